Context: an optimization exercise on an open-source flow, tuned for small area and a short achievable clock period. The choices shown serve that exercise and are no tape-out recipe. RTL that was checked went through simulation tests only; none was proved equivalent to the original. Runs are listed by start time; runs that overlapped did not see each other's results, and the first one shown may already differ from the original design. Some runs may be left out. An edit can pass the tests and still lose a function that they never use. For runs 2 and 3, only the layout was checked, not whether the RTL still works. Power and IR drop assume default switching activity.

File: flow/design.v
module ALU_RV32I #(parameter n = 32) 
	(input [n-1:0] op1, op2,
     input [3:0] op_code,
	 output reg [n-1:0] dout,
	 output zero_flag, sign_out,
	 output reg cry_out);
	wire [4:0] shift_amount = op2[4:0];
	wire [n-1:0] shift_l_1, shift_l_2, shift_l_4, shift_l_8, shift_l;
	wire [n-1:0] shift_r_1, shift_r_2, shift_r_4, shift_r_8, shift_r;
  always@(op1, op2, op_code, shift_l, shift_r) begin
		cry_out = 0;
		case (op_code)
			4'b0000: dout = op1 & op2;	 
			4'b0001: dout = op1 | op2;	 
			4'b0010: dout = op1 ^ op2;	 
			4'b0011: dout = $signed(op1) < $signed(op2) ;	 
			4'b0100: {cry_out, dout} = op1 + op2;	 
			4'b0101: {cry_out, dout} = op1 - op2;	 
			4'b0110: dout = shift_l;	 
			4'b0111: dout = shift_r;	 
			4'b1000: dout = op1 < op2;	 
			default: dout = op1;	
		endcase	
	end
	assign shift_l_1 = shift_amount[0]? {op1[30:0],1'b0} : op1;
	assign shift_l_2 = shift_amount[1]? {op1[29:0],2'b00} : shift_l_1;
	assign shift_l_4 = shift_amount[2]? {op1[27:0],4'b0000} : shift_l_2;
	assign shift_l_8 = shift_amount[3]? {op1[23:0],8'b0000_0000} : shift_l_4;
	assign shift_l = shift_amount[4]? {op1[15:0],16'b0000_0000_0000_0000} : shift_l_8;
	assign shift_r_1 = shift_amount[0]? {1'b0,op1[31:1]} : op1;
	assign shift_r_2 = shift_amount[1]? {2'b00,op1[31:2]} : shift_r_1;
	assign shift_r_4 = shift_amount[2]? {4'b0000,op1[31:4]} : shift_r_2;
	assign shift_r_8 = shift_amount[3]? {8'b0000_0000,op1[31:8]} : shift_r_4;
	assign shift_r = shift_amount[4]? {16'b0000_0000_0000_0000,op1[31:16]} : shift_r_8;
	assign zero_flag = dout ? 0 : 1;
	assign sign_out = dout[31];
endmodule
module Branch_CTLR
	(input [2:0] branch_in,
	 input zero_flag, sign_flag,
	 output reg pc_src);
	wire BEQ, BNQ, BLT, BGT;
	always@(branch_in, BEQ, BNQ, BLT, BGT) begin
		case (branch_in)
			3'b001: pc_src = BEQ;  
			3'b010: pc_src = BNQ;  
			3'b011: pc_src = BLT;  
			3'b100: pc_src = BGT;  
			3'b101: pc_src = 1'b1;	 
			3'b110: pc_src= 1'b1;	 
			default: pc_src = 1'b0;	
		endcase	
	end
	assign BEQ = zero_flag? 1'b1 : 1'b0;
	assign BNQ = zero_flag? 1'b0 : 1'b1;
	assign BLT = sign_flag? 1'b1 : 1'b0;
	assign BGT = sign_flag? 1'b0 : 1'b1;
endmodule
module CTLR_Unit_RV32I
	(input [6:0] op_code, func7,
	 input [2:0] func3,
	 output reg jump, mem_wr, stor_sel, alu_src, wr_reg, jalr_ctl,
	 output reg [2:0] to_reg, branch,
	 output reg [3:0]alu_op);
	always@(op_code, func3, func7) begin
		case (op_code)
			7'b0110011: 	 
				case (func3)
					3'b000:
						case (func7)
							7'b0000000: begin	 
								jump = 1'b0;
								mem_wr = 1'b0;
								stor_sel = 1'b0;
								alu_src = 1'b1;
								jalr_ctl = 1'b0;
								wr_reg = 1'b1;
								branch = 3'b000;
								to_reg = 3'b000;
								alu_op = 4'b0100;	
							end
							7'b0100000: begin	 
								jump = 1'b0;
								mem_wr = 1'b0;
								stor_sel = 1'b0;
								alu_src = 1'b1;
								jalr_ctl = 1'b0;
								wr_reg = 1'b1;
								branch = 3'b000;
								to_reg = 3'b000;
								alu_op = 4'b0101;
							end
							default: begin	 
								jump = 1'b0;
								mem_wr = 1'b0;
								stor_sel = 1'b0;
								alu_src = 1'b0;
								jalr_ctl = 1'b0;
								wr_reg = 1'b0;
								branch = 3'b000;
								to_reg = 3'b000;
								alu_op = 4'b0000;								
							end
						endcase
					3'b001:begin	 
						jump = 1'b0;
						mem_wr = 1'b0;
						stor_sel = 1'b0;
						alu_src = 1'b1;
						jalr_ctl = 1'b0;
						wr_reg = 1'b1;
						branch = 3'b000;
						to_reg = 3'b000;
						alu_op = 4'b0110;						
					end
					3'b010:begin	 
						jump = 1'b0;
						mem_wr = 1'b0;
						stor_sel = 1'b0;
						alu_src = 1'b1;
						jalr_ctl = 1'b0;
						wr_reg = 1'b1;
						branch = 3'b000;
						to_reg = 3'b000;
						alu_op = 4'b0011;						
					end
					3'b011:begin	 
						jump = 1'b0;
						mem_wr = 1'b0;
						stor_sel = 1'b0;
						alu_src = 1'b1;
						jalr_ctl = 1'b0;
						wr_reg = 1'b1;
						branch = 3'b000;
						to_reg = 3'b000;
						alu_op = 4'b1000;						
					end
					3'b100:begin	 
						jump = 1'b0;
						mem_wr = 1'b0;
						stor_sel = 1'b0;
						alu_src = 1'b1;
						jalr_ctl = 1'b0;
						wr_reg = 1'b1;
						branch = 3'b000;
						to_reg = 3'b000;
						alu_op = 4'b0010;						
					end
					3'b101:begin	 
						jump = 1'b0;
						mem_wr = 1'b0;
						stor_sel = 1'b0;
						alu_src = 1'b1;
						jalr_ctl = 1'b0;
						wr_reg = 1'b1;
						branch = 3'b000;
						to_reg = 3'b000;
						alu_op = 4'b0111;						
					end
					3'b110:begin	 
						jump = 1'b0;
						mem_wr = 1'b0;
						stor_sel = 1'b0;
						alu_src = 1'b1;
						jalr_ctl = 1'b0;
						wr_reg = 1'b1;
						branch = 3'b000;
						to_reg = 3'b000;
						alu_op = 4'b0001;						
					end
					3'b111:begin	 
						jump = 1'b0;
						mem_wr = 1'b0;
						stor_sel = 1'b0;
						alu_src = 1'b1;
						jalr_ctl = 1'b0;
						wr_reg = 1'b1;
						branch = 3'b000;
						to_reg = 3'b000;
						alu_op = 4'b0000;						
					end
					default: begin	 
						jump = 1'b0;
						mem_wr = 1'b0;
						stor_sel = 1'b0;
						alu_src = 1'b0;
						jalr_ctl = 1'b0;
						wr_reg = 1'b0;
						branch = 3'b000;
						to_reg = 3'b000;
						alu_op = 4'b0000;						
					end	
				endcase
			7'b0010011:		 
				case (func3)
					3'b000:begin	 
						jump = 1'b0;
						mem_wr = 1'b0;
						stor_sel = 1'b0;
						alu_src = 1'b0;
						jalr_ctl = 1'b0;
						wr_reg = 1'b1;
						branch = 3'b000;
						to_reg = 3'b000;
						alu_op = 4'b0100;						
					end
					3'b111:begin	 
						jump = 1'b0;
						mem_wr = 1'b0;
						stor_sel = 1'b0;
						alu_src = 1'b0;
						jalr_ctl = 1'b0;
						wr_reg = 1'b1;
						branch = 3'b000;
						to_reg = 3'b000;
						alu_op = 4'b0000;						
					end
					3'b100:begin	 
						jump = 1'b0;
						mem_wr = 1'b0;
						stor_sel = 1'b0;
						alu_src = 1'b0;
						jalr_ctl = 1'b0;
						wr_reg = 1'b1;
						branch = 3'b000;
						to_reg = 3'b000;
						alu_op = 4'b0010;						
					end	
					3'b110:begin	 
						jump = 1'b0;
						mem_wr = 1'b0;
						stor_sel = 1'b0;
						alu_src = 1'b0;
						jalr_ctl = 1'b0;
						wr_reg = 1'b1;
						branch = 3'b000;
						to_reg = 3'b000;
						alu_op = 4'b0001;						
					end	
					3'b010:begin	 
						jump = 1'b0;
						mem_wr = 1'b0;
						stor_sel = 1'b0;
						alu_src = 1'b0;
						jalr_ctl = 1'b0;
						wr_reg = 1'b1;
						branch = 3'b000;
						to_reg = 3'b000;
						alu_op = 4'b0011; 
					end	
					3'b011:begin	 
						jump = 1'b0;
						mem_wr = 1'b0;
						stor_sel = 1'b0;
						alu_src = 1'b0;
						jalr_ctl = 1'b0;
						wr_reg = 1'b1;
						branch = 3'b000;
						to_reg = 3'b000;
						alu_op = 4'b1000;  
					end												
					default: begin	 
						jump = 1'b0;
						mem_wr = 1'b0;
						stor_sel = 1'b0;
						alu_src = 1'b0;
						jalr_ctl = 1'b0;
						wr_reg = 1'b0;
						branch = 3'b000;
						to_reg = 3'b000;
						alu_op = 4'b0000;						
					end
				endcase
			7'b0000011:		 
				case (func3)
					3'b000:begin	 
						jump = 1'b0;
						mem_wr = 1'b0;
						stor_sel = 1'b0;
						alu_src = 1'b0;
						jalr_ctl = 1'b0;
						wr_reg = 1'b1;
						branch = 3'b000;
						to_reg = 3'b001;
						alu_op = 4'b0100;						
					end	
					3'b010:begin	 
						jump = 1'b0;
						mem_wr = 1'b0;
						stor_sel = 1'b0;
						alu_src = 1'b0;
						jalr_ctl = 1'b0;
						wr_reg = 1'b1;
						branch = 3'b000;
						to_reg = 3'b010;
						alu_op = 4'b0100;						
					end	
					default: begin	 
						jump = 1'b0;
						mem_wr = 1'b0;
						stor_sel = 1'b0;
						alu_src = 1'b0;
						jalr_ctl = 1'b0;
						wr_reg = 1'b0;
						branch = 3'b000;
						to_reg = 3'b000;
						alu_op = 4'b0000;						
					end					
				endcase
			7'b0100011:		 
				case (func3)
					3'b000:begin	 
						jump = 1'b0;
						mem_wr = 1'b1;
						stor_sel = 1'b1;
						alu_src = 1'b0;
						jalr_ctl = 1'b0;
						wr_reg = 1'b0;
						branch = 3'b000;
						to_reg = 3'b000;
						alu_op = 4'b0100;						
					end	
					3'b010:begin	 
						jump = 1'b0;
						mem_wr = 1'b1;
						stor_sel = 1'b0;
						alu_src = 1'b0;
						jalr_ctl = 1'b0;
						wr_reg = 1'b0;
						branch = 3'b000;
						to_reg = 3'b000;
						alu_op = 4'b0100;						
					end	
					default: begin	 
						jump = 1'b0;
						mem_wr = 1'b0;
						stor_sel = 1'b0;
						alu_src = 1'b0;
						jalr_ctl = 1'b0;
						wr_reg = 1'b0;
						branch = 3'b000;
						to_reg = 3'b000;
						alu_op = 4'b0000;						
					end					
				endcase				
			7'b1100011:		 
				case (func3)
					3'b000:begin	 
						jump = 1'b0;
						mem_wr = 1'b0;
						stor_sel = 1'b0;
						alu_src = 1'b1;
						jalr_ctl = 1'b0;
						wr_reg = 1'b0;
						branch = 3'b001;
						to_reg = 3'b000;
						alu_op = 4'b0101;						
					end	
					3'b001:begin	 
						jump = 1'b0;
						mem_wr = 1'b0;
						stor_sel = 1'b0;
						alu_src = 1'b1;
						jalr_ctl = 1'b0;
						wr_reg = 1'b0;
						branch = 3'b010;
						to_reg = 3'b000;
						alu_op = 4'b0101;						
					end	
					3'b100:begin	 
						jump = 1'b0;
						mem_wr = 1'b0;
						stor_sel = 1'b0;
						alu_src = 1'b1;
						jalr_ctl = 1'b0;
						wr_reg = 1'b0;
						branch = 3'b011;
						to_reg = 3'b000;
						alu_op = 4'b0101;						
					end	
					3'b101:begin	 
						jump = 1'b0;
						mem_wr = 1'b0;
						stor_sel = 1'b0;
						alu_src = 1'b1;
						jalr_ctl = 1'b0;
						wr_reg = 1'b0;
						branch = 3'b100;
						to_reg = 3'b000;
						alu_op = 4'b0101;						
					end						
					default: begin	 
						jump = 1'b0;
						mem_wr = 1'b0;
						stor_sel = 1'b0;
						alu_src = 1'b0;
						jalr_ctl = 1'b0;
						wr_reg = 1'b0;
						branch = 3'b000;
						to_reg = 3'b000;
						alu_op = 4'b0000;						
					end					
				endcase					
			7'b1100111: begin	 
				jump = 1'b1;
				mem_wr = 1'b0;
				stor_sel = 1'b0;
				alu_src = 1'b1;
				jalr_ctl = 1'b1;
				wr_reg = 1'b1;
				branch = 3'b101;
				to_reg = 3'b101;  
				alu_op = 4'b0100;  
			end
			7'b1101111:begin	 
				jump = 1'b0;
				mem_wr = 1'b0;
				stor_sel = 1'b0;
				alu_src = 1'b1;
				jalr_ctl = 1'b1;
				wr_reg = 1'b1;
				branch = 3'b110;
				to_reg = 3'b101;	 
				alu_op = 4'b0100;	 
			end
			7'b0110111: begin	 
				jump = 1'b0;
				mem_wr = 1'b0;
				stor_sel = 1'b0;
				alu_src = 1'b0;
				jalr_ctl = 1'b0;
				wr_reg = 1'b1;
				branch = 3'b000;
				to_reg = 3'b110;
				alu_op = 4'b0000;						
			end		
			7'b0010111: begin	 
				jump = 1'b0;
				mem_wr = 1'b0;
				stor_sel = 1'b0;
				alu_src = 1'b0;
				jalr_ctl = 1'b0;
				wr_reg = 1'b1;
				branch = 3'b000;
				to_reg = 3'b111;
				alu_op = 4'b0000;						
			end						
			default: begin	 
				jump = 1'b0;
				mem_wr = 1'b0;
				stor_sel = 1'b0;
				alu_src = 1'b0;
				jalr_ctl = 1'b0;
				wr_reg = 1'b0;
				branch = 3'b000;
				to_reg = 3'b000;
				alu_op = 4'b0000;						
			end			
		endcase	
	end
endmodule
module Immediate_Gen #(parameter n = 32) 
	(input [n-1:0] instruct,
	 output reg [n-1:0] immediate);
	wire [6:0] op_code = instruct[6:0];
	wire [n-1:0] I_type_imm, S_type_imm, SB_type_imm, UJ_type_imm, I_type_LUI, I_type_AUIPC;
	always@(op_code, I_type_imm, S_type_imm, SB_type_imm, UJ_type_imm) begin
		case (op_code)
			7'b0010011: immediate = I_type_imm;		 
			7'b0000011: immediate = I_type_imm;
			7'b0100011: immediate = S_type_imm;		 
			7'b1100011: immediate = SB_type_imm;	 
			7'b1100111: immediate = I_type_imm;		 
			7'b1101111: immediate = UJ_type_imm;	 
			7'b0110111: immediate = I_type_LUI;	 
			7'b0010111: immediate = I_type_AUIPC;	 
			default: immediate = {n{1'b0}};	
		endcase	
	end
	assign I_type_imm = instruct[31]? {20'hfffff, instruct[31:20]} : {20'h00000, instruct[31:20]};
	assign S_type_imm = instruct[31]? {20'hfffff, instruct[31:25], instruct[11:7]} : {20'h00000, instruct[31:25], instruct[11:7]};
	assign SB_type_imm = instruct[31]? {20'hfffff, instruct[31], instruct[7], instruct[30:25], instruct[11:8]} : {20'h00000, instruct[31], instruct[7], instruct[30:25], instruct[11:8]};
	assign UJ_type_imm = instruct[31]? {20'hfff, instruct[31], instruct[19:12], instruct[20], instruct[30:21]} : {20'h000, instruct[31], instruct[19:12], instruct[20], instruct[30:21]};
    assign I_type_LUI = {instruct[31:12],12'h000};
    assign I_type_AUIPC = {instruct[31:12],12'h000};
endmodule
module MUX_to_Reg_File #(parameter n = 32, m=3) 
  (input [n-1:0] in1, in2, in3, in4, in5, in6, in7, in8,
   input [m-1:0] sel,
   output reg [n-1:0] out);
	wire [n-1:0] load_byte;  
	wire sign_flag;
	 always@(sel, in1, load_byte, in3, in4, in5, in6) begin
		case (sel)
			3'b000: out = in1;	 
			3'b001: out = load_byte;	 
			3'b010: out = in3;	 
			3'b011: out = in4;	 
			3'b100: out = in5;	 
			3'b101: out = in6;	 
			3'b110: out = in7;	 
			3'b111: out = in8;	 
			default : out = {n{1'b0}};
		endcase
	end
	assign sign_flag = in2[7];
	assign load_byte = sign_flag ? (in2 | 32'hffffff00) : (in2 | 32'h000000ff);  
endmodule
module PC #(parameter n = 32) 
	(input clk, rst, shift_done,
	 input [n-1:0] din,
	 output reg [n-1:0] dout);
    always @ (posedge clk) begin
        if (rst)
			dout <= {n{1'b0}};	
        else if (shift_done)		
		  dout <= din;
		else
			dout <= dout;
	end
endmodule
module Register_File #(parameter m = 5, n = 32) 
	(input clk, w_en, rst,
	 input [m-1:0] rs1, rs2, rd,
	 input [n-1:0] din,
	 output [n-1:0] read_data1, read_data2);
  reg [n-1:0] REG [0:n-1];  
  integer j;
	always @ (posedge clk) begin
		if (rst) begin
		  for (j = 0; j<32; j=j+1)
		      REG[j] <= 32'b0;
		end      
		else if (w_en)
			REG[rd] <= din;	
	end
	assign read_data1 = rs1 ? REG[rs1]:{n{1'b0}};  
	assign read_data2 = rs2 ? REG[rs2]:{n{1'b0}};
endmodule
module Data_Path_RV32I #(parameter n = 32)
	(input clk, rst, shift_done,
	 input jalr_ctl, jump, wr_mem, store_sel, alu_src, wr_reg,
	 input [2:0] mux_sel_reg_file, branch,
	 input [3:0] alu_opcode,
	 input [n-1:0] dataout_mem,  
	 input [n-1:0] instruction,  
	 output [6:0] op_code, func7,
	 output [2:0] func3,
	 output [n-1:0] alu_out_to_dmem, datain_mem, pc_out_to_imem);
	wire [n-1:0] pc_in, pc_out, pc_out4, pc_AUIPC, new_addr_for_pc_branch;  
	wire [n-1:0] reg_data1, reg_data2;  
	wire [n-1:0] alu_out; 
	wire [n-1:0] imm;  
	wire [n-1:0] data_in_reg, alu_op2;
	wire [n-1:0] offset, reg_data2_anded, new_addr_for_pc, shifted;
	wire sign_flag, zero_flag, carry_flag;
	wire pc_src;
	assign op_code = instruction[6:0];
	assign func7 = instruction[31:25];
	assign func3 = instruction[14:12];
	assign alu_out_to_dmem = alu_out;
	assign pc_out_to_imem = pc_out;
	PC pc (clk, rst, shift_done, pc_in, pc_out);
	Register_File reg_file (clk, wr_reg, rst, instruction[19:15], instruction[24:20], instruction[11:7], data_in_reg, reg_data1, reg_data2);
	ALU_RV32I alu_rv32i (reg_data1, alu_op2, alu_opcode, alu_out, zero_flag, sign_flag, carry_flag);
	assign alu_op2 = alu_src ? reg_data2 : imm;  
	assign datain_mem = store_sel ? reg_data2_anded : reg_data2;  
	MUX_to_Reg_File mux_to_reg (alu_out, dataout_mem, dataout_mem, pc_out, {n{1'b0}}, pc_out4, imm, pc_AUIPC, mux_sel_reg_file, data_in_reg);
	assign offset = jump ? alu_out : imm;  
	assign pc_in = pc_src ? new_addr_for_pc : pc_out4;  
	Branch_CTLR branch_ctlr (branch, zero_flag, sign_flag, pc_src);
	Immediate_Gen imm_gen (instruction, imm);
	assign reg_data2_anded = reg_data2 & 32'h000000ff;
	assign pc_out4 = pc_out + 4'b0100;  
	assign shifted = {offset[30:0], 1'b0};
	assign new_addr_for_pc_branch = pc_out + shifted;  
	assign new_addr_for_pc = jalr_ctl ? {offset[31:1], 1'b0} : new_addr_for_pc_branch;  
	assign pc_AUIPC = pc_out + imm;
endmodule
module RV32I_Top #(parameter n = 32) 
	(input clk, rst, shift_done,
	input [n-1:0] dmem_out, imem_out,
	output w_en_to_bus_for_dmem,
	output [n-1:0] addr_dmem,
	output [n-1:0] data_dmem,
	output [n-1:0] pc_to_imem);
	wire [6:0] op_code, func7;
	wire [2:0] func3;
	wire jump, stor_sel, alu_src, wr_reg, jalr_ctl_top;  
	wire [2:0] to_reg, branch;
	wire [3:0] alu_op;
	Data_Path_RV32I DUT_data_path (clk, rst, shift_done, jalr_ctl_top, jump, w_en_to_bus_for_dmem, stor_sel, alu_src, wr_reg, to_reg, branch, alu_op, dmem_out,imem_out, op_code, func7, func3, addr_dmem, data_dmem,pc_to_imem);
	CTLR_Unit_RV32I DUT_ctlr_unit (op_code, func7, func3, jump, w_en_to_bus_for_dmem, stor_sel, alu_src, wr_reg, jalr_ctl_top, to_reg, branch, alu_op);
endmodule
File: flow/run.sh
#!/bin/bash
# synth_recipe.tcl (not shown) runs the flow's synth.tcl, then flattens the netlist and writes it again
# the make line also repeats each setting of config.mk as NAME=value (left out here)
make -C /OpenROAD-flow-scripts/flow DESIGN_CONFIG=/design/flow/config.mk WORK_HOME=/design/flow/orfs CLKGATE_MAP_FILE= SYNTH_SCRIPT=/design/flow/synth_recipe.tcl finish
File: flow/config.mk
export PLATFORM = sky130hd
export DESIGN_NAME = RV32I_Top
export DESIGN_NICKNAME = RV32I_Top
export VERILOG_FILES = /design/flow/design.v
export SDC_FILE = /design/flow/constraint.sdc
export NUM_CORES = 4
export LEC_CHECK = 0
export CAP_MARGIN = 20
export CORE_MARGIN = 2
export CORE_UTILIZATION = 40
export SLEW_MARGIN = 20
File: flow/constraint.sdc
create_clock -name core_clock -period 12.5 [get_ports {clk}]
set_input_delay 2.5000 -clock core_clock [delete_from_list [all_inputs] [get_ports {clk}]]
set_output_delay 2.5000 -clock core_clock [all_outputs]
set_load 0.01 [all_outputs]
==> results of run 1 <==
==> critical path: cells and delay by family <==
family,cells,cell delay [ps]
adder cells (fa/ha/maj),1,370
buffers and inverters,6,2300
AND/OR/NAND/NOR,8,2130
AO/OA/AOI/OAI,8,2350
==> logic make-up after synthesis <==
family	Yosys count
AO/OA/AOI/OAI	1118
multiplexers	720
buffers and inverters	708
XOR/XNOR	95
AND/OR/NAND/NOR	2217
adder cells (fa/ha/maj)	165
flip-flops	1055
other	1
==> repair_timing <==
| action | CTS | global route |
|---|---|---|
| endpoints found under the setup margin | 0 | 4 |
| gates resized for setup | 0 | 14 |
| setup buffers | 0 | 0 |
==> power groups by stage <==
stage	clock network, mW	registers, mW	logic (mW)
after global placement	0	4.12	1.76
after detailed placement	0	4.12	1.75
final	3.43	4.05	1.82
after floorplan	0	4.10	0.911
after global routing	3.56	4.06	1.87
after CTS	3.43	4.05	1.76
==> per-layer routing <==
| layer | vias to the layer above | wire length (um) | global-route usage |
|---|---|---|---|
| met4 | 12 | 22900 | 0.212 |
| met5 | - | 116 | 0 |
| met2 | 4214 | 144000 | 0.564 |
| met3 | 1007 | 37200 | 0.0885 |
| li1 | 24087 | - | - |
| met1 | 29332 | 113000 | 0.449 |
==> final cells by class <==
| class | instances | area share |
|---|---|---|
| multi-input cells | 4317 | 0.423 |
| flip-flops and latches | 1055 | 0.390 |
| repair buffers | 946 | 0.100 |
| clock buffers | 140 | 0.0366 |
| well taps | 2218 | 0.0345 |
| clock inverters | 69 | 0.00891 |
| inverters | 149 | 0.00698 |
| diodes | 1 | 0.0000311 |
==> layout by cell type (no fill, tap or decap), drive strengths merged, types with 33 or more instances in the layout <==
cell type,netlist,final
buf,157,794
xor2,35,35
mux4,483,483
nand2,423,423
nand3,84,84
and3,33,33
a22oi,38,38
a21o,47,47
clkbuf,402,142
a21oi,219,219
xnor2,60,60
a31oi,39,39
o22ai,62,62
ha,161,161
a211o,36,36
a221oi,54,54
nor3,84,84
mux2i,215,215
nor2,1322,1322
clkdlybuf4s50,0,150
edfxtp,1024,1024
a211oi,49,49
o221ai,63,63
o21ai,210,210
nor2b,37,37
inv,148,153
clkinv,1,48
or3,40,40
==> final timing paths <==
| path | cells past startpoint | to | from |
|---|---|---|---|
| setup / recovery | 23 | addr_dmem[31] | imem_out[25] |
| hold / removal | 2 | DUT_data_path.pc.dout[3] | DUT_data_path.pc.dout[3] |
| setup reg to reg | 41 | DUT_data_path.pc.dout[31] | DUT_data_path.reg_file.REG[13][0] |
| hold reg to reg | 2 | DUT_data_path.pc.dout[3] | DUT_data_path.pc.dout[3] |
==> registers in the layout, indices dropped and copies added, names as in the netlist <==
signal	flops
DUT_data_path.reg_file.REG	1024
DUT_data_path.pc.dout	31
==> summary.txt, run 1 <==
- The dominant cell type by count on the critical path is buf_4.
- The number of sinks handled by clock tree synthesis is 1055.
- Walking the worst path, the cells encountered are clkdlybuf4s50_1 > nor4_1 > buf_4 > a21oi_2 > o221ai_4 > buf_4 > nor2_1 > a21oi_2 > buf_4 > ha_1 > or2_2 > a2111oi_0 > buf_4 > o21ai_1 > a211oi_1 > nor3_1 > nor3_1 > nor4_1 > o31a_1 > o41ai_1 > nor4b_1 > or3_1 > clkdlybuf4s50_1.
- After routing the design area is around 80000 um^2.
- Setup repair after global routing left no endpoint under its margin.
- The number of different library cells used by synthesis comes to approximately 120.
- The final-report hold violation count is 0.
- Among all flip-flop cells after synthesis, the most frequent one is edfxtp_1.
- The die area is between 150000 and 200000 um^2.
- The finished layout holds between 8000 and 9000 standard cells, fillers aside.
- Across all register-to-register paths, the minimum setup slack is about 2400 ps.
- The routability-driven placement congestion ratio is about 1.1.
- For this block, the initial DRC count from the detailed router was 7981.
- The register bit count reported by yosys is roughly 1100.
- Internal power comes to about 6.6 mW.
- In this run, synthesis inferred 1024 flip-flops with an integrated enable.
- The maximum buffer depth of the clock tree is 3.
- The post-layout net count is between 6000 and 7000.
- From left edge to right edge, the die measures roughly 420 um.
- The commonest cells after synthesis are 1322 x nor2_1, 1024 x edfxtp_1, 483 x mux4_2, 420 x nand2_1, 402 x clkbuf_1.
- For this run, the slowest stage of the critical path takes approximately 640 ps.
- The worst setup path is of the in2out kind.
- The Yosys step of the flow raised 7 warnings.
- The count of vias placed by the detailed router is around 60000.
- The buffer cell driving the clock tree root is clkbuf_16.
- The compound-cell area share of the yosys netlist came to 0.115.
- The leakage power summed over all cells is 29.5 nW.
- The arrival time of data at the critical path endpoint is 9680 ps.
- The final-report max-slew violation count is 0.
- Port buffering added about 160 buffers.
- The switching share of total power is 0.292.
- The utilization after layout is 0.476.
- The simple-gate share of the synthesized area is 0.140.
- After clock tree synthesis, the clock-pin slew on the worst setup and hold paths is 60 ps.
- After synthesis, the share of flip-flops with an asynchronous set or reset is 0.
- Static timing analysis puts the maximum clock frequency at between 0.08 and 0.09 GHz.
- The layout overhead on the synthesized area is 18.4%.
- The cell area after synthesis is approximately 68000 um^2.
- The data required time of the critical path is approximately 10000 ps.
- The xor-xnor portion of the synthesized cell area is 0.0122.
- The minimum setup slack after placement is -521 ps.
- The run finished with no timing, DRC or antenna violations.
- The clock group share of total power is 0.369.
- The sum of internal, switching and leakage power is ~9.3 mW.
- The number of buffers added by the clock tree synthesis step is ~110.
- The number of global-route vias before repair came to 57190.
- The number of search-and-repair iterations in the first detailed-routing pass is 8.
- The setup TNS is 0 ps.
- The slowest stage of the critical path is the clkdlybuf4s50_1 cell.
- The final setup violation count is 0.
- The final period utilization is 0.974.
- After global routing the overflow that remains totals 0.
- The placeable core region is approximately 170000 um^2.
- The share of cells above drive strength 1 is 0.251.
- Entering global routing, the biggest net connects roughly 70 pins.
- The share of the synthesized area in the top cell type is 0.452.
- For this configuration, the core starts out at a cell density of 0.402.
- The max-slew headroom at the worst pin is 0.117.
- The mux contribution to synthesized area is 0.195.
- The total cell area at the placement stage is approximately 77000 um^2.
- The final hold slack is around 630 ps.
- Including well taps, the total number of placed cells is a little under 9000.
- Between clock sinks in the finished design, the worst skew comes to around 47 ps.
- Yosys attributes the largest share of cell area to edfxtp_1 45%, mux4_2 16%, nor2_1 7.3%.
- For this design the total switching power over the nets is 2.72 mW.
- The initial antenna violation count came to 6.
- The per-cell via count in the routed design is 6.59.
- The die is about 420 um tall.
- The per-cell routed wire length is ~36 um.
- Of the total synthesized cell area, the portion taken by full adders, half adders and majority gates is 0.0308.
- After filler insertion, the fill cell instance count of the layout stands at roughly 15000.
- The number of instances in the synthesized netlist is ~6000.
- The number of top-level pins is between 150 and 200.
- The cell taking the most area after synthesis is edfxtp_1.
- The slew of the pin with the lowest slew margin is around 1300 ps.
- The average instance area after synthesis is approximately 11 um^2.
- The post-detailed-routing wire length is between 300000 and 400000 um.
- The element type at the critical path end is an output pin.
- The share of total power dissipated in sequential elements is 0.435.
- STA classifies the critical path startpoint as an input pin.
- The number of nets still failing antenna checks after routing is 0.
- The standard-cell row count is about 150.
- The global-route wire length before repair is about 440000 um.
- The sequential fraction of the synthesis area is 0.461.
- The smallest clock period supported by the final layout is computed as ~12000 ps.
- Summing all flip-flop and latch instances after layout gives roughly 31000 um^2.
- For this run, the total global-route usage over all layers was measured as 0.359.
- Along the worst path, the maximum fanout reaches 25.
- After legalization and detailed placement, the total HPWL measured 227000 um.
- In the post-synthesis netlist, the cell with the most instances is nor2_1.
- The clock latency reported for the late side of the worst-skew pair is between 700 and 800 ps.
- The worst vdd rail ir drop is roughly 0.13 mV.
- The TritonCTS clock tree is done.
- The least setup slack across all paths after layout is around 320 ps.
- The main combinational cell family by area after synthesis is multiplexers.
- The multi-input combinational cell area is between 30000 and 40000 um^2.
- The count of H-tree levels built during CTS is 3.
- The final routed DRC violation total is 0.
- Of the total power, combinational logic draws 0.196.
- The number of maximum-capacitance constraint violations is 0.
- For this design the ratio of total power to cell area is 116 nW/um^2.
- The count of hold-fix buffers inserted at cts is 0.
- The tightest min-delay check is of the reg2reg type.
==> run 2: changes to the inputs <==
==> flow/design.v (replaced) <==
module Addr_Add
	(input [31:0] a_n, b,
	 output [31:0] s);
	wire [31:0] g0, p0;
	genvar i, l;
	generate
		for (i = 0; i < 32; i = i + 1) begin : g_pg
			g_nor2b  ug (.a(a_n[i]), .bn(b[i]), .y(g0[i]));    
			g_xnor2  up (.a(a_n[i]), .b(b[i]), .y(p0[i]));     
		end
	endgenerate
	wire [31:0] gg [0:5];
	wire [31:0] pp [0:5];
	assign gg[0] = g0;
	assign pp[0] = p0;
	generate
		for (l = 1; l <= 5; l = l + 1) begin : g_lvl
			localparam integer d = 1 << (l - 1);
			for (i = 0; i < 32; i = i + 1) begin : g_node
				if (i < d) begin : g_pass
					g_inv ug (.a(gg[l-1][i]), .y(gg[l][i]));
					assign pp[l][i] = 1'b0;
				end else if (l % 2 == 1) begin : g_odd
					g_a21oi ug (.a1(pp[l-1][i]), .a2(gg[l-1][i-d]), .b1(gg[l-1][i]), .y(gg[l][i]));
					if (i >= 2*d) begin : g_p
						g_nand2 up (.a(pp[l-1][i]), .b(pp[l-1][i-d]), .y(pp[l][i]));
					end else begin : g_np
						assign pp[l][i] = 1'b1;
					end
				end else begin : g_even
					g_o21ai ug (.a1(pp[l-1][i]), .a2(gg[l-1][i-d]), .b1(gg[l-1][i]), .y(gg[l][i]));
					if (i >= 2*d) begin : g_p
						g_nor2 up (.a(pp[l-1][i]), .b(pp[l-1][i-d]), .y(pp[l][i]));
					end else begin : g_np
						assign pp[l][i] = 1'b0;
					end
				end
			end
		end
	endgenerate
	assign s[0] = p0[0];
	generate
		for (i = 1; i < 32; i = i + 1) begin : g_sum
			g_xnor2 us (.a(p0[i]), .b(gg[5][i-1]), .y(s[i]));
		end
	endgenerate
endmodule
module g_o22ai (input a1, a2, b1, b2, output y); assign y = ~((a1 | a2) & (b1 | b2)); endmodule
module g_o21ai (input a1, a2, b1, output y); assign y = ~((a1 | a2) & b1); endmodule
module g_a21oi (input a1, a2, b1, output y); assign y = ~((a1 & a2) | b1); endmodule
module g_nor4 (input a, b, c, d, output y); assign y = ~(a | b | c | d); endmodule
module g_nand4 (input a, b, c, d, output y); assign y = ~(a & b & c & d); endmodule
module g_nand2 (input a, b, output y); assign y = ~(a & b); endmodule
module g_nor2 (input a, b, output y); assign y = ~(a | b); endmodule
module g_xor2 (input a, b, output y); assign y = a ^ b; endmodule
module g_xnor2 (input a, b, output y); assign y = ~(a ^ b); endmodule
module g_inv (input a, output y); assign y = ~a; endmodule
module g_or16 (input [15:0] a, output y); assign y = |a; endmodule
module g_nor2b (input a, bn, output y); assign y = ~a & bn; endmodule
module RF_Read
	(input [991:0] rf,
	 input [4:0] rs,
	 output [31:0] q_n);
	wire [3:0] lo;
	wire [7:0] hi;
	assign lo[0] = ~rs[1] & ~rs[0];
	assign lo[1] = ~rs[1] &  rs[0];
	assign lo[2] =  rs[1] & ~rs[0];
	assign lo[3] =  rs[1] &  rs[0];
	genvar gi, gb, gj;
	generate
		for (gi = 0; gi < 8; gi = gi + 1) begin : g_hi
			assign hi[gi] = (rs[4:2] == gi);
		end
	endgenerate
	wire [31:0] sn;
	generate
		for (gi = 0; gi < 32; gi = gi + 1) begin : g_sel
			g_nand2 u (.a(lo[gi % 4]), .b(hi[gi / 4]), .y(sn[gi]));
		end
	endgenerate
	generate
		for (gb = 0; gb < 32; gb = gb + 1) begin : g_bit
			wire [15:0] y;
			g_o21ai u0 (.a1(sn[1]), .a2(rf[gb]), .b1(sn[0]), .y(y[0]));
			for (gj = 1; gj < 16; gj = gj + 1) begin : g_pair
				g_o22ai u (.a1(sn[2*gj]), .a2(rf[32*(2*gj-1) + gb]),
				           .b1(sn[2*gj+1]), .b2(rf[32*(2*gj) + gb]), .y(y[gj]));
			end
			g_or16 un (.a(y), .y(q_n[gb]));
		end
	endgenerate
endmodule
module RV32I_Top #(parameter n = 32)
	(input clk, rst, shift_done,
	input [n-1:0] dmem_out, imem_out,
	output w_en_to_bus_for_dmem,
	output [n-1:0] addr_dmem,
	output [n-1:0] data_dmem,
	output [n-1:0] pc_to_imem);
	wire [31:0] in = imem_out;
	wire [6:0] op = in[6:0];
	wire [2:0] f3 = in[14:12];
	wire [6:0] f7 = in[31:25];
	wire [4:0] rs1 = in[19:15];
	wire [4:0] rs2 = in[24:20];
	wire [4:0] rd  = in[11:7];
	wire op_r     = op == 7'b0110011;
	wire op_i     = op == 7'b0010011;
	wire op_ld    = op == 7'b0000011;
	wire op_st    = op == 7'b0100011;
	wire op_br    = op == 7'b1100011;
	wire op_jalr  = op == 7'b1100111;
	wire op_jal   = op == 7'b1101111;
	wire op_lui   = op == 7'b0110111;
	wire op_auipc = op == 7'b0010111;
	wire r_ok  = op_r & ((f3 != 3'b000) | (f7 == 7'b0000000) | (f7 == 7'b0100000));
	wire i_ok  = op_i & (f3 != 3'b001) & (f3 != 3'b101);
	wire ld_ok = op_ld & ~f3[2] & ~f3[0];           
	wire st_ok = op_st & ~f3[2] & ~f3[0];           
	wire wr_reg = r_ok | i_ok | ld_ok | op_jalr | op_jal | op_lui | op_auipc;
	wire br_eq  = op_br & (f3 == 3'b000);
	wire br_ne  = op_br & (f3 == 3'b001);
	wire br_lt  = op_br & (f3 == 3'b100);
	wire br_ge  = op_br & (f3 == 3'b101);
	wire [31:0] immI = {{20{in[31]}}, in[31:20]};
	wire [31:0] immLS = {{20{in[31]}}, in[31:25], in[5] ? in[11:7] : in[24:20]};
	wire [31:0] immB = {{19{in[31]}}, in[31], in[7], in[30:25], in[11:8], 1'b0};
	wire [31:0] immU = {in[31:12], 12'h000};
	wire [31:0] immJ = {{12{in[31]}}, in[31], in[19:12], in[20], in[30:21]};
	reg [31:0] rf [1:31];
	wire [31:0] wdata;
	wire [31:0] wdata_r = wdata & {32{~rst}};
	wire [31:1] wen;
	wire [991:0] rf_flat;
	genvar gi;
	generate
		for (gi = 1; gi < 32; gi = gi + 1) begin : g_rf
			assign wen[gi] = rst | (wr_reg & (rd == gi));
			always @(posedge clk)
				if (wen[gi]) rf[gi] <= wdata_r;
			assign rf_flat[32*gi-1 -: 32] = rf[gi];
		end
	endgenerate
	wire [31:0] a_n, b_n;
	RF_Read rd1 (.rf(rf_flat), .rs(rs1), .q_n(a_n));
	RF_Read rd2 (.rf(rf_flat), .rs(rs2), .q_n(b_n));
	wire [31:0] a = ~a_n;
	wire [31:0] b = ~b_n;
	reg [31:0] pc;
	wire [31:0] pc4 = pc + 32'd4;
	wire [31:0] sum_ls;
	Addr_Add addr_add (.a_n(a_n), .b(immLS), .s(sum_ls));
	wire use_b = op_r | op_br | op_jalr;
	wire [31:0] op2 = use_b ? b : immI;
	wire sub = op_br | ((op_r | op_i) & (f3[2:1] == 2'b01)) | (op_r & (f3 == 3'b000) & in[30]);
	wire [32:0] sum_ab = {1'b0, a} + {1'b0, op2 ^ {32{sub}}} + {32'b0, sub};
	wire [31:0] res_as = sum_ab[31:0];
	wire carry = sum_ab[32];
	wire lt_s = (a[31] ^ op2[31]) ? a[31] : res_as[31];
	wire lt_u = ~carry;
	wire [31:0] sll = b[4] ? {a[15:0], 16'b0} : b[3] ? {a[23:0], 8'b0} : b[2] ? {a[27:0], 4'b0} :
	                  b[1] ? {a[29:0], 2'b0} : b[0] ? {a[30:0], 1'b0} : a;
	wire [31:0] srl = b[4] ? {16'b0, a[31:16]} : b[3] ? {8'b0, a[31:8]} : b[2] ? {4'b0, a[31:4]} :
	                  b[1] ? {2'b0, a[31:2]} : b[0] ? {1'b0, a[31:1]} : a;
	reg [31:0] alu;
	always @(*) begin
		case (f3)
			3'b000: alu = op_r ? res_as : sum_ls;
			3'b001: alu = sll;
			3'b010: alu = {31'b0, lt_s};
			3'b011: alu = {31'b0, lt_u};
			3'b100: alu = a ^ op2;
			3'b101: alu = srl;
			3'b110: alu = a | op2;
			default: alu = a & op2;
		endcase
	end
	wire [31:0] lb = dmem_out[7] ? (dmem_out | 32'hffffff00) : (dmem_out | 32'h000000ff);
	wire [31:0] pc_imm = pc + (op[6] ? immB : immU);
	assign wdata = op[2] ? (op[6] ? pc4 : (op[5] ? immU : pc_imm))
	                     : (op[4] ? alu : (f3[1] ? dmem_out : lb));
	wire eq = (a == b);
	wire taken = op_jal | op_jalr | (br_eq & eq) | (br_ne & ~eq) | (br_lt & res_as[31]) | (br_ge & ~res_as[31]);
	wire [31:0] tgt = op_jal ? {immJ[31:1], 1'b0} : op_jalr ? {res_as[31:1], 1'b0} : pc_imm;
	always @(posedge clk)
		if (rst) pc <= 32'b0;
		else if (shift_done) pc <= taken ? tgt : pc4;
	assign pc_to_imem = pc;
	assign w_en_to_bus_for_dmem = st_ok;
	assign addr_dmem = sum_ls;
	assign data_dmem = {in[13] ? b[31:8] : 24'b0, b[7:0]};
endmodule
--- a/flow/config.mk
+++ b/flow/config.mk
@@ -9,3 +9,5 @@
 export CORE_MARGIN = 2
 export CORE_UTILIZATION = 40
 export SLEW_MARGIN = 20
+export SYNTH_HIERARCHICAL = 1
+export SYNTH_MINIMUM_KEEP_SIZE = 0
==> run 2 against run 1 <==
Against the previous run: still clean on timing, DRC and antenna; clock power shrank 5%; routed wire length is 12% lower; area after synthesis is 20% lower; die area decreased by 20%; clock-buffer cell count down 14; via count decreased by 12%; sequential cell count decreased by 32; total power grew 13%; synthesized cell count fell by 19%; final cell count is 18% lower; critical path type unchanged; largest power group unchanged.
==> summary.txt, run 2 <==
- The initial antenna violation count was 23 (+17).
- The cell area after synthesis is 54200 um^2 (-20%).
- The number of search-and-repair iterations in the first detailed-routing pass is 7 (-1).
- The number of global-route vias before repair came to 47514 (-17%).
- The worst setup path is captured at an output pin.
- The die area is 139000 um^2 (-20%).
- The count of vias placed by the detailed router came to 51590 (-12%).
- The maximum buffer depth of the clock tree is 3 (unchanged).
- The register bit count reported by yosys is 1023 (-3.0%).
- The most used flip-flop cell after synthesis is edfxtp_1.
- By count the netlist is led by 995 x o22ai_1, 992 x edfxtp_1, 308 x nand2_1, 265 x nor4_1, 256 x nor2_1.
- The number of sinks handled by clock tree synthesis was 1023 (-3.0%).
- The sequential fraction of the synthesis area came to 0.561 (+0.0994).
- The yosys synthesis warning count is 9 (+2).
- The arrival time of data at the critical path endpoint is 9670 ps (about the same).
- The post-layout instance area is 65000 um^2 (-19%).
- The share of the synthesized area in the top cell type is 0.549 (+0.0971).
- The count of H-tree levels built during CTS is 3 (unchanged).
- The xor-xnor portion of the synthesized cell area is 0.0342 (+0.0220).
- The worst register-to-register path ends at rf[1][18].
- The worst hold path belongs to the class reg2reg.
- The final period utilization is 0.974 (about the same).
- The clock group share of total power is 0.312 (-0.057).
- The number of instances in the synthesized netlist is 4906 (-19%).
- The layout overhead on the synthesized area is 19.9%.
- The post-layout net count is 5600 (-18%).
- The global-route wire length before repair is 379000 um (-14%).
- The leakage power summed over all cells was 22.9 nW (-22%).
- The number of flip-flops under the largest register name is 992 (-3.1%).
- The worst register-to-register path begins at rf[24][1].
- The register with the most flip-flops in the final layout is rf.
- The logic gate share of total power is 0.281 (+0.085).
- The worst vdd rail ir drop came to 0.103 mV (-19%).
- The per-cell via count in the routed design is 7.08 (+7.4%).
- The data required time of the critical path was 10000 ps (about the same).
- The maximum fanout encountered on the critical timing path came to 18 (-28%).
- The multi-input combinational cell area came to 23400 um^2 (-31%).
- The number of instances on the worst hold path is 2 (unchanged).
- The placeable core region came to 135000 um^2 (-20%).
- The largest registers in the layout are rf (992), pc (31).
- The setup TNS is 0 ps (unchanged).
- The sequential cell area was 30400 um^2 (-3.1%).
- The number of top-level pins is 164 (unchanged).
- The clock-pin slew on the worst setup and hold paths is 60 ps (about the same).
- The number of cells on the worst reg-to-reg path is 19 (-54%).
- The cell taking the most area after synthesis is edfxtp_1.
- The portion of total power attributed to sequential cells is 0.407 (-0.028).
- The final hold slack is 553 ps (-74.8 ps).
- The placed wire-length estimate is 192000 um (-16%).
- In the layout the commonest cells are 992 x edfxtp_1, 991 x o22ai_1, 381 x buf_4.
- By area, the combinational part of the netlist is dominated by compound AO/OA/AOI/OAI gates.
- TritonCTS built the clock tree.
- The final cell count without fillers is 7284 (-18%).
- In this run the worst setup path begins at imem_out[19].
- The final-report max-slew violation count came to 0 (unchanged).
- The power density over the cells is 161 nW/um^2 (+40%).
- The type of the worst setup path is in2out.
- The max-slew headroom at the worst pin is 0.0824 (-0.0345).
- The internal power is 6.87 mW (+4.4%).
- The routability-driven placement congestion ratio is 1.10 (+4.2%).
- The most frequent cell after synthesis is o22ai_1.
- By area the synthesized netlist is led by edfxtp_1 55%, o22ai_1 11%, nor4_1 3.1%.
- The maximum number of pins on one net before global-route repair came to 70 (+1.4%).
- The flow ran to the end and the layout has no timing, DRC or antenna violations.
- The minimum setup slack after placement came to 959 ps (+1480 ps).
- The height of the die is 372 um (-11%).
- The utilization after layout was 0.482 (+0.00566).
- In this run the most critical hold path is launched from pc[1].
- The mux contribution to synthesized area is 0.00438 (-0.191).
- The most frequent standard cell in the layout excluding fill and tap cells is edfxtp_1.
- The count of buffers inserted at the top-level ports is 162 (unchanged).
- The clock latency reported for the late side of the worst-skew pair is 760 ps (-30 ps).
- The number of maximum-capacitance constraint violations is 0 (unchanged).
- The final routed DRC violation total is 0 (unchanged).
- The chip width is 372 um (-11%).
- The share of cells above drive strength 1 was 0.154 (-0.0969).
- The number of flops mapped to enable cells by yosys is 992 (-3.1%).
- The switching share of total power is 0.344 (+0.0520).
- The total cell area at the placement stage is 61200 um^2 (-20%).
- The number of buffers added for setup after CTS is 0 (unchanged).
- The per-cell routed wire length was 38.2 um (+7.0%).
- Setup repair after global routing left no endpoint under its margin.
- The highest achievable clock rate is 0.0821 GHz (about the same).
- The fill cell instance count of the final layout is 12246 (-20%).
- The standard-cell row count is 135 (-11%).
- The fraction of the mapped netlist area in adder cells is 0.0300 (-0.000759).
- The post-detailed-routing wire length came to 278000 um (-12%).
- The effective utilization at floorplan is 0.402 (about the same).
- The buffer cell driving the clock tree root is clkbuf_16.
- The share of flip-flops with an asynchronous set or reset after synthesis is 0 (unchanged).
- The final global-route overflow total is 0 (unchanged).
- The final setup violation count is 0 (unchanged).
- The register-to-register setup slack is 5550 ps (+3130 ps).
- The count of placed standard cells including taps is 7072 (-19%).
- The compound-cell area share of the yosys netlist is 0.233 (+0.118).
- The count of hold-fix buffers inserted at cts came to 0 (unchanged).
- The detailed router's first-iteration violation count is 8738 (+9.5%).
- The number of resized instances in the post-cts repair step is 0 (unchanged).
- The number of nets still failing antenna checks after routing came to 0 (unchanged).
- The simple-gate share of the synthesized area is 0.114 (-0.0266).
- For hold timing, the worst endpoint is pc[1].
- The overall fraction of global-route tracks in use is 0.392 (+0.0329).
- The final-report hold violation count is 0 (unchanged).
- The sum of internal, switching and leakage power is 10.5 mW (+13%).
- The slew of the pin with the lowest slew margin was 1360 ps (+59.9 ps).
- The worst setup path is launched from an input pin.
- The final worst clock skew is 80.8 ps (+34.1 ps).
- The number of unique standard cell types used by synthesis came to 88 (-25%).
- The power spent charging and discharging nets is 3.61 mW (+33%).
- The least setup slack across all paths after layout is 326 ps (+2.01 ps).
- The number of buffers added by the clock tree synthesis step is 106 (-6.2%).
- The time the final worst path needs with I/O delays and setup is 12170 ps (-2.01 ps).
- The average instance area after synthesis is 11.1 um^2 (-1.2%).
[run 2: how the worst max path moves through the flow]
stage,endpoint,cells after the start
2_1_floorplan,rf[10][5],23
3_3_place_gp,addr_dmem[10],15
3_5_place_dp,addr_dmem[10],15
4_1_cts,addr_dmem[10],15
5_1_grt,addr_dmem[10],15
6_report,addr_dmem[10],15
[run 2: logic make-up (layout without fill, tap and decap cells)]
kind of cell    after synthesis  count (layout)
mux                          23              23
compound gates             2024            2024
flops                      1023            1023
simple gates               1171            1171
buf+inv                     323             909
fa+ha+maj                   129             129
other cells                   1              12
xor+xnor                    212             212
[run 2: layer usage]
layer / GRT usage / vias to the layer above / share of wire
met1: 0.480 / 25251 / 0.35
met3: 0.129 / 963 / 0.13
met4: 0.311 / 12 / 0.096
li1: - / 21025 / -
met2: 0.565 / 4339 / 0.42
met5: 0 / - / 0.00039
[run 2: area by class of cell]
cell class	instances	share of cell area
Sequential cell	1023	0.468
Multi-Input combinational cell	3560	0.360
Timing Repair Buffer	565	0.0740
Clock buffer	126	0.0426
Tap cell	1781	0.0343
Clock inverter	70	0.0127
Inverter	148	0.00854
Antenna cell	11	0.000423
[run 2: worst max-delay path: stages]
cell and delay, ps:
clkdlybuf4s50_1 890, nor3b_1 330, nand2_1 880, buf_4 400, o22ai_1 130, nor4_1 990, nand4_1 470, xnor2_1 560
nand2_1 220, nor2_1 340, nand2_1 140, o21ai_1 290, inv_1 100, xnor2_1 710, clkdlybuf4s50_1 680
[run 2: per-module statistics from Yosys, one instance, submodules excluded, excerpt]
module / area [um^2] / flip-flops and latches / times used / cells
RF_Read: 87.6 / 0 / 2 / 12
g_or16: 31.3 / 0 / 64 / 5
g_inv: 3.75 / 0 / 31 / 1
g_o22ai: 6.26 / 0 / 960 / 1
g_o21ai: 5.00 / 0 / 116 / 1
g_nor2b: 13.8 / 0 / 31 / 1
g_nand2: 3.75 / 0 / 116 / 1
RV32I_Top: 43100 / 1023 / 1 / 3130
[run 2: power groups by stage]
| stage | Combinational [mW] | Clock [mW] | Sequential [mW] |
|---|---|---|---|
| detailed placement | 2.80 | 0 | 4.33 |
| CTS | 2.81 | 3.29 | 4.26 |
| global placement | 2.80 | 0 | 4.32 |
| finish | 2.95 | 3.27 | 4.26 |
| floorplan | 1.36 | 0 | 4.28 |
| global route | 3.01 | 3.42 | 4.29 |
==> run 3: changes to the inputs <==
--- a/flow/config.mk
+++ b/flow/config.mk
@@ -8,6 +8,8 @@
 export CAP_MARGIN = 20
 export CORE_MARGIN = 2
 export CORE_UTILIZATION = 40
+export SETUP_SLACK_MARGIN = 4.5
 export SLEW_MARGIN = 20
 export SYNTH_HIERARCHICAL = 1
 export SYNTH_MINIMUM_KEEP_SIZE = 0
+export TNS_END_PERCENT = 10
==> run 3 against run 2 <==
Against the previous run: first-iteration DRC count is 14% higher; critical path depth is 3 higher; sequential share of layout area is 5.6 points lower; critical path type unchanged; global-route usage is 0.41 points higher; critical endpoint unchanged; sequential power hardly changed; utilization is 6.6 points higher; highest routed layer unchanged; largest power group unchanged.
==> summary.txt, run 3 <==
- The chip width came to 372 um (unchanged).
- The share of the synthesized area in the top cell type came to 0.549 (unchanged).
- The post-layout net count is 5878 (+5.0%).
- The number of flip-flops under the largest register name is 992 (unchanged).
- The leakage power summed over all cells is 27.0 nW (+18%).
- The final global-route overflow total was 0 (unchanged).
- The timing startpoint of the critical path is imem_out[18].
- The run finished with no timing, DRC or antenna violations.
- The startpoint identified for the worst hold timing path is pc[1].
- The worst path buffer plus inverter count is 7 (+3).
- By area the synthesized netlist is led by edfxtp_1 55%, o22ai_1 11%, nor4_1 3.1%.
- The cell family contributing the most delay on the critical path is simple AND/OR/NAND/NOR gates.
- The global-route wire length before repair is 387000 um (+2.1%).
- The type of the worst setup path is in2out.
- The final worst clock skew was 76.0 ps (-4.75 ps).
- The die area is 139000 um^2 (unchanged).
- The TritonCTS clock tree is done.
- The overall fraction of global-route tracks in use is 0.396 (+0.00411).
- The sum of internal, switching and leakage power was 11.2 mW (+7.1%).
- The final routed DRC violation total was 0 (unchanged).
- The number of buffers added by the clock tree synthesis step is 107 (+0.94%).
- The setup TNS is 0 ps (unchanged).
- The most used flip-flop cell after synthesis is edfxtp_1.
- The per-cell routed wire length came to 37.7 um (-1.3%).
- The clock-pin slew on the worst setup and hold paths is 60 ps (about the same).
- The standard-cell row count is 135 (unchanged).
- The final-report hold violation count is 0 (unchanged).
- The final hold slack is 569 ps (+15.1 ps).
- The count of hold-fix buffers inserted at cts is 0 (unchanged).
- The share of flip-flops with an asynchronous set or reset after synthesis was 0 (unchanged).
- The number of search-and-repair iterations in the first detailed-routing pass is 9 (+2).
- The final-report max-slew violation count is 0 (unchanged).
- The most frequent standard cell in the layout excluding fill and tap cells is edfxtp_1.
- The count of H-tree levels built during CTS came to 3 (unchanged).
- The placeable core region is 135000 um^2 (unchanged).
- The average instance area after synthesis was 11.1 um^2 (unchanged).
- The path type of the worst min-delay path is reg2reg.
- The number of flops mapped to enable cells by yosys is 992 (unchanged).
- The clock latency reported for the late side of the worst-skew pair is 790 ps (+30 ps).
- The slew of the pin with the lowest slew margin is 1300 ps (-65.8 ps).
- The post-layout instance area was 73900 um^2 (+14%).
- The number of instances in the synthesized netlist is 4906 (unchanged).
- The maximum number of pins on one net before global-route repair is 68 (-2.9%).
- Setup repair after global routing could not meet its margin everywhere.
- The number of global-route vias before repair is 50505 (+6.3%).
- The number of sinks handled by clock tree synthesis is 1023 (unchanged).
- The placed wire-length estimate is 182000 um (-5.0%).
- The data required time of the critical path came to 10000 ps (about the same).
- The final setup violation count is 0 (unchanged).
- The utilization after layout is 0.547 (+0.0656).
- The cell area after synthesis is 54200 um^2 (unchanged).
- The number of top-level pins came to 164 (unchanged).
- The largest registers in the layout are rf (992), pc (31).
- The highest achievable clock rate came to 0.116 GHz (+42%).
- The register bit count reported by yosys is 1023 (unchanged).
- The initial antenna violation count is 24 (+4.3%).
- The power density over the cells is 152 nW/um^2 (-5.7%).
- The worst vdd rail ir drop is 0.121 mV (+18%).
- Summed over all instances, the cell type with the most area after synthesis is edfxtp_1.
- The total cell area at the placement stage is 60700 um^2 (-0.95%).
- The effective utilization at floorplan came to 0.402 (unchanged).
- The library cells used most frequently in the layout, excluding fill and tap cells, are 992 x edfxtp_1, 929 x o22ai_1, 433 x buf_4.
- The number of nets still failing antenna checks after routing is 0 (unchanged).
- The maximum fanout encountered on the critical timing path is 8 (-10).
- The detailed router's first-iteration violation count was 9918 (+14%).
- The yosys synthesis warning count is 9 (unchanged).
- The count of vias placed by the detailed router is 54730 (+6.1%).
- The post-detailed-routing wire length is 285000 um (+2.4%).
- The count of buffers inserted at the top-level ports is 162 (unchanged).
- The signal on the critical path passes through buf_16 > buf_12 > buf_6 > and3b_4 > nand2_8 > buf_12 > o22ai_2 > nor4_4 > nand4_1 > buf_6 > xnor2_4 > nand2_4 > nor2_4 > nand2_2 > o21ai_4 > inv_2 > xnor2_4 > buf_2.
- The number of unique standard cell types used by synthesis is 88 (unchanged).
- The per-cell via count in the routed design is 7.24 (+2.3%).
- The number of maximum-capacitance constraint violations is 0 (unchanged).
- The routability-driven placement congestion ratio came to 1.06 (-3.2%).
- The register with the most flip-flops is rf.
- The most frequent cell after synthesis is o22ai_1.
- The biggest cell delay along the critical path is 590 ps (-400 ps).
- The final period utilization is 0.687 (-0.287).
- The maximum buffer depth of the clock tree is 3 (unchanged).
- The time the final worst path needs with I/O delays and setup is 8590 ps (-3590 ps).
- The element type at the critical path end is an output pin.
- The arrival time of data at the critical path endpoint is 6090 ps (-3580 ps).
- The critical path launch point type is an input pin.
- In the synthesized netlist, the cells that appear most often are 995 x o22ai_1, 992 x edfxtp_1, 308 x nand2_1, 265 x nor4_1, 256 x nor2_1.
- The sequential fraction of the synthesis area is 0.561 (unchanged).
- The layout overhead on the synthesized area is 36.2%.
- The beginning of the worst register-to-register path is rf[30][0].
- The critical path's slowest cell is nor4_4.
- The max-slew headroom at the worst pin is 0.135 (+0.0522).
- The tree is rooted in a clkbuf_16.
- The height of the die was 372 um (unchanged).
- The share of cells above drive strength 1 came to 0.279 (+0.125).
## run 3: logic make-up (layout without fill, tap and decap cells)
| group | Yosys count | count (layout) | share of synthesized area |
|---|---|---|---|
| compound gates | 2024 | 2024 | 0.233 |
| flops | 1023 | 1023 | 0.561 |
| buf+inv | 323 | 1180 | 0.0235 |
| simple gates | 1171 | 1172 | 0.114 |
| fa+ha+maj | 129 | 129 | 0.0300 |
| other cells | 1 | 12 | 0.0000691 |
| mux | 23 | 23 | 0.00438 |
| xor+xnor | 212 | 212 | 0.0342 |
## run 3: area by class of cell
cell class / instances / area (um^2)
Sequential cell: 1023 / 30400
Fill cell: 11193 / 61100
Timing Repair Buffer: 841 / 9060
Clock buffer: 126 / 2770
Antenna cell: 11 / 27.5
Tap cell: 1781 / 2230
Inverter: 148 / 559
Multi-Input combinational cell: 3561 / 27900
Clock inverter: 65 / 942
## run 3: timing repair
| item | in CTS | in global routing |
|---|---|---|
| endpoints found under the setup margin | 1087 | 931 |
| resized for setup | 1160 | 142 |
| hold endpoints to repair | 0 | 0 |
| pin swaps | 268 | 90 |
| gates cloned | 29 | 3 |
| setup buffers | 241 | 72 |
## run 3: tightest hold or removal path, stage by stage (launching register included)
cell and delay (ps):
dfxtp_1 370, nand2_1 90, a21oi_1 60
## run 3: where the power goes
group / total [mW] / internal [mW] / leakage, nW / switching, mW
Clock: 3.39 / 1.95 / 1.76 / 1.43
Sequential: 4.28 / 4.11 / 10.4 / 0.166
Combinational: 3.56 / 1.27 / 14.8 / 2.30
## run 3: layer usage
| layer | GRT usage | vias to the layer above | share of wire |
|---|---|---|---|
| met2 | 0.574 | 5162 | 0.41 |
| met3 | 0.164 | 1292 | 0.16 |
| met1 | 0.470 | 26636 | 0.33 |
| met5 | 0 | - | 0.00048 |
| li1 | - | 21620 | - |
| met4 | 0.291 | 20 | 0.094 |
## run 3: worst paths after layout
path	slack [ps]	depth (start not counted)	end
setup / recovery	3910	18	addr_dmem[10]
hold / removal	570	2	pc[1]
setup reg to reg	6790	21	rf[5][4]
hold reg to reg	570	2	pc[1]
## run 3: modules after synthesis, one instance, submodules excluded, a selection
module | times used | flops+latches
RV32I_Top | 1 | 1023
g_a21oi | 72 | 0
g_inv | 31 | 0
g_nand2 | 116 | 0
g_nor2 | 42 | 0
g_nor2b | 31 | 0
g_o21ai | 116 | 0
g_o22ai | 960 | 0
g_or16 | 64 | 0
g_xnor2 | 63 | 0
## run 3: through the flow
step | setup WS (ps) | cells
3_5_place_dp | 1020 | 7007
4_1_cts | 4260 | 7468
5_1_grt | 3940 | 7545
6_report | 3910 | 7556
2_1_floorplan | 4060 | 4906
3_3_place_gp | 764 | 7002
==> run 4: changes to the inputs <==
--- a/flow/design.v
+++ b/flow/design.v
@@ -1,12 +1,13 @@
 module Addr_Add
-	(input [31:0] a_n, b,
+	(input [31:0] a, b,
 	 output [31:0] s);
 	wire [31:0] g0, p0;
+	wire [31:0] b_n = ~b;
 	genvar i, l;
 	generate
 		for (i = 0; i < 32; i = i + 1) begin : g_pg
-			g_nor2b  ug (.a(a_n[i]), .bn(b[i]), .y(g0[i]));    
-			g_xnor2  up (.a(a_n[i]), .b(b[i]), .y(p0[i]));     
+			g_nor2b  ug (.a(b_n[i]), .bn(a[i]), .y(g0[i]));    
+			g_xor2   up (.a(a[i]), .b(b[i]), .y(p0[i]));
 		end
 	endgenerate
 	wire [31:0] gg [0:5];
@@ -42,6 +43,68 @@
 	generate
 		for (i = 1; i < 32; i = i + 1) begin : g_sum
 			g_xnor2 us (.a(p0[i]), .b(gg[5][i-1]), .y(s[i]));
+		end
+	endgenerate
+endmodule
+module Pfx32
+	(input [31:0] g, p,
+	 output [31:0] gn);
+	wire [31:0] gg [0:5];
+	wire [31:0] pp [0:5];
+	assign gg[0] = g;
+	assign pp[0] = p;
+	genvar i, l;
+	generate
+		for (l = 1; l <= 5; l = l + 1) begin : g_lvl
+			localparam integer d = 1 << (l - 1);
+			for (i = 0; i < 32; i = i + 1) begin : g_node
+				if (i < d) begin : g_pass
+					g_inv ug (.a(gg[l-1][i]), .y(gg[l][i]));
+					assign pp[l][i] = 1'b0;
+				end else if (l % 2 == 1) begin : g_odd
+					g_a21oi ug (.a1(pp[l-1][i]), .a2(gg[l-1][i-d]), .b1(gg[l-1][i]), .y(gg[l][i]));
+					if (i >= 2*d) begin : g_p
+						g_nand2 up (.a(pp[l-1][i]), .b(pp[l-1][i-d]), .y(pp[l][i]));
+					end else begin : g_np
+						assign pp[l][i] = 1'b1;
+					end
+				end else begin : g_even
+					g_o21ai ug (.a1(pp[l-1][i]), .a2(gg[l-1][i-d]), .b1(gg[l-1][i]), .y(gg[l][i]));
+					if (i >= 2*d) begin : g_p
+						g_nor2 up (.a(pp[l-1][i]), .b(pp[l-1][i-d]), .y(pp[l][i]));
+					end else begin : g_np
+						assign pp[l][i] = 1'b0;
+					end
+				end
+			end
+		end
+	endgenerate
+	assign gn = gg[5];
+endmodule
+module Inc30
+	(input [31:0] x,
+	 output [31:0] y);
+	wire [29:0] v = x[31:2];
+	wire [29:0] c [0:5];    
+	assign c[0] = v;
+	genvar i, l;
+	generate
+		for (l = 1; l <= 5; l = l + 1) begin : g_lvl
+			localparam integer d = 1 << (l - 1);
+			for (i = 0; i < 30; i = i + 1) begin : g_n
+				if ((i / d) % 2 == 1) begin : g_and
+					assign c[l][i] = c[l-1][i] & c[l-1][(i / d) * d - 1];
+				end else begin : g_keep
+					assign c[l][i] = c[l-1][i];
+				end
+			end
+		end
+	endgenerate
+	assign y[1:0] = x[1:0];
+	assign y[2] = ~v[0];
+	generate
+		for (i = 1; i < 30; i = i + 1) begin : g_s
+			assign y[i+2] = v[i] ^ c[5][i-1];
 		end
 	endgenerate
 endmodule
@@ -60,7 +123,7 @@
 module RF_Read
 	(input [991:0] rf,
 	 input [4:0] rs,
-	 output [31:0] q_n);
+	 output [31:0] q);
 	wire [3:0] lo;
 	wire [7:0] hi;
 	assign lo[0] = ~rs[1] & ~rs[0];
@@ -87,7 +150,14 @@
 				g_o22ai u (.a1(sn[2*gj]), .a2(rf[32*(2*gj-1) + gb]),
 				           .b1(sn[2*gj+1]), .b2(rf[32*(2*gj) + gb]), .y(y[gj]));
 			end
-			g_or16 un (.a(y), .y(q_n[gb]));
+			wire [7:0] z;
+			wire [1:0] w;
+			for (gj = 0; gj < 8; gj = gj + 1) begin : g_z
+				g_nor2 u (.a(y[2*gj]), .b(y[2*gj+1]), .y(z[gj]));
+			end
+			g_nand4 uw0 (.a(z[0]), .b(z[1]), .c(z[2]), .d(z[3]), .y(w[0]));
+			g_nand4 uw1 (.a(z[4]), .b(z[5]), .c(z[6]), .d(z[7]), .y(w[1]));
+			g_nor2 uq (.a(w[0]), .b(w[1]), .y(q[gb]));
 		end
 	endgenerate
 endmodule
@@ -142,21 +212,24 @@
 			assign rf_flat[32*gi-1 -: 32] = rf[gi];
 		end
 	endgenerate
-	wire [31:0] a_n, b_n;
-	RF_Read rd1 (.rf(rf_flat), .rs(rs1), .q_n(a_n));
-	RF_Read rd2 (.rf(rf_flat), .rs(rs2), .q_n(b_n));
-	wire [31:0] a = ~a_n;
-	wire [31:0] b = ~b_n;
+	wire [31:0] a, b;
+	RF_Read rd1 (.rf(rf_flat), .rs(rs1), .q(a));
+	RF_Read rd2 (.rf(rf_flat), .rs(rs2), .q(b));
 	reg [31:0] pc;
-	wire [31:0] pc4 = pc + 32'd4;
+	wire [31:0] pc4;
+	Inc30 inc (.x(pc), .y(pc4));
 	wire [31:0] sum_ls;
-	Addr_Add addr_add (.a_n(a_n), .b(immLS), .s(sum_ls));
+	Addr_Add addr_add (.a(a), .b(immLS), .s(sum_ls));
 	wire use_b = op_r | op_br | op_jalr;
 	wire [31:0] op2 = use_b ? b : immI;
 	wire sub = op_br | ((op_r | op_i) & (f3[2:1] == 2'b01)) | (op_r & (f3 == 3'b000) & in[30]);
-	wire [32:0] sum_ab = {1'b0, a} + {1'b0, op2 ^ {32{sub}}} + {32'b0, sub};
-	wire [31:0] res_as = sum_ab[31:0];
-	wire carry = sum_ab[32];
+	wire [31:0] x = op2 ^ {32{sub}};
+	wire [31:0] g_ab = a & x;
+	wire [31:0] p_ab = a ^ x;
+	wire [31:0] gn_ab;
+	Pfx32 pfx_ab (.g({g_ab[31:1], g_ab[0] | (p_ab[0] & sub)}), .p(p_ab), .gn(gn_ab));
+	wire [31:0] res_as = p_ab ^ {~gn_ab[30:0], sub};
+	wire carry = ~gn_ab[31];
 	wire lt_s = (a[31] ^ op2[31]) ? a[31] : res_as[31];
 	wire lt_u = ~carry;
 	wire [31:0] sll = b[4] ? {a[15:0], 16'b0} : b[3] ? {a[23:0], 8'b0} : b[2] ? {a[27:0], 4'b0} :
@@ -177,7 +250,10 @@
 		endcase
 	end
 	wire [31:0] lb = dmem_out[7] ? (dmem_out | 32'hffffff00) : (dmem_out | 32'h000000ff);
-	wire [31:0] pc_imm = pc + (op[6] ? immB : immU);
+	wire [31:0] imm_pc = op[6] ? immB : immU;
+	wire [31:0] gn_pc;
+	Pfx32 pfx_pc (.g(pc & imm_pc), .p(pc ^ imm_pc), .gn(gn_pc));
+	wire [31:0] pc_imm = (pc ^ imm_pc) ^ {~gn_pc[30:0], 1'b0};
 	assign wdata = op[2] ? (op[6] ? pc4 : (op[5] ? immU : pc_imm))
 	                     : (op[4] ? alu : (f3[1] ? dmem_out : lb));
 	wire eq = (a == b);
==> run 4 against run 3 <==
Against the previous run: utilization down 2.6 points; worst hold slack worse by 5.0 ps; combinational power up 3%; largest cell class unchanged; register-to-register slack worse by 170 ps; area after synthesis up 3.6%; final cell count up 6.4%; sequential power about the same; clock power down 6%; fmax down 3.1%; non-clock buffer count down 127; first-iteration DRC count down 6.8%; critical path depth up 1.
==> summary.txt, run 4 <==
- The type of the worst setup path is in2out.
- The yosys synthesis warning count is 11 (+2).
- The post-layout net count came to 6269 (+6.7%).
- The run finished with no timing, DRC or antenna violations.
- The initial antenna violation count is 10 (-58%).
- The family with the most delay on the worst path is simple AND/OR/NAND/NOR gates.
- The sum of internal, switching and leakage power came to 11.1 mW (-0.79%).
- The number of buffers added by the clock tree synthesis step is 107 (unchanged).
- The effective utilization at floorplan is 0.403 (+0.000905).
- The number of nets still failing antenna checks after routing was 0 (unchanged).
- The layout overhead on the synthesized area is 29.4%.
- The final setup violation count is 0 (unchanged).
- The leakage power summed over all cells is 26.4 nW (-2.2%).
- The share of cells above drive strength 1 is 0.237 (-0.0426).
- The final worst clock skew is 66.3 ps (-9.75 ps).
- The average instance area after synthesis is 10.4 um^2 (-6.3%).
- In this run the most critical hold path is launched from pc[3].
- The clock-pin slew on the worst setup and hold paths is 60 ps (about the same).
- The final hold slack is 564 ps (-5.02 ps).
- In the final layout, the registers with the most flip-flops are rf (992), pc (32).
- The register with the most flip-flops is rf.
- The arrival time of data at the critical path endpoint is 6360 ps (+270 ps).
- The maximum buffer depth of the clock tree was 3 (unchanged).
- The number of sinks handled by clock tree synthesis was 1024 (+0.098%).
- The clock latency reported for the late side of the worst-skew pair is 770 ps (-20 ps).
- The overall fraction of global-route tracks in use came to 0.390 (-0.00582).
- The setup TNS is 0 ps (unchanged).
- The per-cell routed wire length was 35.9 um (-4.6%).
- The standard-cell row count came to 137 (+1.5%).
- The beginning of the worst register-to-register path is rf[20][9].
- The count of hold-fix buffers inserted at cts is 0 (unchanged).
- The number of instances in the synthesized netlist is 5426 (+11%).
- The number of flip-flops under the largest register name is 992 (unchanged).
- The final-report hold violation count came to 0 (unchanged).
- Traced cell by cell, the critical path runs through buf_16 > buf_12 > nor3b_4 > buf_6 > nand2_8 > buf_12 > o22ai_1 > nor2_1 > nand4_1 > nor2_4 > buf_6 > xor2_4 > nand2_4 > nor2_4 > nand2_2 > o21ai_4 > a21oi_2 > xnor2_2 > buf_2.
- The power density over the cells was 153 nW/um^2 (+0.79%).
- The critical path's slowest cell is nand4_1.
- The cell sitting at the root of the clock tree is a clkbuf_16.
- The library cell used most frequently in the layout, excluding fill and tap cells, is edfxtp_1.
- The critical path launch point type is an input pin.
- The die area was 144000 um^2 (+3.6%).
- The max-slew headroom at the worst pin is 0.105 (-0.0295).
- The number of search-and-repair iterations in the first detailed-routing pass is 7 (-2).
- The worst vdd rail ir drop is 0.119 mV (-2.2%).
- The maximum number of pins on one net before global-route repair came to 65 (-4.4%).
- The library cells used most frequently in the layout, excluding fill and tap cells, are 992 x edfxtp_1, 965 x o22ai_1, 767 x nor2_1.
- The maximum fanout encountered on the critical timing path is 8 (unchanged).
- The global-route wire length before repair is 392000 um (+1.4%).
- The final-report max-slew violation count is 0 (unchanged).
- The routability-driven placement congestion ratio is 1.07 (+0.64%).
- The cell area after synthesis is 56200 um^2 (+3.6%).
- The time the final worst path needs with I/O delays and setup came to 8860 ps (+278 ps).
- The number of global-route vias before repair is 51147 (+1.3%).
- The chip width is 379 um (+1.8%).
- The highest achievable clock rate came to 0.113 GHz (-3.1%).
- The slew of the pin with the lowest slew margin was 1340 ps (+39.3 ps).
- The final period utilization is 0.709 (+0.0222).
- The post-detailed-routing wire length is 289000 um (+1.6%).
- The placeable core region is 140000 um^2 (+3.4%).
- The path type of the worst min-delay path is reg2reg.
- The number of top-level pins is 164 (unchanged).
- The detailed router's first-iteration violation count came to 9240 (-6.8%).
- The number of maximum-capacitance constraint violations was 0 (unchanged).
- The placed wire-length estimate is 179000 um (-1.6%).
- The TritonCTS clock tree is done.
- The count of H-tree levels built during CTS came to 3 (unchanged).
- The final routed DRC violation total is 0 (unchanged).
- The final global-route overflow total is 0 (unchanged).
- The most critical setup path has its startpoint at imem_out[18].
- The biggest cell delay along the critical path was 820 ps (+230 ps).
- The data required time of the critical path came to 10000 ps (about the same).
- The count of buffers inserted at the top-level ports was 163 (+0.62%).
- Setup repair after global routing could not meet its margin everywhere.
- The count of vias placed by the detailed router is 54912 (+0.33%).
- The worst path buffer plus inverter count is 6 (-1).
- The per-cell via count in the routed design was 6.83 (-5.7%).
- The height of the die is 379 um (+1.8%).
- STA classifies the critical path endpoint as an output pin.
-- run 4: changes by cell type in the layout (fill, tap and decap cells not counted), moves of 49 or more --
cell | previous run | this run
nor4_1 | 100 | 4
o21ai_0 | 223 | 134
buf_4 | 433 | 371
nor2_1 | 207 | 767
nor4_2 | 79 | 2
nand4_1 | 88 | 143
o21ai_1 | 98 | 187
a21oi_2 | 57 | 215
buf_6 | 97 | 45
nor4_4 | 87 | 0
nand2_1 | 207 | 319
inv_1 | 133 | 208
a21oi_1 | 234 | 185
-- run 4: what timing repair did --
item,CTS,global route
gates resized for setup,864,88
pin swaps,185,60
setup buffers,199,67
endpoints found under the setup margin,1088,1026
gates cloned,34,3
-- run 4: per-stage QoR --
stage                     utilization  std cells  area, um^2  setup slack (ps)
after floorplan                     -       5427       56200              3940
after global placement          0.445       7532       62100              1390
after detailed placement        0.445       7532       62100              1390
after CTS                       0.513       7964       71500              4160
after global routing            0.521       8036       72700              3750
final                           0.521       8041       72700              3640
-- run 4: cell type report --
class                   count  area [um^2]
diodes                      5         12.5
clock buffers             132         2770
clock inverters            67          681
fillers                 12166        66800
inverters                 216          811
multi-input cells        4007        27900
flip-flops and latches   1024        30400
well taps                1876         2350
repair buffers            714         7800
-- run 4: worst register-to-register path, stage by stage, from the launching register on --
cell	delay [ps]
edfxtp_1	370
o22ai_1	90
nor2_1	200
nand4_1	660
nor2_2	380
buf_8	170
buf_4	150
buf_4	270
ha_1	330
nand2_1	150
nor2_2	220
nand2_1	100
o21ai_1	210
inv_1	80
xor2_1	550
nor2_1	80
a21oi_1	300
o211ai_1	140
o22ai_2	560
a221oi_4	150
buf_4	310
-- run 4: path summary, 6_finish.rpt --
check / end / slack (ps) / depth (start not counted)
worst max-delay path: addr_dmem[26] / 3640 / 19
worst max register to register: rf[12][16] / 6620 / 20
worst min-delay path: pc[3] / 560 / 2
worst min register to register: pc[3] / 560 / 2
-- run 4: layer usage --
| layer | part of all wire | GRT usage | vias to the layer above | routed length [um] |
|---|---|---|---|---|
| li1 | - | - | 22337 | - |
| met1 | 0.35 | 0.482 | 26662 | 101000 |
| met2 | 0.42 | 0.568 | 4758 | 121000 |
| met3 | 0.14 | 0.134 | 1147 | 41800 |
| met4 | 0.089 | 0.277 | 8 | 25700 |
| met5 | 0.00034 | 0.00343 | - | 99 |
-- run 4: where the power goes --
group          internal [mW]  total [mW]  leakage, nW  switching, mW
Combinational           1.25        3.68         14.3           2.43
Sequential              4.12        4.28         10.4          0.154
Clock                   1.77        3.19         1.67           1.42
Total                   7.14        11.1         26.4           4.00
==> run 5: changes to the inputs <==
--- a/flow/design.v
+++ b/flow/design.v
@@ -136,19 +136,21 @@
 			assign hi[gi] = (rs[4:2] == gi);
 		end
 	endgenerate
-	wire [31:0] sn;
-	generate
-		for (gi = 0; gi < 32; gi = gi + 1) begin : g_sel
-			g_nand2 u (.a(lo[gi % 4]), .b(hi[gi / 4]), .y(sn[gi]));
+	wire [31:0] sn [0:1];
+	generate
+		for (gj = 0; gj < 2; gj = gj + 1) begin : g_half
+			for (gi = 0; gi < 32; gi = gi + 1) begin : g_sel
+				g_nand2 u (.a(lo[gi % 4]), .b(hi[gi / 4]), .y(sn[gj][gi]));
+			end
 		end
 	endgenerate
 	generate
 		for (gb = 0; gb < 32; gb = gb + 1) begin : g_bit
 			wire [15:0] y;
-			g_o21ai u0 (.a1(sn[1]), .a2(rf[gb]), .b1(sn[0]), .y(y[0]));
+			g_o21ai u0 (.a1(sn[gb / 16][1]), .a2(rf[gb]), .b1(sn[gb / 16][0]), .y(y[0]));
 			for (gj = 1; gj < 16; gj = gj + 1) begin : g_pair
-				g_o22ai u (.a1(sn[2*gj]), .a2(rf[32*(2*gj-1) + gb]),
-				           .b1(sn[2*gj+1]), .b2(rf[32*(2*gj) + gb]), .y(y[gj]));
+				g_o22ai u (.a1(sn[gb / 16][2*gj]), .a2(rf[32*(2*gj-1) + gb]),
+				           .b1(sn[gb / 16][2*gj+1]), .b2(rf[32*(2*gj) + gb]), .y(y[gj]));
 			end
 			wire [7:0] z;
 			wire [1:0] w;
@@ -215,7 +217,8 @@
 	wire [31:0] a, b;
 	RF_Read rd1 (.rf(rf_flat), .rs(rs1), .q(a));
 	RF_Read rd2 (.rf(rf_flat), .rs(rs2), .q(b));
-	reg [31:0] pc;
+	reg [31:1] pc_r;
+	wire [31:0] pc = {pc_r, 1'b0};
 	wire [31:0] pc4;
 	Inc30 inc (.x(pc), .y(pc4));
 	wire [31:0] sum_ls;
@@ -260,8 +263,8 @@
 	wire taken = op_jal | op_jalr | (br_eq & eq) | (br_ne & ~eq) | (br_lt & res_as[31]) | (br_ge & ~res_as[31]);
 	wire [31:0] tgt = op_jal ? {immJ[31:1], 1'b0} : op_jalr ? {res_as[31:1], 1'b0} : pc_imm;
 	always @(posedge clk)
-		if (rst) pc <= 32'b0;
-		else if (shift_done) pc <= taken ? tgt : pc4;
+		if (rst) pc_r <= 31'b0;
+		else if (shift_done) pc_r <= taken ? tgt[31:1] : pc4[31:1];
 	assign pc_to_imem = pc;
 	assign w_en_to_bus_for_dmem = st_ok;
 	assign addr_dmem = sum_ls;
--- a/flow/config.mk
+++ b/flow/config.mk
@@ -12,4 +12,4 @@
 export SLEW_MARGIN = 20
 export SYNTH_HIERARCHICAL = 1
 export SYNTH_MINIMUM_KEEP_SIZE = 0
-export TNS_END_PERCENT = 10
+export TNS_END_PERCENT = 0
==> run 5 against run 4 <==
Against the previous run: combinational power about the same; utilization is 2.3 points lower; area after synthesis increased by 1.7%; final cell count about the same; sequential cell count shrank 1; non-clock buffer count down 215; register-to-register slack improved by 20 ps; worst hold slack better by 130 ps; via count up 0.61%; critical endpoint is now rf[8][18]; first-iteration DRC count rose by 0.60%; sequential power about the same.
==> summary.txt, run 5 <==
- The tree is rooted in a clkbuf_16.
- The total cell area at the placement stage is 62000 um^2 (-0.15%).
- The count of vias placed by the detailed router is 55248 (+0.61%).
- The number of sinks handled by clock tree synthesis came to 1023 (-0.098%).
- The placed wire-length estimate is 199000 um (+11%).
- The final worst clock skew is 50.5 ps (-15.8 ps).
- The type of the worst setup path is in2reg.
- The final hold slack is 692 ps (+128 ps).
- The post-detailed-routing wire length is 282000 um (-2.3%).
- The post-layout instance area is 70700 um^2 (-2.9%).
- The slew of the pin with the lowest slew margin is 1220 ps (-114 ps).
- The highest achievable clock rate is 0.115 GHz (+1.9%).
- The number of flip-flops under the largest register name is 992 (unchanged).
- The effective utilization at floorplan is 0.403 (about the same).
- The number of buffers added by the clock tree synthesis step came to 108 (+0.93%).
- The utilization after layout came to 0.498 (-0.0228).
- The detailed router's first-iteration violation count came to 9295 (+0.60%).
- The post-layout net count is 6244 (-0.40%).
- The arrival time of data at the critical path endpoint came to 9200 ps (+2840 ps).
- The global-route wire length before repair came to 390000 um (-0.72%).
- The share of cells above drive strength 1 is 0.203 (-0.0337).
- The maximum number of pins on one net before global-route repair is 69 (+6.2%).
- The number of search-and-repair iterations in the first detailed-routing pass is 11 (+4).
- The worst hold path belongs to the class reg2reg.
- The number of maximum-capacitance constraint violations came to 0 (unchanged).
- The count of H-tree levels built during CTS is 3 (unchanged).
- The data required time of the critical path came to 13000 ps (+3000 ps).
- The number of instances in the synthesized netlist is 5630 (+3.8%).
- The layout overhead on the synthesized area is 23.6%.
- The max-slew headroom at the worst pin is 0.184 (+0.0792).
- The final period utilization was 0.696 (-0.0130).
- STA classifies the critical path startpoint as an input pin.
- The multi-input combinational cell area was 28700 um^2 (+2.9%).
- The standard-cell row count was 138 (+0.73%).
- The initial antenna violation count is 13 (+3).
- The yosys synthesis warning count is 12 (+1).
- The library cell used most frequently in the layout, excluding fill and tap cells, is o22ai_1.
- The chip width came to 382 um (+0.83%).
- The power density over the cells is 158 nW/um^2 (+3.2%).
- The placeable core region is 142000 um^2 (+1.6%).
- The count of hold-fix buffers inserted at cts is 0 (unchanged).
- The element type at the critical path end is a register.
- The maximum fanout encountered on the critical timing path is 31 (+23).
- In the layout the commonest cells are 1069 x o22ai_1, 992 x edfxtp_1, 744 x nor2_1.
- The number of nets still failing antenna checks after routing is 0 (unchanged).
- The setup TNS is 0 ps (unchanged).
- In the final layout, the registers with the most flip-flops are rf (992), pc_r (31).
- The clock latency reported for the late side of the worst-skew pair is 770 ps (about the same).
- The overall fraction of global-route tracks in use is 0.373 (-0.0168).
- rf holds more flip-flops than any other register.
- The sequential cell area is 30400 um^2 (about the same).
- The maximum buffer depth of the clock tree was 3 (unchanged).
- The flow ran to the end and the layout has no timing, DRC or antenna violations.
- The average instance area after synthesis is 10.2 um^2 (-2.0%).
- The final routed DRC violation total came to 0 (unchanged).
- The time the final worst path needs with I/O delays and setup is 8700 ps (-162 ps).
- The final global-route overflow total came to 0 (unchanged).
- The final-report hold violation count is 0 (unchanged).
- The worst vdd rail ir drop came to 0.118 mV (-0.91%).
- The leakage power summed over all cells is 24.9 nW (-5.6%).
- The fill cell instance count of the final layout came to 12684 (+4.3%).
- The sum of internal, switching and leakage power is 11.2 mW (+0.23%).
- The clock-pin slew on the worst setup and hold paths is 60 ps (about the same).
- The per-cell via count in the routed design is 6.88 (+0.71%).
- The number of global-route vias before repair is 50947 (-0.39%).
- The height of the die is 382 um (+0.83%).
- The count of buffers inserted at the top-level ports is 162 (-0.61%).
- The number of top-level pins is 164 (unchanged).
- On the critical path, the stage with the largest delay is an instance of nor2_1.
- The final setup violation count was 0 (unchanged).
- The cell area after synthesis was 57200 um^2 (+1.7%).
- The routability-driven placement congestion ratio is 1.09 (+1.9%).
- The biggest cell delay along the critical path is 630 ps (-190 ps).
- The die area is 146000 um^2 (+1.7%).
- Traced cell by cell, the critical path runs through clkdlybuf4s18_2 > buf_4 > and3b_4 > nand2_2 > o22ai_1 > nor2_1 > nand4_1 > nor2_1 > a21oi_1 > buf_4 > xnor2_1 > ha_1 > nand2_1 > nor2_1 > nand2_1 > o21ai_1 > a21oi_2 > xnor2_2 > nand2_1 > a21oi_2 > nor4_1 > a2111oi_2 > buf_4.
- TritonCTS built the clock tree.
- The per-cell routed wire length is 35.2 um (-2.2%).
- Setup repair after global routing could not meet its margin everywhere.
- The final-report max-slew violation count is 0 (unchanged).
-- run 5: cell type report --
type,instances,area share
tap,1890,0.0335
sequential,1023,0.430
antenna,10,0.000354
clock inverter,70,0.00955
timing repair buffer,499,0.0697
multi-input combinational,4199,0.406
clock buffer,128,0.0393
inverter,214,0.0114
-- run 5: power by group --
part,switching (mW),internal (mW)
registers,0.163,4.14
logic,2.50,1.19
clock network,1.43,1.75
-- run 5: routing by layer --
| metal | track usage | vias up | share of wire |
|---|---|---|---|
| met2 | 0.545 | 4607 | 0.42 |
| met3 | 0.117 | 839 | 0.14 |
| met1 | 0.494 | 27088 | 0.37 |
| met4 | 0.200 | 12 | 0.067 |
| met5 | 0 | - | 0.00028 |
| li1 | - | 22702 | - |
-- run 5: path summary, 6_finish.rpt --
| kind | startpoint | to | slack (ps) | cells past startpoint |
|---|---|---|---|---|
| min | pc_r[10] | pc_r[10] | 690 | 4 |
| min reg2reg | pc_r[10] | pc_r[10] | 690 | 4 |
| max | imem_out[23] | rf[8][18] | 3800 | 23 |
| max reg2reg | rf[10][5] | rf[6][28] | 6640 | 18 |
-- run 5: through the flow --
stage          std cells  setup slack [ps]
3_3_place_gp        7662              1070
3_5_place_dp        7662              1460
4_1_cts             8003              4110
6_report            8033              3800
2_1_floorplan       5633              3620
5_1_grt             8023              3950
-- run 5: critical path: cells and delay by family --
kind,cells,cell delay (ps)
simple gates,10,2860
buf+inv,4,1470
xor+xnor,2,510
fa+ha+maj,1,480
compound gates,6,1300
-- run 5: what timing repair did --
action | in CTS | in global routing
buffers inserted | 137 | 16
resized for setup | 792 | 72
setup endpoints to repair | 1087 | 932
gates cloned | 6 | 1
pin swaps | 147 | 65
==> run 6: changes to the inputs <==
--- a/flow/config.mk
+++ b/flow/config.mk
@@ -8,7 +8,7 @@
 export CAP_MARGIN = 20
 export CORE_MARGIN = 2
 export CORE_UTILIZATION = 40
-export SETUP_SLACK_MARGIN = 4.5
+export SETUP_SLACK_MARGIN = 5.0
 export SLEW_MARGIN = 20
 export SYNTH_HIERARCHICAL = 1
 export SYNTH_MINIMUM_KEEP_SIZE = 0
==> run 6 against run 5 <==
Against the previous run: still clean; first-iteration DRC count increased by 4.1%; register-to-register slack improved by 310 ps; area after synthesis unchanged; synthesized cell count unchanged; critical path type unchanged; largest cell class unchanged; largest power group unchanged; highest routed layer unchanged.
==> summary.txt, run 6 <==
- The start point of the worst hold path is pc_r[30].
- The maximum number of pins on one net before global-route repair is 67 (-2.9%).
- The critical path's slowest cell is nor2_4.
- The portion of total power attributed to sequential cells is 0.376 (-0.009).
- The slew of the pin with the lowest slew margin is 1200 ps (-21.1 ps).
- The number of maximum-capacitance constraint violations was 0 (unchanged).
- The number of nets still failing antenna checks after routing was 0 (unchanged).
- The power spent charging and discharging nets is 4.05 mW (-1.2%).
- The placed wire-length estimate is 189000 um (-5.3%).
- The placeable core region is 142000 um^2 (unchanged).
- The cell that appears most often on the critical path is nand2_1.
- The time the final worst path needs with I/O delays and setup is 8520 ps (-178 ps).
- The multi-input combinational cell area came to 29000 um^2 (+1.2%).
- The internal power is 7.38 mW (+4.3%).
- The final worst clock skew is 61.0 ps (+10.5 ps).
- The worst min-delay path endpoint is pc_r[30].
- The highest achievable clock rate was 0.117 GHz (+2.1%).
- The final-report hold violation count was 0 (unchanged).
- The final global-route overflow total came to 0 (unchanged).
- The number of flip-flops under the largest register name is 992 (unchanged).
- The count of vias placed by the detailed router was 55367 (+0.22%).
- The height of the die came to 382 um (unchanged).
- In the final layout, the registers with the most flip-flops are rf (992), pc_r (31).
- The most frequent standard cell in the layout excluding fill and tap cells is o22ai_1.
- From synthesis to final layout, the design area changed by 27.5%.
- The number of global-route vias before repair came to 50394 (-1.1%).
- The post-detailed-routing wire length is 280000 um (-0.80%).
- The number of instances in the synthesized netlist is 5630 (unchanged).
- The final routed DRC violation total is 0 (unchanged).
- The maximum buffer depth of the clock tree is 3 (unchanged).
- The clock group share of total power is 0.301 (+0.016).
- The count of H-tree levels built during CTS is 3 (unchanged).
- The chip width was 382 um (unchanged).
- The maximum fanout encountered on the critical timing path is 31 (unchanged).
- The global-route wire length before repair was 382000 um (-2.1%).
- The path type of the worst min-delay path is reg2reg.
- The utilization after layout was 0.514 (+0.0156).
- The post-layout net count is 6370 (+2.0%).
- Leaving out fill and tap cells, the most frequent cells in the layout are 1060 x o22ai_1, 992 x edfxtp_1, 717 x nor2_1.
- The cell area after synthesis is 57200 um^2 (unchanged).
- The critical path goes through dlygate4sd2_1 > nor2_4 > nand2_1 > o21ai_1 > nor2_1 > nand4_1 > nor2_4 > buf_4 > a21oi_1 > xnor2_1 > ha_1 > nand2_1 > nor2_1 > nand2_1 > o21ai_1 > inv_1 > xnor2_1 > nand2_1 > a21oi_1 > nor3_1 > a2111oi_4 > buf_6.
- The number of search-and-repair iterations in the first detailed-routing pass is 10 (-1).
- The sum of internal, switching and leakage power is 11.4 mW (+2.3%).
- The per-cell routed wire length was 34.4 um (-2.3%).
- The data required time of the critical path is 12950 ps (-50 ps).
- The worst setup path is captured at a register.
- The register-to-register setup slack came to 6950 ps (+310 ps).
- The TritonCTS clock tree is done.
- The fill cell instance count of the final layout is 12506 (-1.4%).
- The yosys synthesis warning count was 12 (unchanged).
- The die area is 146000 um^2 (unchanged).
- The capture point of the worst reg-to-reg path is rf[31][15].
- The root buffer cell chosen for the clock tree is clkbuf_16.
- The routability-driven placement congestion ratio is 1.06 (-3.0%).
- The switching share of total power is 0.354 (-0.0126).
- The setup path with the least slack is of type in2reg.
- The initial antenna violation count is 11 (-2).
- The leakage power summed over all cells was 26.1 nW (+5.0%).
- Ranked by flip-flop count, first place goes to rf.
- The worst vdd rail ir drop was 0.133 mV (+13%).
- The detailed router's first-iteration violation count is 9674 (+4.1%).
- The standard-cell row count is 138 (unchanged).
- The run finished with no timing, DRC or antenna violations.
- The number of instances on the worst hold path is 4 (unchanged).
- Setup repair after global routing could not meet its margin everywhere.
- The overall fraction of global-route tracks in use was 0.365 (-0.00790).
- The logic gate share of total power is 0.323 (-0.007).
- The clock-pin slew on the worst setup and hold paths is 70 ps (about the same).
- The setup TNS is 0 ps (unchanged).
- The number of top-level pins is 164 (unchanged).
- The critical path launch point type is an input pin.
- The effective utilization at floorplan is 0.403 (unchanged).
- The share of cells above drive strength 1 is 0.229 (+0.0257).
- The arrival time of data at the critical path endpoint is 8980 ps (-220 ps).
- The number of cells on the worst reg-to-reg path came to 18 (unchanged).
- The final period utilization is 0.682 (-0.0143).
- The sequential cell area is 30400 um^2 (unchanged).
- The number of sinks handled by clock tree synthesis was 1023 (unchanged).
- The average instance area after synthesis is 10.2 um^2 (unchanged).
- The biggest cell delay along the critical path came to 640 ps (about the same).
- The count of buffers inserted at the top-level ports came to 162 (unchanged).
- The per-cell via count in the routed design came to 6.79 (-1.3%).
- The final-report max-slew violation count is 0 (unchanged).
- The final setup violation count is 0 (unchanged).
- The power density over the cells is 157 nW/um^2 (-0.81%).
- The clock latency reported for the late side of the worst-skew pair is 750 ps (-20 ps).
- The number of buffers added by the clock tree synthesis step is 106 (-1.9%).
- The beginning of the worst register-to-register path is rf[14][6].
- The max-slew headroom at the worst pin is 0.193 (+0.00860).
[run 6: timing repair]
action	CTS	global route
setup endpoints to repair	1087	1087
buffers inserted	142	87
hold buffers	0	0
cloned	13	6
pin swaps	177	121
resized for setup	881	188
[run 6: how the worst max path moves through the flow]
stage                       startpoint             to  slack, ps  cells past startpoint
final                     imem_out[21]     rf[31][15]       3980                     22
after global routing      imem_out[17]  addr_dmem[31]       3960                     22
after CTS                 imem_out[15]  addr_dmem[29]       4240                     18
after detailed placement  imem_out[15]   addr_dmem[9]       1610                     15
after global placement    imem_out[24]     rf[14][23]       1390                     21
after floorplan           imem_out[21]     rf[10][14]       4590                     22
[run 6: cell type report]
| class | instances | area share |
|---|---|---|
| flip-flops and latches | 1023 | 0.417 |
| diodes | 3 | 0.000103 |
| clock buffers | 124 | 0.0379 |
| multi-input cells | 4202 | 0.398 |
| inverters | 214 | 0.0110 |
| repair buffers | 624 | 0.0889 |
| well taps | 1890 | 0.0325 |
| clock inverters | 74 | 0.0141 |
[run 6: layer usage]
metal / vias up / GRT usage / routed length, um / share of wire
met3: 983 / 0.111 / 37800 / 0.13
met4: 10 / 0.226 / 21800 / 0.078
met1: 26964 / 0.467 / 102000 / 0.36
met5: - / 0 / 74 / 0.00026
li1: 22927 / - / - / -
met2: 4483 / 0.541 / 119000 / 0.42
[run 6: critical path, delay by kind of cell]
kind                       cells  cell delay, ps
AOI/OAI and AO/OA              5            1580
adders and majority gates      1             420
xor gates and xnor gates       2             700
and+or+nand+nor               10            2600
buffers and inverters          4            1080
[run 6: through the flow]
step / std cells / hold slack (ps) / instance area (um^2) / worst slack (ps)
3_5_place_dp: 7702 / 670 / 62500 / 1610
6_report: 8154 / 701 / 72900 / 3980
5_1_grt: 8151 / 698 / 72900 / 3960
4_1_cts: 8055 / 678 / 71100 / 4240
3_3_place_gp: 7701 / 657 / 62500 / 1390
2_1_floorplan: 5633 / 585 / 57300 / 4590
[run 6: power groups by stage]
stage	Sequential, mW	Combinational (mW)	Clock (mW)
2_1_floorplan	4.32	1.54	0
3_3_place_gp	4.35	2.92	0
3_5_place_dp	4.36	2.91	0
4_1_cts	4.29	3.38	3.45
5_1_grt	4.33	3.76	3.58
6_report	4.30	3.69	3.43
==> run 7: changes to the inputs <==
--- a/flow/config.mk
+++ b/flow/config.mk
@@ -7,8 +7,9 @@
 export LEC_CHECK = 0
 export CAP_MARGIN = 20
 export CORE_MARGIN = 2
-export CORE_UTILIZATION = 40
-export SETUP_SLACK_MARGIN = 5.0
+export CORE_UTILIZATION = 45
+export PLACE_DENSITY = 0.7
+export SETUP_SLACK_MARGIN = 4.5
 export SLEW_MARGIN = 20
 export SYNTH_HIERARCHICAL = 1
 export SYNTH_MINIMUM_KEEP_SIZE = 0
==> run 7 against run 6 <==
Against the previous run: still clean; critical path depth rose by 3; synthesized cell count is the same; routed wire length up 0.29%; area after synthesis stayed put; sequential power is essentially flat; global-route usage is 4.9 points higher; utilization rose by 5.1 points; total power decreased by 3.1%; largest power group unchanged; highest routed layer unchanged.
==> summary.txt, run 7 <==
- The flow ran to the end and the layout has no timing, DRC or antenna violations.
- The number of nets still failing antenna checks after routing came to 0 (unchanged).
- The worst vdd rail ir drop was 0.138 mV (+3.5%).
- The leakage power summed over all cells is 25.0 nW (-4.3%).
- The average instance area after synthesis was 10.2 um^2 (unchanged).
- The final-report hold violation count is 0 (unchanged).
- The placed wire-length estimate came to 191000 um (+1.5%).
- The setup TNS was 0 ps (unchanged).
- The post-layout net count is 6285 (-1.3%).
- The height of the die came to 360 um (-5.7%).
- The count of hold-fix buffers inserted at cts is 0 (unchanged).
- The number of instances in the synthesized netlist is 5630 (unchanged).
- The maximum fanout encountered on the critical timing path came to 31 (unchanged).
- The number of buffers added by the clock tree synthesis step is 102 (-3.8%).
- The count of vias placed by the detailed router was 55759 (+0.71%).
- The maximum buffer depth of the clock tree is 3 (unchanged).
- The final period utilization came to 0.689 (+0.00687).
- The count of buffers inserted at the top-level ports came to 162 (unchanged).
- The cell area after synthesis is 57200 um^2 (unchanged).
- The number of top-level pins is 164 (unchanged).
- The clock latency reported for the late side of the worst-skew pair is 780 ps (+30 ps).
- The number of global-route vias before repair was 51401 (+2.0%).
- The die area is 130000 um^2 (-11%).
- The power density over the cells is 156 nW/um^2 (-0.77%).
- The sum of internal, switching and leakage power is 11.1 mW (-3.1%).
- The routability-driven placement congestion ratio is 1.12 (+5.9%).
- The global-route wire length before repair came to 385000 um (+0.98%).
- The final worst clock skew came to 67.4 ps (+6.40 ps).
- The placeable core region was 126000 um^2 (-11%).
- The maximum number of pins on one net before global-route repair was 67 (unchanged).
- The highest achievable clock rate is 0.116 GHz (-1.0%).
- The final global-route overflow total came to 0 (unchanged).
- The number of search-and-repair iterations in the first detailed-routing pass is 10 (unchanged).
- Leaving out fill and tap cells, the most frequent cells in the layout are 1067 x o22ai_1, 992 x edfxtp_1, 733 x nor2_1.
- The chip width is 360 um (-5.7%).
- STA classifies the critical path startpoint as an input pin.
- The element type at the critical path end is a register.
- The initial antenna violation count is 16 (+5).
- The count of H-tree levels built during CTS is 3 (unchanged).
- The buffer cell driving the clock tree root is clkbuf_16.
- The number of maximum-capacitance constraint violations was 0 (unchanged).
- The number of flip-flops under the largest register name is 992 (unchanged).
- By startpoint and endpoint, the worst setup path is classified as in2reg.
- The post-detailed-routing wire length is 281000 um (+0.29%).
- The number of sinks handled by clock tree synthesis is 1023 (unchanged).
- The detailed router's first-iteration violation count is 10029 (+3.7%).
- TritonCTS built the clock tree.
- The overall fraction of global-route tracks in use is 0.415 (+0.0495).
- The count of placed standard cells including taps came to 7437 (-3.4%).
- The share of cells above drive strength 1 is 0.213 (-0.0159).
- Leaving out fill and tap cells, the most frequent cell in the layout is o22ai_1.
- The per-cell via count in the routed design is 7.12 (+4.9%).
- The final routed DRC violation total is 0 (unchanged).
- The layout overhead on the synthesized area is 24.5%.
- The fill cell instance count of the final layout is 10566 (-16%).
- The per-cell routed wire length is 35.9 um (+4.5%).
- The max-slew headroom at the worst pin is 0.133 (-0.0605).
- The data required time of the critical path is 12910 ps (-40 ps).
- The path type of the worst min-delay path is reg2reg.
- Setup repair after global routing could not meet its margin everywhere.
- The time the final worst path needs with I/O delays and setup is 8610 ps (+85.9 ps).
- The final cell count without fillers was 7827 (-4.0%).
- The yosys synthesis warning count was 12 (unchanged).
- rf holds more flip-flops than any other register.
- The arrival time of data at the critical path endpoint is 9020 ps (+40 ps).
- The final setup violation count was 0 (unchanged).
- The standard-cell row count is 130 (-5.8%).
- The final-report max-slew violation count is 0 (unchanged).
- The largest registers in the layout are rf (992), pc_r (31).
- The clock-pin slew on the worst setup and hold paths is 60 ps (about the same).
- The effective utilization at floorplan is 0.454 (+0.0508).
- The slew of the pin with the lowest slew margin is 1300 ps (+94.8 ps).
-- run 7: cell types whose count changed in the layout (fill, tap and decap cells not counted), sizes merged, moves of 2 or more --
cell | previous run | this run
bufbuf | 3 | 1
dlygate4sd2 | 5 | 3
clkinvlp | 8 | 6
buf | 490 | 406
bufinv | 21 | 8
clkdlybuf4s50 | 111 | 114
clkbuf | 133 | 131
inv | 215 | 213
nand2 | 514 | 520
clkinv | 44 | 53
-- run 7: final timing paths --
check / slack [ps] / endpoint / cells after the start / from
max: 3890 / rf[20][26] / 25 / imem_out[21]
min: 680 / pc_r[10] / 4 / pc_r[10]
max reg2reg: 6720 / rf[20][26] / 18 / rf[14][5]
min reg2reg: 680 / pc_r[10] / 4 / pc_r[10]
-- run 7: per-layer routing --
metal,wire length [um],track usage,up-vias
met1,98600,0.524,26941
met3,43900,0.159,1129
met2,116000,0.602,4854
li1,-,-,22805
met5,300,0,-
met4,22500,0.249,30
-- run 7: stage by stage --
step	worst slack, ps	utilization	area [um^2]	hold WS (ps)
2_1_floorplan	3620	-	57200	584
3_3_place_gp	368	0.491	61800	650
3_5_place_dp	1470	0.492	61900	669
4_1_cts	4270	0.555	69900	682
5_1_grt	4060	0.565	71100	739
6_report	3890	0.565	71100	684
-- run 7: cell type report --
class	count	area [um^2]	share of cell area
Multi-Input combinational cell	4208	29100	0.409
Inverter	214	803	0.0113
Sequential cell	1023	30400	0.427
Tap cell	1650	2060	0.0290
Clock inverter	66	679	0.00955
Timing Repair Buffer	537	5420	0.0762
Clock buffer	125	2660	0.0374
Antenna cell	4	10.0	0.000141
-- run 7: power by group --
part / switching [mW] / leakage, nW / internal [mW] / total [mW]
clock network: 1.39 / 1.60 / 1.69 / 3.09
logic: 2.53 / 13.1 / 1.16 / 3.68
registers: 0.161 / 10.4 / 4.14 / 4.30
-- run 7: critical path: stages --
cell and delay, ps:
clkdlybuf4s15_1 420, nor2b_4 260, buf_12 180, buf_4 170, buf_4 150, nand2_1 80
buf_4 280, o22ai_1 140, nor2_2 300, nand4_1 220, nor2_4 400, a21oi_1 350
xnor2_1 220, ha_1 480, a21oi_2 280, o21ai_1 150, a21oi_2 170, o21ai_1 140
a21oi_2 190, xor2_2 500, nor2_1 110, a21oi_2 570, o2111ai_1 210, o21a_1 210
buf_4 280
-- run 7: what timing repair did --
item | in CTS | in global routing
endpoints found under the setup margin | 1087 | 963
gates cloned | 13 | 3
resized for setup | 836 | 109
pin swaps | 141 | 95
setup buffers | 121 | 55
==> run 8: changes to the inputs <==
--- a/flow/design.v
+++ b/flow/design.v
@@ -235,10 +235,17 @@
 	wire carry = ~gn_ab[31];
 	wire lt_s = (a[31] ^ op2[31]) ? a[31] : res_as[31];
 	wire lt_u = ~carry;
-	wire [31:0] sll = b[4] ? {a[15:0], 16'b0} : b[3] ? {a[23:0], 8'b0} : b[2] ? {a[27:0], 4'b0} :
-	                  b[1] ? {a[29:0], 2'b0} : b[0] ? {a[30:0], 1'b0} : a;
-	wire [31:0] srl = b[4] ? {16'b0, a[31:16]} : b[3] ? {8'b0, a[31:8]} : b[2] ? {4'b0, a[31:4]} :
-	                  b[1] ? {2'b0, a[31:2]} : b[0] ? {1'b0, a[31:1]} : a;
+	reg [31:0] a_rev, shr_rev;
+	integer k;
+	always @(*)
+		for (k = 0; k < 32; k = k + 1) a_rev[k] = a[31-k];
+	wire [31:0] shr_in = f3[2] ? a : a_rev;
+	wire [31:0] shr = b[4] ? {16'b0, shr_in[31:16]} : b[3] ? {8'b0, shr_in[31:8]} : b[2] ? {4'b0, shr_in[31:4]} :
+	                  b[1] ? {2'b0, shr_in[31:2]} : b[0] ? {1'b0, shr_in[31:1]} : shr_in;
+	always @(*)
+		for (k = 0; k < 32; k = k + 1) shr_rev[k] = shr[31-k];
+	wire [31:0] sll = shr_rev;
+	wire [31:0] srl = shr;
 	reg [31:0] alu;
 	always @(*) begin
 		case (f3)
@@ -259,7 +266,7 @@
 	wire [31:0] pc_imm = (pc ^ imm_pc) ^ {~gn_pc[30:0], 1'b0};
 	assign wdata = op[2] ? (op[6] ? pc4 : (op[5] ? immU : pc_imm))
 	                     : (op[4] ? alu : (f3[1] ? dmem_out : lb));
-	wire eq = (a == b);
+	wire eq = &p_ab;
 	wire taken = op_jal | op_jalr | (br_eq & eq) | (br_ne & ~eq) | (br_lt & res_as[31]) | (br_ge & ~res_as[31]);
 	wire [31:0] tgt = op_jal ? {immJ[31:1], 1'b0} : op_jalr ? {res_as[31:1], 1'b0} : pc_imm;
 	always @(posedge clk)
--- a/flow/config.mk
+++ b/flow/config.mk
@@ -7,9 +7,8 @@
 export LEC_CHECK = 0
 export CAP_MARGIN = 20
 export CORE_MARGIN = 2
-export CORE_UTILIZATION = 45
-export PLACE_DENSITY = 0.7
-export SETUP_SLACK_MARGIN = 4.5
+export CORE_UTILIZATION = 40
+export SETUP_SLACK_MARGIN = 4.0
 export SLEW_MARGIN = 20
 export SYNTH_HIERARCHICAL = 1
 export SYNTH_MINIMUM_KEEP_SIZE = 0
==> run 8 against run 7 <==
Against the previous run: still clean on timing, DRC and antenna; setup slack lost 320 ps; die area grew 12%; utilization shrank 7.4 points; non-clock buffer count shrank 44; synthesized cell count shrank 2.8%; final cell count grew 0.98%; via count shrank 4.3%; sequential share of layout area grew 0.96 points; worst hold slack lost 90 ps; fmax shrank 3.6%; clock skew grew 14 ps; highest routed layer unchanged.
==> summary.txt, run 8 <==
- The number of top-level pins is 164 (unchanged).
- The per-cell routed wire length is 34.6 um (-3.7%).
- The global-route wire length before repair is 375000 um (-2.6%).
- The final setup violation count is 0 (unchanged).
- The flow ran to the end and the layout has no timing, DRC or antenna violations.
- The placed wire-length estimate is 190000 um (-0.95%).
- The clock latency reported for the late side of the worst-skew pair is 780 ps (about the same).
- The maximum fanout encountered on the critical timing path is 31 (unchanged).
- Compared with the post-synthesis result, the final layout area differs by 22.0%.
- The number of search-and-repair iterations in the first detailed-routing pass is 8 (-2).
- The per-cell via count in the routed design is 6.75 (-5.2%).
- The final global-route overflow total is 0 (unchanged).
- The standard-cell row count is 138 (+6.2%).
- The effective utilization at floorplan came to 0.403 (-0.0512).
- The post-detailed-routing wire length is 273000 um (-2.7%).
- Setup repair after global routing could not meet its margin everywhere.
- The count of vias placed by the detailed router came to 53384 (-4.3%).
- The number of nets still failing antenna checks after routing is 0 (unchanged).
- The number of instances on the worst hold path is 2 (-2).
- The most frequent standard cell in the layout excluding fill and tap cells is edfxtp_1.
- The chip width was 382 um (+5.9%).
- The final routed DRC violation total is 0 (unchanged).
- The total cell area at the placement stage is 62200 um^2 (+0.47%).
- The final worst clock skew is 81.0 ps (+13.6 ps).
- The number of cells on the worst reg-to-reg path is 18 (unchanged).
- The number of sinks handled by clock tree synthesis is 1023 (unchanged).
- The worst vdd rail ir drop is 0.120 mV (-13%).
- The final cell count without fillers came to 7904 (+0.98%).
- The number of flip-flops under the largest register name was 992 (unchanged).
- The final-report hold violation count is 0 (unchanged).
- The maximum number of pins on one net before global-route repair is 62 (-7.5%).
- The yosys synthesis warning count was 12 (unchanged).
- The data required time of the critical path is 12960 ps (+50 ps).
- The slew of the pin with the lowest slew margin is 1250 ps (-51.0 ps).
- The initial antenna violation count is 10 (-6).
- The power density over the cells is 158 nW/um^2 (+1.3%).
- STA classifies the critical path startpoint as an input pin.
- STA classifies the critical path endpoint as a register.
- The routability-driven placement congestion ratio is 1.05 (-6.3%).
- The count of hold-fix buffers inserted at cts came to 0 (unchanged).
- The count of buffers inserted at the top-level ports came to 162 (unchanged).
- The share of cells above drive strength 1 was 0.211 (-0.00221).
- In the layout the commonest cells are 992 x edfxtp_1, 981 x o22ai_1, 808 x nor2_1.
- The time the final worst path needs with I/O delays and setup is 8930 ps (+324 ps).
- TritonCTS built the clock tree.
- The average instance area after synthesis was 10.4 um^2 (+2.6%).
- The clock-pin slew on the worst setup and hold paths is 60 ps (about the same).
- The number of global-route vias before repair is 48809 (-5.0%).
- The detailed router's first-iteration violation count came to 8724 (-13%).
- Counting flops per register, the top entry is rf.
- The maximum buffer depth of the clock tree was 3 (unchanged).
- The overall fraction of global-route tracks in use was 0.361 (-0.0536).
- The post-layout instance area is 69600 um^2 (-2.2%).
- The post-layout net count is 6123 (-2.6%).
- The placeable core region came to 142000 um^2 (+12%).
- The die area is 146000 um^2 (+12%).
- The max-slew headroom at the worst pin is 0.160 (+0.0279).
- In this run the worst hold path is classified as reg2reg.
- The cell area after synthesis is 57000 um^2 (-0.22%).
- The sum of internal, switching and leakage power was 11.0 mW (-0.92%).
- The highest achievable clock rate is 0.112 GHz (-3.6%).
- The leakage power summed over all cells is 24.7 nW (-1.4%).
- The setup TNS was 0 ps (unchanged).
- The arrival time of data at the critical path endpoint was 9400 ps (+380 ps).
- The buffer cell driving the clock tree root is clkbuf_16.
- The number of maximum-capacitance constraint violations is 0 (unchanged).
- The count of placed standard cells including taps is 7563 (+1.7%).
- The number of buffers added by the clock tree synthesis step is 109 (+6.9%).
- The count of H-tree levels built during CTS came to 3 (unchanged).
- The type of the worst setup path is in2reg.
- The final-report max-slew violation count is 0 (unchanged).
- The final period utilization is 0.715 (+0.0259).
- In the final layout, the registers with the most flip-flops are rf (992), pc_r (31).
- The number of instances in the synthesized netlist is 5473 (-2.8%).
- The height of the die is 382 um (+5.9%).
## run 8: worst paths after layout
check | from | endpoint | slack [ps]
max | imem_out[24] | rf[1][28] | 3570
min | pc_r[31] | pc_r[31] | 590
max reg2reg | rf[18][6] | rf[2][30] | 6500
min reg2reg | pc_r[31] | pc_r[31] | 590
## run 8: stage by stage
stage	setup WS, ps	utilization	hold WS, ps
global placement	1370	0.439	581
CTS	3730	0.488	593
detailed placement	1440	0.439	582
finish	3570	0.491	594
global route	3750	0.491	624
floorplan	4230	-	533
## run 8: metal layers
metal,up-vias,GRT usage,part of all wire
li1,22184,-,-
met1,26188,0.489,0.38
met2,4240,0.519,0.42
met3,764,0.113,0.14
met4,8,0.185,0.064
met5,-,0,0.00049
## run 8: report_power, final
group	switching (mW)	leakage, nW	internal, mW
Sequential	0.160	10.4	4.13
Clock	1.42	1.66	1.72
Combinational	2.43	12.6	1.11
Total	4.00	24.7	6.96
## run 8: worst max-delay path: stages
cell and delay [ps]:
clkdlybuf4s50_1 740, nor3b_4 610, nand2_2 370, buf_4 280, o22ai_1 130, nor2_1 130, nand4_1 400, nor2_4 140
a21oi_2 430, xnor2_1 150, ha_1 580, nand2_1 200, nor2_1 260, nand2_1 100, o21ai_1 320, a21oi_2 110
xnor2_1 970, nand2_1 120, nand2_1 130, a221o_1 140, o21a_1 130, buf_4 380
## run 8: timing repair
| action | CTS | global route |
|---|---|---|
| setup endpoints to repair | 1056 | 1048 |
| gates resized for setup | 614 | 70 |
| pin swaps | 144 | 33 |
| setup buffers | 108 | 22 |
| cloned | 9 | 1 |
## run 8: area by class of cell
| cell class | count | area [um^2] |
|---|---|---|
| diodes | 4 | 10.0 |
| clock inverters | 63 | 622 |
| fillers | 12925 | 72000 |
| flip-flops and latches | 1023 | 30400 |
| multi-input cells | 4070 | 27900 |
| repair buffers | 493 | 4600 |
| inverters | 228 | 856 |
| well taps | 1890 | 2360 |
| clock buffers | 133 | 2830 |
==> run 9: changes to the inputs <==
--- a/flow/design.v
+++ b/flow/design.v
@@ -120,6 +120,7 @@
 module g_inv (input a, output y); assign y = ~a; endmodule
 module g_or16 (input [15:0] a, output y); assign y = |a; endmodule
 module g_nor2b (input a, bn, output y); assign y = ~a & bn; endmodule
+module g_and2n (input a, bn, output y); assign y = a & ~bn; endmodule
 module RF_Read
 	(input [991:0] rf,
 	 input [4:0] rs,
@@ -202,7 +203,15 @@
 	wire [31:0] immJ = {{12{in[31]}}, in[31], in[19:12], in[20], in[30:21]};
 	reg [31:0] rf [1:31];
 	wire [31:0] wdata;
-	wire [31:0] wdata_r = wdata & {32{~rst}};
+	wire [31:0] wdata_r [0:1];
+	genvar gw, gb;
+	generate
+		for (gw = 0; gw < 2; gw = gw + 1) begin : g_wd
+			for (gb = 0; gb < 32; gb = gb + 1) begin : g_b
+				g_and2n u (.a(wdata[gb]), .bn(rst), .y(wdata_r[gw][gb]));
+			end
+		end
+	endgenerate
 	wire [31:1] wen;
 	wire [991:0] rf_flat;
 	genvar gi;
@@ -210,7 +219,7 @@
 		for (gi = 1; gi < 32; gi = gi + 1) begin : g_rf
 			assign wen[gi] = rst | (wr_reg & (rd == gi));
 			always @(posedge clk)
-				if (wen[gi]) rf[gi] <= wdata_r;
+				if (wen[gi]) rf[gi] <= wdata_r[gi / 16];
 			assign rf_flat[32*gi-1 -: 32] = rf[gi];
 		end
 	endgenerate
--- a/flow/config.mk
+++ b/flow/config.mk
@@ -8,7 +8,7 @@
 export CAP_MARGIN = 20
 export CORE_MARGIN = 2
 export CORE_UTILIZATION = 40
-export SETUP_SLACK_MARGIN = 4.0
+export SETUP_SLACK_MARGIN = 4.5
 export SLEW_MARGIN = 20
 export SYNTH_HIERARCHICAL = 1
 export SYNTH_MINIMUM_KEEP_SIZE = 0
==> run 9 against run 8 <==
Against the previous run: cell area rose by 1.7%; fmax up 2.4%; critical path depth increased by 3; sequential cell count stayed put; global-route usage shrank 0.74 points; worst hold slack better by 2.0 ps; setup slack better by 210 ps; utilization rose by 0.81 points; area after synthesis hardly changed; via count is 0.23% higher; clock-buffer cell count shrank 6; critical path type unchanged.
==> summary.txt, run 9 <==
- The post-detailed-routing wire length came to 272000 um (-0.51%).
- The clock latency reported for the late side of the worst-skew pair is 770 ps (about the same).
- The count of hold-fix buffers inserted at cts is 0 (unchanged).
- The final routed DRC violation total is 0 (unchanged).
- The fill cell instance count of the final layout was 12626 (-2.3%).
- The detailed router's first-iteration violation count is 9095 (+4.3%).
- The data required time of the critical path is 12950 ps (about the same).
- The cell area after synthesis is 57100 um^2 (about the same).
- The count of H-tree levels built during CTS is 3 (unchanged).
- The number of sinks handled by clock tree synthesis is 1023 (unchanged).
- The max-slew headroom at the worst pin came to 0.196 (+0.0354).
- The arrival time of data at the critical path endpoint was 9180 ps (-220 ps).
- The final hold slack is 596 ps (+1.97 ps).
- The time the final worst path needs with I/O delays and setup is 8730 ps (-207 ps).
- The number of nets still failing antenna checks after routing is 0 (unchanged).
- The standard-cell row count was 138 (unchanged).
- In this run the critical register-to-register path is captured at rf[4][4].
- The timing startpoint of the critical path is imem_out[21].
- The height of the die is 382 um (about the same).
- The logic gate share of total power is 0.313 (-0.009).
- The effective utilization at floorplan came to 0.403 (about the same).
- The maximum buffer depth of the clock tree was 3 (unchanged).
- The final period utilization is 0.698 (-0.0165).
- The final global-route overflow total is 0 (unchanged).
- The sum of internal, switching and leakage power is 10.8 mW (-1.7%).
- The final setup violation count is 0 (unchanged).
- The routability-driven placement congestion ratio is 1.09 (+3.4%).
- The highest achievable clock rate is 0.115 GHz (+2.4%).
- The largest registers in the layout are rf (992), pc_r (31).
- In the layout the commonest cells are 992 x edfxtp_1, 964 x o22ai_1, 736 x nor2_1.
- The die area is 146000 um^2 (about the same).
- The number of instances in the synthesized netlist is 5423 (-0.91%).
- The number of maximum-capacitance constraint violations is 0 (unchanged).
- The path type of the worst min-delay path is reg2reg.
- The power spent charging and discharging nets came to 3.85 mW (-3.8%).
- The final-report hold violation count came to 0 (unchanged).
- The initial antenna violation count came to 17 (+7).
- The clock-pin slew on the worst setup and hold paths is 60 ps (about the same).
- The placeable core region is 142000 um^2 (unchanged).
- The setup TNS is 0 ps (unchanged).
- The worst setup path is launched from an input pin.
- The maximum number of pins on one net before global-route repair is 91 (+47%).
- The run finished with no timing, DRC or antenna violations.
- The tree is rooted in a clkbuf_16.
- The share of cells above drive strength 1 is 0.229 (+0.0178).
- The per-cell routed wire length came to 34.4 um (-0.57%).
- The number of top-level pins was 164 (unchanged).
- The count of vias placed by the detailed router is 53508 (+0.23%).
- The number of search-and-repair iterations in the first detailed-routing pass is 7 (-1).
- The final worst clock skew was 88.5 ps (+7.53 ps).
- The average instance area after synthesis came to 10.5 um^2 (+0.99%).
- The endpoint of the most critical setup path is rf[4][4].
- The register-to-register setup slack came to 6520 ps (+20 ps).
- Setup repair after global routing could not meet its margin everywhere.
- The internal power is 6.93 mW (-0.42%).
- The placed wire-length estimate is 187000 um (-1.3%).
- Relative to the synthesized area, the layout overhead comes to 23.9%.
- The slew of the pin with the lowest slew margin came to 1210 ps (-40.0 ps).
- The per-cell via count in the routed design is 6.77 (+0.17%).
- The leakage power summed over all cells came to 24.7 nW (+0.30%).
- The number of global-route vias before repair is 48413 (-0.81%).
- The switching share of total power is 0.357 (-0.00805).
- The register with the most flip-flops is rf.
- The most frequent standard cell in the layout excluding fill and tap cells is edfxtp_1.
- The clock group share of total power is 0.291 (+0.005).
- The overall fraction of global-route tracks in use is 0.354 (-0.00744).
- The power density over the cells is 152 nW/um^2 (-3.3%).
- The maximum fanout encountered on the critical timing path was 22 (-29%).
- The post-layout net count was 6118 (-0.082%).
- The final-report max-slew violation count is 0 (unchanged).
- The worst setup path is captured at a register.
- The portion of total power attributed to sequential cells is 0.397 (+0.006).
- The worst vdd rail ir drop is 0.118 mV (-1.4%).
- The global-route wire length before repair is 369000 um (-1.8%).
- The number of flip-flops under the largest register name is 992 (unchanged).
- The beginning of the worst register-to-register path is rf[19][3].
- The number of buffers added by the clock tree synthesis step came to 107 (-1.8%).
- The number of cells on the worst reg-to-reg path is 19 (+1).
- The worst setup path is of the in2reg kind.
- The chip width came to 382 um (about the same).
- The utilization after layout is 0.500 (+0.00812).
- TritonCTS built the clock tree.
- The yosys synthesis warning count is 13 (+1).
- The count of buffers inserted at the top-level ports came to 162 (unchanged).
run 9: power by group through the flow:
stage	logic, mW	clock network (mW)	registers (mW)
floorplan	1.41	0	4.30
global placement	2.73	0	4.32
detailed placement	2.72	0	4.34
CTS	3.02	3.15	4.27
global route	3.41	3.27	4.31
finish	3.37	3.13	4.28
run 9: per-stage QoR:
stage	setup slack, ps	cells	instance area [um^2]
3_5_place_dp	1340	7531	62300
4_1_cts	4110	7812	68700
3_3_place_gp	1330	7531	62200
5_1_grt	3970	7899	70700
2_1_floorplan	4740	5426	57100
6_report	3770	7909	70700
run 9: metal layers:
metal,vias to the layer above,part of all wire,GRT usage
li1,22069,-,-
met1,26318,0.37,0.470
met2,4294,0.42,0.510
met3,815,0.15,0.122
met4,12,0.061,0.179
met5,-,0.00029,0.000661
run 9: worst max-delay path, cell delays in order:
cell and delay [ps]:
clkdlybuf4s50_1 450, buf_4 230, nor2b_1 70, buf_4 250
nand2_1 120, buf_4 260, o22ai_1 100, nor2_1 260
nand4_1 420, nor2_2 200, buf_4 310, mux2i_1 230
xnor2_1 320, ha_2 410, a21oi_2 270, o21ai_1 170
inv_1 110, inv_1 70, inv_1 60, xor2_1 150
o21ai_0 490, a221oi_1 230, o221a_2 220, a211oi_2 680
nor2b_4 520
run 9: area by class of cell:
type	instances	area (um^2)	area share
clock buffers	127	2750	0.0389
flip-flops and latches	1023	30400	0.430
well taps	1890	2360	0.0334
inverters	214	803	0.0114
clock inverters	71	626	0.00885
diodes	10	25.0	0.000354
repair buffers	533	5230	0.0739
multi-input cells	4041	28500	0.403
run 9: how the worst min path moves through the flow:
stage	startpoint	end	slack, ps	depth (start not counted)
after floorplan	pc_r[1]	pc_r[1]	580	1
after global placement	pc_r[3]	pc_r[3]	560	1
after detailed placement	pc_r[4]	pc_r[4]	590	1
after CTS	pc_r[4]	pc_r[4]	600	1
after global routing	pc_r[4]	pc_r[4]	630	1
final	pc_r[3]	pc_r[3]	600	1
run 9: what timing repair did:
item / in CTS / in global routing
gates cloned: 3 / 6
endpoints found under the hold margin: 0 / 0
pin swaps: 99 / 129
gates resized for setup: 640 / 262
setup buffers: 80 / 80
endpoints found under the setup margin: 1087 / 1077
==> run 10: changes to the inputs <==
--- a/flow/design.v
+++ b/flow/design.v
@@ -120,7 +120,6 @@
 module g_inv (input a, output y); assign y = ~a; endmodule
 module g_or16 (input [15:0] a, output y); assign y = |a; endmodule
 module g_nor2b (input a, bn, output y); assign y = ~a & bn; endmodule
-module g_and2n (input a, bn, output y); assign y = a & ~bn; endmodule
 module RF_Read
 	(input [991:0] rf,
 	 input [4:0] rs,
@@ -203,15 +202,7 @@
 	wire [31:0] immJ = {{12{in[31]}}, in[31], in[19:12], in[20], in[30:21]};
 	reg [31:0] rf [1:31];
 	wire [31:0] wdata;
-	wire [31:0] wdata_r [0:1];
-	genvar gw, gb;
-	generate
-		for (gw = 0; gw < 2; gw = gw + 1) begin : g_wd
-			for (gb = 0; gb < 32; gb = gb + 1) begin : g_b
-				g_and2n u (.a(wdata[gb]), .bn(rst), .y(wdata_r[gw][gb]));
-			end
-		end
-	endgenerate
+	wire [31:0] wdata_r = wdata & {32{~rst}};
 	wire [31:1] wen;
 	wire [991:0] rf_flat;
 	genvar gi;
@@ -219,7 +210,7 @@
 		for (gi = 1; gi < 32; gi = gi + 1) begin : g_rf
 			assign wen[gi] = rst | (wr_reg & (rd == gi));
 			always @(posedge clk)
-				if (wen[gi]) rf[gi] <= wdata_r[gi / 16];
+				if (wen[gi]) rf[gi] <= wdata_r;
 			assign rf_flat[32*gi-1 -: 32] = rf[gi];
 		end
 	endgenerate
--- a/flow/config.mk
+++ b/flow/config.mk
@@ -8,6 +8,8 @@
 export CAP_MARGIN = 20
 export CORE_MARGIN = 2
 export CORE_UTILIZATION = 40
+export CTS_CLUSTER_DIAMETER = 100
+export CTS_CLUSTER_SIZE = 24
 export SETUP_SLACK_MARGIN = 4.5
 export SLEW_MARGIN = 20
 export SYNTH_HIERARCHICAL = 1
==> run 10 against run 9 <==
Against the previous run: still clean; total power down 8.5%; combinational power rose by 8.9%; synthesized cell count is 0.92% higher; clock skew is 18 ps higher; clock power fell by 39%; largest cell class unchanged.
==> summary.txt, run 10 <==
- The flow ran to the end and the layout has no timing, DRC or antenna violations.
- The effective utilization at floorplan is 0.403 (about the same).
- The maximum number of pins on one net before global-route repair is 81 (-11%).
- The number of flip-flops under the largest register name is 992 (unchanged).
- The placed wire-length estimate is 189000 um (+1.1%).
- The placeable core region came to 142000 um^2 (unchanged).
- In the layout the commonest cells are 992 x edfxtp_1, 962 x o22ai_1, 792 x nor2_1.
- The number of global-route vias before repair is 47569 (-1.7%).
- The number of instances in the synthesized netlist is 5473 (+0.92%).
- The number of sinks handled by clock tree synthesis came to 1023 (unchanged).
- The leakage power summed over all cells is 24.8 nW (+0.16%).
- The element type at the critical path end is a register.
- The overall fraction of global-route tracks in use is 0.356 (+0.00193).
- The number of nets still failing antenna checks after routing is 0 (unchanged).
- The cell area after synthesis is 57000 um^2 (about the same).
- The critical path launch point type is an input pin.
- The clock latency reported for the late side of the worst-skew pair is 770 ps (about the same).
- The arrival time of data at the critical path endpoint came to 8900 ps (-280 ps).
- The final period utilization is 0.684 (-0.0144).
- The internal power is 6.08 mW (-12%).
- The layout overhead on the synthesized area is 22.2%.
- The TritonCTS clock tree is done.
- The standard-cell row count is 138 (unchanged).
- The path type of the worst min-delay path is reg2reg.
- The switching share of total power is 0.384 (+0.0268).
- The maximum buffer depth of the clock tree is 3 (unchanged).
- The final global-route overflow total is 0 (unchanged).
- The count of vias placed by the detailed router is 53656 (+0.28%).
- The utilization after layout is 0.492 (-0.00727).
- The final routed DRC violation total was 0 (unchanged).
- The count of H-tree levels built during CTS is 2 (-1).
- The tree is rooted in a clkbuf_16.
- The power spent charging and discharging nets is 3.78 mW (-1.7%).
- The share of cells above drive strength 1 is 0.231 (+0.00194).
- The logic gate share of total power is 0.373 (+0.060).
- The per-cell via count in the routed design was 6.83 (+0.91%).
- The height of the die came to 382 um (about the same).
- The clock group share of total power is 0.193 (-0.098).
- The register with the most flip-flops is rf.
- The count of buffers inserted at the top-level ports is 162 (unchanged).
- The clock-pin slew on the worst setup and hold paths is 100 ps (+40 ps).
- The final cell count without fillers is 7859 (-0.63%).
- The number of top-level pins came to 164 (unchanged).
- The number of buffers added by the clock tree synthesis step is 51 (-52%).
- The time the final worst path needs with I/O delays and setup is 8550 ps (-180 ps).
- The final-report hold violation count is 0 (unchanged).
- The sum of internal, switching and leakage power came to 9.86 mW (-8.5%).
- The initial antenna violation count is 13 (-4).
- The per-cell routed wire length is 35.1 um (+2.1%).
- The type of the worst setup path is in2reg.
- The die area is 146000 um^2 (about the same).
- The number of search-and-repair iterations in the first detailed-routing pass is 9 (+2).
- The least setup slack across all paths after layout is 3950 ps (+180 ps).
- The final-report max-slew violation count is 0 (unchanged).
- The minimum setup slack after placement is 1360 ps (+14.6 ps).
- The post-layout net count is 6151 (+0.54%).
- The detailed router's first-iteration violation count was 9950 (+9.4%).
- The portion of total power attributed to sequential cells is 0.434 (+0.037).
- The count of placed standard cells including taps is 7546 (+0.20%).
- The chip width is 382 um (about the same).
- In the final layout, the registers with the most flip-flops are rf (992), pc_r (31).
- The global-route wire length before repair is 369000 um (+0.22%).
- The routability-driven placement congestion ratio came to 1.04 (-4.4%).
- The yosys synthesis warning count is 12 (-1).
- The post-detailed-routing wire length is 276000 um (+1.5%).
- The worst vdd rail ir drop is 0.127 mV (+7.4%).
- The highest achievable clock rate was 0.117 GHz (+2.1%).
- The data required time of the critical path is 12850 ps (-100 ps).
- The maximum fanout encountered on the critical timing path came to 31 (+41%).
- Setup repair after global routing could not meet its margin everywhere.
- Leaving out fill and tap cells, the most frequent cell in the layout is edfxtp_1.
- The slew of the pin with the lowest slew margin is 1200 ps (-7.18 ps).
- The power density over the cells is 141 nW/um^2 (-7.2%).
- The average instance area after synthesis is 10.4 um^2 (-0.98%).
- The final worst clock skew is 107 ps (+18.3 ps).
- The count of hold-fix buffers inserted at cts is 0 (unchanged).
- The final setup violation count is 0 (unchanged).
- The number of maximum-capacitance constraint violations was 0 (unchanged).
- The max-slew headroom at the worst pin was 0.199 (+0.00301).
- The setup TNS came to 0 ps (unchanged).
==> run 10: cell count changes in the layout (fill, tap and decap cells not counted), moves of 22 or more <==
| cell | change |
|---|---|
| a21oi_1 | +22 |
| o21ai_0 | -41 |
| a2111oi_2 | +23 |
| nor2_2 | +26 |
| a221o_1 | -31 |
| nor4_1 | -30 |
| nor2b_4 | -63 |
| nor2_1 | +56 |
| a41o_2 | +31 |
| clkinv_1 | -29 |
| clkbuf_16 | -47 |
| o211ai_1 | +31 |
| nand2_1 | -27 |
| nand2_2 | +23 |
==> run 10: path summary, 6_finish.rpt <==
path / start / endpoint / slack, ps / depth (start not counted)
max: imem_out[21] / rf[29][0] / 3950 / 21
min: pc_r[1] / pc_r[1] / 640 / 2
max reg2reg: rf[18][8] / rf[28][10] / 6720 / 18
min reg2reg: pc_r[1] / pc_r[1] / 640 / 2
==> run 10: layer usage <==
layer,track usage,part of all wire,vias to the layer above,routed length (um)
li1,-,-,22162,-
met1,0.494,0.38,26275,105000
met2,0.500,0.41,4475,113000
met3,0.109,0.15,740,40200
met4,0.180,0.066,4,18100
met5,0,0.000083,-,23
==> run 10: power by group through the flow <==
stage	Combinational [mW]	Clock, mW	Sequential, mW
after floorplan	1.50	0	4.31
after global placement	2.93	0	4.34
after detailed placement	2.92	0	4.35
after CTS	3.22	1.91	4.28
after global routing	3.72	2.03	4.32
final	3.67	1.90	4.28
==> run 10: final cells by class <==
| class | count | area [um^2] |
|---|---|---|
| repair buffers | 575 | 5850 |
| well taps | 1890 | 2360 |
| diodes | 2 | 5.00 |
| clock inverters | 12 | 181 |
| fillers | 12879 | 71900 |
| flip-flops and latches | 1023 | 30400 |
| inverters | 228 | 856 |
| clock buffers | 55 | 1290 |
| multi-input cells | 4074 | 28700 |
==> run 10: timing repair <==
action | in CTS | in global routing
resized for setup | 500 | 437
buffers inserted | 72 | 144
setup endpoints to repair | 1070 | 1056
pin swaps | 80 | 173
cloned | 5 | 22
==> run 10: metrics by stage <==
step                      hold slack (ps)  area, um^2
after global routing                  638       69700
after detailed placement              604       62100
after floorplan                       533       57000
after CTS                             620       66400
final                                 637       69700
after global placement                589       62100
==> run 10: critical path, cell delays in order <==
cell and delay (ps):
dlymetal6s2s_1 430, nor2b_4 530, buf_4 330, nand2_2 340, o22ai_1 300, nor2_1 80
nand4_1 310, nor2_4 90, a21oi_2 310, xnor2_1 210, ha_1 630, a21oi_2 130
o21ai_1 370, a21oi_2 110, o21ai_1 260, a21oi_2 150, o211ai_1 620, o2111ai_1 260
a2111oi_2 450, a211oi_4 110, buf_4 290
==> run 11: changes to the inputs <==
--- a/flow/design.v
+++ b/flow/design.v
@@ -120,6 +120,7 @@
 module g_inv (input a, output y); assign y = ~a; endmodule
 module g_or16 (input [15:0] a, output y); assign y = |a; endmodule
 module g_nor2b (input a, bn, output y); assign y = ~a & bn; endmodule
+module g_and2n (input a, bn, output y); assign y = a & ~bn; endmodule
 module RF_Read
 	(input [991:0] rf,
 	 input [4:0] rs,
@@ -202,7 +203,15 @@
 	wire [31:0] immJ = {{12{in[31]}}, in[31], in[19:12], in[20], in[30:21]};
 	reg [31:0] rf [1:31];
 	wire [31:0] wdata;
-	wire [31:0] wdata_r = wdata & {32{~rst}};
+	wire [31:0] wdata_r [0:1];
+	genvar gw, gb;
+	generate
+		for (gw = 0; gw < 2; gw = gw + 1) begin : g_wd
+			for (gb = 0; gb < 32; gb = gb + 1) begin : g_b
+				g_and2n u (.a(wdata[gb]), .bn(rst), .y(wdata_r[gw][gb]));
+			end
+		end
+	endgenerate
 	wire [31:1] wen;
 	wire [991:0] rf_flat;
 	genvar gi;
@@ -210,7 +219,7 @@
 		for (gi = 1; gi < 32; gi = gi + 1) begin : g_rf
 			assign wen[gi] = rst | (wr_reg & (rd == gi));
 			always @(posedge clk)
-				if (wen[gi]) rf[gi] <= wdata_r;
+				if (wen[gi]) rf[gi] <= wdata_r[gi / 16];
 			assign rf_flat[32*gi-1 -: 32] = rf[gi];
 		end
 	endgenerate
==> run 11 against run 10 <==
Against the previous run: die area barely moved; sequential cell count stayed put; clock-buffer cell count grew 3; clock power rose by 3%; register-to-register slack gained 20 ps; fmax is 0.46% lower; routed wire length shrank 1.5%; first-iteration DRC count shrank 7.1%; largest cell class unchanged.
==> summary.txt, run 11 <==
- The fill cell instance count of the final layout is 12728 (-1.2%).
- The maximum fanout encountered on the critical timing path was 22 (-29%).
- The height of the die is 382 um (about the same).
- The final period utilization is 0.687 (+0.00318).
- The number of search-and-repair iterations in the first detailed-routing pass is 7 (-2).
- The maximum buffer depth of the clock tree came to 3 (unchanged).
- The average instance area after synthesis came to 10.5 um^2 (+0.99%).
- The switching share of total power was 0.373 (-0.0107).
- The clock latency reported for the late side of the worst-skew pair is 720 ps (-50 ps).
- The count of H-tree levels built during CTS is 2 (unchanged).
- The final setup violation count is 0 (unchanged).
- The TritonCTS clock tree is done.
- The largest registers in the layout are rf (992), pc_r (31).
- The global-route wire length before repair is 372000 um (+0.59%).
- The chip width is 382 um (about the same).
- The number of buffers added by the clock tree synthesis step came to 52 (+2.0%).
- The final routed DRC violation total is 0 (unchanged).
- The highest achievable clock rate is 0.116 GHz (-0.46%).
- The count of hold-fix buffers inserted at cts is 0 (unchanged).
- The critical path's slowest cell is a221o_1.
- The clock-pin slew on the worst setup and hold paths is 90 ps (about the same).
- The data required time of the critical path is 12880 ps (+30 ps).
- The detailed router's first-iteration violation count is 9242 (-7.1%).
- The element type at the critical path end is a register.
- Leaving out fill and tap cells, the most frequent cell in the layout is edfxtp_1.
- The post-layout instance area was 69600 um^2 (-0.13%).
- The max-slew headroom at the worst pin is 0.197 (-0.00200).
- The per-cell via count in the routed design came to 6.84 (+0.20%).
- The count of buffers inserted at the top-level ports was 162 (unchanged).
- The per-cell routed wire length came to 34.8 um (-1.0%).
- The leakage power summed over all cells was 24.3 nW (-2.1%).
- The slew of the pin with the lowest slew margin is 1200 ps (+5.67 ps).
- The layout overhead on the synthesized area is 22.0%.
- The final-report max-slew violation count came to 0 (unchanged).
- The placed wire-length estimate is 187000 um (-1.1%).
- Ranked by flip-flop count, first place goes to rf.
- The time the final worst path needs with I/O delays and setup is 8590 ps (+39.7 ps).
- The maximum number of pins on one net before global-route repair is 91 (+12%).
- The utilization after layout is 0.492 (-0.000654).
- The number of global-route vias before repair is 48749 (+2.5%).
- The worst setup path is launched from an input pin.
- The internal power is 6.06 mW (-0.31%).
- The count of vias placed by the detailed router is 53477 (-0.33%).
- The power spent charging and discharging nets is 3.60 mW (-4.7%).
- The worst path buffer plus inverter count is 6 (+3).
- The final global-route overflow total is 0 (unchanged).
- The number of top-level pins is 164 (unchanged).
- The number of flip-flops under the largest register name came to 992 (unchanged).
- The number of nets still failing antenna checks after routing was 0 (unchanged).
- The path class of the tightest hold or removal check is reg2reg.
- The type of the worst setup path is in2reg.
- The final hold slack came to 603 ps (-33.2 ps).
- The buffer cell driving the clock tree root is clkbuf_16.
- The initial antenna violation count came to 22 (+9).
- The portion of total power attributed to sequential cells came to 0.442 (+0.008).
- Setup repair after global routing could not meet its margin everywhere.
- The final-report hold violation count is 0 (unchanged).
- The post-detailed-routing wire length came to 272000 um (-1.5%).
- The number of instances in the synthesized netlist is 5423 (-0.91%).
- The post-layout net count is 6106 (-0.73%).
- The flow ran to the end and the layout has no timing, DRC or antenna violations.
- The biggest cell delay along the critical path came to 600 ps (-30 ps).
- The effective utilization at floorplan is 0.403 (about the same).
- The placeable core region came to 142000 um^2 (unchanged).
- The cell area after synthesis came to 57100 um^2 (about the same).
- The standard-cell row count is 138 (unchanged).
- The share of cells above drive strength 1 is 0.227 (-0.00403).
- The overall fraction of global-route tracks in use is 0.356 (+0.000849).
- The least setup slack across all paths after layout is 3910 ps (-39.7 ps).
- The yosys synthesis warning count is 13 (+1).
- The routability-driven placement congestion ratio is 1.09 (+4.6%).
- The number of sinks handled by clock tree synthesis is 1023 (unchanged).
- The setup TNS is 0 ps (unchanged).
- The logic gate share of total power came to 0.355 (-0.018).
- The total cell area at the placement stage is 62300 um^2 (+0.31%).
- The family with the most delay on the worst path is compound AO/OA/AOI/OAI gates.
- The power density over the cells was 139 nW/um^2 (-1.9%).
- The final worst clock skew is 37.8 ps (-68.9 ps).
- The arrival time of data at the critical path endpoint is 8970 ps (+70 ps).
- The library cells used most frequently in the layout, excluding fill and tap cells, are 992 x edfxtp_1, 959 x o22ai_1, 735 x nor2_1.
- The minimum setup slack after placement came to 1340 ps (-14.6 ps).
- The number of maximum-capacitance constraint violations is 0 (unchanged).
- The worst vdd rail ir drop is 0.129 mV (+1.6%).
- The die area is 146000 um^2 (about the same).
- The clock group share of total power was 0.203 (+0.010).
[run 11: path summary, 6_finish.rpt]
check	from	to	slack [ps]	depth (start not counted)
hold reg to reg	pc_r[3]	pc_r[3]	600	1
setup reg to reg	rf[18][3]	rf[4][24]	6740	19
hold / removal	pc_r[3]	pc_r[3]	600	1
setup / recovery	imem_out[21]	rf[4][24]	3910	25
[run 11: routing by layer]
layer	up-vias	wire (um)	track usage	share of wire
li1	21964	-	-	-
met3	876	39900	0.121	0.15
met2	4278	113000	0.513	0.41
met5	-	178	0	0.00066
met1	26331	101000	0.474	0.37
met4	28	18200	0.186	0.067
[run 11: per-stage QoR]
step	total power [mW]	cells
after floorplan	5.71	5426
after global placement	7.06	7531
after detailed placement	7.06	7531
after CTS	9.40	7767
after global routing	9.84	7813
final	9.66	7817
[run 11: area by class of cell]
type / instances / area (um^2) / area share
diodes: 4 / 10.0 / 0.000144
clock buffers: 58 / 1350 / 0.0193
clock inverters: 11 / 164 / 0.00235
inverters: 214 / 803 / 0.0115
multi-input cells: 4042 / 28600 / 0.412
flip-flops and latches: 1023 / 30400 / 0.437
well taps: 1890 / 2360 / 0.0340
repair buffers: 575 / 5860 / 0.0842
[run 11: timing repair]
item                       4_1_cts  5_1_grt
cloned                          10        1
pin swaps                      162       56
setup endpoints to repair     1087     1054
buffers inserted               157       43
resized for setup              866       72
[run 11: power groups by stage]
stage,Sequential (mW),Clock (mW),Combinational (mW)
2_1_floorplan,4.30,0,1.41
3_3_place_gp,4.32,0,2.73
3_5_place_dp,4.34,0,2.72
4_1_cts,4.26,1.96,3.18
5_1_grt,4.30,2.06,3.48
6_report,4.27,1.96,3.43
==> run 12: changes to the inputs <==
--- a/flow/design.v
+++ b/flow/design.v
@@ -120,7 +120,6 @@
 module g_inv (input a, output y); assign y = ~a; endmodule
 module g_or16 (input [15:0] a, output y); assign y = |a; endmodule
 module g_nor2b (input a, bn, output y); assign y = ~a & bn; endmodule
-module g_and2n (input a, bn, output y); assign y = a & ~bn; endmodule
 module RF_Read
 	(input [991:0] rf,
 	 input [4:0] rs,
@@ -203,15 +202,7 @@
 	wire [31:0] immJ = {{12{in[31]}}, in[31], in[19:12], in[20], in[30:21]};
 	reg [31:0] rf [1:31];
 	wire [31:0] wdata;
-	wire [31:0] wdata_r [0:1];
-	genvar gw, gb;
-	generate
-		for (gw = 0; gw < 2; gw = gw + 1) begin : g_wd
-			for (gb = 0; gb < 32; gb = gb + 1) begin : g_b
-				g_and2n u (.a(wdata[gb]), .bn(rst), .y(wdata_r[gw][gb]));
-			end
-		end
-	endgenerate
+	wire [31:0] wdata_r = wdata & {32{~rst}};
 	wire [31:1] wen;
 	wire [991:0] rf_flat;
 	genvar gi;
@@ -219,7 +210,7 @@
 		for (gi = 1; gi < 32; gi = gi + 1) begin : g_rf
 			assign wen[gi] = rst | (wr_reg & (rd == gi));
 			always @(posedge clk)
-				if (wen[gi]) rf[gi] <= wdata_r[gi / 16];
+				if (wen[gi]) rf[gi] <= wdata_r;
 			assign rf_flat[32*gi-1 -: 32] = rf[gi];
 		end
 	endgenerate
--- a/flow/config.mk
+++ b/flow/config.mk
@@ -9,7 +9,7 @@
 export CORE_MARGIN = 2
 export CORE_UTILIZATION = 40
 export CTS_CLUSTER_DIAMETER = 100
-export CTS_CLUSTER_SIZE = 24
+export CTS_CLUSTER_SIZE = 20
 export SETUP_SLACK_MARGIN = 4.5
 export SLEW_MARGIN = 20
 export SYNTH_HIERARCHICAL = 1
==> run 12 against run 11 <==
Against the previous run: first-iteration DRC count rose by 2.1%; area after synthesis about the same; combinational power rose by 6.4%; sequential power about the same; critical path depth fell by 3; clock power up 4%; highest routed layer unchanged; non-clock buffer count decreased by 37; utilization is 0.19 points lower; routed wire length grew 0.89%; worst hold slack improved by 28 ps; cell area shrank 0.38%.
==> summary.txt, run 12 <==
- The worst path buffer plus inverter count is 4 (-2).
- The number of sinks handled by clock tree synthesis is 1023 (unchanged).
- The average instance area after synthesis was 10.4 um^2 (-0.98%).
- The power density over the cells is 144 nW/um^2 (+3.6%).
- The TritonCTS clock tree is done.
- The number of flip-flops under the largest register name is 992 (unchanged).
- The final-report max-slew violation count came to 0 (unchanged).
- The count of H-tree levels built during CTS is 2 (unchanged).
- The largest registers in the layout are rf (992), pc_r (31).
- The critical path goes through clkdlybuf4s15_2 > buf_4 > and3b_2 > nand2_1 > buf_4 > o22ai_1 > nor2_1 > nand4_1 > nor2_4 > a21oi_2 > xnor2_1 > ha_2 > a21oi_2 > o21ai_1 > a21oi_2 > o21ai_1 > a21oi_2 > xor2_2 > o21ai_0 > a221oi_1 > a21oi_4 > buf_4.
- The number of buffers added by the clock tree synthesis step came to 60 (+15%).
- The number of global-route vias before repair is 48402 (-0.71%).
- The biggest cell delay along the critical path is 600 ps (about the same).
- The per-cell via count in the routed design was 6.83 (-0.23%).
- The final period utilization is 0.685 (-0.00235).
- The clock latency reported for the late side of the worst-skew pair is 760 ps (+40 ps).
- The root buffer cell chosen for the clock tree is clkbuf_16.
- The area growth from synthesis to layout is 21.6%.
- The register with the most flip-flops is rf.
- The slew of the pin with the lowest slew margin is 1190 ps (-14.5 ps).
- The highest achievable clock rate is 0.117 GHz (+0.34%).
- The final-report hold violation count was 0 (unchanged).
- The worst register-to-register path ends at rf[25][0].
- The count of vias placed by the detailed router is 53436 (-0.077%).
- The global-route wire length before repair is 374000 um (+0.71%).
- The clock-pin slew on the worst setup and hold paths is 90 ps (about the same).
- The routability-driven placement congestion ratio is 1.04 (-4.4%).
- The yosys synthesis warning count came to 12 (-1).
- The setup TNS is 0 ps (unchanged).
- The most frequent standard cell in the layout excluding fill and tap cells is edfxtp_1.
- The number of gates on the worst path with buffers counted is 22 (-12%).
- The leakage power summed over all cells came to 24.5 nW (+0.97%).
- The count of buffers inserted at the top-level ports is 162 (unchanged).
- The critical path's slowest cell is xor2_2.
- The number of search-and-repair iterations in the first detailed-routing pass is 9 (+2).
- The time the final worst path needs with I/O delays and setup is 8560 ps (-29.4 ps).
- The data required time of the critical path is 12910 ps (+30 ps).
- Setup repair after global routing could not meet its margin everywhere.
- The final routed DRC violation total came to 0 (unchanged).
- The effective utilization at floorplan is 0.403 (about the same).
- The maximum fanout encountered on the critical timing path was 31 (+41%).
- The final hold slack is 631 ps (+28.0 ps).
- The element type at the critical path end is a register.
- The post-detailed-routing wire length is 274000 um (+0.89%).
- The number of nets still failing antenna checks after routing is 0 (unchanged).
- The number of maximum-capacitance constraint violations is 0 (unchanged).
- The worst vdd rail ir drop is 0.137 mV (+6.5%).
- The number of top-level pins is 164 (unchanged).
- The placed wire-length estimate is 189000 um (+1.1%).
- The standard-cell row count was 138 (unchanged).
- The chip width is 382 um (about the same).
- The final worst clock skew came to 65.8 ps (+27.9 ps).
- The timing startpoint of the critical path is imem_out[23].
- The detailed router's first-iteration violation count is 9432 (+2.1%).
- Broken down by cell family, the worst path's largest delay share belongs to compound AO/OA/AOI/OAI gates.
- The final setup violation count was 0 (unchanged).
- In this run the critical register-to-register path is launched from rf[22][8].
- The placeable core region is 142000 um^2 (unchanged).
- The number of cells on the worst reg-to-reg path is 17 (-2).
- The path type of the worst min-delay path is reg2reg.
- The run finished with no timing, DRC or antenna violations.
- The maximum number of pins on one net before global-route repair is 81 (-11%).
- The fill cell instance count of the final layout is 12943 (+1.7%).
- The maximum buffer depth of the clock tree was 3 (unchanged).
- The height of the die was 382 um (about the same).
- The initial antenna violation count is 16 (-27%).
- The cell area after synthesis is 57000 um^2 (about the same).
- The per-cell routed wire length is 35.0 um (+0.73%).
- The register-to-register setup slack is 6690 ps (-50 ps).
- In the layout the commonest cells are 992 x edfxtp_1, 967 x o22ai_1, 789 x nor2_1.
- The worst setup path is launched from an input pin.
- The post-layout net count came to 6121 (+0.25%).
- The final global-route overflow total is 0 (unchanged).
- The arrival time of data at the critical path endpoint is 8960 ps (about the same).
- The share of cells above drive strength 1 is 0.225 (-0.00192).
- The die area was 146000 um^2 (about the same).
- The overall fraction of global-route tracks in use came to 0.361 (+0.00422).
- The number of instances in the synthesized netlist was 5473 (+0.92%).
- The cell that appears most often on the critical path is a21oi_2.
- The critical path ends at rf[1][21].
- The max-slew headroom at the worst pin came to 0.207 (+0.00967).
- The type of the worst setup path is in2reg.
[run 12: worst min-delay path by stage]
stage / from / cells past startpoint / slack [ps] / to
3_5_place_dp: pc_r[31] / 2 / 600 / pc_r[31]
5_1_grt: pc_r[31] / 2 / 640 / pc_r[31]
2_1_floorplan: pc_r[1] / 2 / 530 / pc_r[1]
6_report: pc_r[1] / 2 / 630 / pc_r[1]
4_1_cts: pc_r[31] / 2 / 620 / pc_r[31]
3_3_place_gp: pc_r[31] / 2 / 590 / pc_r[31]
[run 12: routing by layer]
| metal | wire (um) | part of all wire | up-vias | track usage |
|---|---|---|---|---|
| met3 | 38900 | 0.14 | 760 | 0.111 |
| met2 | 112000 | 0.41 | 4294 | 0.509 |
| li1 | - | - | 22073 | - |
| met5 | 157 | 0.00057 | - | 0 |
| met4 | 18600 | 0.068 | 8 | 0.192 |
| met1 | 105000 | 0.38 | 26301 | 0.495 |
[run 12: final cells by class]
cell class / instances / area (um^2) / share of cell area
clock inverter: 10 / 180 / 0.00260
tap: 1890 / 2360 / 0.0341
sequential: 1023 / 30400 / 0.439
multi-input combinational: 4072 / 28600 / 0.413
antenna: 1 / 2.50 / 0.0000361
timing repair buffer: 538 / 5390 / 0.0777
clock buffer: 67 / 1530 / 0.0220
inverter: 228 / 856 / 0.0123
[run 12: stage by stage]
| step | worst slack [ps] | power, mW | util | instance area (um^2) | std cells |
|---|---|---|---|---|---|
| finish | 3940 | 9.98 | 0.490 | 69300 | 7829 |
| floorplan | 4310 | 5.80 | - | 57000 | 5476 |
| global placement | 1330 | 7.27 | 0.438 | 62100 | 7546 |
| CTS | 4170 | 9.72 | 0.483 | 68300 | 7782 |
| global route | 4010 | 10.2 | 0.490 | 69300 | 7828 |
| detailed placement | 1360 | 7.27 | 0.438 | 62100 | 7546 |
[run 12: worst min-delay path, stage by stage, from the launching register on]
cell and delay [ps]:
dfxtp_1 400, nor2_1 120, a2111oi_0 70
[run 12: power breakdown]
part / internal [mW] / leakage [nW] / switching, mW
clock network: 0.886 / 0.823 / 1.16
logic: 1.17 / 13.3 / 2.48
registers: 4.12 / 10.4 / 0.163
[run 12: repair_timing]
item | CTS | global route
cloned | 12 | 4
buffers inserted | 147 | 41
endpoints found under the setup margin | 1072 | 1056
hold buffers | 0 | 0
pin swaps | 150 | 109
gates resized for setup | 765 | 152
==> run 13: changes to the inputs <==
--- a/flow/config.mk
+++ b/flow/config.mk
@@ -9,7 +9,7 @@
 export CORE_MARGIN = 2
 export CORE_UTILIZATION = 40
 export CTS_CLUSTER_DIAMETER = 100
-export CTS_CLUSTER_SIZE = 20
+export CTS_CLUSTER_SIZE = 16
 export SETUP_SLACK_MARGIN = 4.5
 export SLEW_MARGIN = 20
 export SYNTH_HIERARCHICAL = 1
==> run 13 against run 12 <==
Against the previous run: sequential share of layout area is 0.62 points lower; still clean on timing, DRC and antenna; sequential cell count is the same; global-route usage increased by 0.47 points; die area is the same; total power grew 3.5%; critical path type is now in2out; via count is 0.54% higher; register-to-register slack hardly changed; final cell count increased by 0.56%; first-iteration DRC count increased by 0.40%; non-clock buffer count grew 25; highest routed layer unchanged; routed wire length up 1.2%; clock skew fell by 13 ps.
==> summary.txt, run 13 <==
- The flow ran to the end and the layout has no timing, DRC or antenna violations.
- The global-route wire length before repair came to 379000 um (+1.2%).
- The standard-cell row count is 138 (unchanged).
- The final setup violation count is 0 (unchanged).
- The maximum buffer depth of the clock tree is 3 (unchanged).
- The utilization after layout is 0.497 (+0.00707).
- The post-detailed-routing wire length is 277000 um (+1.2%).
- The power density over the cells is 147 nW/um^2 (+2.0%).
- The detailed router's first-iteration violation count was 9470 (+0.40%).
- The per-cell routed wire length was 35.2 um (+0.59%).
- The maximum fanout encountered on the critical timing path is 16 (-48%).
- The register with the most flip-flops is rf.
- The final routed DRC violation total is 0 (unchanged).
- The least setup slack across all paths after layout came to 3960 ps (+19.6 ps).
- The worst vdd rail ir drop is 0.128 mV (-7.0%).
- The yosys synthesis warning count is 12 (unchanged).
- Compared with the post-synthesis result, the final layout area differs by 23.3%.
- The overall fraction of global-route tracks in use was 0.365 (+0.00468).
- The buffer cell driving the clock tree root is clkbuf_16.
- The multi-input combinational cell area was 28800 um^2 (+0.83%).
- The library cell used most frequently in the layout, excluding fill and tap cells, is edfxtp_1.
- The highest achievable clock rate is 0.117 GHz (+0.23%).
- The final period utilization is 0.683 (-0.00157).
- The slew of the pin with the lowest slew margin is 1270 ps (+77.1 ps).
- The placed wire-length estimate came to 189000 um (unchanged).
- The number of instances in the synthesized netlist is 5473 (unchanged).
- The die area is 146000 um^2 (unchanged).
- The number of maximum-capacitance constraint violations is 0 (unchanged).
- The count of H-tree levels built during CTS is 3 (+1).
- The count of buffers inserted at the top-level ports was 162 (unchanged).
- The max-slew headroom at the worst pin is 0.154 (-0.0523).
- The effective utilization at floorplan is 0.403 (unchanged).
- The count of vias placed by the detailed router was 53725 (+0.54%).
- The number of search-and-repair iterations in the first detailed-routing pass is 8 (-1).
- The final-report max-slew violation count is 0 (unchanged).
- The final worst clock skew came to 53.2 ps (-12.6 ps).
- The average instance area after synthesis came to 10.4 um^2 (unchanged).
- The setup TNS is 0 ps (unchanged).
- The number of sinks handled by clock tree synthesis is 1023 (unchanged).
- The number of top-level pins was 164 (unchanged).
- The fill cell instance count of the final layout was 12808 (-1.0%).
- The post-layout net count was 6164 (+0.70%).
- The worst setup path is launched from an input pin.
- The time the final worst path needs with I/O delays and setup is 8540 ps (-19.6 ps).
- The number of flip-flops under the largest register name was 992 (unchanged).
- Setup repair after global routing could not meet its margin everywhere.
- The clock latency reported for the late side of the worst-skew pair is 730 ps (-30 ps).
- The chip width was 382 um (unchanged).
- The worst setup path is of the in2out kind.
- The routability-driven placement congestion ratio is 1.04 (unchanged).
- The data required time of the critical path is 10000 ps (-2910 ps).
- The largest registers in the layout are rf (992), pc_r (31).
- The final-report hold violation count was 0 (unchanged).
- The maximum number of pins on one net before global-route repair is 81 (unchanged).
- The number of nets still failing antenna checks after routing was 0 (unchanged).
- The leakage power summed over all cells is 24.9 nW (+1.6%).
- The number of global-route vias before repair came to 48966 (+1.2%).
- TritonCTS built the clock tree.
- The sequential cell area is 30400 um^2 (unchanged).
- The sum of internal, switching and leakage power is 10.3 mW (+3.5%).
- The initial antenna violation count came to 13 (-3).
- The placeable core region is 142000 um^2 (unchanged).
- The per-cell via count in the routed design is 6.82 (about the same).
- The element type at the critical path end is an output pin.
- The cell area after synthesis is 57000 um^2 (unchanged).
- The height of the die is 382 um (unchanged).
- The final global-route overflow total is 0 (unchanged).
- The arrival time of data at the critical path endpoint came to 6040 ps (-2920 ps).
- The number of buffers added by the clock tree synthesis step was 75 (+25%).
- The minimum setup slack after placement is 1360 ps (unchanged).
- The top cell types in the final layout, fill and taps aside, are 992 x edfxtp_1, 969 x o22ai_1, 780 x nor2_1.
- The share of cells above drive strength 1 is 0.235 (+0.00996).
- The clock-pin slew on the worst setup and hold paths came to 90 ps (about the same).
- The min-delay analysis places its worst path in the category reg2reg.
run 13: changes by cell type in the layout (fill, tap and decap cells not counted), sizes merged:
cell | previous run | this run
clkinvlp | 0 | 1
dlygate4sd2 | 9 | 7
buf | 399 | 430
nand2 | 419 | 421
clkinv | 10 | 7
clkdlybuf4s50 | 111 | 110
diode | 1 | 3
clkdlybuf4s15 | 8 | 11
bufbuf | 5 | 3
clkbuf | 73 | 82
inv | 228 | 231
a31oi | 12 | 13
run 13: worst max-delay path, stage by stage:
cell and delay [ps]:
buf_12 130, and3b_2 280, buf_12 170, buf_4 160, nand2_8 130, o22ai_1 100
nor2_1 210, nand4_1 360, nor2_4 310, buf_12 150, xor2_4 270, nand2_4 130
nor2_4 210, nand2_2 110, o21ai_4 170, a21oi_2 90, xnor2_2 280, buf_2 210
run 13: report_power, final:
part	internal [mW]	switching (mW)	leakage, nW
combinational	1.21	2.51	13.5
sequential	4.12	0.164	10.4
clock	1.11	1.21	1.01
run 13: layout make-up:
cell class | instances | area share
Sequential cell | 1023 | 0.432
Multi-Input combinational cell | 4075 | 0.410
Timing Repair Buffer | 563 | 0.0823
Tap cell | 1890 | 0.0336
Clock buffer | 80 | 0.0273
Inverter | 228 | 0.0122
Clock inverter | 11 | 0.00213
Antenna cell | 3 | 0.000107
run 13: layer usage:
| layer | vias up | global-route usage | wire length, um |
|---|---|---|---|
| li1 | 22207 | - | - |
| met1 | 26316 | 0.495 | 104000 |
| met2 | 4405 | 0.514 | 114000 |
| met3 | 787 | 0.126 | 41000 |
| met4 | 10 | 0.190 | 18100 |
| met5 | - | 0.000992 | 69 |
run 13: final timing paths:
path / slack (ps) / from / end / depth (start not counted)
setup / recovery: 3960 / imem_out[17] / addr_dmem[27] / 18
hold / removal: 620 / pc_r[31] / pc_r[31] / 2
setup reg to reg: 6700 / rf[16][10] / rf[27][0] / 17
hold reg to reg: 620 / pc_r[31] / pc_r[31] / 2
run 13: repair_timing:
action                     in CTS  in global routing
resized for setup             903                 79
setup buffers                 164                 46
pin swaps                     194                 76
hold buffers                    0                  0
gates cloned                   18                  3
setup endpoints to repair    1086               1056
run 13: through the flow:
stage,instance area (um^2),hold slack [ps],cells
2_1_floorplan,57000,533,5476
3_3_place_gp,62100,589,7546
3_5_place_dp,62100,604,7546
4_1_cts,69600,618,7819
5_1_grt,70300,641,7870
6_report,70300,622,7873
==> run 14: changes to the inputs <==
--- a/flow/design.v
+++ b/flow/design.v
@@ -120,6 +120,7 @@
 module g_inv (input a, output y); assign y = ~a; endmodule
 module g_or16 (input [15:0] a, output y); assign y = |a; endmodule
 module g_nor2b (input a, bn, output y); assign y = ~a & bn; endmodule
+module g_and2n (input a, bn, output y); assign y = a & ~bn; endmodule
 module RF_Read
 	(input [991:0] rf,
 	 input [4:0] rs,
@@ -202,7 +203,15 @@
 	wire [31:0] immJ = {{12{in[31]}}, in[31], in[19:12], in[20], in[30:21]};
 	reg [31:0] rf [1:31];
 	wire [31:0] wdata;
-	wire [31:0] wdata_r = wdata & {32{~rst}};
+	wire [31:0] wdata_r [0:1];
+	genvar gw, gb;
+	generate
+		for (gw = 0; gw < 2; gw = gw + 1) begin : g_wd
+			for (gb = 0; gb < 32; gb = gb + 1) begin : g_b
+				g_and2n u (.a(wdata[gb]), .bn(rst), .y(wdata_r[gw][gb]));
+			end
+		end
+	endgenerate
 	wire [31:1] wen;
 	wire [991:0] rf_flat;
 	genvar gi;
@@ -210,7 +219,7 @@
 		for (gi = 1; gi < 32; gi = gi + 1) begin : g_rf
 			assign wen[gi] = rst | (wr_reg & (rd == gi));
 			always @(posedge clk)
-				if (wen[gi]) rf[gi] <= wdata_r;
+				if (wen[gi]) rf[gi] <= wdata_r[gi / 16];
 			assign rf_flat[32*gi-1 -: 32] = rf[gi];
 		end
 	endgenerate
--- a/flow/config.mk
+++ b/flow/config.mk
@@ -9,7 +9,7 @@
 export CORE_MARGIN = 2
 export CORE_UTILIZATION = 40
 export CTS_CLUSTER_DIAMETER = 100
-export CTS_CLUSTER_SIZE = 16
+export CTS_CLUSTER_SIZE = 20
 export SETUP_SLACK_MARGIN = 4.5
 export SLEW_MARGIN = 20
 export SYNTH_HIERARCHICAL = 1
==> run 14 against run 13 <==
Against the previous run: still clean on timing, DRC and antenna; routed wire length shrank 3.3%; sequential share of layout area grew 1.1 points; worst hold slack lost 22 ps; register-to-register slack gained 30 ps; clock power shrank 11%; critical path depth grew 3; setup slack lost 130 ps; sequential cell count is the same; clock skew shrank 14 ps; cell area shrank 2.4%; largest cell class unchanged; largest power group unchanged.
==> summary.txt, run 14 <==
- The flow ran to the end and the layout has no timing, DRC or antenna violations.
- Setup repair after global routing could not meet its margin everywhere.
- The per-cell routed wire length is 34.5 um (-2.0%).
- The element type at the critical path end is a register.
- The maximum buffer depth of the clock tree is 3 (unchanged).
- The effective utilization at floorplan came to 0.403 (about the same).
- The type of the worst setup path is in2reg.
- The start point of the worst hold path is pc_r[3].
- The detailed router's first-iteration violation count is 9349 (-1.3%).
- The final setup violation count came to 0 (unchanged).
- The clock latency reported for the late side of the worst-skew pair is 740 ps (about the same).
- The number of instances on the worst hold path is 1 (-1).
- The number of maximum-capacitance constraint violations is 0 (unchanged).
- Relative to the synthesized area, the layout overhead comes to 20.3%.
- The endpoint identified for the worst register-to-register timing path is rf[1][24].
- The internal power is 6.09 mW (-5.4%).
- The utilization after layout is 0.485 (-0.0121).
- The leakage power summed over all cells is 23.9 nW (-4.0%).
- The final routed DRC violation total is 0 (unchanged).
- The worst vdd rail ir drop is 0.137 mV (+7.5%).
- The final period utilization came to 0.693 (+0.0102).
- The maximum number of pins on one net before global-route repair is 91 (+12%).
- The highest achievable clock rate is 0.115 GHz (-1.5%).
- The post-detailed-routing wire length is 268000 um (-3.3%).
- The number of instances in the synthesized netlist is 5423 (-0.91%).
- The critical path launch point type is an input pin.
- The final-report hold violation count came to 0 (unchanged).
- The per-cell via count in the routed design came to 6.83 (about the same).
- The max-slew headroom at the worst pin is 0.189 (+0.0349).
- The placed wire-length estimate was 187000 um (-1.1%).
- In this run the critical register-to-register path is launched from rf[19][3].
- The count of H-tree levels built during CTS came to 2 (-1).
- The chip width is 382 um (about the same).
- The final worst clock skew was 38.9 ps (-14.3 ps).
- The arrival time of data at the critical path endpoint is 9080 ps (+3040 ps).
- The count of buffers inserted at the top-level ports is 162 (unchanged).
- The final-report max-slew violation count is 0 (unchanged).
- The signal on the critical path passes through clkdlybuf4s18_2 > and3b_2 > nand2_2 > o22ai_1 > nor2_1 > nand4_1 > nor2_4 > mux2i_1 > xnor2_1 > ha_1 > nand2_1 > nor2_1 > nand2_1 > o21ai_1 > inv_1 > xor2_1 > o21ai_0 > a221oi_1 > o21ai_0 > o2bb2ai_2 > nor2b_4.
- The number of nets still failing antenna checks after routing is 0 (unchanged).
- Among cell families on the critical path, the largest total delay comes from simple AND/OR/NAND/NOR gates.
- The overall fraction of global-route tracks in use is 0.354 (-0.0112).
- The worst path buffer plus inverter count is 2 (-3).
- The path type of the worst min-delay path is reg2reg.
- The share of cells above drive strength 1 is 0.211 (-0.0235).
- The setup TNS is 0 ps (unchanged).
- The timing startpoint of the critical path is imem_out[24].
- The number of top-level pins came to 164 (unchanged).
- The number of search-and-repair iterations in the first detailed-routing pass is 9 (+1).
- The clock-pin slew on the worst setup and hold paths is 80 ps (about the same).
- The power density over the cells is 141 nW/um^2 (-4.1%).
- The number of global-route vias before repair is 48642 (-0.66%).
- The clock group share of total power came to 0.214 (-0.011).
- The number of flip-flops under the largest register name came to 992 (unchanged).
- The sum of internal, switching and leakage power is 9.66 mW (-6.4%).
- In the layout the commonest cells are 992 x edfxtp_1, 967 x o22ai_1, 746 x nor2_1.
- The placeable core region is 142000 um^2 (unchanged).
- The fill cell instance count of the final layout is 12819 (+0.086%).
- The post-layout net count was 6050 (-1.8%).
- The final global-route overflow total came to 0 (unchanged).
- The number of cells on the worst reg-to-reg path is 19 (+2).
- The cell area after synthesis came to 57100 um^2 (about the same).
- The maximum fanout encountered on the critical timing path is 16 (unchanged).
- TritonCTS built the clock tree.
- The logic gate share of total power is 0.344 (-0.016).
- The worst hold path terminates at pc_r[3].
- The die area is 146000 um^2 (about the same).
- The global-route wire length before repair is 370000 um (-2.3%).
- The switching share of total power is 0.370 (-0.00662).
- The slew of the pin with the lowest slew margin is 1210 ps (-55.5 ps).
- The number of sinks handled by clock tree synthesis came to 1023 (unchanged).
- The average instance area after synthesis came to 10.5 um^2 (+0.99%).
- The total cell area at the placement stage is 62300 um^2 (+0.31%).
- The post-layout instance area came to 68600 um^2 (-2.4%).
- The register with the most flip-flops is rf.
- The largest registers in the layout are rf (992), pc_r (31).
- The yosys synthesis warning count is 13 (+1).
- The standard-cell row count came to 138 (unchanged).
- The routability-driven placement congestion ratio is 1.09 (+4.6%).
- The count of vias placed by the detailed router is 53078 (-1.2%).
- The register-to-register setup slack is 6730 ps (+30 ps).
- The biggest cell delay along the critical path is 590 ps (+230 ps).
- The library cell used most frequently in the layout, excluding fill and tap cells, is edfxtp_1.
- The height of the die came to 382 um (about the same).
- The portion of total power attributed to sequential cells is 0.442 (+0.027).
- The power spent charging and discharging nets is 3.57 mW (-8.1%).
- The data required time of the critical path is 12910 ps (+2910 ps).
- The number of buffers added by the clock tree synthesis step is 61 (-19%).
- The initial antenna violation count is 26 (+13).
- The count of hold-fix buffers inserted at cts is 0 (unchanged).
- The final hold slack was 600 ps (-21.7 ps).
- The time the final worst path needs with I/O delays and setup came to 8670 ps (+128 ps).
- The root buffer cell chosen for the clock tree is clkbuf_16.
- Among all stages on the critical path, the largest delay is contributed by ha_1.
## run 14: worst max path at each step
stage                    end  depth (start not counted)
2_1_floorplan  addr_dmem[29]                         13
3_5_place_dp   addr_dmem[31]                         15
3_3_place_gp   addr_dmem[31]                         16
5_1_grt            rf[24][0]                         24
4_1_cts        addr_dmem[31]                         21
6_report          rf[14][10]                         21
## run 14: metrics by stage
step	worst slack (ps)	cells
6_report	3830	7771
3_3_place_gp	1330	7531
2_1_floorplan	4740	5426
4_1_cts	4240	7737
3_5_place_dp	1340	7531
5_1_grt	3980	7763
## run 14: layout make-up
class | count | area, um^2 | share of cell area
repair buffers | 512 | 5100 | 0.0743
clock buffers | 69 | 1560 | 0.0227
inverters | 214 | 803 | 0.0117
multi-input cells | 4040 | 28200 | 0.411
flip-flops and latches | 1023 | 30400 | 0.443
diodes | 11 | 27.5 | 0.000401
well taps | 1890 | 2360 | 0.0345
clock inverters | 12 | 156 | 0.00228
## run 14: what timing repair did
item,CTS,global route
resized for setup,787,36
pin swaps,136,28
gates cloned,7,0
endpoints found under the setup margin,1087,1056
hold endpoints to repair,0,0
buffers inserted,118,22
## run 14: power by group through the flow
stage | clock network (mW) | registers, mW | logic (mW)
finish | 2.07 | 4.27 | 3.32
global route | 2.19 | 4.30 | 3.37
CTS | 2.08 | 4.26 | 3.12
detailed placement | 0 | 4.34 | 2.72
global placement | 0 | 4.32 | 2.73
floorplan | 0 | 4.30 | 1.41
## run 14: worst register-to-register path, stage by stage (launching register included)
cell and delay [ps]:
edfxtp_1 370, o22ai_1 90, nor2_1 250, nand4_1 390, nor2_2 200, buf_4 320
mux2i_1 240, xnor2_1 300, ha_1 410, a21oi_2 300, o21ai_1 180, a21oi_2 220
inv_1 90, a21oi_2 170, xor2_1 510, o21ai_0 150, a22oi_1 170, o221ai_1 220
a221o_1 590, nor2b_4 260
## run 14: layer usage
metal	up-vias	share of wire	global-route usage
li1	21870	-	-
met1	26113	0.37	0.474
met2	4236	0.42	0.513
met3	829	0.15	0.114
met4	30	0.064	0.179
met5	-	0.00082	0

-- afterwards: timing with drivers on the ports --
The flow's constraints put no driver on any port. The routed layouts listed below were extracted and timed again, unchanged, in two steps. Step 1 (the two cells are an assumption about what drives the block):
set clk [get_ports {clk}]
set_driving_cell -lib_cell sky130_fd_sc_hd__clkbuf_16 $clk
set_driving_cell -lib_cell sky130_fd_sc_hd__buf_2 [delete_from_list [all_inputs] $clk]
Step 2, shift: input delay + t, output delay - t, t = (earliest + latest rising clock arrival at the registers) / 2. This alone moves slack from input paths to output paths. Three values: ideal ports, drivers, drivers and shift; two values: the first two.
| run | shift t [ns] | setup WS [ns] | worst hold slack (ns) | latest minus earliest clock arrival (ns) | worst data-port slew with drivers (ns) |
|---|---|---|---|---|---|
| run 1 | 0.851 | 0.324 / 0.276 / -0.177 | 0.628 / 0.628 / 0.628 | 0.047 / 0.047 | 0.06 |
| run 2 | 0.791 | 0.326 / 0.298 / 0.298 | 0.553 / 0.553 / 0.553 | 0.081 / 0.081 | 0.07 |
| run 3 | 0.824 | 3.913 / 3.761 / 3.351 | 0.569 / 0.569 / 0.569 | 0.076 / 0.076 | 0.26 |
| run 4 | 0.812 | 3.635 / 3.547 / 3.117 | 0.564 / 0.564 / 0.564 | 0.067 / 0.067 | 0.18 |
| run 5 | 0.825 | 3.798 / 3.816 / 3.014 | 0.692 / 0.692 / 0.692 | 0.051 / 0.050 | 0.17 |
| run 6 | 0.804 | 3.976 / 3.929 / 3.230 | 0.701 / 0.701 / 0.701 | 0.061 / 0.061 | 0.10 |
| run 7 | 0.834 | 3.890 / 3.908 / 3.106 | 0.684 / 0.684 / 0.684 | 0.067 / 0.067 | 0.18 |
| run 8 | 0.833 | 3.566 / 3.616 / 2.793 | 0.594 / 0.594 / 0.594 | 0.081 / 0.081 | 0.09 |
| run 9 | 0.793 | 3.773 / 3.818 / 3.025 | 0.596 / 0.596 / 0.596 | 0.088 / 0.088 | 0.18 |
| run 10 | 0.799 | 3.953 / 3.833 / 3.207 | 0.637 / 0.637 / 0.637 | 0.106 / 0.106 | 0.21 |
| run 11 | 0.782 | 3.913 / 3.934 / 3.184 | 0.603 / 0.603 / 0.603 | 0.038 / 0.038 | 0.09 |
| run 12 | 0.805 | 3.943 / 3.850 / 3.192 | 0.631 / 0.631 / 0.631 | 0.066 / 0.066 | 0.16 |
| run 13 | 0.789 | 3.962 / 3.840 / 3.261 | 0.622 / 0.622 / 0.622 | 0.053 / 0.054 | 0.19 |
| run 14 | 0.788 | 3.835 / 3.883 / 3.096 | 0.600 / 0.600 / 0.600 | 0.039 / 0.039 | 0.09 |
Met with ideal ports but missed after step 2: setup timing in run 1.
